From an optimization exercise on the open Yosys and OpenROAD flow, aimed at small area; shortcuts taken in it are not production practice. Function was checked by simulation only, so behaviour that the tests miss may differ from the original. The runs stand in the order in which they began. Some may have run side by side, so a run need not build on the results above it, and the first need not be the original design. Some runs may be left out. An edit can pass the tests and still lose a function that they never use. The clock cells of runs 9 to 14 come from the design's own scripts or RTL, not from TritonCTS. The flow treats the clock pin as an ideal source. Dropping or thinning the clock tree relies on that and would not hold on a real chip. No activity file was given, so power comes from the tool's default toggle rates.

$ cat design/flow/config.mk
export PLATFORM = sky130hd
export DESIGN_NAME = ceas_top
export DESIGN_NICKNAME = ceas_top
export VERILOG_FILES = /design/flow/design.v
export SDC_FILE = /design/flow/constraint.sdc
export NUM_CORES = 4
export LEC_CHECK = 0
export CAP_MARGIN = 20
export CORE_MARGIN = 2
export CORE_UTILIZATION = 40
export SLEW_MARGIN = 20
$ cat design/flow/constraint.sdc
create_clock -name core_clock -period 10.0 [get_ports {clock}]
set_input_delay 2.0000 -clock core_clock [delete_from_list [all_inputs] [get_ports {clock}]]
set_output_delay 2.0000 -clock core_clock [all_outputs]
set_load 0.01 [all_outputs]
$ cat design/flow/design.v
`timescale 1ns / 1ps
module debounce(
	 pb,
	 clock,
	 reset,
	 semnal
    );
	 input pb;
	 input clock;
	 input reset;
	 output semnal;
	 reg semnal;
	 reg semnal_d;
	 reg [7:0] count_d;
	 reg [7:0] count_q;
	always @(*) begin
		count_d[7:0] = {count_q[6:0],pb};
		if(count_d[7:0] == 8'b00000000)begin
			semnal_d = 1'b0;
		end else begin
			if(count_d[7:0] == 8'b11111111) begin
				semnal_d = 1'b1;
			end else begin
				semnal_d = semnal;
			end
		end
	end
	always@(posedge clock) begin
		if(reset == 1'b1) begin
			count_q <= 8'b00000000;
			semnal <= 1'b0;
		end else begin
			count_q <= count_d; 
			semnal <= semnal_d;
		end
	end	
endmodule
`timescale 1ns / 1ps
module rising_edge(
	clk,               
	reset,
	signal_in,   
	signal_out       
    );
input clk;
input reset;
input signal_in;
output signal_out;
reg  signal_d;
always@(posedge clk)begin
	if(reset == 1'b1)
		signal_d <= 1'b0;
	else
		signal_d <= signal_in;
end
assign signal_out = (!signal_d) && signal_in;
endmodule
`timescale 1ns / 1ps
module falling_edge(
	clk,               
	reset,
	signal_in,   
	signal_out       
    );
input clk;
input reset;
input signal_in;
output signal_out;
reg  signal_d;
always@(posedge clk)begin
	if(reset == 1'b1)
		signal_d <= 1'b0;
	else
		signal_d <= signal_in;
end
assign signal_out = (signal_d) && (!signal_in);
endmodule
`timescale 1ns / 1ps
module semnale_peclock(
	clock,
	reset,  
	b1,
	b2,
	b3,
	lung_1,
	lung_2,
	lung_3,
	scurt_1,
	scurt_2,
	scurt_3
    );
	 input clock;
	 input reset;
	 input b1;
	 input b2;
	 input b3;
	 output lung_1;
	 output lung_2;
	 output lung_3;
	 output scurt_1;
	 output scurt_2;
	 output scurt_3;
	 reg [3:0] counter_1;	      
	 reg [3:0] counter_2;								            
	 reg [3:0] counter_3;
	 wire b1_d;
	 wire b2_d;
	 wire b3_d;
	 wire s1;
	 wire s2;
	 wire s3;
	 wire l1;
	 wire l2;
	 wire l3;
	reg lung_1;
	reg lung_2;
	reg lung_3;
	reg scurt_1;
	reg scurt_2;
	reg scurt_3;
	reg lung_1_i;
	reg lung_2_i;
	reg lung_3_i;
	reg scurt_1_i;
	reg scurt_2_i;
	reg scurt_3_i;
	 reg [1:0] n1;  
	 reg [1:0] n2;    
	 reg [1:0] n3;    
	 reg [1:0] n1_o;
	 reg [1:0] n2_o;
	 reg [1:0] n3_o;
	 debounce d1(
	 .pb(b1),
	 .clock(clock),
	 .reset(reset),
	 .semnal(b1_d));
	 debounce d2(
	 .pb(b2),
	 .clock(clock),
	 .reset(reset),
	 .semnal(b2_d));
	 debounce d3(
	 .pb(b3),
	 .clock(clock),
	 .reset(reset),
	 .semnal(b3_d));
	rising_edge R1(
	.clk(clock),               
	.reset(reset),
	.signal_in(b1_d),   
	.signal_out(s1) );
	rising_edge R2(
	.clk(clock),               
	.reset(reset),
	.signal_in(b2_d),   
	.signal_out(s2) );
	rising_edge R3(
	.clk(clock),               
	.reset(reset),
	.signal_in(b3_d),   
	.signal_out(s3) );
	falling_edge F1(
	.clk(clock),               
	.reset(reset),
	.signal_in(b1_d),   
	.signal_out(l1) );
	falling_edge F2(
	.clk(clock),               
	.reset(reset),
	.signal_in(b2_d),   
	.signal_out(l2) );
	falling_edge F3(
	.clk(clock),               
	.reset(reset),
	.signal_in(b3_d),   
	.signal_out(l3) );
 always@(*)begin
		lung_1_i = lung_1;
		lung_2_i = lung_2;
		lung_3_i = lung_3;
		scurt_1_i = scurt_1;
		scurt_2_i = scurt_2;
		scurt_3_i = scurt_3;
		n1 = n1_o;
		n2 = n2_o;
		n3 = n3_o;
		case(n1_o) 
		'd2:begin
			lung_1_i = 'd1;
			n1 = 'd0;
			end
		'd1:begin 
			if(counter_1 == 4'b1111) begin
				n1 = 'd2;
			end else begin
				if(l1 == 'd1)begin
					scurt_1_i = 'd1;
					n1 = 'd0;
				end
			end
			end
		'd0:begin
			scurt_1_i = 'd0;
			lung_1_i = 'd0;
			if(s1 == 'd1) begin
				n1 = 'd1;
			end
			end
		endcase 
		case(n2_o) 
		'd2:begin
			lung_2_i = 'd1;
			n2 = 'd0;
			end
		'd1:begin 
			if(counter_2 == 4'b1111) begin
				n2 = 'd2;
			end else begin
				if(l2 == 'd1)begin
					scurt_2_i = 'd1;
					n2 = 'd0;
				end
			end
			end
		'd0:begin
			scurt_2_i = 'd0;
			lung_2_i = 'd0;
			if(s2 == 'd1) begin
				n2 = 'd1;
			end			
			end
		endcase 
		case(n3_o) 
		'd2:begin
			lung_3_i = 'd1;
			n3 = 'd0;
			end
		'd1:begin 
			if(counter_3 == 4'b1111) begin
				n3 = 'd2;
			end else begin
				if(l3 == 'd1)begin
					scurt_3_i = 'd1;
					n3 = 'd0;
				end
			end
			end
		'd0:begin
			scurt_3_i = 'd0;
			lung_3_i = 'd0;
			if(s3 == 'd1) begin
				n3 = 'd1;
			end			
			end
		endcase 
 end
 always@(posedge clock)begin
	if(reset == 'd1) begin
		lung_1 <= 'd0;
		lung_2 <= 'd0;
		lung_3 <= 'd0;
		scurt_1 <= 'd0;
		scurt_2 <= 'd0;
		scurt_3 <= 'd0;
		n1_o <= 0;
		n2_o <= 0;
		n3_o <= 0;
		counter_1 <= 'd0;
		counter_2 <= 'd0;
		counter_3 <= 'd0;
	end else begin
		if(n2 == 'd1) begin 
			counter_2 <= counter_2 +'d1;
		end else begin
			counter_2 <= 'd0;
		end
		if(n3 == 'd1) begin
			counter_3 <= counter_3 +'d1;
		end else begin
			counter_3 <= 'd0;
		end
		if(n1 == 'd1) begin 
			counter_1 <= counter_1 +'d1;
		end else begin
			counter_1 <= 'd0;
		end
		lung_1 <= lung_1_i;
		lung_2 <= lung_2_i;
		lung_3 <= lung_3_i;
		scurt_1 <= scurt_1_i;
		scurt_2 <= scurt_2_i;
		scurt_3 <= scurt_3_i;
		n1_o <= n1;
		n2_o <= n2;
		n3_o <= n3;
	end
 end
endmodule
`timescale 1ns / 1ps
module control_top(
	clock,
	reset,  
	b1,
	b2,
	b3,
	semnal_setare,
	semnal_setare_a,
	semnal_stop,
	semnal_b1,
	semnal_b2
    );
	 input clock;
	 input reset;
	 input b1;
	 input b2;
	 input b3;
	 output semnal_setare;
	 output semnal_setare_a;
	 output semnal_stop;
	 output semnal_b1;
	 output semnal_b2;
	 reg semnal_setare;
	 reg semnal_setare_a;
	 reg semnal_stop;
	 reg semnal_b1;
	 reg semnal_b2;	 
	 wire lung_1;
	 wire lung_2;
	 wire lung_3;
	 wire scurt_1;
	 wire scurt_2;
	 wire scurt_3;
	parameter S_ID  = 2'b00;  
	parameter S_CE = 2'b01;
	parameter S_AL = 2'b10;
	parameter S_ST = 2'b11;
	reg [1:0] S_MAIN;
	semnale_peclock PC(
	.clock(clock),
	.reset(reset),  
	.b1(b1),
	.b2(b2),
	.b3(b3),
	.lung_1(lung_1),
	.lung_2(lung_2),
	.lung_3(lung_3),
	.scurt_1(scurt_1),
	.scurt_2(scurt_2),
	.scurt_3(scurt_3)
 );
	always@(posedge clock) begin
		if(reset == 'd1)begin
			semnal_setare <= 'd0;
			semnal_setare_a <= 'd0;
			semnal_stop <= 'd0;
			semnal_b1 <= 'd0;
			semnal_b2 <= 'd0;
			S_MAIN <= S_ID;
		end else begin
		case(S_MAIN) 
		S_ID:begin
			if(lung_3 == 'd1)begin
				semnal_stop <= 'd1;
			end else begin
				semnal_stop <= 'd0;
			end
			semnal_setare <= 'd0;
			semnal_setare_a <= 'd0;
			semnal_b1 <= 'd0;
			semnal_b2 <= 'd0;
			if(lung_1 == 'd1)begin
				S_MAIN <= S_CE;
			end else begin
				if(lung_2 == 'd1) begin
					S_MAIN<= S_AL;
				end
			end	
		end
		S_CE:begin
			semnal_setare <= 'd1;
			if(lung_3 == 'd1)begin
				semnal_stop <= 'd1;
				S_MAIN <= S_ID;
			end else begin
				if(lung_1 == 'd1 || scurt_1 == 'd1)begin
					semnal_b1 <= 'd1;
					S_MAIN <= S_CE;
				end else begin
					if(lung_2 == 'd1 || scurt_2 == 'd1) begin
						semnal_b2 <= 'd1;
						S_MAIN <= S_CE;
					end else begin
						semnal_b1 <= 'd0;
						semnal_b2 <= 'd0;
					end
				end	
			end
		end
		S_AL:begin
			semnal_setare_a <= 'd1;
			if(lung_3 == 'd1)begin
				semnal_stop <= 'd1;
				S_MAIN <= S_ID;
			end else begin
				if(lung_1 == 'd1 || scurt_1 == 'd1)begin
					semnal_b1 <= 'd1;
					S_MAIN <= S_AL;
				end else begin
					if(lung_2 == 'd1 || scurt_2 == 'd1) begin
						semnal_b2 <= 'd1;
						S_MAIN <= S_AL;
					end else begin
						semnal_b1 <= 'd0;
						semnal_b2 <= 'd0;
					end
				end	
			end
		end
		endcase
	end
	end
endmodule
`timescale 1ns / 1ps
module counter_timp(
     timp_ore1,
	  timp_minute1, 
	  timp_ore2,
	  timp_minute2,
	  ore,
	  minute,
     load_1,    
     load_2,	 
	  clock,
	  reset
    );
	 input [4:0] timp_ore1;
	 input [5:0] timp_minute1; 
	 input [4:0] timp_ore2;
	 input [5:0] timp_minute2;
	 input load_1;
	 input load_2;
	 input clock;
	 input reset;
	 output [4:0] ore;
	 output [5:0] minute;
	 reg [4:0] out_ore;
	 reg [5:0] out_minute;
	 reg [5:0] minute;
	 reg [4:0] ore;
	 reg [26:0] counter;
	 reg [26:0] counter_out;
always @ (*) begin
	out_ore = ore;
	out_minute = minute;
	counter_out = counter;
	if( counter == 'd50) begin  
		counter_out = 'd0;
			if(ore == 'd23 && minute == 'd59)  begin  
				out_ore = 'd0;
				out_minute = 'd0;
			end else
				if(minute == 'd59)  begin  
					out_ore = out_ore + 'd1;
					out_minute = 'd0;
				end else begin
					out_minute = out_minute + 'd1;
				end
	 end
end
always @ (posedge clock) begin 
 if (reset == 1'b1) begin
		  minute <= 'd0;
		  ore <= 'd0;
		  counter <= 'd0;
    end else begin 
		if (load_1 == 1'b1) begin
		  ore <=    timp_ore1;
		  minute <=  timp_minute1;
		end else begin
			if (load_2 == 1'b1) begin
				ore <=    timp_ore2;
				minute <=  timp_minute2;
			end else begin
				ore <= out_ore;
				minute <= out_minute;
				counter <= counter_out + 'd1;
			end
		end
	 end 
end	 
 endmodule  
`timescale 1ns / 1ps
module display_onedigit(
    input  [3:0]x,
    output reg [6:0]z
    );
always @*
    case (x)
    4'b0000 :      	 
        z = 7'b1111110;
    4'b0001 :    		 
        z = 7'b0110000  ;
    4'b0010 :  		 
        z = 7'b1101101 ; 
    4'b0011 : 		 
        z = 7'b1111001 ;
    4'b0100 :		 
        z = 7'b0110011 ;
    4'b0101 :		 
        z = 7'b1011011 ;  
    4'b0110 :		 
        z = 7'b1011111 ;
    4'b0111 :		 
        z = 7'b1110000;
    4'b1000 :     		  
        z = 7'b1111111;
    4'b1001 :    		 
        z = 7'b1111011 ;
    4'b1010 :  		 
        z = 7'b1110111 ; 
    4'b1011 : 		 
        z = 7'b0011111;
    4'b1100 :		 
        z = 7'b1001110 ;
    4'b1101 :		 
        z = 7'b0111101 ;
    4'b1110 :		 
        z = 7'b1001111 ;
    4'b1111 :		 
        z = 7'b1000111 ;
endcase
endmodule
`timescale 1ns / 1ps
module display_fourdigit(
    minute,
    ore,
	 clock,
	 reset,
    digit_select,
    digit_display
    );
	 input [5:0] minute;
    input [4:0] ore;
	 input clock;
	 input reset;
    output [3:0] digit_select;
    output [6:0] digit_display;
	 reg [3:0] digit_select;
	 reg [3:0] digit_value;
	 reg [1:0] counter;
	 always@(posedge clock) 
	 begin	 
	 if(reset == 'd1) begin
		counter <= 'd0;
		end
	 else if(counter == 'd3) begin
		counter <= 'd0;
		end
	 else begin 
		counter <= counter + 'd1;
		end 
	 end
	 always@(*) begin
		case(counter)
		'd0:begin 
			digit_select = 4'b0111;
			if(ore < 'd10) begin
				digit_value = 'd0;
			end else begin
				if(ore < 'd20) begin
					digit_value = 'd1;
				end else begin
					digit_value = 'd2;
				end
			end		
		end
		'd1:begin 
			digit_select = 4'b1011;
			if(ore < 'd10) begin
				digit_value = ore[3:0] ;
			end else begin
				if(ore < 'd20) begin
					digit_value = ore - 'd10;
				end else begin
					digit_value = ore - 'd20;
				end
			end		
		end
		'd2:begin
			digit_select = 4'b1101;
			if(minute <= 'd10) begin
				digit_value = 'd0;
			end else begin
				if(minute <= 'd20) begin
					digit_value = 'd1;
				end else begin
					if(minute < 'd30) begin
						digit_value = 'd2;
				   end else begin
						if(minute < 'd40)begin
							digit_value = 'd3;
						end else begin
							if(minute < 'd50) begin
								digit_value = 'd4;
							end else begin
								digit_value = 'd5;
							end		
						end
					end
				end
			end				
		end
		'd3:begin
			digit_select = 4'b1110;	
			if(minute <= 'd10) begin
				digit_value = minute[3:0];
			end else begin
				if(minute <= 'd20) begin
					digit_value = minute - 'd10;
				end else begin
					if(minute < 'd30) begin
						digit_value = minute - 'd20;
				   end else begin
						if(minute < 'd40)begin
							digit_value = minute - 'd30;
						end else begin
							if(minute < 'd50) begin
								digit_value = minute - 'd40;
							end else begin
								digit_value = minute - 'd50;
							end		
						end
					end
				end
			end
		end
		endcase
	 end
	 	display_onedigit D1(
		.x(digit_value),
		.z(digit_display)
		);
endmodule
`timescale 1ns / 1ps
module display(
    minute,
    ore,
	 minute_setare,
	 ore_setare,
	 semnal_setare,
	 semnal_setare_a,
	 clock,
	 reset,
    digit_select,
    digit_display
    );
	 input [5:0] minute;
    input [4:0] ore;
	 input [5:0] minute_setare;
    input [4:0] ore_setare;
	 input semnal_setare;
	 input semnal_setare_a;
	 input clock;
	 input reset;
    output [3:0] digit_select;
    output [6:0] digit_display;
	 reg [4:0] ore_i;
	 reg [5:0] minute_i;
	always@(posedge clock) begin
	 if(reset == 'd1) begin
		ore_i <= 'd0;
		minute_i <= 'd0;
	 end else if(semnal_setare == 'd1 || semnal_setare_a == 'd1) begin
		ore_i <= ore_setare;
		minute_i <= minute_setare;
	 end else begin
	 	ore_i <= ore;
		minute_i <= minute;
	 end
	 end
	 display_fourdigit f2(
	 .minute(minute_i),
    .ore(ore_i),
	 .clock(clock),
	 .reset(reset),
    .digit_select(digit_select),
    .digit_display(digit_display)
	 );
endmodule
`timescale 1ns / 1ps
module setare(   
	clock,
	reset,      
	semnal_setare,
	semnal_setare_a,
	semnal_b1,
	semnal_b2,
	semnal_stop,
	ore,
	minute,
	load_alarma,
	load_timp
    );
	input clock;
	input reset;	
	input semnal_setare;     
	input semnal_setare_a;   
	input semnal_b1;         
	input semnal_b2;         
	input semnal_stop;       
	output [4:0] ore;     
	output [5:0] minute;
	output load_alarma;
	output load_timp;
	reg [4:0] ore;          
	reg [5:0] minute;
	reg load_alarma;   
	reg load_timp;
	always@(posedge clock)begin
	if(reset == 'd1)begin
		ore <= 'd0;
		minute <= 'd0;
		load_alarma <= 'd0;
		load_timp <= 'd0;
	end else begin	
		if(semnal_stop) begin
				if(semnal_setare) begin
					load_timp <= 'd1;
				end else begin
					if(semnal_setare_a)begin
						load_alarma <= 'd1;
					end	
				end
		end else begin 
			load_alarma <= 'd0;      
			load_timp <= 'd0;
			if(semnal_setare == 'd1 || semnal_setare_a == 'd1) begin 
				if(semnal_b1) begin
					if(ore == 'd23) begin
						ore <= 'd0;
					end else begin
						ore <= ore + 'd1;
					end		
				end 
				if(semnal_b2) begin
					if(minute == 'd59) begin
						minute <= 'd0;
					end else begin
						minute <= minute + 'd1;
					end
				end
			end else begin
				ore <= 'd0;
				minute <= 'd0;
			end
		end	
	end
end	
endmodule
`timescale 1ns / 1ps
module uart(
    input i_clock,
    input i_reset,
    input i_rx_serial,
    output i_rx_dv,
    output [7:0] i_rx_byte      
);
parameter CLKS_PER_BIT  = 'd16;
parameter S_IDLE  = 3'b000;  
parameter S_RX_START_BIT = 3'b001;
parameter S_RX_DATA_BITS = 3'b010;
parameter S_RX_STOP_BIT  = 3'b011;
parameter S_CLEANUP = 3'b100;
reg r_rx_data_r;
reg r_rx_data;
reg [7:0] r_clock_count;
reg [2:0] r_bit_index;  
reg [7:0] r_rx_byte;  
reg r_rx_dv;
reg [2:0] R_SM_MAIN;
always @(posedge i_clock)begin
    if (i_reset == 1'b1) begin
        r_rx_data_r <= 1'b1;
        r_rx_data <= 1'b1;
    end else begin
        r_rx_data_r <= i_rx_serial;
        r_rx_data <= r_rx_data_r;
    end
    end
always @(posedge i_clock) begin
    if (i_reset == 1'b1) begin
        r_clock_count <= 0;
        r_bit_index <= 0;
        r_rx_byte <= 0;
        r_rx_dv <= 1'b0;
        R_SM_MAIN <= S_IDLE;
    end else
    case (R_SM_MAIN)
    S_IDLE :
        begin
        r_rx_dv  <= 1'b0;
        r_clock_count <= 0;
        r_bit_index <= 0;
        if (r_rx_data == 1'b0)       
            R_SM_MAIN <= S_RX_START_BIT;
        else
            R_SM_MAIN <= S_IDLE;
        end
    S_RX_START_BIT :
        begin
        if (r_clock_count == (CLKS_PER_BIT-1)/2)
            begin
            if (r_rx_data == 1'b0)
                begin
                r_clock_count <= 0;  
                R_SM_MAIN <= S_RX_DATA_BITS;
                end
            else
                R_SM_MAIN <= S_IDLE;
            end
        else
            begin
            r_clock_count <= r_clock_count + 1;
            R_SM_MAIN <= S_RX_START_BIT;
            end
        end 
    S_RX_DATA_BITS :
        begin
        if (r_clock_count < CLKS_PER_BIT-1)
            begin
            r_clock_count <= r_clock_count + 1;
            R_SM_MAIN <= S_RX_DATA_BITS;
            end
        else
            begin
            r_clock_count <= 0;
            r_rx_byte[r_bit_index] <= r_rx_data;
            if (r_bit_index < 7)
                begin
                r_bit_index <= r_bit_index + 1;
                R_SM_MAIN <= S_RX_DATA_BITS;
                end
            else
                begin
                r_bit_index <= 0;
                R_SM_MAIN <= S_RX_STOP_BIT;
                end
            end
        end 
    S_RX_STOP_BIT :
        begin
        if (r_clock_count < CLKS_PER_BIT-1)
            begin
            r_clock_count <= r_clock_count + 1;
            R_SM_MAIN <= S_RX_STOP_BIT;
            end
        else
            begin
            r_rx_dv <= 1'b1;
            r_clock_count <= 0;
            R_SM_MAIN <= S_CLEANUP;
            end
        end 
    S_CLEANUP :
        begin
        R_SM_MAIN <= S_IDLE;
        r_rx_dv <= 1'b0;
        end
    default :
        R_SM_MAIN <= S_IDLE;
    endcase
end
assign i_rx_dv = r_rx_dv;
assign i_rx_byte = r_rx_byte;
endmodule 
`timescale 1ns / 1ps
module uart_top(
        reset,
        clock,
        i_rx_serial,
        minute,
        ore,
        load	
);
    input reset;
    input clock;
    input i_rx_serial;
    output [5:0] minute;
    output [4:0] ore;
    output load;	 
    reg [1:0] count;
    reg [1:0] count_c;	 
    reg [4:0] ore_iner;
    reg [5:0] minute_iner;
	 reg [4:0] ore;
    reg [5:0] minute;
    reg i_rx_dv;
    wire rx_dv;
    reg [7:0] i_rx_byte;
    wire[7:0] rx_byte;
	 reg load;  
	 reg load_c;
uart U1(
    .i_clock(clock),
    .i_reset(reset),
    .i_rx_serial(i_rx_serial),
    .i_rx_dv(rx_dv),
    .i_rx_byte(rx_byte)
);
always@(posedge clock) begin
	if(reset == 1) begin
	    ore <= 'd0;
        minute <= 'd0;
        count <='d0;
        i_rx_dv <= 'd0;
        i_rx_byte <= 'd0;
        ore_iner <= 'd0;
        minute_iner <= 'd0;
        load <= 'd0;
	end else begin
		count <= count_c;
		i_rx_dv <= rx_dv;
		i_rx_byte <= rx_byte; 
		load <= load_c;
		if(count == 'd1 && i_rx_dv == 'd1) begin
			ore_iner <= i_rx_byte[4:0];
		end
		if(count == 'd2 && i_rx_dv == 'd1) begin
			minute_iner <= i_rx_byte[5:0];
		end
		if(load_c == 'd1) begin
			ore <= ore_iner;
			minute <= minute_iner;
		end
	end
end
always@(*) begin
	count_c = 'd0;
	load_c = 'd0;
	case (count)
	'd0:
		begin
			if(i_rx_dv == 'd0)begin
				count_c = 'd0;
			end else begin 
				if(i_rx_byte == 8'hff) begin
					count_c ='d1;
				end
			end 
		end
	'd1:
		begin
			if(i_rx_dv == 'd0)begin
				count_c = 'd1;
			end else begin 
				count_c = 'd2;	
 			end 
		end
	'd2:
		begin
			if(i_rx_dv == 'd0)begin
				count_c = 'd2;
			end else begin 
				count_c = 'd3;
 			end 
		end
	'd3:
		begin
			if(i_rx_dv == 'd0)begin
				count_c = 'd3;
			end else begin 
				if(i_rx_byte == 8'hff) begin
					load_c = 'd1;
				end
				count_c ='d0;
 			end 
		end
	endcase
end
endmodule
`timescale 1ns / 1ps
module alarma_top(
	clock,
	reset,
	minute_counter,
	ore_counter,
	load,         
	minute_setare,
	ore_setare,
	stop,         
	led,
	led2
    );
	input stop; 
	input clock;
	input reset;
	input [5:0]minute_counter;
	input [4:0]ore_counter;
	input load;
	input [5:0]minute_setare;
	input [4:0]ore_setare;
	output led;
	output led2;
	reg [5:0]minute_alarma;
	reg [5:0]minute_alarma_i;
	reg [4:0]ore_alarma;
	reg [4:0]ore_alarma_i;
	reg semnal;	 
   reg semnal_i;
	reg led;
	reg led2;
	always@(*) begin
		minute_alarma = minute_alarma_i;
		ore_alarma = ore_alarma_i;
		semnal = semnal_i;		
			if(minute_alarma_i == minute_counter && ore_alarma_i == ore_counter)begin  
				semnal = 'd1;
			end else begin
				if(semnal_i == 'd1 && minute_alarma_i != minute_counter)begin  
					semnal ='d0;
					if(ore_alarma_i == 'd23 && minute_alarma_i >= 'd50)  begin  
							ore_alarma = 'd0;
							minute_alarma = minute_alarma - 'd50;
					end else begin 
							if(minute_alarma_i >= 'd50)  begin           
								ore_alarma = ore_alarma + 'd1;
								minute_alarma = minute_alarma - 'd50;
							end else begin
								minute_alarma = minute_alarma + 'd10;
							end
					end
				end
			end
	end
	always@(posedge clock)begin 
		if(reset == 'd1) begin
			minute_alarma_i <= 6'b111111;
			ore_alarma_i <= 5'b11111;
			semnal_i <= 'd0;
			led <= 'd0;
			led2 <= 'd0;
		end else if(stop == 'd1) begin
			minute_alarma_i <= 6'b111111;
			ore_alarma_i <= 5'b11111;
			semnal_i <= 'd0;
			led <= 'd0;
		end else begin
			led2 <= semnal;
			minute_alarma_i <= minute_alarma;
			ore_alarma_i <= ore_alarma;
			semnal_i <= semnal;
			if(load == 'd1) begin
				led <= 'd1;
				minute_alarma_i <= minute_setare;
				ore_alarma_i <= ore_setare;
			end
		end
	end
	endmodule
`timescale 1ns / 1ps
module ceas_top(
		clock,
		reset,
		i_rx_serial,
		b1,
		b2,
		b3,
		digit_select,       
      digit_display,
		led,
		led2
    );
		input clock;
		input reset;
		input i_rx_serial;
		input b1;
		input b2;
		input b3;
		output [3:0] digit_select;
      output [6:0]digit_display;
		output led;
		output led2;
wire semnal_setare;
wire semnal_setare_a;
wire semnal_stop;
wire semnal_b1;
wire semnal_b2;
wire load_alarma;
wire load_timp_manual;
wire load_timp_uart;	
wire [4:0] ore_setare_out;
wire [5:0] minute_setare_out;
wire [4:0] ore_counter_out;
wire [5:0] minute_counter_out;
wire [4:0] ore_uart_out;
wire [5:0] minute_uart_out;
control_top C(
	.clock(clock),
	.reset(reset),                                                
	.b1(b1),
	.b2(b2),
	.b3(b3),
	.semnal_setare(semnal_setare),
	.semnal_setare_a(semnal_setare_a),
	.semnal_stop(semnal_stop),
	.semnal_b1(semnal_b1),
	.semnal_b2(semnal_b2)
);
counter_timp CT(
     .timp_ore1(ore_setare_out),
	  .timp_minute1(minute_setare_out), 
	  .timp_ore2(ore_uart_out),
	  .timp_minute2(minute_uart_out),
	  .ore(ore_counter_out),
	  .minute(minute_counter_out),
     .load_1(load_timp_manual),
     .load_2(load_timp_uart),
	  .clock(clock),
	  .reset(reset)
    );
display D(
    .minute(minute_counter_out),
    .ore(ore_counter_out),
	 .minute_setare(minute_setare_out),
	 .ore_setare(ore_setare_out),
	 .semnal_setare(semnal_setare),
	 .semnal_setare_a(semnal_setare_a),
	 .clock(clock),
	 .reset(reset),
    .digit_select(digit_select),
    .digit_display(digit_display)
    );	 
setare S(  
	 .clock(clock),
 	 .reset(reset),                              
	 .semnal_setare(semnal_setare),
	 .semnal_setare_a(semnal_setare_a),
	 .semnal_b1(semnal_b1),
	 .semnal_b2(semnal_b2),
	 .semnal_stop(semnal_stop),
	 .ore(ore_setare_out),
	 .minute(minute_setare_out),
	 .load_alarma(load_alarma),
	 .load_timp(load_timp_manual)
    );
uart_top U(  
	.reset(reset),
	.clock(clock),
	.i_rx_serial(i_rx_serial),
	.minute(minute_uart_out),
	.ore(ore_uart_out),
	.load(load_timp_uart)	
	);	 
alarma_top A(  
	 .clock(clock),
	 .reset(reset),
	 .minute_counter(minute_counter_out),
	 .ore_counter(ore_counter_out),
	 .load(load_alarma),        
	 .minute_setare(minute_setare_out),
	 .ore_setare(ore_setare_out),
	 .stop(semnal_stop),         
	 .led(led),
	 .led2(led2)
    );	 
endmodule
$ cat design/flow/run.sh
#!/bin/bash
# synth_recipe.tcl (not shown) runs the flow's synth.tcl, then flattens the netlist and writes it again
# the make line also repeats each setting of config.mk as NAME=value (left out here)
make -C /OpenROAD-flow-scripts/flow DESIGN_CONFIG=/design/flow/config.mk WORK_HOME=/design/flow/orfs CLKGATE_MAP_FILE= SYNTH_SCRIPT=/design/flow/synth_recipe.tcl finish
==> qor.log, run 1 <==
INFO  yosys          synthTopCellsByCount=194 x sky130_fd_sc_hd__dfxtp_1, 141 x sky130_fd_sc_hd__nor2_1, 103 x sky130_fd_sc_hd__nand2_1, 79 x sky130_fd_sc_hd__a21oi_1, 47 x sky130_fd_sc_hd__o21ai_0
INFO  clock_tree     cts_tree=built
INFO  sta            hold_viol_final=0
INFO  cells_and_area finish.instance_area=10400um2
INFO  clock_tree     post_cts.repair.setup_buffers=0
INFO  sta            final-setup-viol-count=0
INFO  job            cap_violations=0
INFO  route          drt_first_pass_iters=4
INFO  die            fp-row-count=56
INFO  route          wl_per_cell=13.2um
INFO  critical_path  required=8.00ns
INFO  yosys          synth-main-ff-cell=sky130_fd_sc_hd__dfxtp_1
INFO  yosys          postSynthAreaPerCell=8.53um2
INFO  critical_path  chain_of_cells_forming_the_critical_path=inv_1 > ha_1 > nand2b_1 > o21ai_1 > a31o_2 > o21ai_0 > nand2_1 > inv_1 > ha_1 > nor2_1 > a32o_1 > a31oi_1 > clkdlybuf4s50_1
INFO  pwr            cellLeakagePower=3.86nW
INFO  pwr            worst_ir_drop_vdd=0.115mV
INFO  yosys          number_of_enable_flip_flop_cells_after_synthesis=0
INFO  global_routing pin_count_of_the_biggest_net_entering_global_routing=90
INFO  placed_design  global_placement_routability_congestion=0.841
INFO  global_routing grt_first_pass_wirelength=32000um
INFO  cells_and_area finalNetCount=1146
INFO  die            die_y=158um
INFO  sta            achievable-frequency=167MHz
INFO  yosys          synth.largest_area_cell=sky130_fd_sc_hd__dfxtp_1
INFO  critical_path  path_buf_inv=3
INFO  route          via_count_normalized_by_instance_count=5.21
INFO  clock_tree     ctsResizeCount=0
INFO  critical_path  r2r_end=CT.counter[26]$_SDFFE_PP0P_
INFO  clock_tree     clk_root_buffer_cell=sky130_fd_sc_hd__clkbuf_16
INFO  sta            relSlewSlack=0.279
INFO  yosys          synth_fp_nets=1160
INFO  route          route.vias.total=7455
INFO  critical_path  worstReg2RegStart=CT.counter[12]$_SDFFE_PP0P_
INFO  route          ant_nets=0
INFO  yosys          synth.ff_latch_count=194
INFO  min_path       worst_hold_path.endpoint=U.U1.r_rx_data$_SDFF_PP1_
INFO  critical_path  worstSetupEndpointType=output port
INFO  yosys          synthesis.yosys.warnings=13
INFO  sta            period_share=0.600
INFO  route          drt_first_iter_violations=444
INFO  die            floorplan.initialDensity=0.405
INFO  cells_and_area antenna-diode-count=0
INFO  yosys          synthesis.instances=1112
INFO  sta            clock-skew-final=0.0109ns
INFO  clock_tree     cts_hold_repair.buffers=0
INFO  min_path       hp-class=flop to flop
INFO  sta            slew_viol_final=0
INFO  sta            rsz0062_at_grt=false
INFO  global_routing grt_overflow_total=0
INFO  yosys          yosysSeqAreaShare=0.409
INFO  yosys          synth_most_common_cell=sky130_fd_sc_hd__dfxtp_1
INFO  die            die_area=25000um2
INFO  placed_design  placed_cell_area=9840um2
INFO  critical_path  critPathArrivalTime=4.00ns
INFO  yosys          synth_top_area_share=0.409
INFO  route          drc_errors=0
INFO  die            floorplan.die.width=158um
INFO  critical_path  criticalPathCategory=flop to output port
INFO  cells_and_area final_layout_size_suffix_gt1_frac=0.0639
INFO  critical_path  rrSetupSlack=7.26ns
INFO  sta            post_layout_min_period=6.00ns
INFO  outcome        status=no timing/DRC/antenna violations
INFO  global_routing vias_in_the_first_global_route=6644
INFO  critical_path  timing.reg2reg.worst_path_depth=10
INFO  min_path       worst_hold_stages=1
INFO  sta            timing_worst_slew_pin_value=1.07ns
INFO  yosys          netlist_area=9490um2
INFO  sta            setup_tns=0ns
INFO  pwr            total_power=1.67mW
INFO  clock_tree     numCtsBuffers=17
INFO  clock_tree     cts.clk_slew.worst_paths=0.08ns
INFO  critical_path  cp_max_fo=13
INFO  cells_and_area fillers=2290
INFO  placed_design  io_buffer_count=18
INFO  pwr            power.density_cell_area=160nW/um2
INFO  yosys          ys_async_sr_fraction=0
INFO  placed_design  hpwlAfterDp=12900um
INFO  critical_path  peak_per_stage_delay_on_the_critical_path=0.59ns
INFO  yosys          yosys-top-cells-area=sky130_fd_sc_hd__dfxtp_1 41%, sky130_fd_sc_hd__nor2_1 5.6%, sky130_fd_sc_hd__ha_1 5.5%, sky130_fd_sc_hd__mux2i_1 4.6%, sky130_fd_sc_hd__a21oi_1 4.2%
INFO  clock_tree     insertion_delay=0.44ns
INFO  clock_tree     clock_path_buffers=2
INFO  sta            finalHoldWorstSlack=0.415ns
INFO  die            design.core.area=23400um2
INFO  cells_and_area areaGrowthSynthToFinish=10.1%
INFO  yosys          synth.lib_cells_used.distinct=82
INFO  placed_design  placed_cells_incl_taps=1398
INFO  clock_tree     clock-sinks=194
INFO  clock_tree     cts-htree-levels=4
INFO  min_path       min_from=U.U1.r_rx_data_r$_SDFF_PP1_
INFO  critical_path  cpMaxStageDelayCell=sky130_fd_sc_hd__dfxtp_1
INFO  critical_path  startpoint_type=flop
INFO  global_routing grt_antenna_before_repair=0
INFO  critical_path  path_delay_family=compound AO/OA/AOI/OAI gates
INFO  cells_and_area final-instance-count-excl-fill=1430
INFO  route          drt-total-wl=18800um
INFO  global_routing track_usage=0.156
INFO  die            ios=19
## cells by family (layout without fill, tap and decap cells)
family,after synthesis,count (layout),share of synthesized area
adders and majority gates,42,42,0.0554
DFF,194,194,0.409
buffers and inverters,96,95,0.0423
xor gates and xnor gates,53,53,0.0489
muxes,47,47,0.0500
and+or+nand+nor,461,461,0.242
AOI/OAI and AO/OA,219,219,0.152
## sequential cells by signal (all words and copies together) (netlist names), 7 cells and up
name,flops
U.U1.r_rx_byte,8
U.U1.r_clock_count,8
C.PC.d2.count_q,7
C.PC.d3.count_q,7
C.PC.d1.count_q,7
CT.counter,27
U.i_rx_byte,8
## worst max path at each step
stage	startpoint	end	slack, ns	cells after the start
2_1_floorplan	D.minute_i[2]$_SDFF_PP0_	digit_display[2]	5.39	10
3_3_place_gp	D.minute_i[3]$_SDFF_PP0_	digit_display[3]	4.57	13
3_5_place_dp	D.minute_i[3]$_SDFF_PP0_	digit_display[3]	4.46	13
4_1_cts	D.minute_i[3]$_SDFF_PP0_	digit_display[3]	3.99	13
5_1_grt	D.minute_i[3]$_SDFF_PP0_	digit_display[3]	3.73	13
6_report	D.minute_i[3]$_SDFF_PP0_	digit_display[3]	4.00	13
## placed cells by master, fill, tap and decap left out, types with 39 or more instances in the layout
cell type                   n
sky130_fd_sc_hd__nand2_1  103
sky130_fd_sc_hd__o21ai_0   47
sky130_fd_sc_hd__inv_1     42
sky130_fd_sc_hd__nor2_1   141
sky130_fd_sc_hd__nand3_1   39
sky130_fd_sc_hd__dfxtp_1  194
sky130_fd_sc_hd__a21oi_1   79
sky130_fd_sc_hd__nor2b_1   39
sky130_fd_sc_hd__ha_1      42
sky130_fd_sc_hd__mux2i_1   44
## stage by stage
stage / worst slack, ns / utilization
global placement: 4.57 / 0.420
global route: 3.73 / 0.446
finish: 4.00 / 0.446
CTS: 3.99 / 0.446
floorplan: 5.39 / -
detailed placement: 4.46 / 0.420
## power by group
part	switching [mW]	leakage [nW]	total (mW)	internal (mW)
Clock	0.329	0.296	0.694	0.365
Combinational	0.110	1.99	0.174	0.0643
Sequential	0.0146	1.57	0.799	0.784
## per-layer routing
layer  vias up  global-route usage  routed length [um]
met5         -                   0                   0
met4         0              0.0446                 257
met3        19              0.0320                 552
met2       105               0.249                8510
met1      3462               0.214                9500
li1       3869                   -                   -
## cell type report
type                            instances  area [um2]  share of cell area
Clock buffer                           19         443              0.0424
Clock inverter                         13         160              0.0153
Inverter                               43         161              0.0155
Multi-Input combinational cell        822        5200               0.498
Sequential cell                       194        3880               0.372
Tap cell                              319         399              0.0382
Timing Repair Buffer                   20         193              0.0185
==> inputs of run 2 (changes only) <==
==> design/flow/design.v (replaced) <==
module debounce(
	input clock,
	input reset,
	input pb,
	output s,    
	output l     
);
	reg v;           
	reg [2:0] k;     
	reg sd;          
	wire uni = &k;
	wire all1 = uni & v;
	wire all0 = uni & ~v;
	wire sem = all1 | (~all0 & sd);
	assign s = all1 & ~sd;
	assign l = all0 & sd;
	always @(posedge clock) begin
		if (reset) begin
			v <= 1'b0;
			k <= 3'd7;
			sd <= 1'b0;
		end else begin
			sd <= sem;
			if (pb == v) begin
				if (!uni) k <= k + 3'd1;
			end else begin
				v <= pb;
				k <= 3'd0;
			end
		end
	end
endmodule
module semnale_peclock #(parameter SC = 1)(
	input clock,
	input reset,
	input b,
	output lung,
	output scurt
);
	wire s, l;
	debounce d(.clock(clock), .reset(reset), .pb(b), .s(s), .l(l));
	reg [4:0] p;
	assign lung = p[4] & p[0];
	assign scurt = SC ? (p[4] & p[3]) : 1'b0;
	wire idle = (p == 5'd0) | lung | scurt;
	wire cnt = ~p[4] & (p[3:0] != 4'd15);
	always @(posedge clock) begin
		if (reset)
			p <= 5'd0;
		else if (idle)
			p <= {4'd0, s};
		else if (cnt & l)
			p <= SC ? 5'd24 : 5'd0;
		else
			p <= p + 5'd1;
	end
endmodule
module control_top(
	input clock,
	input reset,
	input b1,
	input b2,
	input b3,
	output reg semnal_setare,
	output reg semnal_setare_a,
	output reg semnal_stop,
	output reg semnal_b1,
	output reg semnal_b2
);
	localparam S_ID = 2'b00, S_CE = 2'b01, S_AL = 2'b10;
	reg [1:0] S_MAIN;
	wire lung_1, lung_2, lung_3, scurt_1, scurt_2, scurt_3;
	semnale_peclock #(1) P1(.clock(clock), .reset(reset), .b(b1), .lung(lung_1), .scurt(scurt_1));
	semnale_peclock #(1) P2(.clock(clock), .reset(reset), .b(b2), .lung(lung_2), .scurt(scurt_2));
	semnale_peclock #(0) P3(.clock(clock), .reset(reset), .b(b3), .lung(lung_3), .scurt(scurt_3));
	always @(posedge clock) begin
		if (reset) begin
			semnal_setare <= 1'b0;
			semnal_setare_a <= 1'b0;
			semnal_stop <= 1'b0;
			semnal_b1 <= 1'b0;
			semnal_b2 <= 1'b0;
			S_MAIN <= S_ID;
		end else if (S_MAIN == S_ID) begin
			semnal_stop <= lung_3;
			semnal_setare <= 1'b0;
			semnal_setare_a <= 1'b0;
			semnal_b1 <= 1'b0;
			semnal_b2 <= 1'b0;
			if (lung_1) S_MAIN <= S_CE;
			else if (lung_2) S_MAIN <= S_AL;
		end else begin
			if (S_MAIN == S_CE) semnal_setare <= 1'b1;
			else semnal_setare_a <= 1'b1;
			if (lung_3) begin
				semnal_stop <= 1'b1;
				S_MAIN <= S_ID;
			end else if (lung_1 | scurt_1) begin
				semnal_b1 <= 1'b1;
			end else if (lung_2 | scurt_2) begin
				semnal_b2 <= 1'b1;
			end else begin
				semnal_b1 <= 1'b0;
				semnal_b2 <= 1'b0;
			end
		end
	end
endmodule
module counter_timp(
	input [4:0] timp_ore1,
	input [5:0] timp_minute1,
	input [4:0] timp_ore2,
	input [5:0] timp_minute2,
	output reg [4:0] ore,
	output reg [5:0] minute,
	input load_1,
	input load_2,
	input clock,
	input reset
);
	reg [5:0] counter;   
	wire tick = counter[5] & counter[4] & counter[1];   
	always @(posedge clock) begin
		if (reset) begin
			minute <= 6'd0;
			ore <= 5'd0;
			counter <= 6'd0;
		end else if (load_1) begin
			ore <= timp_ore1;
			minute <= timp_minute1;
		end else if (load_2) begin
			ore <= timp_ore2;
			minute <= timp_minute2;
		end else begin
			counter <= tick ? 6'd1 : counter + 6'd1;
			if (tick) begin
				if (ore == 5'd23 && minute == 6'd59) begin
					ore <= 5'd0;
					minute <= 6'd0;
				end else if (minute == 6'd59) begin
					ore <= ore + 5'd1;
					minute <= 6'd0;
				end else
					minute <= minute + 6'd1;
			end
		end
	end
endmodule
module display_onedigit(
	input [3:0] x,
	output reg [6:0] z
);
	always @*
		case (x)
		4'h0: z = 7'b1111110;
		4'h1: z = 7'b0110000;
		4'h2: z = 7'b1101101;
		4'h3: z = 7'b1111001;
		4'h4: z = 7'b0110011;
		4'h5: z = 7'b1011011;
		4'h6: z = 7'b1011111;
		4'h7: z = 7'b1110000;
		4'h8: z = 7'b1111111;
		4'h9: z = 7'b1111011;
		4'hA: z = 7'b1110111;
		4'hB: z = 7'b0011111;
		4'hC: z = 7'b1001110;
		4'hD: z = 7'b0111101;
		4'hE: z = 7'b1001111;
		default: z = 7'b1000111;
		endcase
endmodule
module display(
	input [5:0] minute,
	input [4:0] ore,
	input [5:0] minute_setare,
	input [4:0] ore_setare,
	input semnal_setare,
	input semnal_setare_a,
	input clock,
	input reset,
	output reg [3:0] digit_select,
	output [6:0] digit_display
);
	reg [1:0] counter;
	reg [3:0] dv;
	wire [1:0] cn = counter + 2'd1;
	wire msel = semnal_setare | semnal_setare_a;
	wire [4:0] h = msel ? ore_setare : ore;
	wire [5:0] m = msel ? minute_setare : minute;
	reg [3:0] val;
	always @(*) begin
		case (cn)
		2'd0: val = (h < 5'd10) ? 4'd0 : (h < 5'd20) ? 4'd1 : 4'd2;
		2'd1: val = (h < 5'd10) ? h[3:0] : (h < 5'd20) ? h[3:0] - 4'd10 : h[3:0] - 4'd4;
		2'd2: val = (m <= 6'd10) ? 4'd0 : (m <= 6'd20) ? 4'd1 : (m < 6'd30) ? 4'd2 :
		            (m < 6'd40) ? 4'd3 : (m < 6'd50) ? 4'd4 : 4'd5;
		default: val = (m <= 6'd10) ? m[3:0] : (m <= 6'd20) ? m[3:0] - 4'd10 :
		            (m < 6'd30) ? m[3:0] - 4'd4 : (m < 6'd40) ? m[3:0] - 4'd14 :
		            (m < 6'd50) ? m[3:0] - 4'd8 : m[3:0] - 4'd2;
		endcase
	end
	always @(posedge clock) begin
		if (reset) begin
			counter <= 2'd0;
			dv <= 4'd0;
		end else begin
			counter <= cn;
			dv <= val;
		end
	end
	always @(*)
		case (counter)
		2'd0: digit_select = 4'b0111;
		2'd1: digit_select = 4'b1011;
		2'd2: digit_select = 4'b1101;
		default: digit_select = 4'b1110;
		endcase
	display_onedigit D1(.x(dv), .z(digit_display));
endmodule
module setare(
	input clock,
	input reset,
	input semnal_setare,
	input semnal_setare_a,
	input semnal_b1,
	input semnal_b2,
	input semnal_stop,
	output reg [4:0] ore,
	output reg [5:0] minute,
	output reg load_alarma,
	output reg load_timp
);
	always @(posedge clock) begin
		if (reset) begin
			ore <= 5'd0;
			minute <= 6'd0;
			load_alarma <= 1'b0;
			load_timp <= 1'b0;
		end else if (semnal_stop) begin
			if (semnal_setare) load_timp <= 1'b1;
			else if (semnal_setare_a) load_alarma <= 1'b1;
		end else begin
			load_alarma <= 1'b0;
			load_timp <= 1'b0;
			if (semnal_setare | semnal_setare_a) begin
				if (semnal_b1) ore <= (ore == 5'd23) ? 5'd0 : ore + 5'd1;
				if (semnal_b2) minute <= (minute == 6'd59) ? 6'd0 : minute + 6'd1;
			end else begin
				ore <= 5'd0;
				minute <= 6'd0;
			end
		end
	end
endmodule
module uart_top(
	input reset,
	input clock,
	input i_rx_serial,
	output reg [5:0] minute,
	output reg [4:0] ore,
	output reg load
);
	reg r1, r2;
	reg [7:0] u;
	reg f;             
	reg [1:0] count;
	wire dv = u[7] & u[5] & u[0];                
	wire idle = (u[7:3] == 5'd0) | dv;           
	wire samp = (u[3:0] == 4'hF) & (u[7:4] != 4'h0) & (u[7:4] != 4'h9);
	wire first = u[7:4] == 4'h1;
	always @(posedge clock) begin
		if (reset) begin
			r1 <= 1'b1;
			r2 <= 1'b1;
			u <= 8'h00;
			count <= 2'd0;
			load <= 1'b0;
		end else begin
			r1 <= i_rx_serial;
			r2 <= r1;
			if (idle) u <= r2 ? 8'h00 : 8'h08;
			else if (u == 8'h0F && r2) u <= 8'h00;
			else u <= u + 8'd1;
			load <= (count == 2'd3) & dv & f;
			if (dv) count <= (count == 2'd0) ? {1'b0, f} : count + 2'd1;
		end
	end
	always @(posedge clock) begin
		if (samp) f <= (first | f) & r2;
		if (samp && count == 2'd1 && u[7:4] <= 4'h5) ore <= {r2, ore[4:1]};
		if (samp && count == 2'd2 && u[7:4] <= 4'h6) minute <= {r2, minute[5:1]};
	end
endmodule
module alarma_top(
	input clock,
	input reset,
	input [5:0] minute_counter,
	input [4:0] ore_counter,
	input load,
	input [5:0] minute_setare,
	input [4:0] ore_setare,
	input stop,
	output reg led,
	output reg led2
);
	reg [5:0] minute_alarma, minute_alarma_i;
	reg [4:0] ore_alarma, ore_alarma_i;
	reg semnal, semnal_i;
	always @(*) begin
		minute_alarma = minute_alarma_i;
		ore_alarma = ore_alarma_i;
		semnal = semnal_i;
		if (minute_alarma_i == minute_counter && ore_alarma_i == ore_counter)
			semnal = 1'b1;
		else if (semnal_i && minute_alarma_i != minute_counter) begin
			semnal = 1'b0;
			if (minute_alarma_i >= 6'd50) begin
				ore_alarma = (ore_alarma_i == 5'd23) ? 5'd0 : ore_alarma_i + 5'd1;
				minute_alarma = minute_alarma_i - 6'd50;
			end else
				minute_alarma = minute_alarma_i + 6'd10;
		end
	end
	always @(posedge clock) begin
		if (reset) begin
			minute_alarma_i <= 6'b111111;
			ore_alarma_i <= 5'b11111;
			semnal_i <= 1'b0;
			led <= 1'b0;
			led2 <= 1'b0;
		end else if (stop) begin
			minute_alarma_i <= 6'b111111;
			ore_alarma_i <= 5'b11111;
			semnal_i <= 1'b0;
			led <= 1'b0;
		end else begin
			led2 <= semnal;
			semnal_i <= semnal;
			if (load) begin
				led <= 1'b1;
				minute_alarma_i <= minute_setare;
				ore_alarma_i <= ore_setare;
			end else begin
				minute_alarma_i <= minute_alarma;
				ore_alarma_i <= ore_alarma;
			end
		end
	end
endmodule
`timescale 1ns / 1ps
module ceas_top(
	input clock,
	input reset,
	input i_rx_serial,
	input b1,
	input b2,
	input b3,
	output [3:0] digit_select,
	output [6:0] digit_display,
	output led,
	output led2
);
	wire semnal_setare, semnal_setare_a, semnal_stop, semnal_b1, semnal_b2;
	wire load_alarma, load_timp_manual, load_timp_uart;
	wire [4:0] ore_setare_out, ore_counter_out, ore_uart_out;
	wire [5:0] minute_setare_out, minute_counter_out, minute_uart_out;
	control_top C(.clock(clock), .reset(reset), .b1(b1), .b2(b2), .b3(b3),
		.semnal_setare(semnal_setare), .semnal_setare_a(semnal_setare_a),
		.semnal_stop(semnal_stop), .semnal_b1(semnal_b1), .semnal_b2(semnal_b2));
	counter_timp CT(.timp_ore1(ore_setare_out), .timp_minute1(minute_setare_out),
		.timp_ore2(ore_uart_out), .timp_minute2(minute_uart_out),
		.ore(ore_counter_out), .minute(minute_counter_out),
		.load_1(load_timp_manual), .load_2(load_timp_uart), .clock(clock), .reset(reset));
	display D(.minute(minute_counter_out), .ore(ore_counter_out),
		.minute_setare(minute_setare_out), .ore_setare(ore_setare_out),
		.semnal_setare(semnal_setare), .semnal_setare_a(semnal_setare_a),
		.clock(clock), .reset(reset), .digit_select(digit_select), .digit_display(digit_display));
	setare S(.clock(clock), .reset(reset), .semnal_setare(semnal_setare),
		.semnal_setare_a(semnal_setare_a), .semnal_b1(semnal_b1), .semnal_b2(semnal_b2),
		.semnal_stop(semnal_stop), .ore(ore_setare_out), .minute(minute_setare_out),
		.load_alarma(load_alarma), .load_timp(load_timp_manual));
	uart_top U(.reset(reset), .clock(clock), .i_rx_serial(i_rx_serial),
		.minute(minute_uart_out), .ore(ore_uart_out), .load(load_timp_uart));
	alarma_top A(.clock(clock), .reset(reset), .minute_counter(minute_counter_out),
		.ore_counter(ore_counter_out), .load(load_alarma), .minute_setare(minute_setare_out),
		.ore_setare(ore_setare_out), .stop(semnal_stop), .led(led), .led2(led2));
endmodule
==> run 2 against run 1 <==
Compared with the run above:
- global-route usage is 2.1 points higher
- critical path depth is 9 lower
- final cell count fell by 30%
- non-clock buffer count up 1
- clock skew is 0.0027 ns lower
- sequential power down 38%
- fmax grew 58%
- routed wire length shrank 19%
- via count shrank 26%
- critical path type unchanged
==> qor.log, run 2 <==
INFO  route          drt_first_pass_iters=5 [+1]
INFO  yosys          synth_fp_nets=832 [-28%]
INFO  critical_path  required=8.00ns [about the same]
INFO  sta            period_share=0.378 [-0.221]
INFO  cells_and_area antenna-diode-count=0 [unchanged]
INFO  cells_and_area flip_flop_count_of_the_largest_register_after_layout=8 [-70%]
INFO  route          ant_nets=0 [unchanged]
INFO  yosys          synthesis.yosys.warnings=10 [-3]
INFO  yosys          synth_top_area_share=0.310 [-0.0996]
INFO  yosys          synth-main-ff-cell=sky130_fd_sc_hd__dfxtp_1
INFO  yosys          synth.ff_latch_count=115 [-41%]
INFO  cells_and_area finalNetCount=819 [-29%]
INFO  route          via_count_normalized_by_instance_count=5.52 [+5.9%]
INFO  critical_path  cp_max_fo=5 [-8]
INFO  clock_tree     cts_hold_repair.buffers=0 [unchanged]
INFO  outcome        status=no timing/DRC/antenna violations
INFO  global_routing track_usage=0.178 [+0.0211]
INFO  route          route.vias.total=5522 [-26%]
INFO  clock_tree     clock-sinks=115 [-41%]
INFO  yosys          postSynthAreaPerCell=8.54um2 [about the same]
INFO  critical_path  startpoint_type=flop
INFO  sta            achievable-frequency=264MHz [+58%]
INFO  clock_tree     cts-htree-levels=4 [unchanged]
INFO  global_routing gr-max-usage-layer=met2
INFO  yosys          synth_most_common_cell=sky130_fd_sc_hd__dfxtp_1
INFO  clock_tree     numCtsBuffers=17 [unchanged]
INFO  yosys          number_of_enable_flip_flop_cells_after_synthesis=12 [+12]
INFO  cells_and_area final_layout_size_suffix_gt1_frac=0.0744 [+0.0105]
INFO  global_routing grt_first_pass_wirelength=25600um [-20%]
INFO  cells_and_area most-common-layout-cells=103 x sky130_fd_sc_hd__dfxtp_1, 79 x sky130_fd_sc_hd__nor2_1, 61 x sky130_fd_sc_hd__nand2_1
INFO  critical_path  worstSetupEndpointType=output port
INFO  placed_design  placed_cell_area=6890um2 [-30%]
INFO  yosys          yosys-top-cells-area=sky130_fd_sc_hd__dfxtp_1 31%, sky130_fd_sc_hd__ha_1 8.6%, sky130_fd_sc_hd__edfxtp_1 5.4%, sky130_fd_sc_hd__nor2_1 4.5%, sky130_fd_sc_hd__mux2i_1 4.2%
INFO  die            floorplan.initialDensity=0.406 [about the same]
INFO  cells_and_area share_of_the_core_filled_with_cells_in_the_final_layout=0.457 [+0.0109]
INFO  placed_design  io_buffer_count=18 [unchanged]
INFO  pwr            cellLeakagePower=2.86nW [-26%]
INFO  yosys          synthesis.instances=780 [-30%]
INFO  critical_path  critPathArrivalTime=1.78ns [-2.22 ns]
INFO  clock_tree     post_cts.repair.setup_buffers=0 [unchanged]
INFO  route          drt-total-wl=15200um [-19%]
INFO  yosys          netlist_area=6660um2 [-30%]
INFO  clock_tree     clock_path_buffers=2 [unchanged]
INFO  clock_tree     cts.clk_slew.worst_paths=0.06ns [-0.02 ns]
INFO  die            die_y=133um [-16%]
INFO  route          drt_first_iter_violations=398 [-10%]
INFO  sta            clock-skew-final=0.00829ns [-0.00265 ns]
INFO  global_routing grt_util_met1=0.230 [+0.0158]
INFO  clock_tree     cts_tree=built
INFO  global_routing met3_usage=0.0395 [+0.00744]
INFO  pwr            worst_ir_drop_vdd=0.110mV [-4.3%]
INFO  die            ios=19 [unchanged]
INFO  global_routing vias_in_the_first_global_route=5241 [-21%]
INFO  global_routing pin_count_of_the_biggest_net_entering_global_routing=61 [-32%]
INFO  sta            slew_viol_final=0 [unchanged]
INFO  yosys          yosysSeqAreaShare=0.364 [-0.0455]
INFO  min_path       hp-class=flop to flop
INFO  die            die_area=17700um2 [-29%]
INFO  cells_and_area regMostFlops=U.u
INFO  yosys          synthTopCellsByCount=103 x sky130_fd_sc_hd__dfxtp_1, 79 x sky130_fd_sc_hd__nor2_1, 61 x sky130_fd_sc_hd__nand2_1, 51 x sky130_fd_sc_hd__a21oi_1, 46 x sky130_fd_sc_hd__ha_1
INFO  sta            final-setup-viol-count=0 [unchanged]
INFO  cells_and_area finish.instance_area=7500um2 [-28%]
INFO  sta            post_layout_min_period=3.78ns [-2.21 ns]
INFO  global_routing grt_antenna_before_repair=0 [unchanged]
INFO  job            cap_violations=0 [unchanged]
INFO  placed_design  global_placement_routability_congestion=0.884 [+5.2%]
INFO  cells_and_area areaGrowthSynthToFinish=12.6%
INFO  sta            timing_worst_slew_pin_value=0.902ns [-0.172 ns]
INFO  yosys          ys_async_sr_fraction=0 [unchanged]
INFO  sta            setup_tns=0ns [unchanged]
INFO  yosys          synth.lib_cells_used.distinct=81 [-1.2%]
INFO  route          wl_per_cell=15.2um [+16%]
INFO  clock_tree     ctsResizeCount=0 [unchanged]
INFO  global_routing groute.layer.met2.usage=0.290 [+0.0404]
INFO  sta            relSlewSlack=0.382 [+0.103]
INFO  sta            hold_viol_final=0 [unchanged]
INFO  pwr            power.density_cell_area=159nW/um2 [-0.34%]
INFO  yosys          synth.largest_area_cell=sky130_fd_sc_hd__dfxtp_1
INFO  cells_and_area most_common_cell_after_layout_fill_and_taps_aside=sky130_fd_sc_hd__dfxtp_1
INFO  die            fp-row-count=47 [-16%]
INFO  die            floorplan.die.width=133um [-16%]
INFO  placed_design  hpwlAfterDp=10600um [-18%]
INFO  clock_tree     clk_root_buffer_cell=sky130_fd_sc_hd__clkbuf_16
INFO  clock_tree     insertion_delay=0.41ns [-0.03 ns]
INFO  sta            rsz0062_at_grt=false
INFO  die            design.core.area=16400um2 [-30%]
INFO  route          drc_errors=0 [unchanged]
INFO  critical_path  criticalPathCategory=flop to output port
INFO  global_routing grt_overflow_total=0 [unchanged]
run 2: where the power goes:
part,switching [mW],internal (mW)
Sequential,0.0119,0.481
Combinational,0.0415,0.0352
Clock,0.207,0.417
Total,0.261,0.933
run 2: worst paths after layout:
kind,end,slack [ns],depth (start not counted),start
setup / recovery,digit_select[2],6.22,4,D.counter[1]$_SDFF_PP0_
hold / removal,U.r2$_SDFF_PP1_,0.41,1,U.r1$_SDFF_PP1_
setup reg to reg,digit_display[3]$_DFF_P_,6.32,9,C.semnal_setare$_SDFFE_PP0N_
hold reg to reg,U.r2$_SDFF_PP1_,0.41,1,U.r1$_SDFF_PP1_
run 2: worst max-delay path, stage by stage, from the launching register on:
cell and delay (ns):
sky130_fd_sc_hd__dfxtp_1 0.40, sky130_fd_sc_hd__inv_1 0.11, sky130_fd_sc_hd__ha_1 0.23, sky130_fd_sc_hd__inv_1 0.09
sky130_fd_sc_hd__clkdlybuf4s50_1 0.54
run 2: layout make-up:
| cell class | count | area [um2] |
|---|---|---|
| Multi-Input combinational cell | 568 | 3830 |
| Timing Repair Buffer | 21 | 198 |
| Tap cell | 220 | 275 |
| Fill cell | 1555 | 8910 |
| Clock inverter | 10 | 128 |
| Inverter | 44 | 165 |
| Sequential cell | 115 | 2420 |
| Clock buffer | 22 | 485 |
run 2: per-stage QoR:
step	total power, mW	setup slack [ns]	instances	hold WS (ns)
6_report	1.19	6.22	1000	0.408
3_3_place_gp	0.573	6.12	968	0.392
4_1_cts	1.21	6.18	1000	0.408
3_5_place_dp	0.579	6.03	968	0.396
5_1_grt	1.24	6.09	1000	0.431
2_1_floorplan	0.554	6.59	780	0.389
run 2: metal layers:
metal,share of wire,routed length [um]
met1,0.46,7030
met2,0.47,7220
met3,0.044,672
met4,0.019,285
met5,0,0
run 2: logic make-up after synthesis:
group | Yosys count | synth area share
xor+xnor | 43 | 0.0566
flops | 115 | 0.364
compound gates | 182 | 0.179
buf+inv | 97 | 0.0615
simple gates | 262 | 0.197
mux | 35 | 0.0558
fa+ha+maj | 46 | 0.0864
==> inputs of run 3 (changes only) <==
--- a/design/flow/design.v
+++ b/design/flow/design.v
@@ -39,20 +39,28 @@
 );
 	wire s, l;
 	debounce d(.clock(clock), .reset(reset), .pb(b), .s(s), .l(l));
-	reg [4:0] p;
-	assign lung = p[4] & p[0];
-	assign scurt = SC ? (p[4] & p[3]) : 1'b0;
-	wire idle = (p == 5'd0) | lung | scurt;
-	wire cnt = ~p[4] & (p[3:0] != 4'd15);
+	reg m;
+	reg [3:0] q;
+	wire [3:0] st = {q[2:0], q[3] ^ q[2]};
+	wire c15 = ~m & (q == 4'b1000);
+	assign lung = m & q[1];
+	assign scurt = SC ? (m & ~q[1] & ~q[0]) : 1'b0;
+	wire idle = (q == 4'd0) | lung;
+	wire kill = ~m & ~c15 & l;
 	always @(posedge clock) begin
-		if (reset)
-			p <= 5'd0;
-		else if (idle)
-			p <= {4'd0, s};
-		else if (cnt & l)
-			p <= SC ? 5'd24 : 5'd0;
-		else
-			p <= p + 5'd1;
+		if (reset) begin
+			m <= 1'b0;
+			q <= 4'd0;
+		end else if (idle) begin
+			m <= 1'b0;
+			q <= {3'd0, s};
+		end else if (kill) begin
+			m <= SC ? 1'b1 : 1'b0;
+			q <= 4'd0;
+		end else begin
+			m <= m | c15;
+			q <= st;
+		end
 	end
 endmodule
 module control_top(
@@ -106,43 +114,22 @@
 		end
 	end
 endmodule
-module counter_timp(
-	input [4:0] timp_ore1,
-	input [5:0] timp_minute1,
-	input [4:0] timp_ore2,
-	input [5:0] timp_minute2,
-	output reg [4:0] ore,
-	output reg [5:0] minute,
-	input load_1,
-	input load_2,
-	input clock,
-	input reset
-);
-	reg [5:0] counter;   
-	wire tick = counter[5] & counter[4] & counter[1];   
-	always @(posedge clock) begin
-		if (reset) begin
-			minute <= 6'd0;
-			ore <= 5'd0;
-			counter <= 6'd0;
-		end else if (load_1) begin
-			ore <= timp_ore1;
-			minute <= timp_minute1;
-		end else if (load_2) begin
-			ore <= timp_ore2;
-			minute <= timp_minute2;
-		end else begin
-			counter <= tick ? 6'd1 : counter + 6'd1;
-			if (tick) begin
-				if (ore == 5'd23 && minute == 6'd59) begin
-					ore <= 5'd0;
-					minute <= 6'd0;
-				end else if (minute == 6'd59) begin
-					ore <= ore + 5'd1;
-					minute <= 6'd0;
-				end else
-					minute <= minute + 6'd1;
-			end
+module counter_timp(input [4:0] timp_ore1, input [5:0] timp_minute1, input [4:0] timp_ore2, input [5:0] timp_minute2,
+	output reg [4:0] ore, output reg [5:0] minute, input load_1, input load_2, input clock, input reset);
+	reg [5:0] counter;
+	wire tick = counter == 6'd14;
+	wire m59 = minute == 6'd59;
+	wire h23 = ore[4] & ore[2] & ore[1] & ore[0];
+	wire hold = load_1 | load_2;
+	always @(posedge clock) begin
+		if (reset) counter <= 6'd46;
+		else if (!hold) counter <= {counter[4:0], counter[5] ^ counter[4] ^ tick};
+		if (reset) begin minute <= 0; ore <= 0; end
+		else if (load_1) begin ore <= timp_ore1; minute <= timp_minute1; end
+		else if (load_2) begin ore <= timp_ore2; minute <= timp_minute2; end
+		else if (tick) begin
+			minute <= m59 ? 6'd0 : minute + 6'd1;
+			if (m59) ore <= h23 ? 5'd0 : ore + 5'd1;
 		end
 	end
 endmodule
@@ -188,18 +175,19 @@
 	wire msel = semnal_setare | semnal_setare_a;
 	wire [4:0] h = msel ? ore_setare : ore;
 	wire [5:0] m = msel ? minute_setare : minute;
-	reg [3:0] val;
+	wire ism = cn[1];
+	wire [5:0] x = ism ? m : {1'b0, h};
+	reg [2:0] t;
 	always @(*) begin
-		case (cn)
-		2'd0: val = (h < 5'd10) ? 4'd0 : (h < 5'd20) ? 4'd1 : 4'd2;
-		2'd1: val = (h < 5'd10) ? h[3:0] : (h < 5'd20) ? h[3:0] - 4'd10 : h[3:0] - 4'd4;
-		2'd2: val = (m <= 6'd10) ? 4'd0 : (m <= 6'd20) ? 4'd1 : (m < 6'd30) ? 4'd2 :
-		            (m < 6'd40) ? 4'd3 : (m < 6'd50) ? 4'd4 : 4'd5;
-		default: val = (m <= 6'd10) ? m[3:0] : (m <= 6'd20) ? m[3:0] - 4'd10 :
-		            (m < 6'd30) ? m[3:0] - 4'd4 : (m < 6'd40) ? m[3:0] - 4'd14 :
-		            (m < 6'd50) ? m[3:0] - 4'd8 : m[3:0] - 4'd2;
-		endcase
+		if (x < {5'd5, ism}) t = 3'd0;           
+		else if (x < {5'd10, ism}) t = 3'd1;     
+		else if (x < 6'd30 || !ism) t = 3'd2;
+		else if (x < 6'd40) t = 3'd3;
+		else if (x < 6'd50) t = 3'd4;
+		else t = 3'd5;
 	end
+	wire [3:0] u = x[3:0] - {t, 1'b0} - {t[0], 3'b000} - {t[1], 4'b0000};   
+	wire [3:0] val = cn[0] ? u : {1'b0, t};
 	always @(posedge clock) begin
 		if (reset) begin
 			counter <= 2'd0;
@@ -231,26 +219,18 @@
 	output reg load_alarma,
 	output reg load_timp
 );
-	always @(posedge clock) begin
-		if (reset) begin
-			ore <= 5'd0;
-			minute <= 6'd0;
-			load_alarma <= 1'b0;
-			load_timp <= 1'b0;
-		end else if (semnal_stop) begin
-			if (semnal_setare) load_timp <= 1'b1;
-			else if (semnal_setare_a) load_alarma <= 1'b1;
-		end else begin
-			load_alarma <= 1'b0;
-			load_timp <= 1'b0;
-			if (semnal_setare | semnal_setare_a) begin
-				if (semnal_b1) ore <= (ore == 5'd23) ? 5'd0 : ore + 5'd1;
-				if (semnal_b2) minute <= (minute == 6'd59) ? 6'd0 : minute + 6'd1;
-			end else begin
-				ore <= 5'd0;
-				minute <= 6'd0;
-			end
-		end
+	wire clr = ~semnal_stop & ~(semnal_setare | semnal_setare_a);
+	wire i1 = ~semnal_stop & semnal_b1;
+	wire i2 = ~semnal_stop & semnal_b2;
+	wire w1 = ore[4] & ore[2] & ore[1] & ore[0];                       
+	wire w2 = minute[5] & minute[4] & minute[3] & minute[1] & minute[0];  
+	always @(posedge clock) begin
+		load_timp <= ~reset & semnal_stop & semnal_setare;
+		load_alarma <= ~reset & semnal_stop & semnal_setare_a;
+		if (clr | (i1 & w1)) ore <= 5'd0;
+		else if (i1) ore <= ore + 5'd1;
+		if (clr | (i2 & w2)) minute <= 6'd0;
+		else if (i2) minute <= minute + 6'd1;
 	end
 endmodule
 module uart_top(
@@ -259,37 +239,39 @@
 	input i_rx_serial,
 	output reg [5:0] minute,
 	output reg [4:0] ore,
-	output reg load
+	output load
 );
-	reg r1, r2;
 	reg [7:0] u;
 	reg f;             
-	reg [1:0] count;
+	reg [2:0] count;   
+	wire rx = i_rx_serial;
 	wire dv = u[7] & u[5] & u[0];                
 	wire idle = (u[7:3] == 5'd0) | dv;           
 	wire samp = (u[3:0] == 4'hF) & (u[7:4] != 4'h0) & (u[7:4] != 4'h9);
 	wire first = u[7:4] == 4'h1;
+	assign load = count[2] & count[1];
 	always @(posedge clock) begin
 		if (reset) begin
-			r1 <= 1'b1;
-			r2 <= 1'b1;
 			u <= 8'h00;
-			count <= 2'd0;
-			load <= 1'b0;
+			count <= 3'd0;
 		end else begin
-			r1 <= i_rx_serial;
-			r2 <= r1;
-			if (idle) u <= r2 ? 8'h00 : 8'h08;
-			else if (u == 8'h0F && r2) u <= 8'h00;
+			if (idle) u <= rx ? 8'h00 : 8'h08;
+			else if (u == 8'h0F && rx) u <= 8'h00;
 			else u <= u + 8'd1;
-			load <= (count == 2'd3) & dv & f;
-			if (dv) count <= (count == 2'd0) ? {1'b0, f} : count + 2'd1;
+			if (count[2]) count <= count[1] ? 3'd0 : count + 3'd1;
+			else if (dv) begin
+				case (count[1:0])
+				2'd0: count <= {2'b00, f};
+				2'd3: count <= {f, 2'b00};
+				default: count <= count + 3'd1;
+				endcase
+			end
 		end
 	end
 	always @(posedge clock) begin
-		if (samp) f <= (first | f) & r2;
-		if (samp && count == 2'd1 && u[7:4] <= 4'h5) ore <= {r2, ore[4:1]};
-		if (samp && count == 2'd2 && u[7:4] <= 4'h6) minute <= {r2, minute[5:1]};
+		if (samp) f <= (first | f) & rx;
+		if (samp && count == 3'd1 && u[7:4] <= 4'h5) ore <= {rx, ore[4:1]};
+		if (samp && count == 3'd2 && u[7:4] <= 4'h6) minute <= {rx, minute[5:1]};
 	end
 endmodule
 module alarma_top(
==> design/flow/flow/run.sh (new file) <==
#!/bin/bash
# Standard layout, except that the standard synthesis's combinational logic
# is re-mapped by ABC for area (flip-flops untouched), the clock tree uses
# small buffers without dummy loads, and the ports get buf_1 buffers.
set -euo pipefail
R=orfs/results/sky130hd/ceas_top/base
LIB=$FLOW_HOME/platforms/sky130hd/lib/sky130_fd_sc_hd__tt_025C_1v80.lib
bash standard.sh synth > synth.log 2>&1
mkdir -p remap
cp $R/1_2_yosys.v remap/in.v
cp flow/area.abc remap/area.abc
sed "s#lib.lib#$LIB#g" flow/remap.ys > remap/remap.ys
(cd remap && yosys -s remap.ys > ../remap.log 2>&1)
cp remap/out.v $R/1_2_yosys.v
rm -f $R/1_synth.odb $R/1_synth.sdc
CTS="-sink_clustering_enable -repair_clock_nets -dont_use_dummy_load"
CTS="$CTS $(cat flow/cts_args.txt)"
bash standard.sh finish "CTS_ARGS=$CTS" "BUFFER_PORTS_ARGS=-buffer_cell sky130_fd_sc_hd__buf_1" > finish.log 2>&1
==> design/flow/flow/area.abc (new file) <==
strash
dc2
strash
dch -f
amap
mfs2 -a
strash
dch -f
amap
mfs2 -a
strash
dch -f
amap
topo
==> design/flow/flow/cts_args.txt (new file) <==
-sink_clustering_size 20 -sink_clustering_max_diameter 60 -buf_list sky130_fd_sc_hd__clkbuf_8
==> design/flow/flow/remap.ys (new file) <==
# Re-map the combinational logic of the standard synthesis for area.
# Flip-flops are kept as they are (same instances, names and cell types).
read_liberty -ignore_miss_func -ignore_miss_data_latch lib.lib
read_verilog in.v
hierarchy -top ceas_top
setattr -mod -set keep_hierarchy 1 sky130_fd_sc_hd__dfxtp_1 sky130_fd_sc_hd__edfxtp_1
flatten
delete t:$scopeinfo
opt_clean
abc -script area.abc -liberty lib.lib -dont_use *lpflow* -dont_use *probe*
opt_clean
setundef -zero
hilomap -singleton -hicell sky130_fd_sc_hd__conb_1 HI -locell sky130_fd_sc_hd__conb_1 LO
blackbox sky130_fd_sc_hd__dfxtp_1 sky130_fd_sc_hd__edfxtp_1
opt_clean -purge
write_verilog -noattr -nohex -nodec out.v
==> design/flow/standard.sh (new file) <==
#!/bin/bash
# synth_recipe.tcl (not shown) runs the flow's synth.tcl, then flattens the netlist and writes it again
# the make line also repeats each setting of config.mk as NAME=value (left out here)
make -C /OpenROAD-flow-scripts/flow DESIGN_CONFIG=/design/flow/config.mk WORK_HOME=/design/flow/orfs CLKGATE_MAP_FILE= SYNTH_SCRIPT=/design/flow/synth_recipe.tcl "${@:-finish}"
removed: design/flow/run.sh
==> run 3 against run 2 <==
Compared with the run above:
- largest power group is now registers
- die area shrank 25%
- final cell count is 19% lower
- register-to-register slack better by 0.14 ns
==> qor.log, run 3 <==
INFO  placed_design  placed_cell_area=5210um2 [-24%]
INFO  route          ant_nets=0 [unchanged]
INFO  cells_and_area multiInputGateArea=2260um2 [-41%]
INFO  yosys          postSynthAreaPerCell=7.85um2 [-8.1%]
INFO  critical_path  criticalPathCategory=flop to output port
INFO  global_routing grt_first_pass_wirelength=19400um [-24%]
INFO  cells_and_area finish.instance_area=5330um2 [-29%]
INFO  cells_and_area finalNetCount=667 [-19%]
INFO  sta            relSlewSlack=0.397 [+0.0156]
INFO  pwr            internal_power_of_the_cells=0.553mW [-41%]
INFO  critical_path  cpMaxStageDelayCell=sky130_fd_sc_hd__dfxtp_1
INFO  yosys          synth_fp_nets=635 [-24%]
INFO  critical_path  r2r_end=D.dv[2]$_SDFF_PP0_
INFO  placed_design  placed_cells_incl_taps=797 [-18%]
INFO  critical_path  worstReg2RegStart=C.semnal_setare$_SDFFE_PP0N_
INFO  outcome        status=no timing/DRC/antenna violations
INFO  route          drt-total-wl=11500um [-25%]
INFO  cells_and_area regMostFlops=U.u
INFO  pwr            power.density_cell_area=137nW/um2 [-14%]
INFO  cells_and_area flip_flop_count_of_the_largest_register_after_layout=8 [unchanged]
INFO  cells_and_area final_layout_size_suffix_gt1_frac=0.0182 [-0.0561]
INFO  die            floorplan.initialDensity=0.411 [+0.00516]
INFO  placed_design  dp_worst_setup_slack=6.02ns [-0.0143 ns]
INFO  critical_path  peak_per_stage_delay_on_the_critical_path=0.39ns [-0.15 ns]
INFO  clock_tree     post_cts.repair.setup_buffers=0 [unchanged]
INFO  pwr            clock_power_share=0.295 [-0.228]
INFO  min_path       min_from=C.semnal_setare$_SDFFE_PP0N_
INFO  die            die_y=115um [-13%]
INFO  route          drt_first_iter_violations=388 [-2.5%]
INFO  die            ios=19 [unchanged]
INFO  global_routing grt_antenna_before_repair=0 [unchanged]
INFO  sta            slew_viol_final=0 [unchanged]
INFO  global_routing grt_util_met1=0.240 [+0.00958]
INFO  sta            final-setup-viol-count=0 [unchanged]
INFO  critical_path  rrSetupSlack=6.46ns [+0.14 ns]
INFO  cells_and_area antenna-diode-count=0 [unchanged]
INFO  clock_tree     clock_path_buffers=2 [unchanged]
INFO  sta            period_share=0.394 [+0.0155]
INFO  global_routing met3_usage=0.0406 [+0.00113]
INFO  pwr            netSwitchingFraction=0.241 [+0.0224]
INFO  critical_path  critPathArrivalTime=1.94ns [+0.16 ns]
INFO  sta            finalHoldWorstSlack=0.451ns [+0.0431 ns]
INFO  route          via_count_normalized_by_instance_count=5.63 [+1.9%]
INFO  critical_path  cp.depth=8 [+4]
INFO  global_routing groute.layer.met2.usage=0.292 [+0.00229]
INFO  clock_tree     cts.clk_slew.worst_paths=0.10ns [+0.04 ns]
INFO  sta            achievable-frequency=254MHz [-3.9%]
INFO  pwr            comb_power_share=0.072 [+0.008]
INFO  pwr            net-switching-power=0.176mW [-33%]
INFO  die            floorplan.die.width=115um [-13%]
INFO  critical_path  cp_most_frequent_cell=sky130_fd_sc_hd__clkinv_1
INFO  placed_design  global_placement_routability_congestion=0.875 [-1.0%]
INFO  critical_path  crit_path_start=D.dv[1]$_SDFF_PP0_
INFO  global_routing grt_overflow_total=0 [unchanged]
INFO  clock_tree     insertion_delay=0.38ns [-0.03 ns]
INFO  global_routing gr-max-usage-layer=met2
INFO  route          wl_per_cell=14.2um [-6.5%]
INFO  job            cap_violations=0 [unchanged]
INFO  clock_tree     clock-sinks=110 [-4.3%]
INFO  clock_tree     ctsResizeCount=0 [unchanged]
INFO  cells_and_area fillers=1186 [-24%]
INFO  yosys          netlist_area=4940um2 [-26%]
INFO  sta            setup_tns=0ns [unchanged]
INFO  die            design.core.area=12000um2 [-27%]
INFO  cells_and_area final-instance-count-excl-fill=806 [-19%]
INFO  global_routing track_usage=0.181 [+0.00344]
INFO  critical_path  worstSetupEndpointType=output port
INFO  pwr            sequentialPowerShare=0.633 [+0.220]
INFO  route          drc_errors=0 [unchanged]
INFO  placed_design  io_buffer_count=18 [unchanged]
INFO  pwr            worst_ir_drop_vdd=0.0951mV [-13%]
INFO  yosys          synthesis.instances=629 [-19%]
INFO  sta            post_layout_min_period=3.94ns [+0.155 ns]
INFO  sta            hold_viol_final=0 [unchanged]
INFO  cells_and_area share_of_the_core_filled_with_cells_in_the_final_layout=0.444 [-0.0130]
INFO  die            die_area=13200um2 [-25%]
INFO  cells_and_area most_common_cell_after_layout_fill_and_taps_aside=sky130_fd_sc_hd__nor2_1
INFO  critical_path  path_buf_inv=3 [unchanged]
INFO  cells_and_area most-common-layout-cells=127 x sky130_fd_sc_hd__nor2_1, 98 x sky130_fd_sc_hd__dfxtp_1, 93 x sky130_fd_sc_hd__clkinv_1
INFO  clock_tree     cts_hold_repair.buffers=0 [unchanged]
INFO  cells_and_area areaGrowthSynthToFinish=8.06%
INFO  sta            timing.final.ws_setup=6.06ns [-0.155 ns]
INFO  min_path       hp-class=flop to flop
INFO  placed_design  hpwlAfterDp=8410um [-20%]
INFO  critical_path  startpoint_type=flop
INFO  route          route.vias.total=4537 [-18%]
INFO  critical_path  required=8.00ns [about the same]
INFO  critical_path  chain_of_cells_forming_the_critical_path=clkinv_1 > nand2_1 > clkinv_1 > nor3_1 > and3_1 > nor2_1 > o22a_1 > buf_1
INFO  yosys          synthesis.yosys.warnings=10 [unchanged]
INFO  clock_tree     numCtsBuffers=9 [-8]
INFO  critical_path  critical_path.endpoint=digit_display[6]
INFO  critical_path  cp_max_fo=4 [-1]
INFO  critical_path  timing.reg2reg.worst_path_depth=13 [+4]
INFO  route          drt_first_pass_iters=5 [unchanged]
INFO  cells_and_area sequential_cell_area=2320um2 [-4.1%]
INFO  global_routing vias_in_the_first_global_route=4198 [-20%]
INFO  pwr            total_power=0.729mW [-39%]
INFO  sta            clock-skew-final=0.0302ns [+0.0219 ns]
INFO  clock_tree     cts_tree=built
INFO  sta            rsz0062_at_grt=false
INFO  clock_tree     clk_root_buffer_cell=sky130_fd_sc_hd__clkbuf_8
INFO  critical_path  path_delay_family=simple AND/OR/NAND/NOR gates
INFO  pwr            cellLeakagePower=1.74nW [-39%]
INFO  global_routing pin_count_of_the_biggest_net_entering_global_routing=33 [-46%]
INFO  sta            timing_worst_slew_pin_value=0.899ns [-0.00302 ns]
INFO  clock_tree     cts-htree-levels=3 [-1]
INFO  die            fp-row-count=40 [-15%]
==> run 3: changes by cell type in the layout (fill, tap and decap cells not counted), moves of 18 or more <==
cell | before | now
sky130_fd_sc_hd__mux2i_1 | 28 | 0
sky130_fd_sc_hd__clkinv_1 | 2 | 93
sky130_fd_sc_hd__ha_1 | 46 | 0
sky130_fd_sc_hd__inv_1 | 41 | 0
sky130_fd_sc_hd__xor2_1 | 24 | 0
sky130_fd_sc_hd__a21oi_1 | 51 | 26
sky130_fd_sc_hd__nor2_1 | 79 | 127
sky130_fd_sc_hd__xnor2_1 | 19 | 0
sky130_fd_sc_hd__buf_1 | 0 | 18
sky130_fd_sc_hd__clkbuf_16 | 18 | 0
==> run 3: how the worst min path moves through the flow <==
stage / endpoint / slack, ns / cells after the start
after floorplan: C.P1.q[1]$_SDFF_PP0_ / 0.42 / 2
after global placement: S.load_timp$_DFF_P_ / 0.44 / 2
after detailed placement: S.load_timp$_DFF_P_ / 0.43 / 2
after CTS: A.led$_SDFFE_PP0P_ / 0.45 / 2
after global routing: U.minute[0]$_DFFE_PP_ / 0.46 / 0
final: S.load_timp$_DFF_P_ / 0.45 / 2
==> run 3: final cells by class <==
type	count	share of cell area
clock buffers	9	0.0232
repair buffers	21	0.0169
inverters	93	0.0654
well taps	147	0.0345
multi-input cells	426	0.425
flip-flops and latches	110	0.435
==> run 3: worst reg2reg max path, delay by kind of cell, from the launching register on <==
family	cells	cell delay, ns
AOI/OAI and AO/OA	7	1.17
DFF	1	0.33
and+or+nand+nor	4	1.24
buffers and inverters	2	0.65
==> run 3: layer usage <==
metal  up-vias  part of all wire
li1       2307                 -
met1      2075              0.47
met2       140              0.46
met3        15             0.055
met4         0             0.015
met5         -                 0
==> run 3: power by group through the flow <==
stage	clock network, mW	registers (mW)	logic, mW
final	0.215	0.461	0.0525
after global routing	0.238	0.463	0.0605
after CTS	0.224	0.461	0.0526
after floorplan	0	0.470	0.0377
after global placement	0	0.471	0.0508
after detailed placement	0	0.471	0.0524
==> inputs of run 4 (changes only) <==
--- a/design/flow/design.v
+++ b/design/flow/design.v
@@ -75,41 +75,43 @@
 	output reg semnal_b1,
 	output reg semnal_b2
 );
-	localparam S_ID = 2'b00, S_CE = 2'b01, S_AL = 2'b10;
-	reg [1:0] S_MAIN;
+	reg [2:0] st;
+	wire s_ce = ~st[1] & st[0];
+	wire s_al = st[1] & ~st[0];
+	wire s_id = ~(s_ce | s_al);
+	always @(*) begin
+		semnal_setare = st[2] & ~st[1];
+		semnal_setare_a = st[2] & st[1];
+	end
 	wire lung_1, lung_2, lung_3, scurt_1, scurt_2, scurt_3;
 	semnale_peclock #(1) P1(.clock(clock), .reset(reset), .b(b1), .lung(lung_1), .scurt(scurt_1));
 	semnale_peclock #(1) P2(.clock(clock), .reset(reset), .b(b2), .lung(lung_2), .scurt(scurt_2));
 	semnale_peclock #(0) P3(.clock(clock), .reset(reset), .b(b3), .lung(lung_3), .scurt(scurt_3));
 	always @(posedge clock) begin
 		if (reset) begin
-			semnal_setare <= 1'b0;
-			semnal_setare_a <= 1'b0;
 			semnal_stop <= 1'b0;
 			semnal_b1 <= 1'b0;
 			semnal_b2 <= 1'b0;
-			S_MAIN <= S_ID;
-		end else if (S_MAIN == S_ID) begin
+			st <= 3'b000;
+		end else if (s_id) begin
 			semnal_stop <= lung_3;
-			semnal_setare <= 1'b0;
-			semnal_setare_a <= 1'b0;
 			semnal_b1 <= 1'b0;
 			semnal_b2 <= 1'b0;
-			if (lung_1) S_MAIN <= S_CE;
-			else if (lung_2) S_MAIN <= S_AL;
+			st <= lung_1 ? 3'b001 : lung_2 ? 3'b010 : 3'b000;
 		end else begin
-			if (S_MAIN == S_CE) semnal_setare <= 1'b1;
-			else semnal_setare_a <= 1'b1;
 			if (lung_3) begin
 				semnal_stop <= 1'b1;
-				S_MAIN <= S_ID;
-			end else if (lung_1 | scurt_1) begin
-				semnal_b1 <= 1'b1;
-			end else if (lung_2 | scurt_2) begin
-				semnal_b2 <= 1'b1;
+				st <= s_ce ? 3'b100 : 3'b111;
 			end else begin
-				semnal_b1 <= 1'b0;
-				semnal_b2 <= 1'b0;
+				st <= s_ce ? 3'b101 : 3'b110;
+				if (lung_1 | scurt_1) begin
+					semnal_b1 <= 1'b1;
+				end else if (lung_2 | scurt_2) begin
+					semnal_b2 <= 1'b1;
+				end else begin
+					semnal_b1 <= 1'b0;
+					semnal_b2 <= 1'b0;
+				end
 			end
 		end
 	end
==> design/flow/flow/run.sh (replaced) <==
#!/bin/bash
# Standard layout, except that:
#  - the standard synthesis's combinational logic is re-mapped by ABC for
#    area (several ABC scripts, the smallest result is kept); the
#    flip-flops are kept as they are (same instances, names and cell types);
#  - the clock tree uses clkbuf_8 buffers without dummy loads;
#  - the ports get buf_1 buffers.
set -euo pipefail
R=orfs/results/sky130hd/ceas_top/base
LIB=$FLOW_HOME/platforms/sky130hd/lib/sky130_fd_sc_hd__tt_025C_1v80.lib
bash standard.sh synth > synth.log 2>&1
cp $R/1_2_yosys.v std_synth.v
for s in s0 s1 s2 s3; do
  mkdir -p remap_$s
  cp std_synth.v remap_$s/in.v
  cp flow/$s.abc remap_$s/area.abc
  sed "s#lib.lib#$LIB#g" flow/remap.ys > remap_$s/remap.ys
  (cd remap_$s && yosys -s remap.ys > ../remap_$s.log 2>&1) &
done
wait
python3 flow/pick.py $LIB std_synth.v remap_s0/out.v remap_s1/out.v remap_s2/out.v remap_s3/out.v > pick.log 2>&1
cp "$(tail -1 pick.log)" $R/1_2_yosys.v
rm -f $R/1_synth.odb $R/1_synth.sdc
CTS="-sink_clustering_enable -repair_clock_nets -dont_use_dummy_load"
CTS="$CTS $(cat flow/cts_args.txt)"
bash standard.sh finish "CTS_ARGS=$CTS" "BUFFER_PORTS_ARGS=-buffer_cell sky130_fd_sc_hd__buf_1" > finish.log 2>&1
==> design/flow/flow/pick.py (new file) <==
# pick.py LIB netlist... : prints each netlist's cell area, then the smallest's path
import re, sys
areas = {}
cur = None
for line in open(sys.argv[1]):
    m = re.match(r'\s*cell\s*\(\s*"?(\w+)"?\s*\)', line)
    if m:
        cur = m.group(1)
        continue
    m = re.match(r'\s*area\s*:\s*([\d.]+)', line)
    if m and cur and cur not in areas:
        areas[cur] = float(m.group(1))
best = None
for path in sys.argv[2:]:
    try:
        v = open(path).read()
    except OSError:
        print(path, 'missing')
        continue
    cells = re.findall(r'^\s+(sky130_fd_sc_hd__\w+)\s', v, re.M)
    if not cells:
        print(path, 'empty')
        continue
    a = sum(areas.get(c, 1e9) for c in cells)
    print(path, round(a, 2))
    if best is None or a < best[0]:
        best = (a, path)
print(best[1])
==> design/flow/flow/s0.abc (new file) <==
strash
dc2
strash
dch -f
amap
mfs2 -a
strash
dch -f
amap
mfs2 -a
strash
dch -f
amap
topo
==> design/flow/flow/s1.abc (new file) <==
strash
&get -n
&deepsyn -T 20 -S 0
&put
dch -f
amap
mfs2 -a
strash
&get -n
&deepsyn -T 20 -S 0
&put
dch -f
amap
mfs2 -a
strash
dch -f
amap
topo
==> design/flow/flow/s2.abc (new file) <==
strash
&get -n
&deepsyn -T 20 -S 1
&put
dch -f
amap
mfs2 -a
strash
&get -n
&deepsyn -T 20 -S 1
&put
dch -f
amap
mfs2 -a
strash
dch -f
amap
topo
==> design/flow/flow/s3.abc (new file) <==
strash
&get -n
&deepsyn -T 20 -S 2
&put
dch -f
amap
mfs2 -a
strash
&get -n
&deepsyn -T 20 -S 2
&put
dch -f
amap
mfs2 -a
strash
dch -f
amap
topo
removed: design/flow/flow/area.abc
==> run 4 against run 3 <==
Compared with the run above:
- clock power shrank 2%
- worst hold slack improved by 0.00052 ns
- sequential share of layout area is 2.1 points higher
- clock skew is 0.012 ns lower
- critical path depth unchanged
- sequential power is 2% higher
- via count decreased by 11%
- die area shrank 5.8%
- area after synthesis is 6.0% lower
- register-to-register slack worse by 0.06 ns
- utilization down 0.057 points
- largest cell class unchanged
- largest power group unchanged
==> qor.log, run 4 <==
INFO  cells_and_area finalNetCount=603 [-9.6%]
INFO  cells_and_area most_common_cell_after_layout_fill_and_taps_aside=sky130_fd_sc_hd__nor2_1
INFO  clock_tree     clock_path_buffers=2 [unchanged]
INFO  route          drt_first_iter_violations=279 [-28%]
INFO  cells_and_area finish.instance_area=5040um2 [-5.5%]
INFO  clock_tree     insertion_delay=0.37ns [about the same]
INFO  critical_path  cp_max_fo=26 [+22]
INFO  global_routing grt_antenna_before_repair=0 [unchanged]
INFO  critical_path  worstSetupEndpointType=flop
INFO  route          wl_per_cell=14.0um [-1.5%]
INFO  sta            achievable-frequency=261MHz [+3.0%]
INFO  cells_and_area share_of_the_core_filled_with_cells_in_the_final_layout=0.443 [-0.000571]
INFO  clock_tree     ctsResizeCount=0 [unchanged]
INFO  global_routing pin_count_of_the_biggest_net_entering_global_routing=27 [-18%]
INFO  placed_design  hpwlAfterDp=7780um [-7.4%]
INFO  cells_and_area regMostFlops=U.u
INFO  cells_and_area areaGrowthSynthToFinish=8.63%
INFO  sta            post_layout_min_period=3.83ns [-0.113 ns]
INFO  die            floorplan.initialDensity=0.408 [-0.00266]
INFO  route          via_count_normalized_by_instance_count=5.49 [-2.5%]
INFO  global_routing vias_in_the_first_global_route=3689 [-12%]
INFO  die            ios=19 [unchanged]
INFO  die            die_y=112um [-2.9%]
INFO  pwr            cellLeakagePower=1.66nW [-4.2%]
INFO  sta            rsz0062_at_grt=false
INFO  sta            period_share=0.383 [-0.0113]
INFO  cells_and_area fillers=1147 [-3.3%]
INFO  global_routing grt_first_pass_wirelength=17300um [-11%]
INFO  yosys          synthesis.yosys.warnings=10 [unchanged]
INFO  die            die_area=12500um2 [-5.8%]
INFO  global_routing grt_overflow_total=0 [unchanged]
INFO  yosys          synthesis.instances=565 [-10%]
INFO  outcome        status=no timing/DRC/antenna violations
INFO  sta            final-setup-viol-count=0 [unchanged]
INFO  sta            slew_viol_final=0 [unchanged]
INFO  critical_path  critPathArrivalTime=4.12ns [+2.18 ns]
INFO  sta            clock-skew-final=0.0186ns [-0.0116 ns]
INFO  min_path       hp-class=flop to flop
INFO  job            cap_violations=0 [unchanged]
INFO  sta            hold_viol_final=0 [unchanged]
INFO  sta            setup_tns=0ns [unchanged]
INFO  clock_tree     post_cts.repair.setup_buffers=0 [unchanged]
INFO  pwr            worst_ir_drop_vdd=0.0572mV [-40%]
INFO  placed_design  io_buffer_count=18 [unchanged]
INFO  clock_tree     cts_tree=built
INFO  die            fp-row-count=39 [-2.5%]
INFO  clock_tree     cts.clk_slew.worst_paths=0.08ns [-0.02 ns]
INFO  clock_tree     cts_hold_repair.buffers=0 [unchanged]
INFO  pwr            power.density_cell_area=146nW/um2 [+7.0%]
INFO  die            floorplan.die.width=112um [-2.9%]
INFO  sta            timing_worst_slew_pin_value=0.801ns [-0.0983 ns]
INFO  sta            finalHoldWorstSlack=0.451ns [+0.000517 ns]
INFO  placed_design  global_placement_routability_congestion=0.844 [-3.6%]
INFO  global_routing grt_util_met1=0.219 [-0.0204]
INFO  critical_path  startpoint_type=input port
INFO  global_routing met3_usage=0.0299 [-0.0107]
INFO  clock_tree     clk_root_buffer_cell=sky130_fd_sc_hd__clkbuf_8
INFO  cells_and_area antenna-diode-count=0 [unchanged]
INFO  critical_path  rrSetupSlack=6.40ns [-0.06 ns]
INFO  route          drt_first_pass_iters=5 [unchanged]
INFO  die            design.core.area=11400um2 [-5.3%]
INFO  route          route.vias.total=4052 [-11%]
INFO  global_routing track_usage=0.168 [-0.0126]
INFO  global_routing gr-max-usage-layer=met2
INFO  route          ant_nets=0 [unchanged]
INFO  clock_tree     cts-htree-levels=3 [unchanged]
INFO  cells_and_area flip_flop_count_of_the_largest_register_after_layout=8 [unchanged]
INFO  cells_and_area multiInputGateArea=2020um2 [-11%]
INFO  yosys          netlist_area=4640um2 [-6.0%]
INFO  critical_path  required=10.29ns [+2.29 ns]
INFO  sta            relSlewSlack=0.464 [+0.0672]
INFO  placed_design  placed_cell_area=4910um2 [-5.7%]
INFO  clock_tree     numCtsBuffers=9 [unchanged]
INFO  cells_and_area most-common-layout-cells=102 x sky130_fd_sc_hd__nor2_1, 97 x sky130_fd_sc_hd__dfxtp_1, 88 x sky130_fd_sc_hd__clkinv_1
INFO  critical_path  criticalPathCategory=input port to flop
INFO  clock_tree     clock-sinks=109 [-0.91%]
INFO  cells_and_area sequential_cell_area=2300um2 [-0.86%]
INFO  route          drc_errors=0 [unchanged]
INFO  global_routing groute.layer.met2.usage=0.282 [-0.0105]
INFO  yosys          postSynthAreaPerCell=8.22um2 [+4.7%]
INFO  cells_and_area final_layout_size_suffix_gt1_frac=0.0218 [+0.00364]
INFO  yosys          synth_fp_nets=571 [-10%]
INFO  route          drt-total-wl=10300um [-9.8%]
INFO  pwr            total_power=0.738mW [+1.2%]
==> run 4: routing by layer <==
layer | vias up | wire, um
met2 | 101 | 4810
met4 | 0 | 233
met3 | 20 | 456
met5 | - | 0
met1 | 1855 | 4840
li1 | 2076 | -
==> run 4: worst max-delay path: stages <==
cell and delay (ns):
sky130_fd_sc_hd__buf_1 0.07, sky130_fd_sc_hd__buf_4 0.29, sky130_fd_sc_hd__clkinv_1 0.55, sky130_fd_sc_hd__nand3_1 0.31
sky130_fd_sc_hd__clkinv_1 0.31, sky130_fd_sc_hd__nor2_1 0.39, sky130_fd_sc_hd__nor2_1 0.07, sky130_fd_sc_hd__a21oi_1 0.12
==> run 4: path summary, 6_finish.rpt <==
kind | startpoint | endpoint | cells after the start
hold / removal | A.led$_SDFFE_PP0P_ | A.led$_SDFFE_PP0P_ | 2
setup / recovery | reset | CT.counter[1]$_SDFFE_PP1N_ | 8
setup reg to reg | C.st[2]$_SDFF_PP0_ | D.dv[3]$_SDFF_PP0_ | 13
hold reg to reg | A.led$_SDFFE_PP0P_ | A.led$_SDFFE_PP0P_ | 2
==> run 4: metrics by stage <==
stage | worst slack (ns) | cells
floorplan | 6.69 | 565
global placement | 5.88 | 729
detailed placement | 5.80 | 729
CTS | 6.15 | 738
global route | 5.89 | 738
finish | 6.17 | 738
==> run 4: power by group <==
part	internal, mW	switching [mW]	total, mW
combinational	0.0208	0.0362	0.0570
clock	0.0812	0.130	0.211
sequential	0.458	0.0119	0.469
total	0.560	0.178	0.738
==> run 4: layout make-up <==
class,count,share of cell area
inverters,88,0.0655
clock buffers,9,0.0246
multi-input cells,368,0.400
well taps,143,0.0355
flip-flops and latches,109,0.457
repair buffers,21,0.0179
==> inputs of run 5 (changes only) <==
==> design/flow/flow/cts_args.txt (replaced) <==
-sink_clustering_size 30 -sink_clustering_max_diameter 100 -buf_list sky130_fd_sc_hd__clkbuf_8
==> run 5 against run 4 <==
Compared with the run above:
- critical path depth unchanged
- highest routed layer unchanged
- non-clock buffer count unchanged
- sequential power about the same
- sequential share of layout area unchanged
- still clean
- largest cell class unchanged
- routed wire length unchanged
- worst hold slack unchanged
==> qor.log, run 5 <==
INFO  route          via_count_normalized_by_instance_count=5.49 [unchanged]
INFO  critical_path  chain_of_cells_forming_the_critical_path=buf_1 > buf_4 > clkinv_1 > nand3_1 > clkinv_1 > nor2_1 > nor2_1 > a21oi_1
INFO  route          drc_errors=0 [unchanged]
INFO  cells_and_area share_of_the_core_filled_with_cells_in_the_final_layout=0.443 [unchanged]
INFO  placed_design  hpwlAfterDp=7780um [unchanged]
INFO  sta            timing.final.ws_setup=6.17ns [unchanged]
INFO  min_path       worst_hold_stages=2 [unchanged]
INFO  global_routing pin_count_of_the_biggest_net_entering_global_routing=27 [unchanged]
INFO  critical_path  critPathArrivalTime=4.12ns [about the same]
INFO  die            die_area=12500um2 [unchanged]
INFO  critical_path  worstReg2RegStart=C.st[2]$_SDFF_PP0_
INFO  global_routing grt_overflow_total=0 [unchanged]
INFO  global_routing vias_in_the_first_global_route=3689 [unchanged]
INFO  sta            setup_tns=0ns [unchanged]
INFO  yosys          netlist_area=4640um2 [unchanged]
INFO  cells_and_area final_layout_size_suffix_gt1_frac=0.0218 [unchanged]
INFO  clock_tree     cts-htree-levels=3 [unchanged]
INFO  sta            slew_viol_final=0 [unchanged]
INFO  placed_design  placed_cells_incl_taps=729 [unchanged]
INFO  critical_path  criticalPathCategory=input port to flop
INFO  cells_and_area most_common_cell_after_layout_fill_and_taps_aside=sky130_fd_sc_hd__nor2_1
INFO  sta            timing_worst_slew_pin_value=0.801ns [unchanged]
INFO  pwr            total_power=0.738mW [unchanged]
INFO  sta            hold_viol_final=0 [unchanged]
INFO  yosys          postSynthAreaPerCell=8.22um2 [unchanged]
INFO  placed_design  io_buffer_count=18 [unchanged]
INFO  route          drt_first_pass_iters=5 [unchanged]
INFO  clock_tree     cts_tree=built
INFO  sta            relSlewSlack=0.464 [unchanged]
INFO  sta            post_layout_min_period=3.83ns [unchanged]
INFO  critical_path  timing.reg2reg.worst_path_depth=13 [unchanged]
INFO  yosys          synthesis.instances=565 [unchanged]
INFO  route          drt_first_iter_violations=279 [unchanged]
INFO  route          wl_per_cell=14.0um [unchanged]
INFO  route          drt-total-wl=10300um [unchanged]
INFO  clock_tree     cts.clk_slew.worst_paths=0.08ns [about the same]
INFO  global_routing grt_first_pass_wirelength=17300um [unchanged]
INFO  die            fp-row-count=39 [unchanged]
INFO  cells_and_area multiInputGateArea=2020um2 [unchanged]
INFO  critical_path  cpMaxStageDelayCell=sky130_fd_sc_hd__clkinv_1
INFO  critical_path  r2r_end=D.dv[3]$_SDFF_PP0_
INFO  cells_and_area areaGrowthSynthToFinish=8.63% [unchanged]
INFO  cells_and_area sequential_cell_area=2300um2 [unchanged]
INFO  sta            final-setup-viol-count=0 [unchanged]
INFO  yosys          synthesis.yosys.warnings=10 [unchanged]
INFO  die            floorplan.die.width=112um [unchanged]
INFO  job            cap_violations=0 [unchanged]
INFO  critical_path  worstSetupEndpointType=flop
INFO  min_path       min_from=A.led$_SDFFE_PP0P_
INFO  pwr            power.density_cell_area=146nW/um2 [unchanged]
INFO  cells_and_area final-instance-count-excl-fill=738 [unchanged]
INFO  min_path       hp-class=flop to flop
INFO  sta            period_share=0.383 [unchanged]
INFO  min_path       worst_hold_path.endpoint=A.led$_SDFFE_PP0P_
INFO  critical_path  rrSetupSlack=6.40ns [about the same]
INFO  clock_tree     ctsResizeCount=0 [unchanged]
INFO  pwr            worst_ir_drop_vdd=0.0572mV [unchanged]
INFO  critical_path  path_delay_family=buffers and inverters
INFO  critical_path  required=10.29ns [about the same]
INFO  global_routing track_usage=0.168 [unchanged]
INFO  route          ant_nets=0 [unchanged]
INFO  route          route.vias.total=4052 [unchanged]
INFO  sta            achievable-frequency=261MHz [unchanged]
INFO  cells_and_area most-common-layout-cells=102 x sky130_fd_sc_hd__nor2_1, 97 x sky130_fd_sc_hd__dfxtp_1, 88 x sky130_fd_sc_hd__clkinv_1
INFO  outcome        status=no timing/DRC/antenna violations
INFO  cells_and_area finalNetCount=603 [unchanged]
INFO  cells_and_area flip_flop_count_of_the_largest_register_after_layout=8 [unchanged]
INFO  critical_path  path_buf_inv=4 [unchanged]
INFO  yosys          synth_fp_nets=571 [unchanged]
INFO  clock_tree     insertion_delay=0.37ns [about the same]
INFO  cells_and_area regMostFlops=U.u
INFO  die            die_y=112um [unchanged]
INFO  pwr            cellLeakagePower=1.66nW [unchanged]
INFO  clock_tree     numCtsBuffers=9 [unchanged]
INFO  cells_and_area antenna-diode-count=0 [unchanged]
INFO  critical_path  cp_max_fo=26 [unchanged]
INFO  clock_tree     clock-sinks=109 [unchanged]
INFO  cells_and_area fillers=1147 [unchanged]
INFO  critical_path  startpoint_type=input port
INFO  die            ios=19 [unchanged]
INFO  clock_tree     clock_path_buffers=2 [unchanged]
INFO  die            design.core.area=11400um2 [unchanged]
INFO  clock_tree     clk_root_buffer_cell=sky130_fd_sc_hd__clkbuf_8
INFO  global_routing grt_antenna_before_repair=0 [unchanged]
INFO  clock_tree     cts_hold_repair.buffers=0 [unchanged]
INFO  placed_design  global_placement_routability_congestion=0.844 [unchanged]
INFO  clock_tree     post_cts.repair.setup_buffers=0 [unchanged]
INFO  sta            rsz0062_at_grt=false
INFO  placed_design  dp_worst_setup_slack=5.80ns [unchanged]
INFO  sta            clock-skew-final=0.0186ns [unchanged]
INFO  die            floorplan.initialDensity=0.408 [unchanged]
INFO  critical_path  peak_per_stage_delay_on_the_critical_path=0.55ns [about the same]
[run 5: where the power goes]
group | switching [mW] | leakage, nW | internal [mW]
Combinational | 0.0362 | 0.700 | 0.0208
Clock | 0.130 | 0.0647 | 0.0812
Sequential | 0.0119 | 0.898 | 0.458
[run 5: worst reg2reg max path: stages, from the launching register on]
cell                       delay (ns)
sky130_fd_sc_hd__dfxtp_1         0.63
sky130_fd_sc_hd__clkinv_1        0.45
sky130_fd_sc_hd__a221oi_1        0.62
sky130_fd_sc_hd__a21oi_1         0.13
sky130_fd_sc_hd__o31ai_1         0.43
sky130_fd_sc_hd__a21oi_1         0.10
sky130_fd_sc_hd__o22ai_1         0.28
sky130_fd_sc_hd__clkinv_1        0.16
sky130_fd_sc_hd__a21oi_1         0.19
sky130_fd_sc_hd__or2_0           0.20
sky130_fd_sc_hd__nor2_1          0.07
sky130_fd_sc_hd__nor3_1          0.14
sky130_fd_sc_hd__nor2_1          0.07
sky130_fd_sc_hd__nor2_1          0.07
[run 5: worst max path at each step]
stage	endpoint	slack (ns)	start	cells past startpoint
floorplan	CT.ore[3]$_SDFFE_PP0P_	6.69	reset	5
global placement	CT.ore[3]$_SDFFE_PP0P_	5.88	reset	7
detailed placement	CT.ore[3]$_SDFFE_PP0P_	5.80	reset	7
CTS	CT.counter[0]$_SDFFE_PP0N_	6.15	reset	7
global route	CT.counter[1]$_SDFFE_PP1N_	5.89	reset	8
finish	CT.counter[1]$_SDFFE_PP1N_	6.17	reset	8
[run 5: cell type report]
cell class | instances | share of cell area
Sequential cell | 109 | 0.457
Tap cell | 143 | 0.0355
Multi-Input combinational cell | 368 | 0.400
Clock buffer | 9 | 0.0246
Timing Repair Buffer | 21 | 0.0179
Inverter | 88 | 0.0655
[run 5: metal layers]
metal,global-route usage,wire length [um],vias up
met4,0.0601,233,0
met1,0.219,4840,1855
met2,0.282,4810,101
met3,0.0299,456,20
li1,-,-,2076
met5,0,0,-
[run 5: per-stage QoR]
step | hold slack, ns | area [um2]
3_5_place_dp | 0.437 | 4910
2_1_floorplan | 0.413 | 4640
3_3_place_gp | 0.432 | 4910
5_1_grt | 0.479 | 5040
6_report | 0.451 | 5040
4_1_cts | 0.449 | 5040
==> inputs of run 6 (changes only) <==
==> design/flow/flow/cts_args.txt (replaced) <==
-sink_clustering_size 40 -sink_clustering_max_diameter 200 -buf_list sky130_fd_sc_hd__clkbuf_16
==> run 6 against run 5 <==
Compared with the run above:
- still clean on timing, DRC and antenna
- routed wire length increased by 0.58%
- sequential share of layout area is 0.90 points lower
- flip-flop and latch count stayed put
- critical path depth unchanged
- area after synthesis is the same
- combinational power is essentially flat
- die area unchanged
- final cell count is the same
- power is 12% higher
- register-to-register slack hardly changed
- largest cell class unchanged
- highest routed layer unchanged
==> qor.log, run 6 <==
INFO  cells_and_area final_layout_size_suffix_gt1_frac=0.0218 [unchanged]
INFO  route          wl_met1=4860um [+0.50%]
INFO  placed_design  placed_cell_area=4910um2 [unchanged]
INFO  job            cap_violations=0 [unchanged]
INFO  global_routing vias_in_the_first_global_route=3658 [-0.84%]
INFO  cells_and_area antenna-diode-count=0 [unchanged]
INFO  cells_and_area finalNetCount=603 [unchanged]
INFO  clock_tree     post_cts.repair.setup_buffers=0 [unchanged]
INFO  cells_and_area finish.instance_area=5140um2 [+2.0%]
INFO  critical_path  required=10.27ns [-0.02 ns]
INFO  die            ios=19 [unchanged]
INFO  route          met3_wirelength=510um [+12%]
INFO  sta            period_share=0.384 [+0.00174]
INFO  sta            setup_tns=0ns [unchanged]
INFO  clock_tree     numCtsBuffers=9 [unchanged]
INFO  cells_and_area share_of_the_core_filled_with_cells_in_the_final_layout=0.452 [+0.00891]
INFO  cells_and_area regMostFlops=U.u
INFO  route          via_count_normalized_by_instance_count=5.50 [+0.12%]
INFO  die            die_area=12500um2 [unchanged]
INFO  sta            relSlewSlack=0.479 [+0.0147]
INFO  sta            achievable-frequency=260MHz [-0.45%]
INFO  yosys          synthesis.instances=565 [unchanged]
INFO  critical_path  startpoint_type=input port
INFO  critical_path  cp_max_fo=26 [unchanged]
INFO  cells_and_area sequential_cell_area=2300um2 [unchanged]
INFO  die            floorplan.die.width=112um [unchanged]
INFO  die            floorplan.initialDensity=0.408 [unchanged]
INFO  route          wl_per_cell=14.1um [+0.58%]
INFO  outcome        status=no timing/DRC/antenna violations
INFO  route          maxUsedRoutingLayer=met4
INFO  route          drt_first_pass_iters=4 [-1]
INFO  clock_tree     cts_hold_repair.buffers=0 [unchanged]
INFO  die            design.core.area=11400um2 [unchanged]
INFO  pwr            cellLeakagePower=1.71nW [+2.8%]
INFO  min_path       hp-class=flop to flop
INFO  sta            hold_viol_final=0 [unchanged]
INFO  clock_tree     clock-sinks=109 [unchanged]
INFO  cells_and_area flip_flop_count_of_the_largest_register_after_layout=8 [unchanged]
INFO  die            fp-row-count=39 [unchanged]
INFO  yosys          synth_fp_nets=571 [unchanged]
INFO  critical_path  worstSetupEndpointType=flop
INFO  yosys          netlist_area=4640um2 [unchanged]
INFO  global_routing track_usage=0.170 [+0.00207]
INFO  route          met2WireLength=4800um [-0.21%]
INFO  critical_path  critPathArrivalTime=4.12ns [about the same]
INFO  die            die_y=112um [unchanged]
INFO  route          route.vias.total=4057 [+0.12%]
INFO  clock_tree     cts.clk_slew.worst_paths=0.06ns [-0.02 ns]
INFO  placed_design  hpwlAfterDp=7780um [unchanged]
INFO  sta            post_layout_min_period=3.84ns [+0.0174 ns]
INFO  cells_and_area fillers=1144 [-0.26%]
INFO  sta            clock-skew-final=0.0123ns [-0.00636 ns]
INFO  cells_and_area multiInputGateArea=2020um2 [unchanged]
INFO  sta            slew_viol_final=0 [unchanged]
INFO  route          drt_first_iter_violations=217 [-22%]
INFO  yosys          postSynthAreaPerCell=8.22um2 [unchanged]
INFO  clock_tree     clk_root_buffer_cell=sky130_fd_sc_hd__clkbuf_16
INFO  clock_tree     cts_tree=built
INFO  yosys          synthesis.yosys.warnings=10 [unchanged]
INFO  pwr            power.density_cell_area=161nW/um2 [+10%]
INFO  global_routing pin_count_of_the_biggest_net_entering_global_routing=27 [unchanged]
INFO  critical_path  criticalPathCategory=input port to flop
INFO  route          drt-total-wl=10400um [+0.58%]
INFO  cells_and_area most_common_cell_after_layout_fill_and_taps_aside=sky130_fd_sc_hd__nor2_1
INFO  clock_tree     insertion_delay=0.35ns [-0.02 ns]
INFO  sta            final-setup-viol-count=0 [unchanged]
INFO  clock_tree     cts-htree-levels=3 [unchanged]
INFO  global_routing grt_first_pass_wirelength=17300um [+0.48%]
INFO  clock_tree     ctsResizeCount=0 [unchanged]
INFO  global_routing grt_overflow_total=0 [unchanged]
INFO  placed_design  io_buffer_count=18 [unchanged]
INFO  placed_design  global_placement_routability_congestion=0.844 [unchanged]
INFO  route          ant_nets=0 [unchanged]
INFO  sta            timing_worst_slew_pin_value=0.779ns [-0.0219 ns]
INFO  cells_and_area most-common-layout-cells=102 x sky130_fd_sc_hd__nor2_1, 97 x sky130_fd_sc_hd__dfxtp_1, 88 x sky130_fd_sc_hd__clkinv_1
INFO  clock_tree     clock_path_buffers=2 [unchanged]
INFO  sta            rsz0062_at_grt=false
INFO  route          drc_errors=0 [unchanged]
INFO  pwr            worst_ir_drop_vdd=0.0684mV [+20%]
INFO  cells_and_area areaGrowthSynthToFinish=10.8%
INFO  global_routing grt_antenna_before_repair=0 [unchanged]
==> run 6: worst paths after layout <==
| check | endpoint | depth (start not counted) | start | slack (ns) |
|---|---|---|---|---|
| setup / recovery | CT.counter[1]$_SDFFE_PP1N_ | 8 | reset | 6.16 |
| hold reg to reg | A.led$_SDFFE_PP0P_ | 2 | A.led$_SDFFE_PP0P_ | 0.45 |
| setup reg to reg | D.dv[3]$_SDFF_PP0_ | 13 | C.st[2]$_SDFF_PP0_ | 6.39 |
| hold / removal | A.led$_SDFFE_PP0P_ | 2 | A.led$_SDFFE_PP0P_ | 0.45 |
==> run 6: cell type report <==
type,instances,share of cell area
clock buffers,9,0.0438
well taps,143,0.0348
flip-flops and latches,109,0.448
multi-input cells,368,0.392
repair buffers,21,0.0175
inverters,88,0.0642
==> run 6: critical path, stage by stage <==
cell                       delay (ns)
sky130_fd_sc_hd__buf_1           0.07
sky130_fd_sc_hd__buf_4           0.29
sky130_fd_sc_hd__clkinv_1        0.55
sky130_fd_sc_hd__nand3_1         0.30
sky130_fd_sc_hd__clkinv_1        0.31
sky130_fd_sc_hd__nor2_1          0.39
sky130_fd_sc_hd__nor2_1          0.07
sky130_fd_sc_hd__a21oi_1         0.12
==> run 6: layer usage <==
metal  GRT usage  vias up
li1            -     2082
met1       0.222     1854
met2       0.278      105
met3      0.0381       16
met4      0.0642        0
met5           0        -
==> run 6: metrics by stage <==
step / std cells / total power [mW] / hold slack (ns) / setup WS (ns)
2_1_floorplan: 565 / 0.520 / 0.413 / 6.69
3_3_place_gp: 729 / 0.535 / 0.432 / 5.88
3_5_place_dp: 729 / 0.537 / 0.437 / 5.80
4_1_cts: 738 / 0.835 / 0.446 / 6.15
5_1_grt: 738 / 0.866 / 0.474 / 5.86
6_report: 738 / 0.829 / 0.446 / 6.16
==> run 6: report_power, final <==
part,switching [mW],internal (mW)
sequential,0.0119,0.458
clock,0.143,0.159
combinational,0.0362,0.0208
==> inputs of run 7 (changes only) <==
--- a/design/flow/design.v
+++ b/design/flow/design.v
@@ -5,28 +5,23 @@
 	output s,    
 	output l     
 );
-	reg v;           
-	reg [2:0] k;     
-	reg sd;          
-	wire uni = &k;
-	wire all1 = uni & v;
-	wire all0 = uni & ~v;
-	wire sem = all1 | (~all0 & sd);
-	assign s = all1 & ~sd;
-	assign l = all0 & sd;
+	reg v;
+	reg [2:0] q;
+	reg sd;
+	wire uni = q == 3'd0;
+	wire chg = pb ^ v;
+	wire fb = (q[2] & ~q[1] & q[0]) | (~q[2] & q[1]);   
+	assign s = uni & v & ~sd;
+	assign l = uni & ~v & sd;
 	always @(posedge clock) begin
 		if (reset) begin
 			v <= 1'b0;
-			k <= 3'd7;
+			q <= 3'd0;
 			sd <= 1'b0;
 		end else begin
-			sd <= sem;
-			if (pb == v) begin
-				if (!uni) k <= k + 3'd1;
-			end else begin
-				v <= pb;
-				k <= 3'd0;
-			end
+			v <= pb;
+			q <= chg ? 3'b001 : {q[1:0], fb};
+			sd <= uni ? v : sd;
 		end
 	end
 endmodule
@@ -243,23 +238,32 @@
 	output reg [4:0] ore,
 	output load
 );
-	reg [7:0] u;
+	reg [3:0] hi, lo;
 	reg f;             
 	reg [2:0] count;   
 	wire rx = i_rx_serial;
-	wire dv = u[7] & u[5] & u[0];                
-	wire idle = (u[7:3] == 5'd0) | dv;           
-	wire samp = (u[3:0] == 4'hF) & (u[7:4] != 4'h0) & (u[7:4] != 4'h9);
-	wire first = u[7:4] == 4'h1;
+	wire [3:0] lon = {lo[2:0], lo[3] ^ lo[2] ^ (lo[2:0] == 3'd0)};
+	wire te = lo == 4'd8;                                
+	wire dv = hi[3] & hi[1] & lo[0];                     
+	wire idle = ((hi == 4'd0) & (lo == 4'd0)) | dv;
+	wire samp = te & (hi != 4'd0) & (hi != 4'd9);
+	wire first = hi == 4'd1;
 	assign load = count[2] & count[1];
 	always @(posedge clock) begin
 		if (reset) begin
-			u <= 8'h00;
+			hi <= 4'd0;
+			lo <= 4'd0;
 			count <= 3'd0;
 		end else begin
-			if (idle) u <= rx ? 8'h00 : 8'h08;
-			else if (u == 8'h0F && rx) u <= 8'h00;
-			else u <= u + 8'd1;
+			if (idle) begin
+				hi <= 4'd0;
+				lo <= rx ? 4'd0 : 4'd10;
+			end else if (te && hi == 4'd0 && rx) begin
+				lo <= 4'd0;
+			end else begin
+				lo <= lon;
+				if (te) hi <= hi + 4'd1;
+			end
 			if (count[2]) count <= count[1] ? 3'd0 : count + 3'd1;
 			else if (dv) begin
 				case (count[1:0])
@@ -272,8 +276,8 @@
 	end
 	always @(posedge clock) begin
 		if (samp) f <= (first | f) & rx;
-		if (samp && count == 3'd1 && u[7:4] <= 4'h5) ore <= {rx, ore[4:1]};
-		if (samp && count == 3'd2 && u[7:4] <= 4'h6) minute <= {rx, minute[5:1]};
+		if (samp && count == 3'd1 && hi <= 4'd5) ore <= {rx, ore[4:1]};
+		if (samp && count == 3'd2 && hi <= 4'd6) minute <= {rx, minute[5:1]};
 	end
 endmodule
 module alarma_top(
==> design/flow/flow/run.sh (replaced) <==
#!/bin/bash
# Standard layout, except that:
#  - the standard synthesis's combinational logic is re-mapped by ABC for
#    area (several ABC scripts, the smallest result is kept); the
#    flip-flops are kept as they are (same instances, names and cell types);
#  - the clock tree uses clkbuf_8 buffers without dummy loads;
#  - the ports get buf_1 buffers;
#  - global placement is not timing driven (the 10 ns clock is easy to meet).
# Each tool's output goes to its own log file here.
set -euo pipefail
R=orfs/results/sky130hd/ceas_top/base
LIB=$FLOW_HOME/platforms/sky130hd/lib/sky130_fd_sc_hd__tt_025C_1v80.lib
bash standard.sh synth > synth.log 2>&1
cp $R/1_2_yosys.v std_synth.v
remap() {
  mkdir -p remap_$1
  cp std_synth.v remap_$1/in.v
  cp flow/$1.abc remap_$1/area.abc
  sed "s#lib.lib#$LIB#g" flow/remap.ys > remap_$1/remap.ys
  (cd remap_$1 && yosys -s remap.ys > ../remap_$1.log 2>&1) || true
}
remap s0 & remap d0 & remap d1 & remap d2 &
wait
remap d3 & remap d4 & remap d5 & remap d6 &
wait
python3 flow/pick.py $LIB std_synth.v remap_*/out.v > pick.log 2>&1
cp "$(tail -n 1 pick.log)" $R/1_2_yosys.v
rm -f $R/1_synth.odb $R/1_synth.sdc
CTS="-sink_clustering_enable -repair_clock_nets -dont_use_dummy_load"
CTS="$CTS $(cat flow/cts_args.txt)"
bash standard.sh finish "CTS_ARGS=$CTS" "BUFFER_PORTS_ARGS=-buffer_cell sky130_fd_sc_hd__buf_1" GPL_TIMING_DRIVEN=0 > finish.log 2>&1
==> design/flow/flow/cts_args.txt (replaced) <==
-sink_clustering_size 20 -sink_clustering_max_diameter 60 -buf_list sky130_fd_sc_hd__clkbuf_8
==> design/flow/flow/d0.abc (new file) <==
strash
&get -n
&deepsyn -T 20 -S 0
&put
dch -f
amap
mfs2 -a
strash
&get -n
&deepsyn -T 20 -S 0
&put
dch -f
amap
mfs2 -a
strash
dch -f
amap
topo
==> design/flow/flow/d1.abc (new file) <==
strash
&get -n
&deepsyn -T 20 -S 1
&put
dch -f
amap
mfs2 -a
strash
&get -n
&deepsyn -T 20 -S 1
&put
dch -f
amap
mfs2 -a
strash
dch -f
amap
topo
==> design/flow/flow/d2.abc (new file) <==
strash
&get -n
&deepsyn -T 20 -S 2
&put
dch -f
amap
mfs2 -a
strash
&get -n
&deepsyn -T 20 -S 2
&put
dch -f
amap
mfs2 -a
strash
dch -f
amap
topo
==> design/flow/flow/d3.abc (new file) <==
strash
&get -n
&deepsyn -T 20 -S 3
&put
dch -f
amap
mfs2 -a
strash
&get -n
&deepsyn -T 20 -S 3
&put
dch -f
amap
mfs2 -a
strash
dch -f
amap
topo
==> design/flow/flow/d4.abc (new file) <==
strash
&get -n
&deepsyn -T 20 -S 4
&put
dch -f
amap
mfs2 -a
strash
&get -n
&deepsyn -T 20 -S 4
&put
dch -f
amap
mfs2 -a
strash
dch -f
amap
topo
==> design/flow/flow/d5.abc (new file) <==
strash
&get -n
&deepsyn -T 20 -S 5
&put
dch -f
amap
mfs2 -a
strash
&get -n
&deepsyn -T 20 -S 5
&put
dch -f
amap
mfs2 -a
strash
dch -f
amap
topo
==> design/flow/flow/d6.abc (new file) <==
strash
&get -n
&deepsyn -T 20 -S 6
&put
dch -f
amap
mfs2 -a
strash
&get -n
&deepsyn -T 20 -S 6
&put
dch -f
amap
mfs2 -a
strash
dch -f
amap
topo
removed: design/flow/flow/s1.abc
removed: design/flow/flow/s2.abc
removed: design/flow/flow/s3.abc
==> run 7 against run 6 <==
Compared with the run above:
- still clean
- fmax down 7.5%
- setup slack got worse by 0.31 ns
- die area up 0.11%
- flip-flop and latch count unchanged
- via count down 3.1%
- clock power decreased by about 30%
- non-clock buffer count decreased by 2
- utilization fell by 0.89 points
- design area shrank 2.0%
- routed wire length down 6.1%
- sequential power shrank 1%
- largest power group unchanged
==> qor.log, run 7 <==
INFO  cells_and_area most_common_cell_after_layout_fill_and_taps_aside=sky130_fd_sc_hd__nor2_1
INFO  critical_path  startpoint_type=input port
INFO  die            floorplan.die.width=112um [about the same]
INFO  sta            rsz0062_at_grt=false
INFO  cells_and_area final-instance-count-excl-fill=739 [+0.14%]
INFO  critical_path  required=10.29ns [+0.02 ns]
INFO  die            die_area=12500um2 [+0.11%]
INFO  clock_tree     cts_hold_repair.buffers=0 [unchanged]
INFO  clock_tree     numCtsBuffers=9 [unchanged]
INFO  global_routing pin_count_of_the_biggest_net_entering_global_routing=39 [+44%]
INFO  critical_path  criticalPathCategory=input port to flop
INFO  die            floorplan.initialDensity=0.409 [+0.000440]
INFO  route          via_count_normalized_by_instance_count=5.32 [-3.2%]
INFO  sta            timing_worst_slew_pin_value=0.937ns [+0.159 ns]
INFO  global_routing grt_overflow_total=0 [unchanged]
INFO  route          drt-total-wl=9770um [-6.1%]
INFO  pwr            power.density_cell_area=147nW/um2 [-8.8%]
INFO  clock_tree     cts-htree-levels=3 [unchanged]
INFO  global_routing vias_in_the_first_global_route=3741 [+2.3%]
INFO  route          ant_nets=0 [unchanged]
INFO  critical_path  path_buf_inv=2 [-2]
INFO  clock_tree     clock-sinks=109 [unchanged]
INFO  cells_and_area share_of_the_core_filled_with_cells_in_the_final_layout=0.443 [-0.00891]
INFO  cells_and_area multiInputGateArea=2040um2 [+1.4%]
INFO  sta            achievable-frequency=241MHz [-7.5%]
INFO  route          wl_per_cell=13.2um [-6.2%]
INFO  yosys          synthesis.instances=568 [+0.53%]
INFO  clock_tree     insertion_delay=0.38ns [+0.03 ns]
INFO  cells_and_area fillers=1132 [-1.0%]
INFO  die            fp-row-count=39 [unchanged]
INFO  route          drc_errors=0 [unchanged]
INFO  sta            relSlewSlack=0.370 [-0.109]
INFO  clock_tree     ctsResizeCount=0 [unchanged]
INFO  sta            period_share=0.416 [+0.0314]
INFO  cells_and_area most-common-layout-cells=102 x sky130_fd_sc_hd__nor2_1, 97 x sky130_fd_sc_hd__dfxtp_1, 85 x sky130_fd_sc_hd__clkinv_1
INFO  sta            timing.final.ws_setup=5.84ns [-0.314 ns]
INFO  critical_path  chain_of_cells_forming_the_critical_path=buf_2 > nor3_1 > clkinv_1 > or2_0 > a211oi_1 > a21oi_1 > o21ai_0
INFO  sta            post_layout_min_period=4.16ns [+0.314 ns]
INFO  cells_and_area finalNetCount=604 [+0.17%]
INFO  cells_and_area sequential_cell_area=2300um2 [unchanged]
INFO  cells_and_area antenna-diode-count=0 [unchanged]
INFO  critical_path  cp_max_fo=38 [+46%]
INFO  sta            hold_viol_final=0 [unchanged]
INFO  global_routing grt_first_pass_wirelength=17200um [-0.76%]
INFO  route          route.vias.total=3933 [-3.1%]
INFO  clock_tree     clock_path_buffers=2 [unchanged]
INFO  clock_tree     cts.clk_slew.worst_paths=0.08ns [+0.02 ns]
INFO  clock_tree     post_cts.repair.setup_buffers=0 [unchanged]
INFO  cells_and_area final_layout_size_suffix_gt1_frac=0.0235 [+0.00164]
INFO  placed_design  io_buffer_count=18 [unchanged]
INFO  min_path       hp-class=flop to flop
INFO  outcome        status=no timing/DRC/antenna violations
INFO  clock_tree     cts_tree=built
INFO  route          drt_first_pass_iters=5 [+1]
INFO  sta            setup_tns=0ns [unchanged]
INFO  placed_design  hpwlAfterDp=7360um [-5.4%]
INFO  placed_design  placed_cells_incl_taps=730 [+0.14%]
INFO  global_routing track_usage=0.167 [-0.00378]
INFO  clock_tree     clk_root_buffer_cell=sky130_fd_sc_hd__clkbuf_8
INFO  yosys          netlist_area=4650um2 [+0.11%]
INFO  sta            final-setup-viol-count=0 [unchanged]
INFO  pwr            worst_ir_drop_vdd=0.0839mV [+23%]
INFO  critical_path  worstSetupEndpointType=flop
INFO  sta            clock-skew-final=0.0295ns [+0.0172 ns]
INFO  yosys          synthesis.yosys.warnings=10 [unchanged]
INFO  pwr            cellLeakagePower=1.68nW [-1.9%]
INFO  job            cap_violations=0 [unchanged]
INFO  sta            slew_viol_final=0 [unchanged]
INFO  route          drt_first_iter_violations=210 [-3.2%]
INFO  die            design.core.area=11400um2 [unchanged]
INFO  critical_path  path_delay_family=simple AND/OR/NAND/NOR gates
INFO  placed_design  dp_worst_setup_slack=5.43ns [-0.365 ns]
INFO  critical_path  peak_per_stage_delay_on_the_critical_path=0.86ns [+0.31 ns]
INFO  die            die_y=112um [about the same]
INFO  cells_and_area areaGrowthSynthToFinish=8.51%
INFO  placed_design  global_placement_routability_congestion=0.871 [+3.3%]
INFO  die            ios=19 [unchanged]
INFO  yosys          synth_fp_nets=574 [+0.53%]
INFO  critical_path  critPathArrivalTime=4.45ns [+0.33 ns]
INFO  yosys          postSynthAreaPerCell=8.18um2 [-0.42%]
INFO  global_routing grt_antenna_before_repair=0 [unchanged]
INFO  critical_path  cpMaxStageDelayCell=sky130_fd_sc_hd__nor3_1
[run 7: area by class of cell]
class | instances | share of cell area
clock buffers | 9 | 0.0246
flip-flops and latches | 109 | 0.457
multi-input cells | 374 | 0.405
repair buffers | 19 | 0.0146
inverters | 85 | 0.0633
well taps | 143 | 0.0355
[run 7: per-stage QoR]
stage                     total power [mW]  cell area, um2  hold WS (ns)
after floorplan                      0.523            4650         0.399
after global placement               0.540            4890         0.412
after detailed placement             0.542            4910         0.413
after CTS                            0.753            5030         0.439
after global routing                 0.780            5040         0.460
final                                0.742            5040         0.440
[run 7: tightest hold or removal path, stage by stage (launching register included)]
cell and delay (ns):
sky130_fd_sc_hd__dfxtp_1 0.32, sky130_fd_sc_hd__clkinv_1 0.05, sky130_fd_sc_hd__nor2_1 0.04
[run 7: layer usage]
layer | share of wire | vias up | global-route usage
met1 | 0.49 | 1811 | 0.217
met3 | 0.028 | 18 | 0.0267
met2 | 0.46 | 57 | 0.275
li1 | - | 2047 | -
met5 | 0 | - | 0
met4 | 0.024 | 0 | 0.0724
[run 7: path summary, 6_finish.rpt]
| check | to | depth (start not counted) | start | slack [ns] |
|---|---|---|---|---|
| max | CT.minute[2]$_SDFFE_PP0P_ | 7 | reset | 5.84 |
| min | C.P2.q[1]$_SDFF_PP0_ | 2 | C.P2.q[0]$_SDFF_PP0_ | 0.44 |
| max reg2reg | D.dv[2]$_SDFF_PP0_ | 12 | C.st[2]$_SDFF_PP0_ | 6.11 |
| min reg2reg | C.P2.q[1]$_SDFF_PP0_ | 2 | C.P2.q[0]$_SDFF_PP0_ | 0.44 |
[run 7: power breakdown]
group / internal, mW / total [mW] / leakage, nW / switching (mW)
clock: 0.0811 / 0.210 / 0.0647 / 0.128
combinational: 0.0238 / 0.0673 / 0.715 / 0.0435
sequential: 0.455 / 0.465 / 0.897 / 0.0102
==> inputs of run 8 (changes only) <==
==> design/flow/design.v: back to that of run 4 <==
==> run 8 against run 7 <==
Compared with the run above:
- still clean
- worst hold slack improved by 0.0011 ns
- area after synthesis is essentially flat
- count of clock-buffer cells in the layout is the same
- utilization down 0.088 points
- design area fell by 0.20%
- sequential power hardly changed
- critical endpoint is now CT.counter[1]$_SDFFE_PP1N_
- largest power group unchanged
==> qor.log, run 8 <==
INFO  global_routing grt_overflow_total=0 [unchanged]
INFO  outcome        status=no timing/DRC/antenna violations
INFO  pwr            power.density_cell_area=148nW/um2 [+0.96%]
INFO  critical_path  startpoint_type=input port
INFO  cells_and_area regMostFlops=U.u
INFO  sta            clock-skew-final=0.0294ns [-0.0000676 ns]
INFO  yosys          synth_fp_nets=582 [+1.4%]
INFO  critical_path  path_delay_family=buffers and inverters
INFO  sta            achievable-frequency=240MHz [-0.24%]
INFO  pwr            comb_power_share=0.093 [+0.002]
INFO  sta            relSlewSlack=0.492 [+0.121]
INFO  route          ant_nets=0 [unchanged]
INFO  critical_path  rrSetupSlack=6.10ns [about the same]
INFO  critical_path  worstReg2RegStart=CT.minute[2]$_SDFFE_PP0P_
INFO  cells_and_area final_layout_size_suffix_gt1_frac=0.0216 [-0.00193]
INFO  pwr            internal_power_of_the_cells=0.564mW [+0.72%]
INFO  critical_path  crit_path_start=reset
INFO  route          drt-total-wl=9980um [+2.2%]
INFO  clock_tree     numCtsBuffers=9 [unchanged]
INFO  sta            hold_viol_final=0 [unchanged]
INFO  sta            slew_viol_final=0 [unchanged]
INFO  critical_path  path_buf_inv=3 [+1]
INFO  cells_and_area most-common-layout-cells=115 x sky130_fd_sc_hd__nor2_1, 97 x sky130_fd_sc_hd__dfxtp_1, 95 x sky130_fd_sc_hd__clkinv_1
INFO  route          drt_first_pass_iters=5 [unchanged]
INFO  clock_tree     clk_root_buffer_cell=sky130_fd_sc_hd__clkbuf_8
INFO  min_path       worst_hold_path.endpoint=C.P1.q[1]$_SDFF_PP0_
INFO  global_routing grt_first_pass_wirelength=17100um [-0.32%]
INFO  sta            setup_tns=0ns [unchanged]
INFO  route          drt_first_iter_violations=258 [+23%]
INFO  clock_tree     cts_tree=built
INFO  die            die_y=112um [about the same]
INFO  job            cap_violations=0 [unchanged]
INFO  global_routing track_usage=0.166 [-0.000728]
INFO  cells_and_area finalNetCount=611 [+1.2%]
INFO  critical_path  worstSetupEndpointType=flop
INFO  cells_and_area antenna-diode-count=0 [unchanged]
INFO  route          route.vias.total=4023 [+2.3%]
INFO  sta            final-setup-viol-count=0 [unchanged]
INFO  sta            post_layout_min_period=4.17ns [+0.00998 ns]
INFO  global_routing vias_in_the_first_global_route=3788 [+1.3%]
INFO  placed_design  io_buffer_count=18 [unchanged]
INFO  sta            finalHoldWorstSlack=0.441ns [+0.00109 ns]
INFO  clock_tree     cts.clk_slew.worst_paths=0.10ns [+0.02 ns]
INFO  die            floorplan.initialDensity=0.408 [about the same]
INFO  pwr            net-switching-power=0.184mW [+0.86%]
INFO  cells_and_area fillers=1165 [+2.9%]
INFO  cells_and_area most_common_cell_after_layout_fill_and_taps_aside=sky130_fd_sc_hd__nor2_1
INFO  die            ios=19 [unchanged]
INFO  die            fp-row-count=39 [unchanged]
INFO  min_path       hp-class=flop to flop
INFO  critical_path  r2r_end=A.ore_alarma_i[3]$_SDFFE_PP1P_
INFO  global_routing pin_count_of_the_biggest_net_entering_global_routing=31 [-21%]
INFO  pwr            sequentialPowerShare=0.627 [about the same]
INFO  cells_and_area areaGrowthSynthToFinish=8.38%
INFO  clock_tree     cts-htree-levels=3 [unchanged]
INFO  sta            timing_worst_slew_pin_value=0.761ns [-0.176 ns]
INFO  clock_tree     insertion_delay=0.37ns [about the same]
INFO  placed_design  hpwlAfterDp=7510um [+2.0%]
INFO  placed_design  global_placement_routability_congestion=0.913 [+4.7%]
INFO  critical_path  chain_of_cells_forming_the_critical_path=buf_2 > clkinv_1 > nand3_1 > clkinv_1 > nor2_1 > nor2_1 > a21oi_1
INFO  critical_path  cpMaxStageDelayCell=sky130_fd_sc_hd__clkinv_1
INFO  die            die_area=12500um2 [about the same]
INFO  clock_tree     ctsResizeCount=0 [unchanged]
INFO  critical_path  timing.reg2reg.worst_path_depth=22 [+10]
INFO  clock_tree     post_cts.repair.setup_buffers=0 [unchanged]
INFO  pwr            clock_power_share=0.280 [-0.003]
INFO  critical_path  critPathArrivalTime=4.45ns [about the same]
INFO  yosys          synthesis.instances=576 [+1.4%]
INFO  sta            period_share=0.417 [+0.000998]
INFO  die            floorplan.die.width=112um [about the same]
INFO  min_path       worst_hold_stages=2 [unchanged]
INFO  yosys          netlist_area=4640um2 [about the same]
INFO  yosys          synthesis.yosys.warnings=10 [unchanged]
INFO  clock_tree     clock-sinks=109 [unchanged]
INFO  critical_path  required=10.29ns [about the same]
INFO  die            design.core.area=11400um2 [unchanged]
INFO  pwr            netSwitchingFraction=0.246 [about the same]
INFO  min_path       min_from=C.P1.q[0]$_SDFF_PP0_
INFO  cells_and_area flip_flop_count_of_the_largest_register_after_layout=8
INFO  pwr            worst_ir_drop_vdd=0.104mV [+24%]
INFO  clock_tree     cts_hold_repair.buffers=0 [unchanged]
INFO  clock_tree     clock_path_buffers=2 [unchanged]
INFO  route          via_count_normalized_by_instance_count=5.39 [+1.3%]
INFO  route          wl_per_cell=13.4um [+1.2%]
INFO  sta            rsz0062_at_grt=false
INFO  pwr            cellLeakagePower=1.64nW [-2.3%]
INFO  yosys          postSynthAreaPerCell=8.06um2 [-1.5%]
INFO  critical_path  criticalPathCategory=input port to flop
INFO  critical_path  peak_per_stage_delay_on_the_critical_path=0.62ns [-0.24 ns]
INFO  route          drc_errors=0 [unchanged]
INFO  global_routing grt_antenna_before_repair=0 [unchanged]
INFO  critical_path  cp_max_fo=30 [-21%]
## run 8: how the worst max path moves through the flow
stage                                       endpoint  slack, ns  cells past startpoint
final                     CT.counter[1]$_SDFFE_PP1N_       5.83                      7
after global routing      CT.counter[1]$_SDFFE_PP1N_       5.51                      7
after CTS                 CT.counter[1]$_SDFFE_PP1N_       5.84                      7
after detailed placement  CT.counter[4]$_SDFFE_PP0N_       5.47                      6
after floorplan                     digit_display[5]       6.63                      7
after global placement    CT.counter[5]$_SDFFE_PP1N_       4.56                      7
## run 8: power groups by stage
stage | clock (mW) | combinational (mW) | sequential [mW]
after CTS | 0.217 | 0.0695 | 0.469
after global routing | 0.232 | 0.0802 | 0.471
after global placement | 0 | 0.0675 | 0.478
after floorplan | 0 | 0.0526 | 0.476
after detailed placement | 0 | 0.0693 | 0.478
final | 0.209 | 0.0696 | 0.468
## run 8: routing by layer
| metal | GRT usage | share of wire | up-vias |
|---|---|---|---|
| met2 | 0.271 | 0.47 | 76 |
| met4 | 0.0560 | 0.014 | 0 |
| met3 | 0.0414 | 0.042 | 12 |
| met5 | 0 | 0 | - |
| met1 | 0.216 | 0.48 | 1860 |
| li1 | - | - | 2075 |
## run 8: worst min-delay path: cells and delay by family (launching register included)
family / cells / cell delay, ns
flops: 1 / 0.33
buf+inv: 1 / 0.05
simple gates: 1 / 0.03
## run 8: layout make-up
| cell class | instances | area (um2) | share of cell area |
|---|---|---|---|
| clock buffer | 9 | 124 | 0.0246 |
| sequential | 109 | 2300 | 0.457 |
| timing repair buffer | 18 | 68.8 | 0.0137 |
| inverter | 95 | 357 | 0.0709 |
| multi-input combinational | 372 | 2000 | 0.398 |
| tap | 143 | 179 | 0.0356 |
## run 8: stage by stage
step | cell area, um2 | cells | power [mW] | util | worst slack, ns
floorplan | 4640 | 576 | 0.528 | - | 6.63
global placement | 4890 | 737 | 0.545 | 0.430 | 4.56
detailed placement | 4900 | 737 | 0.548 | 0.431 | 5.47
CTS | 5020 | 746 | 0.755 | 0.442 | 5.84
global route | 5030 | 746 | 0.783 | 0.443 | 5.51
finish | 5030 | 746 | 0.747 | 0.443 | 5.83
==> inputs of run 9 (changes only) <==
==> design/flow/flow/run.sh (replaced) <==
#!/bin/bash
# Standard layout, except that:
#  - the standard synthesis's combinational logic is re-mapped by ABC for
#    area (several ABC scripts, the smallest result is kept); the
#    flip-flops are kept as they are (same instances, names and cell types);
#  - the ports get buf_1 buffers;
#  - global placement is not timing driven (the 10 ns clock is easy to meet);
#  - the clock tree is built by flow/cts_manual.tcl (a few leaf buffers over
#    k-means groups of flip-flops) in place of TritonCTS.
# Each tool's output goes to its own log file here.
set -euo pipefail
R=orfs/results/sky130hd/ceas_top/base
LIB=$FLOW_HOME/platforms/sky130hd/lib/sky130_fd_sc_hd__tt_025C_1v80.lib
ARGS=("BUFFER_PORTS_ARGS=-buffer_cell sky130_fd_sc_hd__buf_1" GPL_TIMING_DRIVEN=0)
bash standard.sh synth > synth.log 2>&1
cp $R/1_2_yosys.v std_synth.v
remap() {
  mkdir -p remap_$1
  cp std_synth.v remap_$1/in.v
  cp flow/$1.abc remap_$1/area.abc
  sed "s#lib.lib#$LIB#g" flow/remap.ys > remap_$1/remap.ys
  (cd remap_$1 && yosys -s remap.ys > ../remap_$1.log 2>&1) || true
}
remap s0 & remap d0 & remap d1 & remap d2 &
wait
remap d3 & remap d4 & remap d5 & remap d6 &
wait
python3 flow/pick.py $LIB std_synth.v remap_*/out.v > pick.log 2>&1
cp "$(tail -n 1 pick.log)" $R/1_2_yosys.v
rm -f $R/1_synth.odb $R/1_synth.sdc
bash standard.sh place "${ARGS[@]}" > place.log 2>&1
source flow/cts_params.sh
export MCTS_NLEAF MCTS_LEAF MCTS_ROOT
bash standard.sh run RUN_SCRIPT=$PWD/flow/cts_manual.tcl RUN_LOG_NAME_STEM=4_1_cts_manual > cts.log 2>&1
bash standard.sh finish "${ARGS[@]}" > finish.log 2>&1
==> design/flow/flow/cts_manual.tcl (new file) <==
set NLEAF $::env(MCTS_NLEAF)
set LEAF $::env(MCTS_LEAF)
set ROOT $::env(MCTS_ROOT)
source $::env(SCRIPTS_DIR)/load.tcl
erase_non_stage_variables cts
load_design 3_place.odb 3_place.sdc

set db [ord::get_db]
set block [ord::get_db_block]
set clknet [$block findNet clock]
$clknet setSigType CLOCK
set pts {}
foreach it [$clknet getITerms] {
  set inst [$it getInst]
  set bb [$inst getBBox]
  set x [expr {([$bb xMin] + [$bb xMax]) / 2.0}]
  set y [expr {([$bb yMin] + [$bb yMax]) / 2.0}]
  lappend pts [list $it $x $y]
}
set n [llength $pts]
puts "manual cts: $n sinks, $NLEAF leaves of $LEAF, root '$ROOT'"

# k-means, seeded by sorting on x then y
set sorted [lsort -real -index 1 $pts]
set cx {}; set cy {}
for {set k 0} {$k < $NLEAF} {incr k} {
  set p [lindex $sorted [expr {int(($k + 0.5) * $n / $NLEAF)}]]
  lappend cx [lindex $p 1]; lappend cy [lindex $p 2]
}
for {set iter 0} {$iter < 50} {incr iter} {
  set sx [lrepeat $NLEAF 0.0]; set sy [lrepeat $NLEAF 0.0]; set sn [lrepeat $NLEAF 0]
  set assign {}
  foreach p $pts {
    set best 0; set bd 1e30
    for {set k 0} {$k < $NLEAF} {incr k} {
      set dx [expr {[lindex $p 1] - [lindex $cx $k]}]
      set dy [expr {[lindex $p 2] - [lindex $cy $k]}]
      set d [expr {abs($dx) + abs($dy)}]
      if {$d < $bd} { set bd $d; set best $k }
    }
    lappend assign $best
    lset sx $best [expr {[lindex $sx $best] + [lindex $p 1]}]
    lset sy $best [expr {[lindex $sy $best] + [lindex $p 2]}]
    lset sn $best [expr {[lindex $sn $best] + 1}]
  }
  for {set k 0} {$k < $NLEAF} {incr k} {
    if {[lindex $sn $k] > 0} {
      lset cx $k [expr {[lindex $sx $k] / [lindex $sn $k]}]
      lset cy $k [expr {[lindex $sy $k] / [lindex $sn $k]}]
    }
  }
}
puts "manual cts: group sizes $sn"

set leafm [$db findMaster $LEAF]
if {$ROOT ne ""} {
  set rootm [$db findMaster $ROOT]
  set rbuf [odb::dbInst_create $block $rootm clkbuf_root]
  set rnet [odb::dbNet_create $block clknet_root]
  $rnet setSigType CLOCK
  [$rbuf findITerm A] connect $clknet
  [$rbuf findITerm X] connect $rnet
  set sx 0.0; set sy 0.0
  foreach x $cx y $cy { set sx [expr {$sx + $x}]; set sy [expr {$sy + $y}] }
  $rbuf setLocation [expr {int($sx / $NLEAF)}] [expr {int($sy / $NLEAF)}]
  $rbuf setPlacementStatus PLACED
  set src $rnet
} else {
  set src $clknet
}
for {set k 0} {$k < $NLEAF} {incr k} {
  set buf [odb::dbInst_create $block $leafm clkbuf_leaf_$k]
  set net [odb::dbNet_create $block clknet_leaf_$k]
  $net setSigType CLOCK
  [$buf findITerm A] connect $src
  [$buf findITerm X] connect $net
  $buf setLocation [expr {int([lindex $cx $k])}] [expr {int([lindex $cy $k])}]
  $buf setPlacementStatus PLACED
  set i 0
  foreach p $pts a $assign {
    if {$a == $k} {
      set it [lindex $p 0]
      $it disconnect
      $it connect $net
    }
  }
}

set_propagated_clock [all_clocks]
estimate_parasitics -placement
set_placement_padding -global \
  -left $::env(CELL_PAD_IN_SITES_DETAIL_PLACEMENT) \
  -right $::env(CELL_PAD_IN_SITES_DETAIL_PLACEMENT)
detailed_placement
check_placement -verbose
estimate_parasitics -placement
report_clock_skew
report_check_types -max_slew -max_capacitance -violators
report_worst_slack -max
report_worst_slack -min
orfs_write_db $::env(RESULTS_DIR)/4_1_cts.odb
orfs_write_sdc $::env(RESULTS_DIR)/4_cts.sdc
==> design/flow/flow/cts_params.sh (new file) <==
MCTS_NLEAF=4
MCTS_LEAF=sky130_fd_sc_hd__clkbuf_16
MCTS_ROOT=
removed: design/flow/flow/cts_args.txt
==> run 9 against run 8 <==
Compared with the run above:
- synthesized cell count decreased by 0.17%
- still clean on timing, DRC and antenna
- flip-flop and latch count unchanged
- worst hold slack improved by 0.013 ns
- utilization decreased by 0.23 points
==> qor.log, run 9 <==
INFO  outcome        status=no timing/DRC/antenna violations
INFO  cells_and_area fillers=1119 [-3.9%]
INFO  sta            post_layout_min_period=4.28ns [+0.111 ns]
INFO  route          wl_per_cell=13.2um [-1.1%]
INFO  critical_path  required=10.07ns [-0.22 ns]
INFO  cells_and_area flip_flop_count_of_the_largest_register_after_layout=8 [unchanged]
INFO  critical_path  cpMaxStageDelayCell=sky130_fd_sc_hd__nor2_1
INFO  placed_design  io_buffer_count=18 [unchanged]
INFO  critical_path  r2r_end=D.dv[2]$_SDFF_PP0_
INFO  critical_path  worstReg2RegStart=C.st[2]$_SDFF_PP0_
INFO  clock_tree     insertion_delay=0.17ns [-0.20 ns]
INFO  placed_design  hpwlAfterDp=7500um [-0.17%]
INFO  cells_and_area most-common-layout-cells=99 x sky130_fd_sc_hd__nor2_1, 97 x sky130_fd_sc_hd__dfxtp_1, 86 x sky130_fd_sc_hd__clkinv_1
INFO  critical_path  startpoint_type=input port
INFO  pwr            worst_ir_drop_vdd=0.116mV [+11%]
INFO  critical_path  rrSetupSlack=6.63ns [+0.53 ns]
INFO  die            ios=19 [unchanged]
INFO  pwr            power.density_cell_area=146nW/um2 [-1.5%]
INFO  sta            setup_tns=0ns [unchanged]
INFO  critical_path  crit_path_start=reset
INFO  cells_and_area regMostFlops=U.u
INFO  critical_path  timing.reg2reg.worst_path_depth=13 [-41%]
INFO  route          drt-total-wl=9790um [-1.9%]
INFO  clock_tree     cts.clk_slew.worst_paths=0.11ns [about the same]
INFO  global_routing grt_first_pass_wirelength=17000um [-0.85%]
INFO  route          drc_errors=0 [unchanged]
INFO  global_routing grt_overflow_total=0 [unchanged]
INFO  yosys          synthesis.instances=575 [-0.17%]
INFO  global_routing vias_in_the_first_global_route=3809 [+0.55%]
INFO  global_routing grt_antenna_before_repair=0 [unchanged]
INFO  min_path       min_from=C.st[1]$_SDFF_PP0_
INFO  critical_path  chain_of_cells_forming_the_critical_path=buf_2 > clkinv_1 > nand2_1 > nor2_1 > clkinv_1 > nor2_1 > a22oi_1 > o21ai_0
INFO  route          drt_first_iter_violations=177 [-31%]
INFO  sta            slew_viol_final=0 [unchanged]
INFO  die            die_y=112um [about the same]
INFO  min_path       hp-class=flop to flop
INFO  critical_path  worstSetupEndpointType=flop
INFO  job            cap_violations=0 [unchanged]
INFO  critical_path  cp_max_fo=25 [-17%]
INFO  sta            final-setup-viol-count=0 [unchanged]
INFO  sta            timing_worst_slew_pin_value=0.820ns [+0.0584 ns]
INFO  pwr            total_power=0.732mW [-2.0%]
INFO  min_path       worst_hold_path.endpoint=S.load_timp$_DFF_P_
INFO  cells_and_area most_common_cell_after_layout_fill_and_taps_aside=sky130_fd_sc_hd__nor2_1
INFO  yosys          synth_fp_nets=581 [-0.17%]
INFO  cells_and_area final_layout_size_suffix_gt1_frac=0.0134 [-0.00816]
INFO  sta            achievable-frequency=234MHz [-2.6%]
INFO  critical_path  peak_per_stage_delay_on_the_critical_path=0.65ns [+0.03 ns]
INFO  yosys          postSynthAreaPerCell=8.07um2 [+0.12%]
INFO  sta            rsz0062_at_grt=false
INFO  placed_design  global_placement_routability_congestion=0.858 [-6.0%]
INFO  global_routing track_usage=0.154 [-0.0116]
INFO  die            die_area=12500um2 [about the same]
INFO  global_routing pin_count_of_the_biggest_net_entering_global_routing=35 [+13%]
INFO  die            floorplan.initialDensity=0.408 [about the same]
INFO  pwr            cellLeakagePower=1.69nW [+3.1%]
INFO  die            fp-row-count=39 [unchanged]
INFO  cells_and_area areaGrowthSynthToFinish=7.87%
INFO  cells_and_area antenna-diode-count=0 [unchanged]
INFO  sta            timing.final.ws_setup=5.72ns [-0.111 ns]
INFO  die            design.core.area=11400um2 [unchanged]
INFO  sta            hold_viol_final=0 [unchanged]
INFO  sta            relSlewSlack=0.452 [-0.0400]
INFO  route          via_count_normalized_by_instance_count=5.29 [-1.8%]
INFO  yosys          synthesis.yosys.warnings=10 [unchanged]
INFO  cells_and_area finalNetCount=605 [-0.98%]
INFO  yosys          netlist_area=4640um2 [about the same]
INFO  min_path       worst_hold_stages=1 [-1]
INFO  sta            clock-skew-final=0.0332ns [+0.00378 ns]
INFO  route          route.vias.total=3918 [-2.6%]
INFO  cells_and_area share_of_the_core_filled_with_cells_in_the_final_layout=0.440 [-0.00231]
INFO  route          drt_first_pass_iters=4 [-1]
INFO  placed_design  dp_worst_setup_slack=5.56ns [+0.0908 ns]
INFO  critical_path  critPathArrivalTime=4.35ns [-0.10 ns]
INFO  die            floorplan.die.width=112um [about the same]
INFO  sta            period_share=0.428 [+0.0111]
INFO  route          ant_nets=0 [unchanged]
INFO  critical_path  criticalPathCategory=input port to flop
==> run 9: final cells by class <==
| class | instances | area [um2] | area share |
|---|---|---|---|
| repair buffers | 18 | 68.8 | 0.0137 |
| inverters | 86 | 323 | 0.0645 |
| flip-flops and latches | 109 | 2300 | 0.460 |
| plain buffers | 4 | 100 | 0.0200 |
| multi-input cells | 380 | 2030 | 0.406 |
| well taps | 143 | 179 | 0.0357 |
==> run 9: critical path: cells and delay by family <==
family,cells,cell delay [ns]
buffers and inverters,3,1.04
and+or+nand+nor,3,1.07
AOI/OAI and AO/OA,2,0.22
==> run 9: layer usage <==
| metal | up-vias | global-route usage | part of all wire |
|---|---|---|---|
| li1 | 2059 | - | - |
| met4 | 0 | 0.0247 | 0.017 |
| met3 | 13 | 0.0109 | 0.036 |
| met1 | 1795 | 0.215 | 0.48 |
| met2 | 51 | 0.269 | 0.47 |
| met5 | - | 0 | 0 |
==> run 9: worst max-delay path by stage <==
stage / to
floorplan: digit_display[5]
global placement: CT.minute[4]$_SDFFE_PP0P_
detailed placement: CT.counter[1]$_SDFFE_PP1N_
global route: CT.ore[2]$_SDFFE_PP0P_
finish: CT.ore[2]$_SDFFE_PP0P_
==> run 9: where the power goes <==
| part | internal [mW] | switching [mW] |
|---|---|---|
| Sequential | 0.458 | 0.0141 |
| Clock | 0.0738 | 0.105 |
| Combinational | 0.0302 | 0.0510 |
==> run 9: metrics by stage <==
stage	instances	area (um2)	hold WS, ns
after floorplan	575	4640	0.413
after global placement	736	4890	0.434
after detailed placement	736	4900	0.435
after global routing	740	5010	0.473
final	740	5010	0.454
==> inputs of run 10 (changes only) <==
--- a/design/flow/flow/run.sh
+++ b/design/flow/flow/run.sh
@@ -25,11 +25,15 @@
 wait
 remap d3 & remap d4 & remap d5 & remap d6 &
 wait
+remap d7 & remap d8 & remap d9 & remap d10 &
+wait
+remap e0 & remap e1 & remap e2 & remap e3 &
+wait
 python3 flow/pick.py $LIB std_synth.v remap_*/out.v > pick.log 2>&1
 cp "$(tail -n 1 pick.log)" $R/1_2_yosys.v
 rm -f $R/1_synth.odb $R/1_synth.sdc
 bash standard.sh place "${ARGS[@]}" > place.log 2>&1
 source flow/cts_params.sh
-export MCTS_NLEAF MCTS_LEAF MCTS_ROOT
+export MCTS_NLEAF MCTS_LEAF MCTS_ROOT MCTS_SLACK
 bash standard.sh run RUN_SCRIPT=$PWD/flow/cts_manual.tcl RUN_LOG_NAME_STEM=4_1_cts_manual > cts.log 2>&1
 bash standard.sh finish "${ARGS[@]}" > finish.log 2>&1
--- a/design/flow/flow/cts_manual.tcl
+++ b/design/flow/flow/cts_manual.tcl
@@ -1,6 +1,7 @@
 set NLEAF $::env(MCTS_NLEAF)
 set LEAF $::env(MCTS_LEAF)
 set ROOT $::env(MCTS_ROOT)
+set SLACK $::env(MCTS_SLACK)
 source $::env(SCRIPTS_DIR)/load.tcl
 erase_non_stage_variables cts
 load_design 3_place.odb 3_place.sdc
@@ -49,6 +50,36 @@
       lset cy $k [expr {[lindex $sy $k] / [lindex $sn $k]}]
     }
   }
+}
+# balance the groups: assign points to centres in order of distance, each
+# centre taking at most CAP points
+set CAP [expr {int(ceil(double($n) / $NLEAF)) + $SLACK}]
+set pairs {}
+set i 0
+foreach p $pts {
+  for {set k 0} {$k < $NLEAF} {incr k} {
+    set d [expr {abs([lindex $p 1] - [lindex $cx $k]) + abs([lindex $p 2] - [lindex $cy $k])}]
+    lappend pairs [list $d $i $k]
+  }
+  incr i
+}
+set assign [lrepeat $n -1]
+set sn [lrepeat $NLEAF 0]
+foreach pr [lsort -real -index 0 $pairs] {
+  lassign $pr d i k
+  if {[lindex $assign $i] >= 0 || [lindex $sn $k] >= $CAP} { continue }
+  lset assign $i $k
+  lset sn $k [expr {[lindex $sn $k] + 1}]
+}
+# recentre each group
+set sx [lrepeat $NLEAF 0.0]; set sy [lrepeat $NLEAF 0.0]
+foreach p $pts a $assign {
+  lset sx $a [expr {[lindex $sx $a] + [lindex $p 1]}]
+  lset sy $a [expr {[lindex $sy $a] + [lindex $p 2]}]
+}
+for {set k 0} {$k < $NLEAF} {incr k} {
+  lset cx $k [expr {[lindex $sx $k] / [lindex $sn $k]}]
+  lset cy $k [expr {[lindex $sy $k] / [lindex $sn $k]}]
 }
 puts "manual cts: group sizes $sn"
 
==> design/flow/flow/cts_params.sh (replaced) <==
MCTS_NLEAF=6
MCTS_LEAF=sky130_fd_sc_hd__clkbuf_8
MCTS_ROOT=sky130_fd_sc_hd__clkbuf_4
MCTS_SLACK=0
==> design/flow/flow/d10.abc (new file) <==
strash
&get -n
&deepsyn -T 20 -S 10
&put
dch -f
amap
mfs2 -a
strash
&get -n
&deepsyn -T 20 -S 10
&put
dch -f
amap
mfs2 -a
strash
dch -f
amap
topo
==> design/flow/flow/d7.abc (new file) <==
strash
&get -n
&deepsyn -T 20 -S 7
&put
dch -f
amap
mfs2 -a
strash
&get -n
&deepsyn -T 20 -S 7
&put
dch -f
amap
mfs2 -a
strash
dch -f
amap
topo
==> design/flow/flow/d8.abc (new file) <==
strash
&get -n
&deepsyn -T 20 -S 8
&put
dch -f
amap
mfs2 -a
strash
&get -n
&deepsyn -T 20 -S 8
&put
dch -f
amap
mfs2 -a
strash
dch -f
amap
topo
==> design/flow/flow/d9.abc (new file) <==
strash
&get -n
&deepsyn -T 20 -S 9
&put
dch -f
amap
mfs2 -a
strash
&get -n
&deepsyn -T 20 -S 9
&put
dch -f
amap
mfs2 -a
strash
dch -f
amap
topo
==> design/flow/flow/e0.abc (new file) <==
strash
&get -n
&deepsyn -T 40 -S 0
&put
dch -f
amap
mfs2 -a
strash
dch -f
amap
topo
==> design/flow/flow/e1.abc (new file) <==
strash
&get -n
&deepsyn -T 40 -S 1
&put
dch -f
amap
mfs2 -a
strash
dch -f
amap
topo
==> design/flow/flow/e2.abc (new file) <==
strash
&get -n
&deepsyn -T 40 -S 2
&put
dch -f
amap
mfs2 -a
strash
dch -f
amap
topo
==> design/flow/flow/e3.abc (new file) <==
strash
&get -n
&deepsyn -T 40 -S 3
&put
dch -f
amap
mfs2 -a
strash
dch -f
amap
topo
==> run 10 against run 9 <==
Compared with the run above:
- still clean
- worst hold slack got worse by 0.016 ns
- critical path depth increased by 2
- design area decreased by 0.85%
- routed wire length increased by 1.3%
- register-to-register slack got worse by 0.27 ns
- synthesized cell count decreased by 1.0%
- utilization decreased by 0.19 points
- global-route usage increased by 0.21 points
- flip-flop and latch count unchanged
- sequential power decreased by 2%
- largest cell class unchanged
- highest routed layer is now met5
==> qor.log, run 10 <==
INFO  critical_path  critPathArrivalTime=2.36ns [-1.99 ns]
INFO  min_path       worst_hold_stages=2 [+1]
INFO  placed_design  placed_cell_area=4870um2 [-0.56%]
INFO  min_path       hp-class=flop to flop
INFO  placed_design  placed_cells_incl_taps=730 [-0.82%]
INFO  outcome        status=no timing/DRC/antenna violations
INFO  pwr            net-switching-power=0.180mW [+6.0%]
INFO  critical_path  rrSetupSlack=6.36ns [-0.27 ns]
INFO  pwr            netSwitchingFraction=0.252 [+0.0202]
INFO  critical_path  peak_per_stage_delay_on_the_critical_path=0.43ns [-0.22 ns]
INFO  min_path       min_from=C.P1.q[0]$_SDFF_PP0_
INFO  critical_path  cp_most_frequent_cell=sky130_fd_sc_hd__clkinv_1
INFO  critical_path  worstSetupEndpointType=output port
INFO  yosys          postSynthAreaPerCell=8.11um2 [+0.48%]
INFO  critical_path  r2r_end=A.ore_alarma_i[3]$_SDFFE_PP1P_
INFO  die            floorplan.initialDensity=0.408 [-0.000562]
INFO  global_routing vias_in_the_first_global_route=3712 [-2.5%]
INFO  cells_and_area most_common_cell_after_layout_fill_and_taps_aside=sky130_fd_sc_hd__nor2_1
INFO  job            cap_violations=0 [unchanged]
INFO  route          drc_errors=0 [unchanged]
INFO  pwr            worst_ir_drop_vdd=0.0864mV [-25%]
INFO  route          ant_nets=0 [unchanged]
INFO  route          via_count_normalized_by_instance_count=5.42 [+2.3%]
INFO  die            design.core.area=11300um2 [-0.43%]
INFO  die            die_y=111um [-0.27%]
INFO  cells_and_area final_layout_size_suffix_gt1_frac=0.0168 [+0.00343]
INFO  die            fp-row-count=39 [unchanged]
INFO  sta            slew_viol_final=0 [unchanged]
INFO  route          drt-total-wl=9920um [+1.3%]
INFO  global_routing grt_first_pass_wirelength=16900um [-0.65%]
INFO  yosys          synthesis.instances=569 [-1.0%]
INFO  route          wl_per_cell=13.5um [+1.7%]
INFO  critical_path  cpMaxStageDelayCell=sky130_fd_sc_hd__dfxtp_1
INFO  sta            clock-skew-final=0.0246ns [-0.00857 ns]
INFO  die            die_area=12400um2 [-0.54%]
INFO  global_routing track_usage=0.156 [+0.00214]
INFO  clock_tree     insertion_delay=0.45ns [+0.28 ns]
INFO  cells_and_area regMostFlops=U.u
INFO  cells_and_area finish.instance_area=4960um2 [-0.85%]
INFO  cells_and_area antenna-diode-count=0 [unchanged]
INFO  sta            timing_worst_slew_pin_value=0.861ns [+0.0411 ns]
INFO  critical_path  path_buf_inv=5 [+2]
INFO  critical_path  path_delay_family=compound AO/OA/AOI/OAI gates
INFO  pwr            comb_power_share=0.083 [-0.028]
INFO  sta            achievable-frequency=229MHz [-1.9%]
INFO  route          route.vias.total=3991 [+1.9%]
INFO  critical_path  criticalPathCategory=flop to output port
INFO  global_routing grt_overflow_total=0 [unchanged]
INFO  sta            period_share=0.436 [+0.00830]
INFO  global_routing pin_count_of_the_biggest_net_entering_global_routing=27 [-23%]
INFO  sta            post_layout_min_period=4.36ns [+0.0830 ns]
INFO  pwr            internal_power_of_the_cells=0.534mW [-5.0%]
INFO  critical_path  cp_max_fo=5 [-80%]
INFO  clock_tree     cts.clk_slew.worst_paths=0.12ns [about the same]
INFO  critical_path  startpoint_type=flop
INFO  placed_design  io_buffer_count=18 [unchanged]
INFO  cells_and_area most-common-layout-cells=102 x sky130_fd_sc_hd__nor2_1, 97 x sky130_fd_sc_hd__dfxtp_1, 87 x sky130_fd_sc_hd__clkinv_1
INFO  die            ios=19 [unchanged]
INFO  route          drt_first_iter_violations=152 [-14%]
INFO  sta            rsz0062_at_grt=false
INFO  placed_design  global_placement_routability_congestion=0.911 [+6.2%]
INFO  pwr            clock_power_share=0.268 [+0.024]
INFO  cells_and_area final-instance-count-excl-fill=737 [-0.41%]
INFO  pwr            cellLeakagePower=1.66nW [-2.0%]
INFO  global_routing grt_antenna_before_repair=1 [+1]
INFO  critical_path  worstReg2RegStart=CT.minute[2]$_SDFFE_PP0P_
INFO  route          drt_first_pass_iters=4 [unchanged]
INFO  yosys          synth_fp_nets=575 [-1.0%]
INFO  pwr            power.density_cell_area=144nW/um2 [-1.6%]
INFO  yosys          netlist_area=4610um2 [-0.57%]
INFO  sta            relSlewSlack=0.423 [-0.0288]
INFO  pwr            sequentialPowerShare=0.648 [+0.003]
INFO  critical_path  required=8.00ns [-2.07 ns]
INFO  cells_and_area flip_flop_count_of_the_largest_register_after_layout=8 [unchanged]
INFO  critical_path  timing.reg2reg.worst_path_depth=19 [+6]
INFO  sta            hold_viol_final=0 [unchanged]
INFO  critical_path  chain_of_cells_forming_the_critical_path=clkinv_1 > nor2_1 > clkinv_1 > nor2_1 > clkinv_1 > a31o_1 > a31oi_1 > clkinv_1 > a21oi_1 > buf_1
INFO  sta            setup_tns=0ns [unchanged]
INFO  yosys          synthesis.yosys.warnings=10 [unchanged]
INFO  placed_design  hpwlAfterDp=7380um [-1.5%]
INFO  cells_and_area areaGrowthSynthToFinish=7.57%
INFO  die            floorplan.die.width=111um [-0.27%]
INFO  sta            final-setup-viol-count=0 [unchanged]
INFO  cells_and_area finalNetCount=602 [-0.50%]
INFO  min_path       worst_hold_path.endpoint=C.P1.q[1]$_SDFF_PP0_
[run 10: worst max-delay path by stage]
stage          depth (start not counted)  slack, ns                      to          startpoint
6_report                              10       5.64        digit_display[1]  D.dv[0]$_SDFF_PP0_
5_1_grt                               10       5.35        digit_display[1]  D.dv[2]$_SDFF_PP0_
3_5_place_dp                           6       5.65  CT.ore[3]$_SDFFE_PP0P_               reset
3_3_place_gp                           6       4.88  CT.ore[3]$_SDFFE_PP0P_               reset
2_1_floorplan                          9       6.17        digit_display[1]  D.dv[3]$_SDFF_PP0_
[run 10: routing by layer]
layer	wire length, um	up-vias	track usage	share of wire
li1	-	2062	-	-
met3	364	22	0.0169	0.037
met5	13	-	0	0.0013
met2	4540	75	0.275	0.46
met1	4720	1830	0.208	0.48
met4	272	2	0.0379	0.027
[run 10: stage by stage]
step	utilization	hold slack, ns	worst slack, ns	power (mW)
after floorplan	-	0.413	6.17	0.516
after global placement	0.429	0.425	4.88	0.530
after detailed placement	0.430	0.430	5.65	0.532
after global routing	0.438	0.464	5.35	0.749
final	0.438	0.438	5.64	0.714
[run 10: worst register-to-register path, cell delays in order (launching register included)]
cell and delay [ns]:
sky130_fd_sc_hd__dfxtp_1 0.45, sky130_fd_sc_hd__clkinv_1 0.17, sky130_fd_sc_hd__a221oi_1 0.29, sky130_fd_sc_hd__nand3_1 0.19, sky130_fd_sc_hd__nand2_1 0.18, sky130_fd_sc_hd__clkinv_1 0.13
sky130_fd_sc_hd__o21ai_0 0.16, sky130_fd_sc_hd__nor2_1 0.07, sky130_fd_sc_hd__nor2_1 0.17, sky130_fd_sc_hd__o21ai_0 0.15, sky130_fd_sc_hd__nor2_1 0.16, sky130_fd_sc_hd__clkinv_1 0.16
sky130_fd_sc_hd__nor2_1 0.16, sky130_fd_sc_hd__clkinv_1 0.10, sky130_fd_sc_hd__nor2_1 0.14, sky130_fd_sc_hd__clkinv_1 0.11, sky130_fd_sc_hd__o21ai_0 0.24, sky130_fd_sc_hd__nor2_1 0.06
sky130_fd_sc_hd__a2111oi_0 0.27, sky130_fd_sc_hd__o21ai_0 0.14
[run 10: cell type report]
| type | count | area, um2 |
|---|---|---|
| buffer | 7 | 90.1 |
| sequential | 109 | 2300 |
| inverter | 87 | 327 |
| timing repair buffer | 18 | 68.8 |
| multi-input combinational | 373 | 2000 |
| tap | 143 | 179 |
| fill | 1141 | 6360 |
[run 10: power by group through the flow]
stage	sequential [mW]	clock, mW	combinational, mW
after floorplan	0.471	0	0.0446
after global placement	0.473	0	0.0575
after global routing	0.466	0.216	0.0675
final	0.463	0.192	0.0595
after detailed placement	0.473	0	0.0592
==> inputs of run 11 (changes only) <==
==> design/flow/flow/cts_params.sh (replaced) <==
MCTS_NLEAF=4
MCTS_LEAF=sky130_fd_sc_hd__clkbuf_16
MCTS_ROOT=
MCTS_SLACK=1
==> run 11 against run 10 <==
Compared with the run above:
- setup slack improved by 0.11 ns
- largest power group unchanged
- still clean on timing, DRC and antenna
- flip-flop and latch count stayed put
- largest cell class unchanged
- first-iteration DRC count grew 24%
==> qor.log, run 11 <==
INFO  cells_and_area antenna-diode-count=0 [unchanged]
INFO  placed_design  hpwlAfterDp=7500um [+1.5%]
INFO  sta            relSlewSlack=0.449 [+0.0263]
INFO  pwr            cellLeakagePower=1.69nW [+2.1%]
INFO  global_routing grt_overflow_total=0 [unchanged]
INFO  job            cap_violations=0 [unchanged]
INFO  outcome        status=no timing/DRC/antenna violations
INFO  yosys          synth_fp_nets=581 [+1.0%]
INFO  yosys          synthesis.yosys.warnings=10 [unchanged]
INFO  route          route.vias.total=3941 [-1.3%]
INFO  clock_tree     insertion_delay=0.16ns [-0.29 ns]
INFO  sta            hold_viol_final=0 [unchanged]
INFO  min_path       hp-class=flop to flop
INFO  placed_design  io_buffer_count=18 [unchanged]
INFO  global_routing pin_count_of_the_biggest_net_entering_global_routing=30 [+11%]
INFO  cells_and_area most-common-layout-cells=99 x sky130_fd_sc_hd__nor2_1, 97 x sky130_fd_sc_hd__dfxtp_1, 86 x sky130_fd_sc_hd__clkinv_1
INFO  critical_path  path_delay_family=simple AND/OR/NAND/NOR gates
INFO  die            design.core.area=11400um2 [+0.43%]
INFO  critical_path  peak_per_stage_delay_on_the_critical_path=0.64ns [+0.21 ns]
INFO  placed_design  global_placement_routability_congestion=0.858 [-5.8%]
INFO  sta            achievable-frequency=235MHz [+2.5%]
INFO  min_path       worst_hold_path.endpoint=C.semnal_b2$_SDFFE_PP0P_
INFO  cells_and_area most_common_cell_after_layout_fill_and_taps_aside=sky130_fd_sc_hd__nor2_1
INFO  global_routing track_usage=0.156 [-0.000881]
INFO  critical_path  cp_max_fo=25 [+20]
INFO  route          via_count_normalized_by_instance_count=5.33 [-1.7%]
INFO  die            floorplan.initialDensity=0.408 [+0.000562]
INFO  sta            rsz0062_at_grt=false
INFO  min_path       min_from=C.semnal_b2$_SDFFE_PP0P_
INFO  critical_path  rrSetupSlack=6.63ns [+0.27 ns]
INFO  pwr            total_power=0.737mW [+3.2%]
INFO  critical_path  worstReg2RegStart=C.st[2]$_SDFF_PP0_
INFO  route          wl_per_cell=13.4um [-0.72%]
INFO  cells_and_area share_of_the_core_filled_with_cells_in_the_final_layout=0.440 [+0.00186]
INFO  yosys          postSynthAreaPerCell=8.07um2 [-0.48%]
INFO  route          ant_nets=0 [unchanged]
INFO  sta            clock-skew-final=0.00628ns [-0.0183 ns]
INFO  cells_and_area regMostFlops=U.u
INFO  global_routing vias_in_the_first_global_route=3804 [+2.5%]
INFO  yosys          netlist_area=4640um2 [+0.57%]
INFO  cells_and_area flip_flop_count_of_the_largest_register_after_layout=8 [unchanged]
INFO  pwr            worst_ir_drop_vdd=0.123mV [+42%]
INFO  clock_tree     cts.clk_slew.worst_paths=0.10ns [-0.02 ns]
INFO  sta            final-setup-viol-count=0 [unchanged]
INFO  cells_and_area finalNetCount=605 [+0.50%]
INFO  critical_path  required=10.09ns [+2.09 ns]
INFO  critical_path  chain_of_cells_forming_the_critical_path=buf_2 > clkinv_1 > nand2_1 > nor2_1 > clkinv_1 > nor2_1 > a222oi_1 > o21ai_0
INFO  die            die_area=12500um2 [+0.55%]
INFO  yosys          synthesis.instances=575 [+1.1%]
INFO  cells_and_area areaGrowthSynthToFinish=7.87%
INFO  route          drt_first_pass_iters=5 [+1]
INFO  route          drt-total-wl=9890um [-0.31%]
INFO  sta            slew_viol_final=0 [unchanged]
INFO  route          drt_first_iter_violations=188 [+24%]
INFO  global_routing grt_first_pass_wirelength=17100um [+1.2%]
INFO  global_routing grt_antenna_before_repair=0 [-1]
INFO  cells_and_area final-instance-count-excl-fill=740 [+0.41%]
INFO  die            ios=19 [unchanged]
INFO  critical_path  cpMaxStageDelayCell=sky130_fd_sc_hd__nor2_1
INFO  sta            setup_tns=0ns [unchanged]
INFO  die            fp-row-count=39 [unchanged]
INFO  pwr            power.density_cell_area=147nW/um2 [+2.3%]
INFO  critical_path  startpoint_type=input port
INFO  critical_path  critPathArrivalTime=4.35ns [+1.99 ns]
INFO  critical_path  r2r_end=D.dv[2]$_SDFF_PP0_
INFO  cells_and_area final_layout_size_suffix_gt1_frac=0.0134 [-0.00343]
INFO  sta            post_layout_min_period=4.25ns [-0.108 ns]
INFO  critical_path  timing.reg2reg.worst_path_depth=13 [-6]
INFO  critical_path  path_buf_inv=3 [-2]
INFO  min_path       worst_hold_stages=2 [unchanged]
INFO  route          drc_errors=0 [unchanged]
INFO  die            die_y=112um [+0.27%]
INFO  sta            period_share=0.425 [-0.0108]
INFO  critical_path  criticalPathCategory=input port to flop
INFO  sta            timing_worst_slew_pin_value=0.824ns [-0.0365 ns]
INFO  placed_design  placed_cells_incl_taps=736 [+0.82%]
INFO  critical_path  worstSetupEndpointType=flop
INFO  die            floorplan.die.width=112um [+0.27%]
## run 11: through the flow
stage          hold WS [ns]  instance area (um2)  worst slack, ns
5_1_grt               0.473                 5010             5.52
3_5_place_dp          0.435                 4900             5.56
6_report              0.457                 5010             5.75
2_1_floorplan         0.413                 4640             6.56
3_3_place_gp          0.434                 4890             4.85
## run 11: cell type report
cell class	instances	area, um2
buffer	4	100
fill	1117	6360
inverter	86	323
multi-input combinational	380	2030
sequential	109	2300
tap	143	179
timing repair buffer	18	68.8
## run 11: power breakdown
part | switching, mW | leakage [nW] | internal (mW)
Sequential | 0.0141 | 0.899 | 0.458
Clock | 0.109 | 0.0493 | 0.0740
Combinational | 0.0511 | 0.742 | 0.0302
Total | 0.174 | 1.69 | 0.563
## run 11: worst register-to-register path, delay by kind of cell, from the launching register on
| family | cells | cell delay [ns] |
|---|---|---|
| buffers and inverters | 3 | 0.74 |
| DFF | 1 | 0.69 |
| AOI/OAI and AO/OA | 6 | 1.19 |
| and+or+nand+nor | 4 | 0.66 |
## run 11: worst max path at each step
| stage | startpoint | to | slack (ns) | cells past startpoint |
|---|---|---|---|---|
| 6_report | reset | CT.ore[4]$_SDFFE_PP0P_ | 5.75 | 8 |
| 5_1_grt | reset | CT.ore[4]$_SDFFE_PP0P_ | 5.52 | 8 |
| 3_5_place_dp | reset | CT.counter[1]$_SDFFE_PP1N_ | 5.56 | 7 |
| 3_3_place_gp | reset | CT.minute[4]$_SDFFE_PP0P_ | 4.85 | 6 |
| 2_1_floorplan | D.dv[2]$_SDFF_PP0_ | digit_display[5] | 6.56 | 7 |
## run 11: layer usage
layer / wire (um) / vias up / global-route usage / share of wire
met4: 150 / 0 / 0.0239 / 0.015
met2: 4610 / 60 / 0.270 / 0.47
met5: 0 / - / 0 / 0
met3: 361 / 12 / 0.0109 / 0.037
met1: 4760 / 1808 / 0.218 / 0.48
li1: - / 2061 / - / -
==> inputs of run 12 (changes only) <==
==> design/flow/design.v: back to that of run 7 <==
==> run 12 against run 11 <==
Compared with the run above:
- still clean on timing, DRC and antenna
- sequential share of layout area grew 0.20 points
- combinational power grew 7.9%
- clock power grew 3%
- power grew 1.0%
- routed wire length grew 0.41%
- critical path type unchanged
==> qor.log, run 12 <==
INFO  global_routing grt_first_pass_wirelength=17000um [-0.49%]
INFO  critical_path  chain_of_cells_forming_the_critical_path=buf_2 > nor3_1 > clkinv_1 > nor2_1 > clkinv_1 > a21oi_1 > a221o_1
INFO  critical_path  timing.reg2reg.worst_path_depth=13 [unchanged]
INFO  pwr            total_power=0.744mW [+1.0%]
INFO  placed_design  global_placement_routability_congestion=0.891 [+3.9%]
INFO  sta            timing_worst_slew_pin_value=0.958ns [+0.134 ns]
INFO  placed_design  placed_cell_area=4880um2 [-0.46%]
INFO  sta            setup_tns=0ns [unchanged]
INFO  critical_path  worstReg2RegStart=C.st[2]$_SDFF_PP0_
INFO  placed_design  dp_worst_setup_slack=5.62ns [+0.0636 ns]
INFO  die            die_area=12400um2 [-0.57%]
INFO  pwr            cellLeakagePower=1.64nW [-3.1%]
INFO  critical_path  r2r_end=D.dv[2]$_SDFF_PP0_
INFO  min_path       min_from=C.P3.d.q[0]$_SDFF_PP0_
INFO  route          met2WireLength=4640um [+0.65%]
INFO  job            cap_violations=0 [unchanged]
INFO  sta            slew_viol_final=0 [unchanged]
INFO  pwr            worst_ir_drop_vdd=0.0973mV [-21%]
INFO  placed_design  placed_cells_incl_taps=732 [-0.54%]
INFO  cells_and_area final-instance-count-excl-fill=736 [-0.54%]
INFO  critical_path  peak_per_stage_delay_on_the_critical_path=0.86ns [+0.22 ns]
INFO  critical_path  cp_most_frequent_cell=sky130_fd_sc_hd__clkinv_1
INFO  pwr            power.density_cell_area=149nW/um2 [+1.4%]
INFO  global_routing pin_count_of_the_biggest_net_entering_global_routing=32 [+6.7%]
INFO  route          drt_first_pass_iters=4 [-1]
INFO  cells_and_area most_common_cell_after_layout_fill_and_taps_aside=sky130_fd_sc_hd__nor2_1
INFO  critical_path  cp_max_fo=31 [+24%]
INFO  yosys          postSynthAreaPerCell=8.09um2 [+0.28%]
INFO  sta            rsz0062_at_grt=false
INFO  cells_and_area finish.instance_area=4980um2 [-0.42%]
INFO  sta            timing.final.ws_setup=5.82ns [+0.0708 ns]
INFO  min_path       worst_hold_stages=2 [unchanged]
INFO  die            die_y=111um [-0.29%]
INFO  route          drc_errors=0 [unchanged]
INFO  yosys          netlist_area=4610um2 [-0.59%]
INFO  pwr            net-switching-power=0.181mW [+3.8%]
INFO  pwr            netSwitchingFraction=0.243 [+0.00648]
INFO  clock_tree     insertion_delay=0.17ns [about the same]
INFO  cells_and_area most-common-layout-cells=107 x sky130_fd_sc_hd__nor2_1, 97 x sky130_fd_sc_hd__dfxtp_1, 92 x sky130_fd_sc_hd__clkinv_1
INFO  clock_tree     cts.clk_slew.worst_paths=0.11ns [about the same]
INFO  die            fp-row-count=39 [unchanged]
INFO  sta            period_share=0.418 [-0.00708]
INFO  die            floorplan.die.width=111um [-0.29%]
INFO  route          met3_wirelength=464um [+29%]
INFO  min_path       worst_hold_path.endpoint=C.P3.d.q[1]$_SDFF_PP0_
INFO  global_routing vias_in_the_first_global_route=3772 [-0.84%]
INFO  route          maxUsedRoutingLayer=met4
INFO  global_routing track_usage=0.157 [+0.00134]
INFO  min_path       hp-class=flop to flop
INFO  die            design.core.area=11300um2 [-0.43%]
INFO  sta            post_layout_min_period=4.18ns [-0.0708 ns]
INFO  pwr            clock_power_share=0.253 [+0.004]
INFO  sta            hold_viol_final=0 [unchanged]
INFO  critical_path  critPathArrivalTime=4.31ns [-0.04 ns]
INFO  route          drt_first_iter_violations=248 [+32%]
INFO  critical_path  required=10.12ns [+0.03 ns]
INFO  pwr            sequentialPowerShare=0.630 [-0.011]
INFO  cells_and_area final_layout_size_suffix_gt1_frac=0.0152 [+0.00178]
INFO  critical_path  cpMaxStageDelayCell=sky130_fd_sc_hd__nor3_1
INFO  route          wl_met1=4660um [-2.2%]
INFO  critical_path  criticalPathCategory=input port to flop
INFO  sta            achievable-frequency=239MHz [+1.7%]
INFO  yosys          synth_fp_nets=576 [-0.86%]
INFO  sta            final-setup-viol-count=0 [unchanged]
INFO  cells_and_area antenna-diode-count=0 [unchanged]
INFO  sta            relSlewSlack=0.356 [-0.0930]
INFO  cells_and_area areaGrowthSynthToFinish=8.06%
INFO  critical_path  rrSetupSlack=6.38ns [-0.25 ns]
INFO  route          drt-total-wl=9930um [+0.41%]
INFO  placed_design  hpwlAfterDp=7450um [-0.59%]
INFO  yosys          synthesis.instances=570 [-0.87%]
INFO  route          route.vias.total=4040 [+2.5%]
INFO  die            floorplan.initialDensity=0.407 [-0.000672]
INFO  route          ant_nets=0 [unchanged]
INFO  route          wl_per_cell=13.5um [+0.96%]
INFO  placed_design  io_buffer_count=18 [unchanged]
INFO  die            ios=19 [unchanged]
INFO  critical_path  worstSetupEndpointType=flop
INFO  yosys          synthesis.yosys.warnings=10 [unchanged]
INFO  route          via_count_normalized_by_instance_count=5.49 [+3.1%]
INFO  global_routing grt_overflow_total=0 [unchanged]
INFO  sta            clock-skew-final=0.0110ns [+0.00472 ns]
INFO  global_routing grt_antenna_before_repair=0 [unchanged]
INFO  cells_and_area finalNetCount=601 [-0.66%]
INFO  outcome        status=no timing/DRC/antenna violations
INFO  pwr            internal_power_of_the_cells=0.563mW [+0.14%]
INFO  pwr            comb_power_share=0.118 [+0.008]
INFO  critical_path  startpoint_type=input port
[run 12: cell types whose count changed in the layout (fill, tap and decap cells not counted), sizes merged, moves of 3 or more]
| cell | change |
|---|---|
| nand2 | -8 |
| nor2 | +8 |
| clkinv | +6 |
| nand3 | -5 |
| nor3 | -5 |
| nor4 | +3 |
| o211ai | -3 |
| or2 | -3 |
[run 12: worst max-delay path by stage]
stage                from                         end  slack, ns  cells after the start
floorplan           reset  CT.counter[2]$_SDFFE_PP1N_       6.50                      3
global placement    reset  CT.counter[1]$_SDFFE_PP1N_       4.85                      7
detailed placement  reset      CT.ore[1]$_SDFFE_PP0P_       5.62                      7
global route        reset      CT.ore[1]$_SDFFE_PP0P_       5.60                      7
finish              reset      CT.ore[1]$_SDFFE_PP0P_       5.82                      7
[run 12: per-layer routing]
metal  track usage  up-vias
met3        0.0169       11
met4        0.0329        0
li1              -     2065
met5             0        -
met2         0.278       94
met1         0.208     1870
[run 12: power by group through the flow]
stage	sequential (mW)	clock (mW)	combinational (mW)
detailed placement	0.479	0	0.0870
global route	0.471	0.208	0.101
finish	0.469	0.188	0.0877
global placement	0.478	0	0.0852
floorplan	0.476	0	0.0671
[run 12: metrics by stage]
step	utilization	hold WS (ns)
2_1_floorplan	-	0.417
3_3_place_gp	0.429	0.426
3_5_place_dp	0.431	0.436
5_1_grt	0.440	0.467
6_report	0.440	0.449
[run 12: cell type report]
class                           count  area [um2]
Fill cell                        1166        6340
Sequential cell                   109        2300
Multi-Input combinational cell    369        1980
Inverter                           92         345
Tap cell                          143         179
Buffer                              4         100
Timing Repair Buffer               19        73.8
[run 12: critical path, delay by kind of cell]
kind | cells | cell delay [ns]
AOI/OAI and AO/OA | 2 | 0.24
and+or+nand+nor | 2 | 1.13
buffers and inverters | 3 | 0.92
==> inputs of run 13 (changes only) <==
--- a/design/flow/config.mk
+++ b/design/flow/config.mk
@@ -5,7 +5,7 @@
 export SDC_FILE = /design/flow/constraint.sdc
 export NUM_CORES = 4
 export LEC_CHECK = 0
-export CAP_MARGIN = 20
+export CAP_MARGIN = 0
 export CORE_MARGIN = 2
 export CORE_UTILIZATION = 40
-export SLEW_MARGIN = 20
+export SLEW_MARGIN = 0
==> run 13 against run 12 <==
Compared with the run above:
- power fell by 0.25%
- largest power group unchanged
- register-to-register slack got worse by 0.03 ns
- fmax barely moved
- critical endpoint unchanged
- die area did not move
- sequential share of layout area barely moved
- sequential power barely moved
- clock power barely moved
- critical path type unchanged
==> qor.log, run 13 <==
INFO  outcome        status=no timing/DRC/antenna violations
INFO  critical_path  criticalPathCategory=input port to flop
INFO  pwr            net-switching-power=0.179mW [-0.98%]
INFO  pwr            total_power=0.743mW [-0.25%]
INFO  pwr            netSwitchingFraction=0.241 [-0.00178]
INFO  sta            slew_viol_final=0 [unchanged]
INFO  critical_path  cp_max_fo=31 [unchanged]
INFO  route          ant_nets=0 [unchanged]
INFO  yosys          synthesis.yosys.warnings=10 [unchanged]
INFO  yosys          netlist_area=4610um2 [unchanged]
INFO  sta            period_share=0.418 [about the same]
INFO  placed_design  global_placement_routability_congestion=0.891 [unchanged]
INFO  route          via_count_normalized_by_instance_count=5.43 [-1.0%]
INFO  pwr            power.density_cell_area=149nW/um2 [-0.15%]
INFO  critical_path  startpoint_type=input port
INFO  route          wl_per_cell=13.4um [-0.85%]
INFO  route          route.vias.total=4005 [-0.87%]
INFO  cells_and_area fillers=1163 [-0.26%]
INFO  pwr            clock_power_share=0.251 [-0.002]
INFO  placed_design  hpwlAfterDp=7480um [+0.42%]
INFO  pwr            cellLeakagePower=1.64nW [about the same]
INFO  yosys          postSynthAreaPerCell=8.09um2 [unchanged]
INFO  global_routing vias_in_the_first_global_route=3711 [-1.6%]
INFO  global_routing grt_first_pass_wirelength=16900um [-0.41%]
INFO  cells_and_area sequential_cell_area=2300um2 [unchanged]
INFO  sta            post_layout_min_period=4.18ns [+0.000530 ns]
INFO  sta            relSlewSlack=0.232 [-0.124]
INFO  placed_design  io_buffer_count=18 [unchanged]
INFO  sta            final-setup-viol-count=0 [unchanged]
INFO  critical_path  required=10.12ns [about the same]
INFO  sta            clock-skew-final=0.0123ns [+0.00134 ns]
INFO  pwr            worst_ir_drop_vdd=0.0875mV [-10%]
INFO  critical_path  critPathArrivalTime=4.30ns [about the same]
INFO  die            floorplan.die.width=111um [unchanged]
INFO  pwr            comb_power_share=0.118 [about the same]
INFO  cells_and_area antenna-diode-count=0 [unchanged]
INFO  die            design.core.area=11300um2 [unchanged]
INFO  cells_and_area areaGrowthSynthToFinish=7.95%
INFO  cells_and_area final_layout_size_suffix_gt1_frac=0.0118 [-0.00339]
INFO  global_routing grt_overflow_total=0 [unchanged]
INFO  cells_and_area most-common-layout-cells=107 x sky130_fd_sc_hd__nor2_1, 97 x sky130_fd_sc_hd__dfxtp_1, 92 x sky130_fd_sc_hd__clkinv_1
INFO  sta            hold_viol_final=0 [unchanged]
INFO  clock_tree     insertion_delay=0.17ns [about the same]
INFO  die            die_y=111um [unchanged]
INFO  die            ios=19 [unchanged]
INFO  global_routing pin_count_of_the_biggest_net_entering_global_routing=32 [unchanged]
INFO  cells_and_area most_common_cell_after_layout_fill_and_taps_aside=sky130_fd_sc_hd__nor2_1
INFO  die            floorplan.initialDensity=0.407 [unchanged]
INFO  sta            timing.final.ws_setup=5.82ns [-0.000530 ns]
INFO  min_path       hp-class=flop to flop
INFO  sta            rsz0062_at_grt=false
INFO  route          drt-total-wl=9860um [-0.72%]
INFO  pwr            sequentialPowerShare=0.631 [about the same]
INFO  critical_path  worstSetupEndpointType=flop
INFO  pwr            internal_power_of_the_cells=0.563mW [about the same]
INFO  sta            achievable-frequency=239MHz [about the same]
INFO  die            fp-row-count=39 [unchanged]
INFO  global_routing grt_antenna_before_repair=0 [unchanged]
INFO  route          drc_errors=0 [unchanged]
INFO  sta            setup_tns=0ns [unchanged]
INFO  job            cap_violations=0 [unchanged]
INFO  clock_tree     cts.clk_slew.worst_paths=0.11ns [about the same]
INFO  placed_design  dp_worst_setup_slack=5.64ns [+0.0170 ns]
INFO  die            die_area=12400um2 [unchanged]
INFO  cells_and_area multiInputGateArea=1970um2 [-0.57%]
INFO  route          drt_first_iter_violations=238 [-4.0%]
INFO  route          drt_first_pass_iters=4 [unchanged]
INFO  yosys          synth_fp_nets=576 [unchanged]
INFO  cells_and_area finalNetCount=602 [+0.17%]
INFO  yosys          synthesis.instances=570 [unchanged]
INFO  global_routing track_usage=0.156 [-0.000595]
INFO  sta            timing_worst_slew_pin_value=1.14ns [+0.183 ns]
run 13: final timing paths:
| check | endpoint | startpoint | depth (start not counted) | slack, ns |
|---|---|---|---|---|
| hold / removal | C.P3.q[1]$_SDFF_PP0_ | C.P3.q[0]$_SDFF_PP0_ | 2 | 0.44 |
| setup reg to reg | D.dv[2]$_SDFF_PP0_ | C.st[2]$_SDFF_PP0_ | 14 | 6.35 |
| setup / recovery | CT.ore[1]$_SDFFE_PP0P_ | reset | 7 | 5.82 |
| hold reg to reg | C.P3.q[1]$_SDFF_PP0_ | C.P3.q[0]$_SDFF_PP0_ | 2 | 0.44 |
run 13: metal layers:
| layer | global-route usage | wire length, um | vias to the layer above | share of wire |
|---|---|---|---|---|
| met5 | 0 | 0 | - | 0 |
| met4 | 0.0255 | 154 | 0 | 0.016 |
| met3 | 0.0174 | 503 | 12 | 0.051 |
| met2 | 0.272 | 4530 | 91 | 0.46 |
| met1 | 0.214 | 4670 | 1841 | 0.47 |
| li1 | - | - | 2061 | - |
run 13: per-stage QoR:
step | cells | util | hold WS [ns] | area [um2]
2_1_floorplan | 570 | - | 0.417 | 4610
3_3_place_gp | 731 | 0.429 | 0.426 | 4860
3_5_place_dp | 733 | 0.431 | 0.431 | 4880
5_1_grt | 737 | 0.440 | 0.460 | 4980
6_report | 737 | 0.440 | 0.442 | 4980
run 13: worst max-delay path, stage by stage:
cell	delay [ns]
sky130_fd_sc_hd__buf_2	0.30
sky130_fd_sc_hd__nor3_1	0.88
sky130_fd_sc_hd__clkinv_1	0.51
sky130_fd_sc_hd__nor2_1	0.26
sky130_fd_sc_hd__clkinv_1	0.10
sky130_fd_sc_hd__a21oi_1	0.12
sky130_fd_sc_hd__a221o_1	0.12
run 13: cell type report:
cell class | instances | share of cell area
sequential | 109 | 0.462
multi-input combinational | 369 | 0.396
inverter | 92 | 0.0693
tap | 143 | 0.0359
buffer | 4 | 0.0201
timing repair buffer | 20 | 0.0161
run 13: power by group through the flow:
stage          sequential [mW]  clock (mW)  combinational, mW
2_1_floorplan            0.476           0             0.0671
3_3_place_gp             0.478           0             0.0852
3_5_place_dp             0.479           0             0.0872
5_1_grt                  0.471       0.212              0.101
6_report                 0.469       0.186             0.0877
==> inputs of run 14 (changes only) <==
--- a/design/flow/flow/run.sh
+++ b/design/flow/flow/run.sh
@@ -29,6 +29,10 @@
 wait
 remap e0 & remap e1 & remap e2 & remap e3 &
 wait
+remap d11 & remap d12 & remap d13 & remap d14 &
+wait
+remap e4 & remap e5 & remap e6 & remap e7 &
+wait
 python3 flow/pick.py $LIB std_synth.v remap_*/out.v > pick.log 2>&1
 cp "$(tail -n 1 pick.log)" $R/1_2_yosys.v
 rm -f $R/1_synth.odb $R/1_synth.sdc
==> design/flow/flow/d11.abc (new file) <==
strash
&get -n
&deepsyn -T 20 -S 11
&put
dch -f
amap
mfs2 -a
strash
&get -n
&deepsyn -T 20 -S 11
&put
dch -f
amap
mfs2 -a
strash
dch -f
amap
topo
==> design/flow/flow/d12.abc (new file) <==
strash
&get -n
&deepsyn -T 20 -S 12
&put
dch -f
amap
mfs2 -a
strash
&get -n
&deepsyn -T 20 -S 12
&put
dch -f
amap
mfs2 -a
strash
dch -f
amap
topo
==> design/flow/flow/d13.abc (new file) <==
strash
&get -n
&deepsyn -T 20 -S 13
&put
dch -f
amap
mfs2 -a
strash
&get -n
&deepsyn -T 20 -S 13
&put
dch -f
amap
mfs2 -a
strash
dch -f
amap
topo
==> design/flow/flow/d14.abc (new file) <==
strash
&get -n
&deepsyn -T 20 -S 14
&put
dch -f
amap
mfs2 -a
strash
&get -n
&deepsyn -T 20 -S 14
&put
dch -f
amap
mfs2 -a
strash
dch -f
amap
topo
==> design/flow/flow/e4.abc (new file) <==
strash
&get -n
&deepsyn -T 40 -S 4
&put
dch -f
amap
mfs2 -a
strash
dch -f
amap
topo
==> design/flow/flow/e5.abc (new file) <==
strash
&get -n
&deepsyn -T 40 -S 5
&put
dch -f
amap
mfs2 -a
strash
dch -f
amap
topo
==> design/flow/flow/e6.abc (new file) <==
strash
&get -n
&deepsyn -T 40 -S 6
&put
dch -f
amap
mfs2 -a
strash
dch -f
amap
topo
==> design/flow/flow/e7.abc (new file) <==
strash
&get -n
&deepsyn -T 40 -S 7
&put
dch -f
amap
mfs2 -a
strash
dch -f
amap
topo
==> run 14 against run 13 <==
Compared with the run above:
- still clean on timing, DRC and antenna
- global-route usage decreased by 0.56 points
- critical path depth increased by 1
- clock skew increased by 0.0065 ns
- fmax decreased by 15%
- first-iteration DRC count decreased by 31%
- power decreased by 0.69%
- register-to-register slack got worse by 0.12 ns
- flip-flop and latch count unchanged
- area after synthesis increased by 0.30%
- final cell count increased by 0.81%
==> qor.log, run 14 <==
INFO  outcome        status=no timing/DRC/antenna violations
INFO  sta            hold_viol_final=0 [unchanged]
INFO  min_path       hp-class=flop to flop
INFO  yosys          synth_fp_nets=583 [+1.2%]
INFO  route          ant_nets=0 [unchanged]
INFO  sta            period_share=0.492 [+0.0740]
INFO  global_routing met3_usage=0.00925 [-0.00817]
INFO  route          drt-total-wl=9540um [-3.3%]
INFO  sta            relSlewSlack=0.138 [-0.0942]
INFO  sta            achievable-frequency=203MHz [-15%]
INFO  sta            timing_worst_slew_pin_value=1.29ns [+0.152 ns]
INFO  global_routing track_usage=0.151 [-0.00560]
INFO  die            floorplan.initialDensity=0.407 [-0.000538]
INFO  cells_and_area final_layout_size_suffix_gt1_frac=0.0100 [-0.00178]
INFO  die            die_area=12400um2 [+0.29%]
INFO  global_routing grt_util_met1=0.209 [-0.00520]
INFO  sta            slew_viol_final=0 [unchanged]
INFO  die            fp-row-count=39 [unchanged]
INFO  yosys          netlist_area=4630um2 [+0.30%]
INFO  route          drt_first_pass_iters=4 [unchanged]
INFO  sta            rsz0062_at_grt=false
INFO  cells_and_area antenna-diode-count=0 [unchanged]
INFO  cells_and_area share_of_the_core_filled_with_cells_in_the_final_layout=0.439 [-0.00123]
INFO  die            die_y=112um [+0.14%]
INFO  critical_path  required=10.06ns [-0.06 ns]
INFO  sta            clock-skew-final=0.0188ns [+0.00645 ns]
INFO  route          drt_first_iter_violations=164 [-31%]
INFO  global_routing groute.layer.met2.usage=0.267 [-0.00569]
INFO  placed_design  global_placement_routability_congestion=0.876 [-1.8%]
INFO  cells_and_area multiInputGateArea=2010um2 [+1.8%]
INFO  cells_and_area most_common_cell_after_layout_fill_and_taps_aside=sky130_fd_sc_hd__nor2_1
INFO  global_routing gr-max-usage-layer=met2
INFO  yosys          synthesis.instances=577 [+1.2%]
INFO  route          via_count_normalized_by_instance_count=5.30 [-2.4%]
INFO  global_routing grt_antenna_before_repair=0 [unchanged]
INFO  route          drc_errors=0 [unchanged]
INFO  die            floorplan.die.width=112um [+0.14%]
INFO  critical_path  startpoint_type=input port
INFO  cells_and_area fillers=1162 [-0.086%]
INFO  sta            setup_tns=0ns [unchanged]
INFO  pwr            cellLeakagePower=1.66nW [+1.2%]
INFO  sta            post_layout_min_period=4.92ns [+0.740 ns]
INFO  critical_path  critPathArrivalTime=4.98ns [+0.68 ns]
INFO  clock_tree     insertion_delay=0.17ns [about the same]
INFO  job            cap_violations=0 [unchanged]
INFO  route          route.vias.total=3939 [-1.6%]
INFO  global_routing grt_first_pass_wirelength=16500um [-2.6%]
INFO  cells_and_area most-common-layout-cells=125 x sky130_fd_sc_hd__nor2_1, 97 x sky130_fd_sc_hd__dfxtp_1, 86 x sky130_fd_sc_hd__clkinv_1
INFO  yosys          synthesis.yosys.warnings=10 [unchanged]
INFO  placed_design  io_buffer_count=18 [unchanged]
INFO  die            ios=19 [unchanged]
INFO  cells_and_area finalNetCount=608 [+1.0%]
INFO  pwr            power.density_cell_area=148nW/um2 [-0.83%]
INFO  global_routing grt_overflow_total=0 [unchanged]
INFO  global_routing vias_in_the_first_global_route=3678 [-0.89%]
INFO  sta            final-setup-viol-count=0 [unchanged]
INFO  pwr            worst_ir_drop_vdd=0.105mV [+20%]
INFO  placed_design  hpwlAfterDp=7360um [-1.6%]
INFO  yosys          postSynthAreaPerCell=8.02um2 [-0.92%]
INFO  die            design.core.area=11400um2 [+0.43%]
INFO  critical_path  worstSetupEndpointType=flop
INFO  cells_and_area sequential_cell_area=2300um2 [unchanged]
INFO  clock_tree     cts.clk_slew.worst_paths=0.10ns [about the same]
INFO  global_routing pin_count_of_the_biggest_net_entering_global_routing=30 [-6.3%]
INFO  route          wl_per_cell=12.8um [-4.0%]
INFO  critical_path  criticalPathCategory=input port to flop
INFO  cells_and_area areaGrowthSynthToFinish=7.79%
INFO  critical_path  cp_max_fo=27 [-13%]
run 14: worst max-delay path, cell delays in order:
cell                       delay [ns]
sky130_fd_sc_hd__buf_1           0.93
sky130_fd_sc_hd__clkinv_1        0.75
sky130_fd_sc_hd__o21ai_0         0.35
sky130_fd_sc_hd__nor2_1          0.22
sky130_fd_sc_hd__clkinv_1        0.19
sky130_fd_sc_hd__nor2_1          0.10
sky130_fd_sc_hd__a222oi_1        0.34
sky130_fd_sc_hd__clkinv_1        0.10
run 14: path summary, 6_finish.rpt:
kind | slack [ns] | from | to | depth (start not counted)
worst min-delay path | 0.45 | C.semnal_b2$_SDFFE_PP0P_ | C.semnal_b2$_SDFFE_PP0P_ | 2
worst min register to register | 0.45 | C.semnal_b2$_SDFFE_PP0P_ | C.semnal_b2$_SDFFE_PP0P_ | 2
worst max register to register | 6.23 | D.counter[0]$_SDFF_PP0_ | D.dv[2]$_SDFF_PP0_ | 15
worst max-delay path | 5.08 | reset | CT.ore[2]$_SDFFE_PP0P_ | 8
run 14: layer usage:
layer | share of wire | vias up
met1 | 0.50 | 1811
met2 | 0.46 | 40
li1 | - | 2077
met4 | 0.017 | 0
met3 | 0.026 | 11
met5 | 0 | -
run 14: layout make-up:
cell class / instances / area share
buffer: 4 / 0.0201
inverter: 86 / 0.0647
multi-input combinational: 382 / 0.403
sequential: 109 / 0.462
tap: 143 / 0.0359
timing repair buffer: 19 / 0.0151
run 14: metrics by stage:
| stage | hold slack (ns) | power (mW) | setup WS [ns] | std cells | area [um2] |
|---|---|---|---|---|---|
| global route | 0.457 | 0.776 | 4.58 | 743 | 4990 |
| finish | 0.449 | 0.738 | 5.08 | 743 | 4990 |
| global placement | 0.436 | 0.566 | 4.88 | 738 | 4870 |
| detailed placement | 0.440 | 0.569 | 4.84 | 739 | 4890 |
| floorplan | 0.417 | 0.546 | 6.30 | 577 | 4630 |
run 14: report_power, final:
| part | internal, mW | total (mW) | switching [mW] | leakage, nW |
|---|---|---|---|---|
| Clock | 0.0738 | 0.179 | 0.105 | 0.0493 |
| Combinational | 0.0329 | 0.0882 | 0.0554 | 0.712 |
| Sequential | 0.458 | 0.470 | 0.0125 | 0.897 |
| Total | 0.564 | 0.738 | 0.173 | 1.66 |

[afterwards: timing with drivers on the ports]
The results above use ideal ports. As a check the final layouts listed here were re-extracted and re-timed, cells and wires unchanged. Step 1 assumes that a clkbuf_16 drives the clock port and a buf_2 every other input. Step 2 moves the port delays by t, midway between the first and last clock arrival at a register: inputs arrive t later, outputs are due t later. That takes back most of the time a late clock gives input paths. Slacks: ideal ports / drivers / drivers and shift; pairs: ideal ports / drivers.
run | t (ns) | setup slack, ns | worst setup path at the end | latest minus earliest clock arrival (ns) | slew at the worst register clock pin (ns)
run 1 | 0.483 | 4.002 / 3.956 / 4.439 | register to output | 0.013 / 0.012 | 0.08 / 0.08
run 2 | 0.450 | 6.216 / 6.173 / 6.004 | input to register | 0.009 / 0.008 | 0.06 / 0.06
run 3 | 0.393 | 6.061 / 6.029 / 6.107 | input to register | 0.030 / 0.030 | 0.10 / 0.10
run 4 | 0.396 | 6.174 / 6.184 / 5.788 | input to register | 0.019 / 0.020 | 0.10 / 0.10
run 5 | 0.396 | 6.174 / 6.184 / 5.788 | input to register | 0.019 / 0.020 | 0.10 / 0.10
run 6 | 0.384 | 6.157 / 6.173 / 5.789 | input to register | 0.013 / 0.014 | 0.07 / 0.07
run 7 | 0.398 | 5.843 / 5.860 / 5.462 | input to register | 0.030 / 0.030 | 0.10 / 0.10
run 8 | 0.389 | 5.833 / 5.844 / 5.455 | input to register | 0.032 / 0.032 | 0.10 / 0.10
run 9 | 0.241 | 5.722 / 5.789 / 5.547 | input to register | 0.034 / 0.035 | 0.12 / 0.12
run 10 | 0.468 | 5.639 / 5.608 / 5.717 | input to register | 0.025 / 0.025 | 0.12 / 0.12
run 11 | 0.242 | 5.747 / 5.811 / 5.569 | input to register | 0.007 / 0.007 | 0.10 / 0.10
run 12 | 0.244 | 5.818 / 5.881 / 5.636 | input to register | 0.011 / 0.011 | 0.11 / 0.11
run 13 | 0.242 | 5.817 / 5.878 / 5.636 | input to register | 0.012 / 0.012 | 0.11 / 0.11
run 14 | 0.238 | 5.077 / 5.128 / 4.889 | input to register | 0.019 / 0.019 | 0.10 / 0.10
After both steps every run listed still meets setup and hold.
